What follows belongs to an exercise in optimizing a design on an open flow for small area, a short achievable clock period and few clock cycles; a production flow would make more cautious choices. The RTL was checked by simulation tests, not by an equivalence proof against the original design. The runs stand in the order in which they began. Some may have run side by side, so a run need not build on the results above it, and the first need not be the original design. Not every run is shown, and edits may drop behaviour that the tests do not exercise. Power is estimated from default activity; no workload was simulated.

**flow/run.sh**
```bash
#!/bin/bash
# synth_recipe.tcl (not shown) runs the flow's synth.tcl, then flattens the netlist and writes it again
# the make line also repeats each setting of config.mk as NAME=value (left out here)
make -C /OpenROAD-flow-scripts/flow DESIGN_CONFIG=/design/flow/config.mk WORK_HOME=/design/flow/orfs CLKGATE_MAP_FILE= SYNTH_SCRIPT=/design/flow/synth_recipe.tcl finish
```
**flow/config.mk**
```make
export PLATFORM = sky130hd
export DESIGN_NAME = zeus_cpu
export DESIGN_NICKNAME = zeus_cpu
export VERILOG_FILES = /design/flow/design.v
export SDC_FILE = /design/flow/constraint.sdc
export NUM_CORES = 4
export LEC_CHECK = 0
export CAP_MARGIN = 20
export CORE_MARGIN = 2
export CORE_UTILIZATION = 40
export SLEW_MARGIN = 20
```
**flow/constraint.sdc**
```tcl
create_clock -name core_clock -period 105.0 [get_ports {clk}]
set_input_delay 21.0000 -clock core_clock [delete_from_list [all_inputs] [get_ports {clk}]]
set_output_delay 21.0000 -clock core_clock [all_outputs]
set_load 0.01 [all_outputs]
```
**flow/design.v**
```verilog
module zeus_cpu (
	input         clk,
	input         rst,
	input  [15:0] entrada,
	input         confirma_bt,
	output [7:0]  imem_addr,
	input  [31:0] imem_rdata,
	output [7:0]  dmem_addr,
	output [31:0] dmem_wdata,
	output        dmem_we,
	output        dmem_re,
	input  [31:0] dmem_rdata,
	output        out_valid,
	output [31:0] out_data,
	output        halted
);
localparam [31:0] NOP = 32'hFC000000;
reg  [7:0]  pc;           
reg  [31:0] ir;           
reg         halted_r;
reg  [31:0] rf [0:31];
reg         busy;
reg  [2:0]  cnt;
reg  [31:0] acc;          
reg  [31:0] qr;           
wire [5:0] op    = ir[31:26];
wire [4:0] rs_a  = ir[25:21];
wire [4:0] rt_a  = ir[20:16];
wire [4:0] rd_a  = ir[15:11];
wire [5:0] funct = ir[5:0];
wire [15:0] imm  = ir[15:0];
wire [31:0] rs_v = rf[rs_a];
wire [31:0] rt_v = rf[rt_a];
wire op_r    = (op == 6'd0);
wire op_addi = (op == 6'd1);
wire op_beq  = (op == 6'd2) | (op == 6'd3);
wire op_lw   = (op == 6'd6);
wire op_sw   = (op == 6'd7);
wire op_j    = (op == 6'd8);
wire op_jr   = (op == 6'd10) | (op == 6'd16) | (op == 6'd17);
wire op_in   = (op == 6'd11);
wire op_out  = (op == 6'd12);
wire op_dly  = (op == 6'd13);
wire op_rec  = (op == 6'd18);
wire op_halt = (op == 6'd19);
wire f_and = op_r & (funct == 6'd2);
wire f_div = (funct == 6'd3) | (funct == 6'd4);
wire f_mul = (funct == 6'd5);
wire f_nor = op_r & (funct == 6'd6);
wire f_xor = op_r & (funct == 6'd7);
wire f_or  = op_r & (funct == 6'd8);
wire f_slt = op_r & (funct == 6'd9);
wire f_sub = (funct == 6'd10) | (funct == 6'd11);
wire is_div = op_r & f_div;
wire is_mul = op_r & f_mul;
wire do_sub = (op_r & (f_sub | f_slt)) | op_beq;
wire [31:0] b_op = (op_addi | op_lw | op_sw) ? {16'd0, imm} : rt_v;
wire [32:0] sum  = {1'b0, rs_v} + {1'b0, b_op ^ {32{do_sub}}} + {32'd0, do_sub};
wire sum_zero = (sum[31:0] == 32'd0);
reg [31:0] alu_res;
always @* begin
	if (f_and)      alu_res = rs_v & rt_v;
	else if (f_nor) alu_res = ~(rs_v | rt_v);
	else if (f_xor) alu_res = rs_v ^ rt_v;
	else if (f_or)  alu_res = rs_v | rt_v;
	else if (f_slt) alu_res = {31'd0, ~sum[32]};
	else            alu_res = sum[31:0];
end
function [3:0] hinib;   
	input [31:0] v;
	begin
		if      (v[31:28] != 0) hinib = 4'd7;
		else if (v[27:24] != 0) hinib = 4'd6;
		else if (v[23:20] != 0) hinib = 4'd5;
		else if (v[19:16] != 0) hinib = 4'd4;
		else if (v[15:12] != 0) hinib = 4'd3;
		else if (v[11:8]  != 0) hinib = 4'd2;
		else if (v[7:4]   != 0) hinib = 4'd1;
		else if (v[3:0]   != 0) hinib = 4'd0;
		else                    hinib = 4'd8;
	end
endfunction
wire [3:0] hn_s = hinib(rs_v);
wire [3:0] hn_t = hinib(rt_v);
wire [2:0] hm_s  = hn_s[3] ? 3'd0 : hn_s[2:0];
wire [2:0] hm_t  = hn_t[3] ? 3'd0 : hn_t[2:0];
wire       swap  = (hm_s < hm_t);           
wire [31:0] mcand = swap ? rt_v : rs_v;
wire [31:0] mplier = swap ? rs_v : rt_v;
wire [2:0] hn_m  = swap ? hm_s : hm_t;
wire       dzero = hn_t[3];
wire [2:0] kq    = dzero ? 3'd0 : ~hn_t[2:0];    
wire [2:0] c = busy ? cnt : (is_mul ? hn_m : kq);
reg [3:0] nib_m, nib_a;
always @* begin
	case (c)
		3'd0: begin nib_m = mplier[3:0];   nib_a = rs_v[3:0];   end
		3'd1: begin nib_m = mplier[7:4];   nib_a = rs_v[7:4];   end
		3'd2: begin nib_m = mplier[11:8];  nib_a = rs_v[11:8];  end
		3'd3: begin nib_m = mplier[15:12]; nib_a = rs_v[15:12]; end
		3'd4: begin nib_m = mplier[19:16]; nib_a = rs_v[19:16]; end
		3'd5: begin nib_m = mplier[23:20]; nib_a = rs_v[23:20]; end
		3'd6: begin nib_m = mplier[27:24]; nib_a = rs_v[27:24]; end
		default: begin nib_m = mplier[31:28]; nib_a = rs_v[31:28]; end
	endcase
end
wire [31:0] p_in = busy ? acc : 32'd0;
wire [31:0] p_next = (p_in << 4)
	+ (nib_m[0] ? mcand : 32'd0)
	+ (nib_m[1] ? {mcand[30:0], 1'b0} : 32'd0)
	+ (nib_m[2] ? {mcand[29:0], 2'b0} : 32'd0)
	+ (nib_m[3] ? {mcand[28:0], 3'b0} : 32'd0);
reg [31:0] r_init;
always @* begin
	case (kq)
		3'd0: r_init = rs_v >> 4;
		3'd1: r_init = rs_v >> 8;
		3'd2: r_init = rs_v >> 12;
		3'd3: r_init = rs_v >> 16;
		3'd4: r_init = rs_v >> 20;
		3'd5: r_init = rs_v >> 24;
		3'd6: r_init = rs_v >> 28;
		default: r_init = 32'd0;
	endcase
end
wire [31:0] r_in = busy ? acc : r_init;
reg [31:0] rr;
reg [3:0]  qn;
reg [32:0] dx, dt;
integer k;
always @* begin
	rr = r_in;
	for (k = 3; k >= 0; k = k - 1) begin
		dx = {rr, nib_a[k]};
		dt = dx - {1'b0, rt_v};
		qn[k] = ~dt[32];
		rr = dt[32] ? dx[31:0] : dt[31:0];
	end
end
wire [31:0] q_next = busy ? {qr[27:0], qn} : {28'd0, qn};
wire [31:0] div_res = dzero ? 32'hFFFFFFFF : q_next;
wire md_more = (is_mul | is_div) & (c != 3'd0);
wire stall = md_more | (op_dly & ~confirma_bt);
wire taken = (op_beq | op_j) & sum_zero;
always @(posedge clk) begin
	if (rst) begin
		pc       <= 8'd0;
		ir       <= NOP;
		halted_r <= 1'b0;
		busy     <= 1'b0;
	end else begin
		if (!halted_r && !stall) begin
			pc <= op_jr ? rs_v[7:0] : (taken ? imm[7:0] : pc + 8'd1);
			ir <= op_halt ? NOP : imem_rdata;
			if (op_halt) halted_r <= 1'b1;
		end
		busy <= md_more;
		if (md_more) begin
			cnt <= c - 3'd1;
			acc <= is_mul ? p_next : rr;
			qr  <= q_next;
		end
	end
end
wire [4:0] wa = op_r ? rd_a : rt_a;
wire we = ((op_r & ~md_more) | op_addi | op_lw | op_in | op_rec);
reg [31:0] wd;
always @* begin
	if (op_lw)        wd = dmem_rdata;
	else if (op_in)   wd = {16'd0, entrada};
	else if (op_rec)  wd = 32'd0;
	else if (is_mul)  wd = p_next;
	else if (is_div)  wd = div_res;
	else              wd = alu_res;
end
always @(posedge clk)
	if (we) rf[wa] <= wd;
assign imem_addr  = pc;
assign dmem_addr  = sum[7:0];
assign dmem_wdata = rt_v;
assign dmem_we    = op_sw & ~rst;
assign dmem_re    = 1'b1;
assign out_valid  = op_out & ~rst;
assign out_data   = rs_v;
assign halted     = halted_r;
endmodule
```
==> run notes, run 1 <==
- The buffer count from post-CTS setup fixing is 0.
- The worst pin sits at a relative slew slack of 18.89%.
- The end of the worst register-to-register path is rf[12][0]$_DFFE_PP_.
- The finished layout holds 8242 standard cells, fillers aside.
- Summed over all layers, the global routing overflow is 0.
- The pre-antenna-repair detailed-routing pass consisted of 6 iterations.
- For this design the static power due to leakage is 27.78 nW.
- The area growth from synthesis to layout is 12.53%.
- The clock skew after layout is 93.80 ps.
- The start point of the worst min-delay path is ir[23]$_SDFFE_PP0P_.
- The share of flip-flops with an asynchronous set or reset after synthesis is 0%.
- The number of distinct library cell variants in the gate-level netlist after synthesis is 104.
- The number of register bits inferred by synthesis is 1139.
- The layout net count is 6218.
- The final critical delay including setup and external delays is 43350 ps.
- The design draws 1.763 mW.
- After detailed routing, the number of vias per cell comes to 6.477.
- The routed length on met1 is 98550 µm.
- The maximum vdd ir drop is 0.02094 mV.
- In this run the core area contains 155 standard-cell rows.
- The core outline area is 177800 µm².
- Cells with a size suffix above 1 make up 17.71% of the layout.
- The detailed-route wire length per cell is 31.90 µm.
- In the synthesized netlist the dominant register cell turns out to be edfxtp_1.
- The starting density of the core is 40.14%.
- Setup violations remaining at the end of the flow were counted as 0.
- The number of sinks handled by clock tree synthesis is 1139.
- The number of placed cells counting well taps is 8016.
- The synthesized cell area is 71390 µm².
- STA puts the critical path data arrival time at 22350 ps.
- The total count of max-transition violations in the final report was 0.
- During placement, the flow inserted port buffers numbering 165.
- Setup repair after global routing left no endpoint under its margin.
- For this run, the top clock speed supported by timing is 0.02307 GHz.
- The width of the die is 426.5 µm.
- The worst hold path cell count is 2.
- At the pin with the least slew margin, the transition time is 1207 ps.
- The worst setup slack after placement is 61640 ps.
- The global-route wire length before repair is 372200 µm.
- The source-to-sink clock delay at the later pin of the worst-skew pair is 780 ps.
- The number of flops mapped to enable cells by yosys is 1087.
- The detailed router used layers up to and including met5.
- The number of gates resized after CTS was 0.
- Dividing total power by cell area gives a power density of 21.94 nW/µm².
- In the synthesized netlist, the number of instances is 5646.
- The number of DRC violations after detailed routing is 0.
- In this run the mean area of a mapped cell was 12.64 µm².
- The number of antenna violations at the first check in global routing is 10.
- The detailed-routed wire length on met3 is 27940 µm.
- STA puts the critical path data required time at 84000 ps.
- Measured in cells, the most critical reg-to-reg path has a length of 85.
- 167 I/O pins were placed.
- Of the synthesized area, sequential elements account for 47.18%.
- Final hold analysis gives a worst-case slack of 423.3 ps.
- The max-cap violation count is 0.
- Detailed placement finished with a half-perimeter wire length of 175600 µm.
- The category of the most critical setup path is in2out.
- The clock transition time at the flip-flop clock pins of the worst setup and hold paths is 60 ps.
- TritonCTS built the clock tree.
- The start point of the critical path is rst.
- The number of buffers created by CTS is 120.
- From bottom edge to top edge, the die measures 426.5 µm.
- The clock tree root driver cell is clkbuf_16.
- In this run the worst path has a maximum fanout of 46.
- The run finished with no timing, DRC or antenna violations.
- The placer's final routability congestion estimate is 0.9652.
- The total routing resource utilization after global routing is 28.39%.
- The type of the tightest min-delay check is reg2reg.
- The share of the clock period used by the worst path after layout is 41.29%.
- The full die area is 181900 µm².
- The finished cells cover 80340 µm².
- The final count of hold timing violations came to 0.
- After detailed routing, the total wire length is 262900 µm.
- The number of H-tree branching levels is 3.
- The total placed instance area is 76370 µm².
- The largest net degree at the start of global routing is 100.
- For this run, the number of Yosys warnings is 1.
- For this run, the share of the core covered by cells in the final layout is 45.17%.
- Setup slack on the worst reg-to-reg path comes out at 77660 ps.
- The total length of routed met2 wires is 120900 µm.
- The maximum buffer depth of the clock tree is 3.
- The via count of the first global-routing pass is 52556.
- The via count is 53386.
- The worst setup path is captured at an output pin.
- The launching element type of the critical path is a primary input.
- The violation count after the first detailed-routing iteration is 6672.
- Setup slack on the critical path of the routed design comes to 61650 ps.
- The number of hold buffers added after CTS is 0.
- The post-route setup TNS is 0 ps.
- Once detail routing completed, the nets flagged for antenna violations numbered 0.
## critical path, cell delays in order
cell,delay [ps]
buf_2,90
buf_4,280
nor4_1,370
clkdlybuf4s50_1,610
## worst max-delay path by stage
stage                 to  slack, ps
2_1_floorplan    dmem_we      62170
3_3_place_gp   out_valid      61710
3_5_place_dp   out_valid      61640
4_1_cts        out_valid      61640
5_1_grt        out_valid      61580
6_report       out_valid      61650
## state kept, by name (all words and copies together) (netlist names), named ones only
register and count:
rf 1024, cnt 3, pc 8, halted_r 1, ir 32, busy 1
qr 28, acc 32
## report_power, final
group	internal (mW)	switching [mW]
logic	0.276	0.477
registers	0.579	0.00393
clock network	0.239	0.187
## cell usage in the layout (no fill, tap or decap), types with 38 or more instances in the layout
master           instances
a21o_1                  69
a21oi_1                304
a22oi_1                163
and2_1                  42
buf_4                  192
clkbuf_16              123
clkdlybuf4s50_1        164
dfxtp_1                 42
edfxtp_1              1087
fa_1                    90
ha_1                   262
inv_1                  210
mux2_2                  53
mux2i_1                280
mux4_2                 465
nand2_1                406
nand2b_1                38
nand3_1                133
nor2_1                 352
nor3_1                  99
o211ai_1                45
o21a_1                  48
o21ai_0                242
xnor2_1                143
xor2_1                  55
## Yosys cell counts (37+ instances only)
master | count | share of area (%)
a21oi_1 | 304 | 2.1
mux2i_1 | 280 | 3.9
o21a_1 | 48 | 0.50
clkbuf_1 | 175 | 0.92
inv_1 | 210 | 1.1
mux4_2 | 465 | 15
nand3_1 | 135 | 0.95
nand2b_1 | 38 | 0.33
ha_1 | 262 | 4.6
nand2_1 | 406 | 2.1
a31oi_1 | 37 | 0.32
dfxtp_1 | 52 | 1.5
xnor2_1 | 146 | 1.8
mux2_2 | 53 | 0.84
a21o_1 | 69 | 0.73
fa_1 | 90 | 2.5
nor3_1 | 100 | 0.70
buf_2 | 102 | 0.72
edfxtp_1 | 1087 | 46
and2_1 | 43 | 0.38
xor2_1 | 55 | 0.67
o211ai_1 | 45 | 0.47
a22oi_1 | 164 | 1.7
nor2_1 | 393 | 2.1
o21ai_0 | 254 | 1.8
## cell families after synthesis
family / synth area share [%]
buffers and inverters: 3.430
adders and majority gates: 7.116
AOI/OAI and AO/OA: 11.27
other: 0.005253
muxes: 19.53
xor gates and xnor gates: 2.497
and+or+nand+nor: 8.968
DFF: 47.18
## routing by layer
layer / global-route usage (%) / vias up
li1: - / 22366
met1: 36.36 / 27093
met2: 45.27 / 3247
met3: 6.350 / 678
met4: 14.39 / 2
met5: 0 / -
## final cells by class
cell class / count / area [µm²]
multi-input combinational: 3943 / 35780
antenna: 2 / 5.005
clock inverter: 80 / 782.0
timing repair buffer: 360 / 3134
inverter: 219 / 824.5
sequential: 1139 / 33710
fill: 15944 / 97500
clock buffer: 144 / 3157
tap: 2355 / 2947
Testbench counts, summed over its fixed seeds: cycles 53,373.
==> run 2, diff against run 1 <==
==> flow/design.v (replaced) <==
module zeus_cpu (
	input         clk,
	input         rst,
	input  [15:0] entrada,
	input         confirma_bt,
	output [7:0]  imem_addr,
	input  [31:0] imem_rdata,
	output [7:0]  dmem_addr,
	output [31:0] dmem_wdata,
	output        dmem_we,
	output        dmem_re,
	input  [31:0] dmem_rdata,
	output        out_valid,
	output [31:0] out_data,
	output        halted
);
localparam [31:0] NOP = 32'hFC000000;
function [32:0] radd32;
	input [31:0] a, b;
	input        ci;
	integer i;
	reg c;
	begin
		c = ci;
		for (i = 0; i < 32; i = i + 1) begin
			radd32[i] = a[i] ^ b[i] ^ c;
			c = (a[i] & b[i]) | (c & (a[i] ^ b[i]));
		end
		radd32[32] = c;
	end
endfunction
function [16:0] radd16;
	input [15:0] a, b;
	input        ci;
	integer i;
	reg c;
	begin
		c = ci;
		for (i = 0; i < 16; i = i + 1) begin
			radd16[i] = a[i] ^ b[i] ^ c;
			c = (a[i] & b[i]) | (c & (a[i] ^ b[i]));
		end
		radd16[16] = c;
	end
endfunction
function [17:0] radd17;
	input [16:0] a, b;
	input        ci;
	integer i;
	reg c;
	begin
		c = ci;
		for (i = 0; i < 17; i = i + 1) begin
			radd17[i] = a[i] ^ b[i] ^ c;
			c = (a[i] & b[i]) | (c & (a[i] ^ b[i]));
		end
		radd17[17] = c;
	end
endfunction
function [33:0] csadd33;
	input [32:0] a, b;
	input        ci;
	reg [16:0] lo;
	reg [17:0] h0, h1;
	begin
		lo = radd16(a[15:0], b[15:0], ci);
		h0 = radd17(a[32:16], b[32:16], 1'b0);
		h1 = radd17(a[32:16], b[32:16], 1'b1);
		csadd33 = {lo[16] ? h1 : h0, lo[15:0]};
	end
endfunction
function [3:0] hinib;
	input [31:0] v;
	begin
		if      (v[31:28] != 0) hinib = 4'd7;
		else if (v[27:24] != 0) hinib = 4'd6;
		else if (v[23:20] != 0) hinib = 4'd5;
		else if (v[19:16] != 0) hinib = 4'd4;
		else if (v[15:12] != 0) hinib = 4'd3;
		else if (v[11:8]  != 0) hinib = 4'd2;
		else if (v[7:4]   != 0) hinib = 4'd1;
		else if (v[3:0]   != 0) hinib = 4'd0;
		else                    hinib = 4'd8;
	end
endfunction
function [3:0] nibble;
	input [31:0] v;
	input [2:0]  i;
	begin
		case (i)
			3'd0: nibble = v[3:0];
			3'd1: nibble = v[7:4];
			3'd2: nibble = v[11:8];
			3'd3: nibble = v[15:12];
			3'd4: nibble = v[19:16];
			3'd5: nibble = v[23:20];
			3'd6: nibble = v[27:24];
			default: nibble = v[31:28];
		endcase
	end
endfunction
reg  [7:0]  pc;           
reg  [31:0] ir;           
reg         halted_r;
reg  [31:0] rf [0:31];
reg         busy;
reg  [2:0]  cnt;
reg  [31:0] acc;          
reg  [31:0] qr;           
wire [5:0] op    = ir[31:26];
wire [4:0] rs_a  = ir[25:21];
wire [4:0] rt_a  = ir[20:16];
wire [4:0] rd_a  = ir[15:11];
wire [5:0] funct = ir[5:0];
wire [15:0] imm  = ir[15:0];
reg  [31:0] rs_v, rt_v;
integer ri;
always @* begin
	rs_v = 32'd0;
	rt_v = 32'd0;
	for (ri = 0; ri < 32; ri = ri + 1) begin
		rs_v = rs_v | (rf[ri] & {32{rs_a == ri}});
		rt_v = rt_v | (rf[ri] & {32{rt_a == ri}});
	end
end
wire op_r    = (op == 6'd0);
wire op_addi = (op == 6'd1);
wire op_beq  = (op == 6'd2) | (op == 6'd3);
wire op_lw   = (op == 6'd6);
wire op_sw   = (op == 6'd7);
wire op_j    = (op == 6'd8);
wire op_jr   = (op == 6'd10) | (op == 6'd16) | (op == 6'd17);
wire op_in   = (op == 6'd11);
wire op_out  = (op == 6'd12);
wire op_dly  = (op == 6'd13);
wire op_rec  = (op == 6'd18);
wire op_halt = (op == 6'd19);
wire f_and = op_r & (funct == 6'd2);
wire f_div = op_r & ((funct == 6'd3) | (funct == 6'd4));
wire f_mul = op_r & (funct == 6'd5);
wire f_nor = op_r & (funct == 6'd6);
wire f_xor = op_r & (funct == 6'd7);
wire f_or  = op_r & (funct == 6'd8);
wire f_slt = op_r & (funct == 6'd9);
wire f_sub = op_r & ((funct == 6'd10) | (funct == 6'd11));
wire do_sub = f_sub | f_slt | op_beq;
wire [31:0] b_op = (op_addi | op_lw | op_sw) ? {16'd0, imm} : rt_v;
wire [32:0] sum  = radd32(rs_v, b_op ^ {32{do_sub}}, do_sub);
wire sum_zero = (sum[31:0] == 32'd0);
reg [31:0] alu_res;
always @* begin
	if (f_and)      alu_res = rs_v & rt_v;
	else if (f_nor) alu_res = ~(rs_v | rt_v);
	else if (f_xor) alu_res = rs_v ^ rt_v;
	else if (f_or)  alu_res = rs_v | rt_v;
	else if (f_slt) alu_res = {31'd0, ~sum[32]};
	else            alu_res = sum[31:0];
end
wire [3:0] hn_s = hinib(rs_v);
wire [3:0] hn_t = hinib(rt_v);
wire [2:0] hm_s  = hn_s[3] ? 3'd0 : hn_s[2:0];
wire [2:0] hm_t  = hn_t[3] ? 3'd0 : hn_t[2:0];
wire       swap  = (hm_s < hm_t);
wire [2:0] hn_m  = swap ? hm_s : hm_t;
wire       dzero = hn_t[3];
wire [2:0] kq    = dzero ? 3'd0 : ~hn_t[2:0];
wire [2:0] c = busy ? cnt : (f_mul ? hn_m : kq);
wire [3:0] nib_s = nibble(rs_v, c);
wire [3:0] nib_t = nibble(rt_v, c);
wire [3:0] nib_m = swap ? nib_s : nib_t;
wire [31:0] y_op = f_div ? ~rt_v : (swap ? rt_v : rs_v);
reg [31:0] r_init;
always @* begin
	case (kq)
		3'd0: r_init = rs_v >> 4;
		3'd1: r_init = rs_v >> 8;
		3'd2: r_init = rs_v >> 12;
		3'd3: r_init = rs_v >> 16;
		3'd4: r_init = rs_v >> 20;
		3'd5: r_init = rs_v >> 24;
		3'd6: r_init = rs_v >> 28;
		default: r_init = 32'd0;
	endcase
end
wire [31:0] r_in = busy ? acc : (f_div ? r_init : 32'd0);
reg [31:0] rr;
reg [3:0]  qn;
reg [32:0] dx;
reg [33:0] dt;
reg        sel;
integer k;
always @* begin
	rr = r_in;
	for (k = 3; k >= 0; k = k - 1) begin
		dx = {rr, f_div & nib_s[k]};
		dt = {1'b0, dx} + {1'b0, f_div, y_op} + {33'd0, f_div};
		sel = f_div ? dt[33] : nib_m[k];
		qn[k] = dt[33];
		rr = sel ? dt[31:0] : dx[31:0];
	end
end
wire [31:0] q_next  = busy ? {qr[27:0], qn} : {28'd0, qn};
wire [31:0] div_res = dzero ? 32'hFFFFFFFF : q_next;
wire md_more = (f_mul | f_div) & (c != 3'd0);
wire stall = md_more | (op_dly & ~confirma_bt);
wire taken = (op_beq | op_j) & sum_zero;
always @(posedge clk) begin
	if (rst) begin
		pc       <= 8'd0;
		ir       <= NOP;
		halted_r <= 1'b0;
	end else if (!halted_r && !stall) begin
		pc <= op_jr ? rs_v[7:0] : (taken ? imm[7:0] : pc + 8'd1);
		ir <= op_halt ? NOP : imem_rdata;
		if (op_halt) halted_r <= 1'b1;
	end
	busy <= md_more & ~rst;
	cnt  <= c - 3'd1;
	acc  <= rr;
	qr   <= q_next;
end
wire [4:0] wa = op_r ? rd_a : rt_a;
wire we = ((op_r & ~md_more) | op_addi | op_lw | op_in | op_rec);
reg [31:0] wd;
always @* begin
	if (op_lw)        wd = dmem_rdata;
	else if (op_in)   wd = {16'd0, entrada};
	else if (op_rec)  wd = 32'd0;
	else if (f_mul)   wd = rr;
	else if (f_div)   wd = div_res;
	else              wd = alu_res;
end
always @(posedge clk)
	if (we) rf[wa] <= wd;
assign imem_addr  = pc;
assign dmem_addr  = sum[7:0];
assign dmem_wdata = rt_v;
assign dmem_we    = op_sw & ~rst;
assign dmem_re    = 1'b1;
assign out_valid  = op_out & ~rst;
assign out_data   = rs_v;
assign halted     = halted_r;
endmodule
==> run 2 against run 1 <==
  * Still clean
  * Clock skew down 4.1 ps
  * Total power up 1.6%
  * Hold slack better by 17 ps
  * Count of clock-buffer cells in the layout down 6
  * Final cell count down 2.5%
  * Setup slack worse by 240 ps
  * Non-clock buffer count up 83
  * Cell area down 9.8%
  * Via count up 15%
  * Flip-flop and latch count down 10
  * Critical path type unchanged
  * Critical endpoint unchanged
  * Largest cell class is now registers
==> run notes, run 2 <==
- The share of synthesized area occupied by flip-flops and latches is 52.27% (+5.1 points).
- The count of synthesis-stage warnings from yosys is 1 (unchanged).
- The placed wire-length estimate after detailed placement was 203200 µm (+16%).
- The full die area is 160300 µm² (-12%).
- The violation count after the first detailed-routing iteration is 13788 (+110%).
- The most used flip-flop cell after synthesis is edfxtp_1.
- The tightest slew margin relative to the limit is 17.22% (-1.7 points).
- The number of cells produced by synthesis was 5703 (+1.0%).
- The type of the tightest min-delay check is reg2reg.
- The number of antenna violations at the first check in global routing was 33 (+23).
- The logic gate share of total power was 43.2% (+0.5 points).
- The total routing resource utilization after global routing is 40.42% (+12 points).
- The net switching power of the design is 0.7080 mW (+6.0%).
- The post-route setup TNS came to 0 ps (unchanged).
- The number of hold buffers added after CTS is 0 (unchanged).
- The clock power share is 24.4% (+0.2 points).
- The worst reg2reg path depth is 89 (+4.7%).
- The via count is 61274 (+15%).
- Yosys attributes the largest share of cell area to edfxtp_1, a22oi_1, and3_1.
- The final critical delay including setup and external delays is 43590 ps (+241.6 ps).
- The I/O pin count is 167 (unchanged).
- The overall overflow remaining after global route was 0 (unchanged).
- The clock skew after layout is 89.66 ps (-4.139 ps).
- The total count of max-transition violations in the final report is 0 (unchanged).
- The source-to-sink clock delay at the later pin of the worst-skew pair came to 820 ps (+40 ps).
- Setup repair after global routing left no endpoint under its margin.
- The total placed instance area is 68350 µm² (-10%).
- The start point of the worst min-delay path is qr[4]$_DFF_P_.
- The data required time of the worst path is 84000 ps (about the same).
- The detailed-route wire length per cell is 42.22 µm (+32%).
- The number of flops mapped to enable cells by yosys came to 1024 (-5.8%).
- The share of cells above drive strength 1 is 11.88% (-5.8 points).
- The count of buffers inserted at the top-level ports is 165 (unchanged).
- The worst flop-to-flop path startpoint is ir[16]$_SDFFE_PP0P_.
- The standard-cell row count is 145 (-6.5%).
- The maximum fanout count along the critical path is 44 (-4.3%).
- The transition at the pin with the smallest max-transition slack is 1239 ps (+31.42 ps).
- The arrival time at the worst endpoint is 22590 ps (+240 ps).
- The post-route cell area is 72450 µm² (-9.8%).
- The kind of cell with the highest combined delay along the critical path is buffers and inverters.
- The maximum clock frequency is 0.02294 GHz (-0.55%).
- The layout net count is 6156 (-1.0%).
- The flow ran to the end and the layout has no timing, DRC or antenna violations.
- The starting density of the core is 40.23% (+0.088 points).
- For this design, the slowest cell found on the critical path is clkdlybuf4s50_1.
- The count of filler cells inserted in the layout is 14187 (-11%).
- TritonCTS built the clock tree.
- The clock transition time at the flip-flop clock pins of the worst setup and hold paths is 60 ps (about the same).
- The final count of hold timing violations is 0 (unchanged).
- In the final layout, the registers with the most flip-flops are rf (1024), acc (32), ir (32).
- The number of sinks handled by clock tree synthesis is 1129 (-0.88%).
- The placer's final routability congestion estimate is 0.9926 (+2.8%).
- The share of the clock period used by the worst path after layout is 41.52% (+0.23 points).
- The number of vias per cell after detailed routing is 7.621 (+18%).
- The number of nets with antenna violations after detailed routing is 0 (unchanged).
- The number of DRC violations after detailed routing is 0 (unchanged).
- The die height is 400.4 µm (-6.1%).
- Walking the worst path, the cells encountered are clkdlybuf4s50_1 > buf_4 > nor4_1 > clkdlybuf4s50_1.
- Counting stages on the worst path, the most repeated cell is clkdlybuf4s50_1.
- The start point of the critical path is rst.
- The count of TritonRoute iterations in the first routing pass was 14 (+8).
- The register with the most flip-flops in the final layout is rf.
- The post-synthesis area per instance came to 11.02 µm² (-13%).
- The most critical setup path has its endpoint at out_valid.
- The global routing met2 resource utilization is 56.50% (+11 points).
- The number of register bits inferred by synthesis is 1129 (-0.88%).
- In the layout the commonest cells are edfxtp_1, a22oi_1, and3_1.
- The total wire length after detailed routing is 339500 µm (+29%).
- The worst setup slack after placement is 61420 ps (-221.2 ps).
- The number of H-tree branching levels is 3 (unchanged).
- The width of the die is 400.4 µm (-6.1%).
- The met3 global-route usage is 18.12% (+12 points).
- The buffer count from post-CTS setup fixing is 0 (unchanged).
- Summed over all instances, the cell type with the most area after synthesis is edfxtp_1.
- The stage delay of the slowest cell on the critical path was 590 ps (-20 ps).
- The static leakage is 27.06 nW (-2.6%).
- The number of failing setup endpoints in the final timing report is 0 (unchanged).
- The launching element type of the critical path is a primary input.
- The area fraction of the dominant cell type after synthesis is 48.93% (+3.2 points).
- The maximum vdd ir drop came to 0.01866 mV (-11%).
- The share of flip-flops with an asynchronous set or reset after synthesis is 0% (unchanged).
- The critical path is of the in2out type.
- The design internal power is 1.084 mW (-1.0%).
- The flip-flop count of the largest register after layout is 1024 (unchanged).
- The most common cell in the synthesized netlist is edfxtp_1.
- The flop-to-flop setup slack came to 74800 ps (-2860 ps).
- The met1 capacity usage during global routing is 48.54% (+12 points).
- The most frequent standard cell in the layout excluding fill and tap cells is edfxtp_1.
- The max-cap violation count is 0 (unchanged).
- The synthesized cell area is 62840 µm² (-12%).
- The clock tree root driver cell is clkbuf_16.
- The core outline area is 156200 µm² (-12%).
- The share of total power consumed by net switching is 39.52% (+1.6 points).
- The global-route wire length before repair is 452200 µm (+21%).
- The power density over the cells is 24.73 nW/µm² (+13%).
- The portion of total power attributed to sequential cells is 32.4% (-0.7 points).
- The synthesis-to-finish area growth is 15.28%.
- The layer with the highest usage after global routing is met2.
- The via count of the first global-routing pass is 55292 (+5.2%).
- The number of distinct library cell variants in the gate-level netlist after synthesis came to 100 (-3.8%).
- The end of the worst register-to-register path is rf[6][13]$_DFFE_PP_.
- The count of buffering cells on the critical path with inverters included came to 3 (unchanged).
- The post-cts gate resize count is 0 (unchanged).
- The capturing element type of the critical path is an output pin.
- The commonest cells after synthesis are edfxtp_1, a22oi_1, and3_1.
- The final worst setup slack was 61410 ps (-241.6 ps).
- The maximum buffer depth of the clock tree is 3 (unchanged).
- The number of buffers created by CTS is 115 (-4.2%).
- The logic depth of the worst path, buffers included is 4 (unchanged).
- The largest net degree at the start of global routing is 67 (-33%).
==> run 2: power groups by stage <==
stage | Sequential (mW) | Clock [mW] | Combinational, mW
floorplan | 0.589 | 0 | 0.478
finish | 0.581 | 0.437 | 0.774
CTS | 0.581 | 0.434 | 0.744
detailed placement | 0.590 | 0 | 0.740
global placement | 0.590 | 0 | 0.734
global route | 0.581 | 0.451 | 0.816
==> run 2: cell families after synthesis <==
group,synth area share [%]
xor+xnor,2.063
other cells,0.005967
mux,1.340
buf+inv,3.807
simple gates,14.53
flops,52.27
compound gates,20.74
fa+ha+maj,5.244
==> run 2: worst min path at each step <==
stage	end	cells after the start	slack, ps
after global placement	qr[22]$_DFF_P_	2	420
after CTS	qr[11]$_DFF_P_	2	440
final	qr[8]$_DFF_P_	2	440
after global routing	qr[11]$_DFF_P_	2	460
after detailed placement	qr[25]$_DFF_P_	2	420
after floorplan	qr[10]$_DFF_P_	2	410
==> run 2: cell type report <==
cell class	count	area (µm²)	area share, %
Antenna cell	49	122.6	0.1692
Timing Repair Buffer	443	3759	5.188
Clock buffer	138	3017	4.164
Sequential cell	1129	32850	45.35
Clock inverter	79	932.1	1.287
Tap cell	2058	2575	3.554
Multi-Input combinational cell	3970	28540	39.39
Inverter	174	653.1	0.9015
==> run 2: metal layers <==
metal	up-vias	wire length, µm	part of all wire [%]
li1	23047	-	-
met1	29242	113100	33
met2	6800	134100	40
met3	2167	58040	17
met4	18	34040	10
met5	-	155	0.046
==> run 2: worst min-delay path, delay by kind of cell (launching register included) <==
kind	cells	cell delay (ps)
buffers and inverters	1	50
DFF	1	300
and+or+nand+nor	1	60
==> run 2: stage by stage <==
| stage | hold slack (ps) | power, mW | utilization [%] | cells |
|---|---|---|---|---|
| global placement | 420.4 | 1.324 | 43.76 | 7773 |
| finish | 440.1 | 1.792 | 46.38 | 8040 |
| global route | 459.8 | 1.848 | 46.31 | 7994 |
| floorplan | 408.5 | 1.067 | - | 5703 |
| CTS | 439.1 | 1.758 | 46.29 | 7990 |
| detailed placement | 422.6 | 1.330 | 43.76 | 7773 |
Testbench counts for the RTL of run 2, summed over its fixed seeds: cycles 53,373.
==> run 3, diff against run 2 <==
--- a/flow/design.v
+++ b/flow/design.v
@@ -30,6 +30,6 @@
 	end
 endfunction
-function [16:0] radd16;
-	input [15:0] a, b;
+function [11:0] radd11;
+	input [10:0] a, b;
 	input        ci;
 	integer i;
@@ -37,35 +37,36 @@
 	begin
 		c = ci;
-		for (i = 0; i < 16; i = i + 1) begin
-			radd16[i] = a[i] ^ b[i] ^ c;
+		for (i = 0; i < 11; i = i + 1) begin
+			radd11[i] = a[i] ^ b[i] ^ c;
 			c = (a[i] & b[i]) | (c & (a[i] ^ b[i]));
 		end
-		radd16[16] = c;
-	end
-endfunction
-function [17:0] radd17;
-	input [16:0] a, b;
+		radd11[11] = c;
+	end
+endfunction
+function [11:0] incr11;
+	input [11:0] s0;
 	input        ci;
 	integer i;
-	reg c;
-	begin
-		c = ci;
-		for (i = 0; i < 17; i = i + 1) begin
-			radd17[i] = a[i] ^ b[i] ^ c;
-			c = (a[i] & b[i]) | (c & (a[i] ^ b[i]));
+	reg p;
+	begin
+		p = 1'b1;
+		for (i = 0; i < 11; i = i + 1) begin
+			incr11[i] = s0[i] ^ (ci & p);
+			p = p & s0[i];
 		end
-		radd17[17] = c;
-	end
-endfunction
-function [33:0] csadd33;
-	input [32:0] a, b;
-	input        ci;
-	reg [16:0] lo;
-	reg [17:0] h0, h1;
-	begin
-		lo = radd16(a[15:0], b[15:0], ci);
-		h0 = radd17(a[32:16], b[32:16], 1'b0);
-		h1 = radd17(a[32:16], b[32:16], 1'b1);
-		csadd33 = {lo[16] ? h1 : h0, lo[15:0]};
+		incr11[11] = s0[11] | (ci & p);
+	end
+endfunction
+function [32:0] ciadd32;
+	input [31:0] a, b;
+	input        ci;
+	reg [11:0] b0, u1, u2, m1, m2;
+	begin
+		b0 = radd11(a[10:0], b[10:0], ci);
+		u1 = radd11(a[21:11], b[21:11], 1'b0);
+		u2 = radd11({1'b0, a[31:22]}, {1'b0, b[31:22]}, 1'b0);
+		m1 = incr11(u1, b0[11]);
+		m2 = incr11({1'b0, u2[10:0]}, m1[11]);
+		ciadd32 = {m2[10], m2[9:0], m1[10:0], b0[10:0]};
 	end
 endfunction
@@ -164,5 +165,6 @@
 wire [2:0] hn_m  = swap ? hm_s : hm_t;
 wire       dzero = hn_t[3];
-wire [2:0] kq    = dzero ? 3'd0 : ~hn_t[2:0];
+wire [3:0] dd    = {1'b0, hn_s[2:0]} - {1'b0, hn_t[2:0]};
+wire [2:0] kq    = (hn_s[3] | hn_t[3] | dd[3]) ? 3'd0 : dd[2:0];
 wire [2:0] c = busy ? cnt : (f_mul ? hn_m : kq);
 wire [3:0] nib_s = nibble(rs_v, c);
@@ -187,5 +189,5 @@
 reg [3:0]  qn;
 reg [32:0] dx;
-reg [33:0] dt;
+reg [32:0] dt;
 reg        sel;
 integer k;
@@ -194,7 +196,7 @@
 	for (k = 3; k >= 0; k = k - 1) begin
 		dx = {rr, f_div & nib_s[k]};
-		dt = {1'b0, dx} + {1'b0, f_div, y_op} + {33'd0, f_div};
-		sel = f_div ? dt[33] : nib_m[k];
-		qn[k] = dt[33];
+		dt = ciadd32(dx[31:0], y_op, f_div);
+		qn[k] = dx[32] | dt[32];
+		sel = f_div ? qn[k] : nib_m[k];
 		rr = sel ? dt[31:0] : dx[31:0];
 	end
==> run 3 against run 2 <==
  * Final cell count down 1.2%
  * Core utilization about the same
  * Clock power increased by 0.9%
  * Sequential power about the same
  * Sequential share of layout area fell by 0.44 points
  * Area after synthesis increased by 1.0%
  * Wire length rose by 8.7%
  * Hold slack gained 2.9 ps
  * Count of clock-buffer cells in the layout unchanged
  * Critical path type is now reg2reg
  * Critical endpoint is now rf[28][17]$_DFFE_PP_
  * Largest power group unchanged
  * Highest routed layer unchanged
==> run notes, run 3 <==
- The standard-cell row count is 146 (+0.69%).
- The predominant post-synthesis flop cell is edfxtp_1.
- The count of buffering cells on the critical path with inverters included is 13 (+10).
- Sorting the synthesized cells by area gives the leading types as edfxtp_1, a22oi_1, fa_1.
- The via count of the first global-routing pass is 55722 (+0.78%).
- The startpoint identified for the worst register-to-register timing path is ir[17]$_SDFFE_PP0P_.
- The launching element type of the critical path is a flop.
- The width of the die came to 402.4 µm (+0.50%).
- The flop-to-flop setup slack was 60890 ps (-13910 ps).
- The share of the clock period used by the worst path after layout is 42.01% (+0.50 points).
- The share of flip-flops with an asynchronous set or reset after synthesis came to 0% (unchanged).
- The flow ran to the end and the layout has no timing, DRC or antenna violations.
- The die height is 402.4 µm (+0.50%).
- The number of sinks handled by clock tree synthesis is 1129 (unchanged).
- The placer's final routability congestion estimate is 1.027 (+3.4%).
- The count of buffers inserted at the top-level ports came to 165 (unchanged).
- The static leakage is 25.58 nW (-5.5%).
- The maximum buffer depth of the clock tree was 3 (unchanged).
- The transition at the pin with the smallest max-transition slack is 1309 ps (+69.86 ps).
- The number of H-tree branching levels is 3 (unchanged).
- The power density over the cells is 25.82 nW/µm² (+4.4%).
- The detailed-route wire length per cell is 46.44 µm (+10%).
- The number of nets with antenna violations after detailed routing is 0 (unchanged).
- The buffer count from post-CTS setup fixing came to 0 (unchanged).
- The number of failing setup endpoints in the final timing report came to 0 (unchanged).
- The post-cts gate resize count is 0 (unchanged).
- The worst hold slack is 443.0 ps (+2.865 ps).
- The area fraction of the dominant cell type after synthesis is 48.44% (-0.49 points).
- The full die area is 161900 µm² (+1.0%).
- The worst setup slack after placement is 61280 ps (-141.9 ps).
- The starting density of the core was 40.17% (-0.059 points).
- The total count of max-transition violations in the final report is 0 (unchanged).
- The maximum vdd ir drop came to 0.02501 mV (+34%).
- The via count is 61773 (+0.81%).
- The overall overflow remaining after global route is 0 (unchanged).
- The final worst setup slack is 60890 ps (-521.6 ps).
- The max-cap violation count is 0 (unchanged).
- STA classifies the critical path endpoint as a flop.
- The total routing resource utilization after global routing is 44.06% (+3.6 points).
- The share of cells above drive strength 1 is 13.65% (+1.8 points).
- The count of TritonRoute iterations in the first routing pass came to 13 (-1).
- The worst hold path cell count is 2 (unchanged).
- The worst reg2reg path depth came to 127 (+43%).
- The violation count after the first detailed-routing iteration is 15671 (+14%).
- The post-synthesis cell type with the largest combined area is edfxtp_1.
- The most common cell in the synthesized netlist is edfxtp_1.
- The endpoint of the worst hold-timing path is qr[6]$_DFF_P_.
- TritonCTS built the clock tree.
- The slowest stage of the critical path belongs to the cell dfxtp_2.
- Setup repair after global routing left no endpoint under its margin.
- The count of synthesis-stage warnings from yosys is 1 (unchanged).
- The number of antenna violations at the first check in global routing was 42 (+27%).
- The top cell types in the final layout, fill and taps aside, are edfxtp_1, a22oi_1, nand2_1.
- The number of register bits inferred by synthesis is 1129 (unchanged).
- The placed wire-length estimate after detailed placement is 230000 µm (+13%).
- The synthesized cell area is 63480 µm² (+1.0%).
- The category of the most critical setup path is reg2reg.
- The total wire length after detailed routing is 368900 µm (+8.7%).
- The flip-flop count of the largest register after layout is 1024 (unchanged).
- The clock transition time at the flip-flop clock pins of the worst setup and hold paths is 70 ps (about the same).
- The end of the worst register-to-register path is rf[28][17]$_DFFE_PP_.
- The synthesis-to-finish area growth was 15.34% (about the same).
- The post-synthesis area per instance is 11.32 µm² (+2.8%).
- The share of synthesized area occupied by flip-flops and latches is 51.75% (-0.52 points).
- The number of DRC violations after detailed routing is 0 (unchanged).
- The core utilization of the finished layout is 46.34% (about the same).
- The number of buffers created by CTS was 118 (+2.6%).
- The layout net count is 6041 (-1.9%).
- The start point of the worst min-delay path is qr[2]$_DFF_P_.
- The arrival time at the worst endpoint is 44690 ps (+22100 ps).
- The I/O pin count is 167 (unchanged).
- The post-route setup TNS is 0 ps (unchanged).
- The number of cells produced by synthesis is 5606 (-1.7%).
- The number of flops mapped to enable cells by yosys is 1024 (unchanged).
- The source-to-sink clock delay at the later pin of the worst-skew pair is 840 ps (+20 ps).
- The tightest slew margin relative to the limit is 12.29% (-4.9 points).
- In this run the worst hold path is classified as reg2reg.
- The largest register by flop count is rf.
- The most frequent standard cell in the layout excluding fill and tap cells is edfxtp_1.
- The global-route wire length before repair is 486900 µm (+7.7%).
- The category of cells accounting for the largest share of critical-path delay is adder cells.
- The maximum clock frequency is 0.02267 GHz (-1.2%).
- The number of distinct library cell variants in the gate-level netlist after synthesis is 107 (+7.0%).
- The largest registers in the layout are rf (1024), acc (32), ir (32).
- The data required time of the worst path is 105570 ps (+21570 ps).
- The cell occurring most often along the worst timing path is fa_1.
- The total power of the final layout is 1.891 mW (+5.5%).
- The commonest cells after synthesis are edfxtp_1, a22oi_1, clkbuf_1.
- The number of hold buffers added after CTS is 0 (unchanged).
- The maximum fanout count along the critical path is 41 (-6.8%).
- The final count of hold timing violations was 0 (unchanged).
- The largest net degree at the start of global routing is 65 (-3.0%).
- The clock tree root driver cell is clkbuf_16.
- The stage delay of the slowest cell on the critical path came to 920 ps (+330 ps).
- The clock skew after layout is 115.0 ps (+25.30 ps).
- The core outline area is 158000 µm² (+1.2%).
- The final critical delay including setup and external delays is 44110 ps (+521.6 ps).
- The number of vias per cell after detailed routing is 7.776 (+2.0%).
[run 3: cell type report]
type / instances / area (µm²)
timing repair buffer: 465 / 3934
fill: 14251 / 84800
sequential: 1129 / 32880
clock inverter: 85 / 910.9
tap: 2072 / 2592
antenna: 55 / 137.6
inverter: 212 / 795.8
multi-input combinational: 3788 / 28900
clock buffer: 138 / 3070
[run 3: routing by layer]
layer / part of all wire [%] / track usage, % / routed length [µm] / up-vias
met4: 10 / 33.23 / 37350 / 24
met5: 0.15 / 1.011 / 544 / -
met2: 38 / 59.29 / 142000 / 7618
li1: - / - / - / 22215
met3: 18 / 22.57 / 67440 / 2274
met1: 33 / 53.06 / 121700 / 29642
[run 3: logic make-up after synthesis]
family | share of synthesized area [%]
simple gates | 14.28
compound gates | 16.77
flops | 51.75
buf+inv | 4.468
mux | 4.530
fa+ha+maj | 6.607
xor+xnor | 1.587
other cells | 0.005908
[run 3: worst register-to-register path: cells and delay by family, from the launching register on]
kind,cells,cell delay (ps)
compound gates,20,6060
mux,2,770
buf+inv,13,3240
flops,1,920
simple gates,43,11850
xor+xnor,4,900
fa+ha+maj,45,20120
[run 3: power by group]
group          switching, mW  total (mW)  internal [mW]
sequential           0.00533       0.583          0.578
clock                  0.199       0.441          0.243
combinational          0.570       0.866          0.297
total                  0.774        1.89           1.12
[run 3: per-stage QoR]
| step | std cells | area (µm²) |
|---|---|---|
| after floorplan | 5606 | 63480 |
| after global placement | 7660 | 68980 |
| after detailed placement | 7661 | 69000 |
| after CTS | 7884 | 72980 |
| after global routing | 7891 | 73080 |
| final | 7944 | 73220 |
[run 3: how the worst max path moves through the flow]
stage                                    from                   end  depth (start not counted)
after global routing      ir[17]$_SDFFE_PP0P_  rf[15][17]$_DFFE_PP_                        127
final                     ir[17]$_SDFFE_PP0P_  rf[28][17]$_DFFE_PP_                        127
after detailed placement  ir[17]$_SDFFE_PP0P_  rf[12][17]$_DFFE_PP_                        125
after floorplan                           rst             out_valid                          3
after CTS                 ir[17]$_SDFFE_PP0P_  rf[20][17]$_DFFE_PP_                        125
after global placement                    rst               dmem_we                          4
Testbench counts for the RTL of run 3, summed over its fixed seeds: cycles 51,593.
==> run 4, diff against run 3 <==
--- a/flow/design.v
+++ b/flow/design.v
@@ -30,43 +30,32 @@
 	end
 endfunction
-function [11:0] radd11;
-	input [10:0] a, b;
-	input        ci;
-	integer i;
-	reg c;
-	begin
-		c = ci;
-		for (i = 0; i < 11; i = i + 1) begin
-			radd11[i] = a[i] ^ b[i] ^ c;
-			c = (a[i] & b[i]) | (c & (a[i] ^ b[i]));
-		end
-		radd11[11] = c;
-	end
-endfunction
-function [11:0] incr11;
-	input [11:0] s0;
-	input        ci;
-	integer i;
-	reg p;
-	begin
-		p = 1'b1;
-		for (i = 0; i < 11; i = i + 1) begin
-			incr11[i] = s0[i] ^ (ci & p);
-			p = p & s0[i];
-		end
-		incr11[11] = s0[11] | (ci & p);
-	end
-endfunction
 function [32:0] ciadd32;
 	input [31:0] a, b;
 	input        ci;
-	reg [11:0] b0, u1, u2, m1, m2;
-	begin
-		b0 = radd11(a[10:0], b[10:0], ci);
-		u1 = radd11(a[21:11], b[21:11], 1'b0);
-		u2 = radd11({1'b0, a[31:22]}, {1'b0, b[31:22]}, 1'b0);
-		m1 = incr11(u1, b0[11]);
-		m2 = incr11({1'b0, u2[10:0]}, m1[11]);
-		ciadd32 = {m2[10], m2[9:0], m1[10:0], b0[10:0]};
+	integer blk, i;
+	reg c, bc, p, g;
+	reg [3:0] s0;
+	reg [31:0] s;
+	begin
+		c = ci;
+		for (blk = 0; blk < 8; blk = blk + 1) begin
+			g = (blk == 0) ? ci : 1'b0;
+			for (i = 0; i < 4; i = i + 1) begin
+				s0[i] = a[4*blk+i] ^ b[4*blk+i] ^ g;
+				g = (a[4*blk+i] & b[4*blk+i]) | (g & (a[4*blk+i] ^ b[4*blk+i]));
+			end
+			if (blk == 0) begin
+				s[3:0] = s0;
+				c = g;
+			end else begin
+				p = 1'b1;
+				for (i = 0; i < 4; i = i + 1) begin
+					s[4*blk+i] = s0[i] ^ (c & p);
+					p = p & s0[i];
+				end
+				c = g | (c & p);
+			end
+		end
+		ciadd32 = {c, s};
 	end
 endfunction
@@ -103,4 +92,5 @@
 reg  [7:0]  pc;           
 reg  [31:0] ir;           
+reg         nv;           
 reg         halted_r;
 reg  [31:0] rf [0:31];
@@ -109,5 +99,5 @@
 reg  [31:0] acc;          
 reg  [31:0] qr;           
-wire [5:0] op    = ir[31:26];
+wire [5:0] op    = nv ? NOP[31:26] : ir[31:26];
 wire [4:0] rs_a  = ir[25:21];
 wire [4:0] rt_a  = ir[20:16];
@@ -208,13 +198,14 @@
 wire taken = (op_beq | op_j) & sum_zero;
 always @(posedge clk) begin
+	nv <= rst;
 	if (rst) begin
 		pc       <= 8'd0;
-		ir       <= NOP;
 		halted_r <= 1'b0;
 	end else if (!halted_r && !stall) begin
 		pc <= op_jr ? rs_v[7:0] : (taken ? imm[7:0] : pc + 8'd1);
+		if (op_halt) halted_r <= 1'b1;
+	end
+	if (!halted_r && !stall)
 		ir <= op_halt ? NOP : imem_rdata;
-		if (op_halt) halted_r <= 1'b1;
-	end
 	busy <= md_more & ~rst;
 	cnt  <= c - 3'd1;
==> flow/flow/run.sh (new file) <==
#!/bin/bash
# The standard layout (standard.sh), with two layout choices changed:
#  - the port buffers are plain buf_2 cells instead of delay buffers;
#  - clock tree synthesis uses sink clusters of up to 20 flip-flops and no dummy loads.
set -euo pipefail
export BUFFER_PORTS_ARGS="-buffer_cell sky130_fd_sc_hd__buf_2"
export CTS_ARGS="-sink_clustering_enable -repair_clock_nets -dont_use_dummy_load -sink_clustering_size 20 -sink_clustering_max_diameter 100"
bash standard.sh finish > standard_finish.log 2>&1
==> flow/standard.sh (new file) <==
#!/bin/bash
# synth_recipe.tcl (not shown) runs the flow's synth.tcl, then flattens the netlist and writes it again
# the make line also repeats each setting of config.mk as NAME=value (left out here)
make -C /OpenROAD-flow-scripts/flow DESIGN_CONFIG=/design/flow/config.mk WORK_HOME=/design/flow/orfs CLKGATE_MAP_FILE= SYNTH_SCRIPT=/design/flow/synth_recipe.tcl "${@:-finish}"
--- a/flow/config.mk
+++ b/flow/config.mk
@@ -9,3 +9,4 @@
 export CORE_MARGIN = 2
 export CORE_UTILIZATION = 40
+export PLACE_DENSITY = 0.45
 export SLEW_MARGIN = 20
removed: flow/run.sh
==> run 4 against run 3 <==
  * Clock power decreased by 37%
  * Area after synthesis is 1.8% lower
  * Die area decreased by 1.7%
  * Final cell count down 5.4%
  * Cell area down 5.9%
  * Count of clock-buffer cells in the layout down 68
  * Combinational power grew 32%
  * Fmax increased by 3.5%
  * Largest power group unchanged
  * Via count down 8.0%
  * Core utilization fell by 1.7 points
  * Critical path type is now in2out
  * Still clean on timing, DRC and antenna
  * Critical path depth down 124
  * Critical endpoint is now out_valid
==> run notes, run 4 <==
- The clock tree root driver cell is clkbuf_16.
- The layout net count is 5802 (-4.0%).
- The area fraction of the dominant cell type after synthesis is 50.85% (+2.4 points).
- The post-synthesis cell type with the largest combined area is edfxtp_1.
- The maximum vdd ir drop is 0.03132 mV (+25%).
- The number of register bits inferred by synthesis was 1130 (+0.089%).
- The post-cts gate resize count is 0 (unchanged).
- The transition at the pin with the smallest max-transition slack is 1329 ps (+20.84 ps).
- The placed wire-length estimate after detailed placement is 231700 µm (+0.75%).
- The share of flip-flops with an asynchronous set or reset after synthesis came to 0% (unchanged).
- Counting instances in the post-synthesis netlist gives the leading cell types as edfxtp_1, a22oi_1, clkbuf_1.
- The starting density of the core is 40.39% (+0.21 points).
- The maximum clock frequency is 0.02346 GHz (+3.5%).
- The number of hold buffers added after CTS came to 0 (unchanged).
- In the layout the commonest cells are edfxtp_1, a22oi_1, buf_4.
- The clock transition time at the flip-flop clock pins of the worst setup and hold paths is 40 ps (-30 ps).
- The synthesized cell area came to 62360 µm² (-1.8%).
- The via count came to 56807 (-8.0%).
- The full die area came to 159100 µm² (-1.7%).
- The run finished with no timing, DRC or antenna violations.
- The clock skew after layout is 76.16 ps (-38.80 ps).
- The data required time of the worst path is 84000 ps (-21570 ps).
- The number of failing setup endpoints in the final timing report is 0 (unchanged).
- The global-route wire length before repair was 488200 µm (+0.26%).
- The start point of the critical path is rst.
- The share of cells above drive strength 1 came to 14.69% (+1.0 points).
- The post-synthesis area per instance is 11.63 µm² (+2.7%).
- The most common cell in the synthesized netlist is edfxtp_1.
- In this run the critical register-to-register path is launched from ir[25]$_SDFFCE_PP0P_.
- The count of filler cells inserted in the layout is 14307 (+0.39%).
- The number of buffers created by CTS was 70 (-41%).
- The die height is 398.8 µm (-0.88%).
- The number of H-tree branching levels is 3 (unchanged).
- The count of buffers inserted at the top-level ports is 165 (unchanged).
- The source-to-sink clock delay at the later pin of the worst-skew pair is 730 ps (-110 ps).
- The critical path in this run is classified as in2out.
- The post-route setup TNS was 0 ps (unchanged).
- The number of cells produced by synthesis is 5363 (-4.3%).
- The total count of max-transition violations in the final report is 0 (unchanged).
- The number of DRC violations after detailed routing is 0 (unchanged).
- The detailed-route wire length per cell is 49.99 µm (+7.6%).
- The total wire length after detailed routing was 375700 µm (+1.8%).
- The buffer count from post-CTS setup fixing is 0 (unchanged).
- The violation count after the first detailed-routing iteration is 11481 (-27%).
- Leaving out fill and tap cells, the most frequent cell in the layout is edfxtp_1.
- The share of the clock period used by the worst path after layout is 40.60% (-1.4 points).
- The standard-cell row count is 144 (-1.4%).
- The area used by multi-input combinational logic is 27690 µm² (-4.2%).
- The final critical delay including setup and external delays was 42630 ps (-1487 ps).
- The number of nets with antenna violations after detailed routing was 0 (unchanged).
- The number of distinct library cell variants in the gate-level netlist after synthesis is 107 (unchanged).
- The largest registers in the layout are rf (1024), acc (32), ir (32).
- The via count of the first global-routing pass is 52364 (-6.0%).
- The power density over the cells came to 30.19 nW/µm² (+17%).
- The combined flip-flop and latch cell area is 33190 µm² (+0.96%).
- The core outline area is 154400 µm² (-2.3%).
- The number of flops mapped to enable cells by yosys is 1056 (+3.1%).
- The count of TritonRoute iterations in the first routing pass is 10 (-3).
- The path class of the tightest hold or removal check is reg2reg.
- The arrival time at the worst endpoint is 21630 ps (-23060 ps).
- Compared with the post-synthesis result, the final layout area differs by 10.44%.
- The maximum fanout count along the critical path came to 13 (-68%).
- The worst hold path cell count came to 1 (-1).
- The total routing resource utilization after global routing is 46.16% (+2.1 points).
- The largest register by flop count is rf.
- The largest net degree at the start of global routing is 65 (unchanged).
- The number of sinks handled by clock tree synthesis is 1130 (+0.089%).
- The final count of hold timing violations came to 0 (unchanged).
- The CTS tree is built.
- The start point of the worst min-delay path is qr[20]$_DFF_P_.
- The static leakage is 24.47 nW (-4.3%).
- The post-route cell area came to 68870 µm² (-5.9%).
- The placer's final routability congestion estimate was 0.9903 (-3.5%).
- The width of the die was 398.8 µm (-0.88%).
- The worst reg2reg path depth came to 106 (-17%).
- The predominant post-synthesis flop cell is edfxtp_1.
- Setup repair after global routing left no endpoint under its margin.
- The total placed instance area is 67030 µm² (-2.9%).
- The number of vias per cell after detailed routing is 7.559 (-2.8%).
- The max-cap violation count came to 0 (unchanged).
- The share of synthesized area occupied by flip-flops and latches came to 53.23% (+1.5 points).
- The I/O pin count is 167 (unchanged).
- The number of antenna violations at the first check in global routing is 35 (-17%).
- The maximum buffer depth of the clock tree is 3 (unchanged).
- The flip-flop count of the largest register after layout is 1024 (unchanged).
- The count of synthesis-stage warnings from yosys was 1 (unchanged).
- Sorting the synthesized cells by area gives the leading types as edfxtp_1, a22oi_1, fa_1.
- The overall overflow remaining after global route is 0 (unchanged).
- The launching element type of the critical path is a primary input.
- The capturing element type of the critical path is an output pin.
- The tightest slew margin relative to the limit is 11.19% (-1.1 points).
- The total power of the final layout came to 2.079 mW (+10%).
## run 4: cell types whose count changed in the layout (fill, tap and decap cells not counted), sizes merged, moves of 34 or more
cell	previous run	this run
clkdlybuf4s50	164	0
buf	300	449
nand2	322	226
a22oi	531	624
clkbuf	139	70
mux2i	186	121
clkinv	55	0
nand3	286	236
inv	218	172
ha	92	132
diode	55	18
nor3	112	77
and2	17	51
## run 4: cells by family after synthesis
group | Yosys count | synth area share [%]
other cells | 1 | 0.006014
mux | 193 | 3.260
buf+inv | 601 | 3.860
xor+xnor | 122 | 1.714
fa+ha+maj | 264 | 6.886
flops | 1130 | 53.23
simple gates | 1597 | 13.98
compound gates | 1455 | 17.06
## run 4: path summary, 6_finish.rpt
kind                                        endpoint  slack [ps]
worst max-delay path                       out_valid       62370
worst min-delay path                  qr[24]$_DFF_P_         460
worst max register to register  rf[13][31]$_DFFE_PP_       71540
worst min register to register        qr[24]$_DFF_P_         460
## run 4: where the power goes
group | total (mW) | switching [mW] | leakage (nW) | internal [mW]
Clock | 0.279 | 0.160 | 0.863 | 0.119
Sequential | 0.661 | 0.00437 | 10.1 | 0.656
Combinational | 1.14 | 0.756 | 13.5 | 0.383
Total | 2.08 | 0.921 | 24.5 | 1.16
## run 4: worst max-delay path, stage by stage
cell	delay (ps)
buf_2	190
nor3_1	260
buf_2	180
## run 4: layer usage
metal	vias to the layer above	wire [µm]	track usage, %
li1	21223	-	-
met1	28412	129700	55.87
met2	5535	155800	66.59
met3	1623	53280	16.47
met4	14	36790	36.37
met5	-	109	0
## run 4: layout make-up
type,instances,area share (%)
Antenna cell,18,0.06541
Clock buffer,70,2.544
Inverter,172,0.9375
Multi-Input combinational cell,3632,40.21
Sequential cell,1130,48.20
Tap cell,2044,3.714
Timing Repair Buffer,449,4.328
## run 4: per-stage QoR
stage | cells | hold WS, ps | worst slack (ps) | utilization (%)
6_report | 7515 | 460.0 | 62370 | 44.60
5_1_grt | 7498 | 485.7 | 62330 | 44.57
4_1_cts | 7494 | 456.1 | 62350 | 44.54
3_5_place_dp | 7424 | 442.5 | 62360 | 43.41
3_3_place_gp | 7424 | 441.5 | 62300 | 43.41
2_1_floorplan | 5363 | 429.1 | 62560 | -
Testbench counts for the RTL of run 4, summed over its fixed seeds: cycles 51,593.
==> run 5, diff against run 4 <==
--- a/flow/design.v
+++ b/flow/design.v
@@ -93,4 +93,6 @@
 reg  [31:0] ir;           
 reg         nv;           
+reg         sw_r;         
+reg         out_r;        
 reg         halted_r;
 reg  [31:0] rf [0:31];
@@ -208,4 +210,11 @@
 	if (!halted_r && !stall)
 		ir <= op_halt ? NOP : imem_rdata;
+	if (rst) begin
+		sw_r  <= 1'b0;
+		out_r <= 1'b0;
+	end else if (!halted_r && !stall) begin
+		sw_r  <= ~op_halt & (imem_rdata[31:26] == 6'd7);
+		out_r <= ~op_halt & (imem_rdata[31:26] == 6'd12);
+	end
 	busy <= md_more & ~rst;
 	cnt  <= c - 3'd1;
@@ -229,7 +238,7 @@
 assign dmem_addr  = sum[7:0];
 assign dmem_wdata = rt_v;
-assign dmem_we    = op_sw & ~rst;
+assign dmem_we    = sw_r & ~rst;
 assign dmem_re    = 1'b1;
-assign out_valid  = op_out & ~rst;
+assign out_valid  = out_r & ~rst;
 assign out_data   = rs_v;
 assign halted     = halted_r;
==> run 5 against run 4 <==
  * Largest cell class unchanged
  * Hold slack worse by 1.3 ps
  * Critical endpoint unchanged
  * Wire length increased by 5.4%
  * Largest power group unchanged
  * Still clean
  * Final cell count increased by 2.7%
  * Flip-flop and latch count up 2
==> run notes, run 5 <==
- The number of DRC violations after detailed routing is 0 (unchanged).
- The data required time of the worst path is 84000 ps (about the same).
- The most common cell in the synthesized netlist is edfxtp_1.
- The number of H-tree branching levels is 3 (unchanged).
- The max-cap violation count is 0 (unchanged).
- The width of the die came to 402.3 µm (+0.86%).
- The worst setup path is captured at an output pin.
- The worst hold slack is 458.7 ps (-1.321 ps).
- The largest net degree at the start of global routing was 65 (unchanged).
- The combined flip-flop and latch cell area was 33230 µm² (+0.12%).
- The worst hold path cell count came to 1 (unchanged).
- On the critical path, the stage with the largest delay is an instance of buf_2.
- The maximum buffer depth of the clock tree is 3 (unchanged).
- The total wire length after detailed routing came to 395900 µm (+5.4%).
- The endpoint of the worst hold-timing path is qr[10]$_DFF_P_.
- The number of nets with antenna violations after detailed routing is 0 (unchanged).
- The full die area is 161800 µm² (+1.7%).
- The area fraction of the dominant cell type after synthesis is 49.98% (-0.87 points).
- The count of buffers inserted at the top-level ports came to 165 (unchanged).
- The count of synthesis-stage warnings from yosys is 1 (unchanged).
- The share of flip-flops with an asynchronous set or reset after synthesis was 0% (unchanged).
- The final critical delay including setup and external delays is 42480 ps (-146.5 ps).
- The via count of the first global-routing pass is 53691 (+2.5%).
- Setup repair after global routing left no endpoint under its margin.
- The flop-to-flop setup slack is 71250 ps (-290 ps).
- The clock transition time at the flip-flop clock pins of the worst setup and hold paths is 50 ps (about the same).
- The count of TritonRoute iterations in the first routing pass is 8 (-2).
- The power density over the cells is 30.29 nW/µm² (+0.34%).
- The source-to-sink clock delay at the later pin of the worst-skew pair was 760 ps (+30 ps).
- The standard-cell row count came to 146 (+1.4%).
- The maximum clock frequency is 0.02354 GHz (+0.34%).
- The via count is 60046 (+5.7%).
- The most frequent standard cell in the layout excluding fill and tap cells is edfxtp_1.
- The number of failing setup endpoints in the final timing report is 0 (unchanged).
- The design internal power is 1.150 mW (-0.67%).
- The share of the clock period used by the worst path after layout came to 40.46% (-0.14 points).
- The total routing resource utilization after global routing came to 47.42% (+1.3 points).
- The number of vias per cell after detailed routing is 7.779 (+2.9%).
- The share of total power consumed by net switching is 45.81% (+1.5 points).
- The stage delay of the slowest cell on the critical path came to 250 ps (about the same).
- The worst reg2reg path depth is 100 (-5.7%).
- The setup path with the least slack is of type in2out.
- The launching element type of the critical path is a primary input.
- The core outline area is 158000 µm² (+2.3%).
- In the layout the commonest cells are edfxtp_1, a22oi_1, buf_4.
- The area used by multi-input combinational logic is 28560 µm² (+3.1%).
- The logic gate share of total power is 56.5% (+1.7 points).
- The number of hold buffers added after CTS is 0 (unchanged).
- The number of antenna violations at the first check in global routing is 57 (+63%).
- The number of register bits inferred by synthesis is 1132 (+0.18%).
- The flow ran to the end and the layout has no timing, DRC or antenna violations.
- The global-route wire length before repair was 511200 µm (+4.7%).
- The clock power share is 13.1% (-0.3 points).
- The placer's final routability congestion estimate was 0.9913 (+0.10%).
- rf holds more flip-flops than any other register.
- The share of synthesized area occupied by flip-flops and latches is 52.38% (-0.85 points).
- Ranked by total cell area, the synthesized netlist is headed by edfxtp_1, a22oi_1, fa_1.
- The total count of max-transition violations in the final report is 0 (unchanged).
- The flip-flop count of the largest register after layout is 1024 (unchanged).
- The clock skew after layout is 86.23 ps (+10.08 ps).
- The synthesized cell area is 63440 µm² (+1.7%).
- The number of cells produced by synthesis came to 5501 (+2.6%).
- The transition at the pin with the smallest max-transition slack came to 1316 ps (-12.95 ps).
- Summed over all instances, the cell type with the most area after synthesis is edfxtp_1.
- The placed wire-length estimate after detailed placement is 248500 µm (+7.2%).
- The number of buffers created by CTS came to 69 (-1.4%).
- The die height is 402.3 µm (+0.86%).
- The net switching power of the design came to 0.9726 mW (+5.6%).
- The number of flops mapped to enable cells by yosys is 1056 (unchanged).
- The share of cells above drive strength 1 is 14.77% (+0.078 points).
- The starting density of the core is 40.15% (-0.23 points).
- The end of the worst register-to-register path is rf[28][26]$_DFFE_PP_.
- In the synthesized netlist the dominant register cell turns out to be edfxtp_1.
- The portion of total power attributed to sequential cells is 30.4% (-1.4 points).
- The violation count after the first detailed-routing iteration is 13594 (+18%).
- The min-delay analysis places its worst path in the category reg2reg.
- The count of filler cells inserted in the layout was 14821 (+3.6%).
- The largest registers in the layout are rf (1024), acc (32), ir (32).
- The number of sinks handled by clock tree synthesis is 1132 (+0.18%).
- The signal on the critical path passes through buf_2 > nor2b_1 > buf_2.
- The post-route setup TNS is 0 ps (unchanged).
- The buffer count from post-CTS setup fixing is 0 (unchanged).
- After synthesis, the most frequently instantiated cells are edfxtp_1, a22oi_1, clkbuf_1.
- The CTS tree is built.
- CTS placed an instance of clkbuf_16 at the clock tree root.
- The maximum vdd ir drop is 0.02937 mV (-6.2%).
- The post-cts gate resize count came to 0 (unchanged).
- The final count of hold timing violations is 0 (unchanged).
- The detailed-route wire length per cell is 51.28 µm (+2.6%).
- The number of distinct library cell variants in the gate-level netlist after synthesis came to 103 (-3.7%).
- The tightest slew margin relative to the limit came to 12.23% (+1.0 points).
- The post-synthesis area per instance is 11.53 µm² (-0.81%).
- The worst flop-to-flop path startpoint is ir[16]$_SDFFCE_PN0P_.
- The synthesis-to-finish area growth is 10.47% (about the same).
- The static leakage was 25.09 nW (+2.5%).
- The maximum fanout count along the critical path is 15 (+2).
- The startpoint identified for the worst hold timing path is qr[6]$_DFF_P_.
- The arrival time at the worst endpoint was 21480 ps (-150 ps).
- By instance count, the cell type seen most on the critical path is buf_2.
- The layout net count is 5956 (+2.7%).
- The I/O pin count is 167 (unchanged).
- The overall overflow remaining after global route was 0 (unchanged).
run 5: cell count changes after synthesis, sizes merged, moves of 12 or more:
| cell | before | now |
|---|---|---|
| and3 | 247 | 262 |
| a22o | 65 | 84 |
| o32ai | 4 | 17 |
| buf | 110 | 124 |
| nand2 | 226 | 279 |
| nand4 | 158 | 135 |
| a21oi | 181 | 193 |
| o21ai | 142 | 174 |
| mux2i | 121 | 187 |
| a22oi | 624 | 519 |
| inv | 171 | 185 |
| nand3 | 236 | 182 |
run 5: layout make-up:
cell class	instances	share of cell area, %
timing repair buffer	477	4.538
antenna	40	0.1428
clock buffer	69	2.464
multi-input combinational	3744	40.75
sequential	1132	47.42
inverter	185	0.9908
tap	2072	3.699
run 5: layer usage:
metal | track usage (%) | wire (µm) | vias up | part of all wire, %
li1 | - | - | 21745 | -
met4 | 30.07 | 31600 | 36 | 8.0
met2 | 63.00 | 152700 | 6462 | 39
met5 | 0 | 256 | - | 0.065
met1 | 63.98 | 148600 | 30160 | 38
met3 | 18.36 | 62710 | 1643 | 16
run 5: worst max-delay path by stage:
stage	start	end	slack, ps
detailed placement	rst	dmem_we	62520
CTS	rst	out_valid	62520
floorplan	rst	dmem_we	62820
global route	rst	dmem_we	62470
finish	rst	out_valid	62520
global placement	rst	out_valid	62510
run 5: cells by family (layout without fill, tap and decap cells):
family,count (synthesis),count (layout),share of synthesized area [%]
other cells,1,41,0.005911
compound gates,1493,1493,17.19
flops,1132,1132,52.38
buf+inv,625,731,4.033
fa+ha+maj,264,264,6.768
xor+xnor,121,121,1.670
simple gates,1608,1608,13.73
mux,257,257,4.216
run 5: worst max-delay path, delay by kind of cell:
family	cells	cell delay (ps)
simple gates	1	80
buf+inv	2	390
run 5: power by group through the flow:
stage | Sequential [mW] | Combinational [mW] | Clock (mW)
after floorplan | 0.657 | 0.710 | 0
after global placement | 0.654 | 1.14 | 0
after detailed placement | 0.655 | 1.15 | 0
after CTS | 0.644 | 1.16 | 0.276
after global routing | 0.645 | 1.27 | 0.289
final | 0.645 | 1.20 | 0.278
run 5: stage by stage:
stage	cells	setup WS, ps	utilization [%]	instance area [µm²]	total power, mW
finish	7719	62520	44.35	70090	2.123
global route	7680	62470	44.29	69990	2.208
CTS	7679	62520	44.28	69970	2.076
detailed placement	7610	62520	43.19	68240	1.800
global placement	7610	62510	43.18	68240	1.792
floorplan	5501	62820	-	63440	1.367
Testbench counts for the RTL of run 5, summed over its fixed seeds: cycles 51,593.
==> run 6, diff against run 5 <==
--- a/flow/design.v
+++ b/flow/design.v
@@ -93,6 +93,4 @@
 reg  [31:0] ir;           
 reg         nv;           
-reg         sw_r;         
-reg         out_r;        
 reg         halted_r;
 reg  [31:0] rf [0:31];
@@ -210,11 +208,4 @@
 	if (!halted_r && !stall)
 		ir <= op_halt ? NOP : imem_rdata;
-	if (rst) begin
-		sw_r  <= 1'b0;
-		out_r <= 1'b0;
-	end else if (!halted_r && !stall) begin
-		sw_r  <= ~op_halt & (imem_rdata[31:26] == 6'd7);
-		out_r <= ~op_halt & (imem_rdata[31:26] == 6'd12);
-	end
 	busy <= md_more & ~rst;
 	cnt  <= c - 3'd1;
@@ -238,7 +229,7 @@
 assign dmem_addr  = sum[7:0];
 assign dmem_wdata = rt_v;
-assign dmem_we    = sw_r & ~rst;
+assign dmem_we    = op_sw & ~rst;
 assign dmem_re    = 1'b1;
-assign out_valid  = out_r & ~rst;
+assign out_valid  = op_out & ~rst;
 assign out_data   = rs_v;
 assign halted     = halted_r;
==> flow/flow/run.sh (replaced) <==
#!/bin/bash
# The standard layout (standard.sh), with two layout choices changed:
#  - the port buffers are plain buf_2 cells instead of delay buffers;
#  - clock tree synthesis uses sink clusters of up to 22 flip-flops and no dummy loads.
set -euo pipefail
export BUFFER_PORTS_ARGS="-buffer_cell sky130_fd_sc_hd__buf_2"
export CTS_ARGS="-sink_clustering_enable -repair_clock_nets -dont_use_dummy_load -sink_clustering_size 22 -sink_clustering_max_diameter 100"
bash standard.sh finish > standard_finish.log 2>&1
--- a/flow/config.mk
+++ b/flow/config.mk
@@ -6,7 +6,7 @@
 export NUM_CORES = 4
 export LEC_CHECK = 0
-export CAP_MARGIN = 20
+export CAP_MARGIN = 5
 export CORE_MARGIN = 2
 export CORE_UTILIZATION = 40
 export PLACE_DENSITY = 0.45
-export SLEW_MARGIN = 20
+export SLEW_MARGIN = 5
==> run 6 against run 5 <==
  * Highest routed layer unchanged
  * Cell area down 1.9%
  * Sequential share of layout area is 0.86 points higher
  * Setup slack got worse by 150 ps
  * Clock skew about the same
  * Now fails the layout checks on max-capacitance violations, max-slew violations
  * Die area shrank 1.7%
  * Register-to-register slack gained 220 ps
  * Fmax fell by 0.35%
  * Largest power group unchanged
==> run notes, run 6 <==
- The number of failing setup endpoints in the final timing report is 0 (unchanged).
- The placed wire-length estimate after detailed placement is 231700 µm (-6.7%).
- The total placed instance area was 67030 µm² (-1.8%).
- The I/O pin count came to 167 (unchanged).
- The clock transition time at the flip-flop clock pins of the worst setup and hold paths is 100 ps (+50 ps).
- The data required time of the worst path is 84000 ps (about the same).
- rf holds more flip-flops than any other register.
- The library cell used most frequently in the layout, excluding fill and tap cells, is edfxtp_1.
- The full die area is 159100 µm² (-1.7%).
- The number of cells in the finished layout apart from fillers came to 7520 (-2.6%).
- The share of flip-flops with an asynchronous set or reset after synthesis is 0% (unchanged).
- The violation count after the first detailed-routing iteration is 11780 (-13%).
- The largest net degree at the start of global routing is 65 (unchanged).
- The number of distinct library cell variants in the gate-level netlist after synthesis is 107 (+3.9%).
- The post-synthesis area per instance was 11.63 µm² (+0.82%).
- The final critical delay including setup and external delays was 42630 ps (+147.5 ps).
- The total routing resource utilization after global routing came to 46.21% (-1.2 points).
- The category of the most critical setup path is in2out.
- The share of cells above drive strength 1 was 14.50% (-0.27 points).
- In the synthesized netlist, the cells that appear most often are edfxtp_1, a22oi_1, clkbuf_1.
- The CTS tree is built.
- The most common cell in the synthesized netlist is edfxtp_1.
- Ranked by total cell area, the synthesized netlist is headed by edfxtp_1, a22oi_1, fa_1.
- The power density over the cells is 30.19 nW/µm² (-0.33%).
- The number of placed cells counting well taps is 7424 (-2.4%).
- The via count of the first global-routing pass is 52363 (-2.5%).
- The final worst setup slack is 62370 ps (-147.5 ps).
- The die height is 398.8 µm (-0.85%).
- The core outline area came to 154400 µm² (-2.3%).
- The number of nets with antenna violations after detailed routing is 0 (unchanged).
- The number of H-tree branching levels came to 3 (unchanged).
- The area fraction of the dominant cell type after synthesis is 50.85% (+0.87 points).
- The max-cap violation count is 1 (+1).
- The overall overflow remaining after global route is 0 (unchanged).
- The number of cells produced by synthesis came to 5363 (-2.5%).
- The flip-flop count of the largest register after layout is 1024 (unchanged).
- The predominant post-synthesis flop cell is edfxtp_1.
- The static leakage is 24.41 nW (-2.7%).
- The source-to-sink clock delay at the later pin of the worst-skew pair came to 730 ps (-30 ps).
- The arrival time at the worst endpoint came to 21630 ps (+150 ps).
- The share of synthesized area occupied by flip-flops and latches is 53.23% (+0.85 points).
- The post-cts gate resize count is 0 (unchanged).
- The post-synthesis cell type with the largest combined area is edfxtp_1.
- The starting density of the core is 40.39% (+0.23 points).
- The worst hold slack came to 450.9 ps (-7.763 ps).
- The maximum buffer depth of the clock tree is 3 (unchanged).
- The post-route setup TNS came to 0 ps (unchanged).
- The count of TritonRoute iterations in the first routing pass is 10 (+2).
- The number of flops mapped to enable cells by yosys is 1056 (unchanged).
- The final count of hold timing violations is 0 (unchanged).
- The synthesized cell area came to 62360 µm² (-1.7%).
- In the final layout, the registers with the most flip-flops are rf (1024), acc (32), ir (32).
- The tightest slew margin relative to the limit is -0.3268% (-13 points).
- The layout net count was 5797 (-2.7%).
- The worst setup slack after placement was 62360 ps (-152.9 ps).
- The maximum vdd ir drop is 0.03147 mV (+7.2%).
- The transition at the pin with the smallest max-transition slack is 1502 ps (+185.3 ps).
- The number of sinks handled by clock tree synthesis came to 1130 (-0.18%).
- The number of register bits inferred by synthesis is 1130 (-0.18%).
- The post-route cell area is 68760 µm² (-1.9%).
- The via count is 57212 (-4.7%).
- The worst setup path is captured at an output pin.
- The total wire length after detailed routing is 376300 µm (-4.9%).
- The count of synthesis-stage warnings from yosys came to 1 (unchanged).
- The total count of max-transition violations in the final report is 5 (+5).
- In this run the layout check failures are max-capacitance violations, max-slew violations.
- The buffer count from post-CTS setup fixing is 0 (unchanged).
- The share of the clock period used by the worst path after layout was 40.60% (+0.14 points).
- The number of antenna violations at the first check in global routing is 42 (-26%).
- The number of DRC violations after detailed routing came to 0 (unchanged).
- The maximum fanout count along the critical path is 13 (-2).
- The placer's final routability congestion estimate is 0.9903 (-0.10%).
- The width of the die is 398.8 µm (-0.85%).
- The clock skew after layout is 86.71 ps (+0.4759 ps).
- The clock tree root driver cell is clkbuf_16.
- The number of buffers created by CTS came to 66 (-4.3%).
- The detailed-route wire length per cell came to 50.03 µm (-2.4%).
- The launching element type of the critical path is a primary input.
- The number of vias per cell after detailed routing was 7.608 (-2.2%).
- The path class of the tightest hold or removal check is reg2reg.
- The global-route wire length before repair is 488500 µm (-4.4%).
- The maximum clock frequency was 0.02346 GHz (-0.35%).
- The standard-cell row count is 144 (-1.4%).
- Setup repair after global routing left no endpoint under its margin.
- The number of hold buffers added after CTS was 0 (unchanged).
- The synthesis-to-finish area growth is 10.27%.
- The library cells used most frequently in the layout, excluding fill and tap cells, are edfxtp_1, a22oi_1, buf_4.
- The count of buffers inserted at the top-level ports is 165 (unchanged).
- The run finished, with violations left.
run 6: changes by cell type after synthesis, sizes merged, moves of 15 or more:
cell / change
a22o: -19
a22oi: +105
and3: -15
mux2i: -66
nand2: -53
nand3: +54
nand4: +23
o21ai: -32
run 6: stage by stage:
step                power (mW)  util, %
CTS                      2.050    44.48
global placement         1.773    43.41
finish                   2.076    44.53
global route             2.170    44.49
floorplan                1.375        -
detailed placement       1.785    43.41
run 6: cells by family after synthesis:
group	count (synthesis)	synth area share (%)
AOI/OAI and AO/OA	1455	17.06
xor gates and xnor gates	122	1.714
adders and majority gates	264	6.886
buffers and inverters	601	3.860
DFF	1130	53.23
muxes	193	3.260
other	1	0.006014
and+or+nand+nor	1597	13.98
run 6: critical path, stage by stage:
cell and delay, ps:
buf_2 190, nor3_1 260, buf_2 180
run 6: power breakdown:
part / switching [mW] / internal, mW
clock network: 0.159 / 0.113
logic: 0.761 / 0.382
registers: 0.00442 / 0.657
run 6: worst paths after layout:
path,startpoint,to,slack (ps),depth (start not counted)
max,rst,out_valid,62370,3
min,qr[8]$_DFF_P_,qr[12]$_DFF_P_,450,1
max reg2reg,ir[25]$_SDFFCE_PP0P_,rf[23][30]$_DFFE_PP_,71470,106
min reg2reg,qr[8]$_DFF_P_,qr[12]$_DFF_P_,450,1
run 6: final cells by class:
cell class              count  area (µm²)
inverters                 172       645.6
diodes                     28       70.07
repair buffers            448        2973
multi-input cells        3632       27670
clock buffers              66        1652
fillers                 14317       85650
well taps                2044        2557
flip-flops and latches   1130       33190
run 6: metal layers:
metal  track usage (%)  up-vias  wire length, µm
met5            0.3935        -              266
met4             35.82       27            35310
met3             16.35     1591            52610
met2             66.84     5678           157100
met1             56.07    28699           131000
li1                  -    21217                -
Testbench counts for the RTL of run 6, summed over its fixed seeds: cycles 51,593.
==> run 7, diff against run 6 <==
--- a/flow/design.v
+++ b/flow/design.v
@@ -93,4 +93,6 @@
 reg  [31:0] ir;           
 reg         nv;           
+reg         sw_r;         
+reg         out_r;        
 reg         halted_r;
 reg  [31:0] rf [0:31];
@@ -208,4 +210,11 @@
 	if (!halted_r && !stall)
 		ir <= op_halt ? NOP : imem_rdata;
+	if (rst) begin
+		sw_r  <= 1'b0;
+		out_r <= 1'b0;
+	end else if (!halted_r && !stall) begin
+		sw_r  <= ~op_halt & (imem_rdata[31:26] == 6'd7);
+		out_r <= ~op_halt & (imem_rdata[31:26] == 6'd12);
+	end
 	busy <= md_more & ~rst;
 	cnt  <= c - 3'd1;
@@ -229,7 +238,7 @@
 assign dmem_addr  = sum[7:0];
 assign dmem_wdata = rt_v;
-assign dmem_we    = op_sw & ~rst;
+assign dmem_we    = sw_r & ~rst;
 assign dmem_re    = 1'b1;
-assign out_valid  = op_out & ~rst;
+assign out_valid  = out_r & ~rst;
 assign out_data   = rs_v;
 assign halted     = halted_r;
==> flow/flow/run.sh (replaced) <==
#!/bin/bash
# The standard layout (standard.sh), with these layout choices changed:
#  - the port buffers are plain buf_2 cells instead of delay buffers;
#  - clock tree synthesis uses sink clusters of up to 20 flip-flops and no dummy loads;
#  - the pins of rst, dmem_we and out_valid are placed next to each other
#    (rst gates both outputs combinationally).
set -euo pipefail
export BUFFER_PORTS_ARGS="-buffer_cell sky130_fd_sc_hd__buf_2"
export CTS_ARGS="-sink_clustering_enable -repair_clock_nets -dont_use_dummy_load -sink_clustering_size 20 -sink_clustering_max_diameter 100"
export IO_CONSTRAINTS="$PWD/flow/io.tcl"
bash standard.sh finish > standard_finish.log 2>&1
==> flow/flow/io.tcl (new file) <==
set_io_pin_constraint -group -order -pin_names {dmem_we rst out_valid}
--- a/flow/config.mk
+++ b/flow/config.mk
@@ -6,7 +6,7 @@
 export NUM_CORES = 4
 export LEC_CHECK = 0
-export CAP_MARGIN = 5
+export CAP_MARGIN = 20
 export CORE_MARGIN = 2
 export CORE_UTILIZATION = 40
 export PLACE_DENSITY = 0.45
-export SLEW_MARGIN = 5
+export SLEW_MARGIN = 20
==> run 7 against run 6 <==
  * The run now finishes clean
  * Die area increased by 1.7%
  * Clock skew rose by 23 ps
  * Wire length is 5.0% higher
  * Core utilization about the same
  * Sequential power is 3% lower
  * Total power up 0.94%
  * Hold slack worse by 2.3 ps
  * Critical path type unchanged
  * Largest cell class unchanged
==> run notes, run 7 <==
- The share of the clock period used by the worst path after layout is 40.45% (-0.15 points).
- The most common cell in the synthesized netlist is edfxtp_1.
- The standard-cell row count came to 146 (+1.4%).
- The number of distinct library cell variants in the gate-level netlist after synthesis was 103 (-3.7%).
- The number of cells produced by synthesis is 5501 (+2.6%).
- The via count was 60122 (+5.1%).
- The post-route cell area was 70320 µm² (+2.3%).
- The starting density of the core was 40.15% (-0.23 points).
- The total wire length after detailed routing is 395100 µm (+5.0%).
- The run finished with no timing, DRC or antenna violations.
- The max-cap violation count is 0 (-1).
- The top cell types in the final layout, fill and taps aside, are edfxtp_1, a22oi_1, buf_4.
- The global routing met2 resource utilization was 62.65% (-4.2 points).
- The area fraction of the dominant cell type after synthesis came to 49.98% (-0.87 points).
- Sorting the synthesized cells by area gives the leading types as edfxtp_1, a22oi_1, fa_1.
- In this run the clock root is driven by a clkbuf_16.
- The full die area is 161800 µm² (+1.7%).
- The synthesized cell area was 63440 µm² (+1.7%).
- The met1 capacity usage during global routing is 62.41% (+6.3 points).
- The overall overflow remaining after global route was 0 (unchanged).
- The tightest slew margin relative to the limit came to 8.556% (+8.9 points).
- The die height is 402.3 µm (+0.86%).
- The number of antenna violations at the first check in global routing is 69 (+64%).
- The maximum fanout count along the critical path is 15 (+2).
- The synthesis-to-finish area growth is 10.84%.
- The total placed instance area is 68370 µm² (+2.0%).
- The portion of total power attributed to sequential cells is 30.8% (-1.1 points).
- The share of total power consumed by net switching is 45.25% (+0.73 points).
- The number of hold buffers added after CTS is 0 (unchanged).
- The number of flops mapped to enable cells by yosys was 1056 (unchanged).
- The capturing element type of the critical path is an output pin.
- The post-cts gate resize count is 0 (unchanged).
- The static leakage was 25.16 nW (+3.1%).
- The transition at the pin with the smallest max-transition slack came to 1372 ps (-130.1 ps).
- The layer with the highest usage after global routing is met2.
- The number of nets with antenna violations after detailed routing is 0 (unchanged).
- The largest net degree at the start of global routing is 65 (unchanged).
- Ranked by instance count, the synthesized netlist is headed by edfxtp_1, a22oi_1, clkbuf_1.
- The number of vias per cell after detailed routing is 7.757 (+2.0%).
- The post-route setup TNS is 0 ps (unchanged).
- The arrival time at the worst endpoint is 21470 ps (-160 ps).
- The layout net count came to 5961 (+2.8%).
- The share of flip-flops with an asynchronous set or reset after synthesis is 0% (unchanged).
- The final critical delay including setup and external delays was 42470 ps (-155.6 ps).
- The maximum vdd ir drop was 0.03096 mV (-1.6%).
- Setup repair after global routing left no endpoint under its margin.
- The number of buffers created by CTS was 69 (+4.5%).
- The CTS tree is built.
- The path class of the tightest hold or removal check is reg2reg.
- The buffer count from post-CTS setup fixing is 0 (unchanged).
- The final count of hold timing violations was 0 (unchanged).
- The power density over the cells is 29.80 nW/µm² (-1.3%).
- The clock power share is 13.3% (+0.2 points).
- The detailed-route wire length per cell is 50.97 µm (+1.9%).
- The width of the die is 402.3 µm (+0.86%).
- The clock skew after layout came to 109.4 ps (+22.68 ps).
- The count of synthesis-stage warnings from yosys was 1 (unchanged).
- The number of failing setup endpoints in the final timing report was 0 (unchanged).
- The clock transition time at the flip-flop clock pins of the worst setup and hold paths is 80 ps (-20 ps).
- The category of the most critical setup path is in2out.
- The total routing resource utilization after global routing was 47.29% (+1.1 points).
- The count of buffers inserted at the top-level ports is 165 (unchanged).
- The I/O pin count came to 167 (unchanged).
- The core outline area is 158000 µm² (+2.3%).
- The largest register by flop count is rf.
- The number of register bits inferred by synthesis is 1132 (+0.18%).
- The source-to-sink clock delay at the later pin of the worst-skew pair is 760 ps (+30 ps).
- The count of filler cells inserted in the layout is 14630 (+2.2%).
- The launching element type of the critical path is a primary input.
- In the synthesized netlist the dominant register cell turns out to be edfxtp_1.
- The flip-flop count of the largest register after layout was 1024 (unchanged).
- The via count of the first global-routing pass is 53626 (+2.4%).
- The design internal power is 1.147 mW (-0.39%).
- The largest registers in the layout are rf (1024), acc (32), ir (32).
- The share of cells above drive strength 1 is 14.77% (+0.27 points).
- The count of TritonRoute iterations in the first routing pass came to 7 (-3).
- The share of synthesized area occupied by flip-flops and latches is 52.38% (-0.85 points).
- The maximum buffer depth of the clock tree is 3 (unchanged).
- The logic gate share of total power is 55.9% (+0.8 points).
- The net switching power of the design is 0.9482 mW (+2.6%).
- The data required time of the worst path came to 84000 ps (about the same).
- The number of H-tree branching levels was 3 (unchanged).
- The met3 global-route usage is 20.18% (+3.8 points).
- The post-synthesis area per instance was 11.53 µm² (-0.81%).
- Leaving out fill and tap cells, the most frequent cell in the layout is edfxtp_1.
- The number of sinks handled by clock tree synthesis is 1132 (+0.18%).
- The placed wire-length estimate after detailed placement is 247300 µm (+6.7%).
- The placer's final routability congestion estimate is 0.9886 (-0.17%).
- The number of DRC violations after detailed routing is 0 (unchanged).
- The largest total area in the synthesized netlist belongs to edfxtp_1.
- The violation count after the first detailed-routing iteration came to 14526 (+23%).
- The maximum clock frequency is 0.02354 GHz (+0.37%).
- The total count of max-transition violations in the final report came to 0 (-5).
- The global-route wire length before repair was 510400 µm (+4.5%).
==> run 7: changes by cell type after synthesis, sizes merged, moves of 15 or more <==
cell	before	now
a22o	65	84
a22oi	624	519
and3	247	262
mux2i	121	187
nand2	226	279
nand3	236	182
nand4	158	135
o21ai	142	174
==> run 7: kinds of logic (layout without fill, tap and decap cells) <==
kind of cell / count (synthesis) / count (layout) / share of synthesized area (%)
adder cells (fa/ha/maj): 264 / 264 / 6.768
XOR/XNOR: 121 / 121 / 1.670
AO/OA/AOI/OAI: 1493 / 1493 / 17.19
AND/OR/NAND/NOR: 1608 / 1608 / 13.73
buffers and inverters: 625 / 736 / 4.033
multiplexers: 257 / 257 / 4.216
flip-flops: 1132 / 1132 / 52.38
other: 1 / 68 / 0.005911
==> run 7: through the flow <==
| stage | hold slack [ps] | utilization, % | total power, mW | setup WS [ps] | instances |
|---|---|---|---|---|---|
| after CTS | 449.5 | 44.36 | 2.051 | 62530 | 7681 |
| after floorplan | 429.1 | - | 1.367 | 62820 | 5501 |
| final | 448.6 | 44.50 | 2.096 | 62530 | 7751 |
| after detailed placement | 440.8 | 43.27 | 1.779 | 62530 | 7612 |
| after global placement | 432.4 | 43.18 | 1.770 | 62470 | 7607 |
| after global routing | 460.0 | 44.40 | 2.181 | 62470 | 7686 |
==> run 7: final timing paths <==
path,start,end,slack (ps),cells past startpoint
setup reg to reg,ir[20]$_SDFFCE_PN0P_,rf[3][4]$_DFFE_PP_,71080,96
hold / removal,qr[10]$_DFF_P_,qr[14]$_DFF_P_,450,1
hold reg to reg,qr[10]$_DFF_P_,qr[14]$_DFF_P_,450,1
setup / recovery,rst,dmem_we,62530,3
==> run 7: cell type report <==
class                           instances  area, µm²  area share, %
Sequential cell                      1132      33230          47.26
Multi-Input combinational cell       3744      28540          40.58
Timing Repair Buffer                  482       3368          4.790
Inverter                              185      694.4         0.9875
Tap cell                             2072       2592          3.687
Clock buffer                           69       1727          2.455
Antenna cell                           67      167.7         0.2384
==> run 7: per-layer routing <==
metal | wire length, µm | vias up
li1 | - | 21804
met1 | 145700 | 29989
met2 | 153200 | 6562
met3 | 64360 | 1739
met4 | 31640 | 28
met5 | 261 | -
==> run 7: power groups by stage <==
stage	logic [mW]	clock network [mW]	registers (mW)
after floorplan	0.710	0	0.657
after global placement	1.12	0	0.654
after detailed placement	1.12	0	0.654
after CTS	1.13	0.276	0.644
after global routing	1.25	0.289	0.645
final	1.17	0.279	0.644
==> run 7: critical path, stage by stage <==
cell	delay [ps]
buf_2	250
nor2b_1	80
buf_2	150
Testbench counts for the RTL of run 7, summed over its fixed seeds: cycles 51,593.
==> run 8, diff against run 7 <==
--- a/flow/design.v
+++ b/flow/design.v
@@ -93,6 +93,4 @@
 reg  [31:0] ir;           
 reg         nv;           
-reg         sw_r;         
-reg         out_r;        
 reg         halted_r;
 reg  [31:0] rf [0:31];
@@ -210,11 +208,4 @@
 	if (!halted_r && !stall)
 		ir <= op_halt ? NOP : imem_rdata;
-	if (rst) begin
-		sw_r  <= 1'b0;
-		out_r <= 1'b0;
-	end else if (!halted_r && !stall) begin
-		sw_r  <= ~op_halt & (imem_rdata[31:26] == 6'd7);
-		out_r <= ~op_halt & (imem_rdata[31:26] == 6'd12);
-	end
 	busy <= md_more & ~rst;
 	cnt  <= c - 3'd1;
@@ -238,7 +229,7 @@
 assign dmem_addr  = sum[7:0];
 assign dmem_wdata = rt_v;
-assign dmem_we    = sw_r & ~rst;
+assign dmem_we    = op_sw & ~rst;
 assign dmem_re    = 1'b1;
-assign out_valid  = out_r & ~rst;
+assign out_valid  = op_out & ~rst;
 assign out_data   = rs_v;
 assign halted     = halted_r;
==> run 8 against run 7 <==
  * Still clean
  * Register-to-register slack gained 1200 ps
  * Cell area shrank 2.1%
  * Combinational power is essentially flat
  * Count of clock-buffer cells in the layout grew 1
  * Sequential share of layout area grew 0.96 points
  * Area after synthesis shrank 1.7%
  * Global-route usage shrank 0.90 points
  * Die area shrank 1.7%
  * Critical path type unchanged
==> run notes, run 8 <==
- The total count of max-transition violations in the final report came to 0 (unchanged).
- The number of buffers created by CTS is 70 (+1.4%).
- The worst flop-to-flop path startpoint is ir[19]$_SDFFCE_PP0P_.
- The post-route cell area is 68840 µm² (-2.1%).
- The final critical delay including setup and external delays is 42680 ps (+203.7 ps).
- The library cell used most frequently in the layout, excluding fill and tap cells, is edfxtp_1.
- The arrival time at the worst endpoint was 21680 ps (+210 ps).
- The count of filler cells inserted in the layout came to 14287 (-2.3%).
- The die height was 398.8 µm (-0.85%).
- The worst hold path cell count is 1 (unchanged).
- The via count came to 56975 (-5.2%).
- The area fraction of the dominant cell type after synthesis is 50.85% (+0.87 points).
- The flop-to-flop setup slack is 72230 ps (+1150 ps).
- The number of cells produced by synthesis is 5363 (-2.5%).
- The post-synthesis cell type with the largest combined area is edfxtp_1.
- The maximum fanout count along the critical path was 13 (-2).
- The count of TritonRoute iterations in the first routing pass came to 9 (+2).
- The global-route wire length before repair is 491400 µm (-3.7%).
- The worst hold slack was 462.3 ps (+13.65 ps).
- The maximum clock frequency is 0.02343 GHz (-0.48%).
- The share of the clock period used by the worst path after layout is 40.64% (+0.19 points).
- The layout net count is 5800 (-2.7%).
- The standard-cell row count is 144 (-1.4%).
- The number of failing setup endpoints in the final timing report is 0 (unchanged).
- The count of synthesis-stage warnings from yosys is 1 (unchanged).
- The post-cts gate resize count is 0 (unchanged).
- The clock tree root driver cell is clkbuf_16.
- The number of flops mapped to enable cells by yosys came to 1056 (unchanged).
- The start point of the critical path is rst.
- The placed wire-length estimate after detailed placement is 232700 µm (-5.9%).
- The max-cap violation count is 0 (unchanged).
- The total placed instance area came to 66990 µm² (-2.0%).
- The starting density of the core was 40.39% (+0.23 points).
- The static leakage is 24.45 nW (-2.8%).
- The endpoint of the worst hold-timing path is qr[20]$_DFF_P_.
- The number of nets with antenna violations after detailed routing came to 0 (unchanged).
- The I/O pin count is 167 (unchanged).
- The worst register-to-register path ends at rf[0][31]$_DFFE_PP_.
- The worst setup slack after placement came to 62320 ps (-211.6 ps).
- The placer's final routability congestion estimate came to 0.9945 (+0.60%).
- The clock transition time at the flip-flop clock pins of the worst setup and hold paths came to 40 ps (-40 ps).
- The share of flip-flops with an asynchronous set or reset after synthesis is 0% (unchanged).
- The number of register bits inferred by synthesis is 1130 (-0.18%).
- The run finished with no timing, DRC or antenna violations.
- STA classifies the critical path endpoint as an output pin.
- The top cell types in the final layout, fill and taps aside, are edfxtp_1, a22oi_1, buf_4.
- The worst setup path is launched from a primary input.
- The synthesized cell area was 62360 µm² (-1.7%).
- The count of buffers inserted at the top-level ports is 165 (unchanged).
- The share of synthesized area occupied by flip-flops and latches is 53.23% (+0.85 points).
- The number of cells in the finished layout apart from fillers is 7519 (-3.0%).
- The number of sinks handled by clock tree synthesis is 1130 (-0.18%).
- The core utilization of the finished layout was 44.58% (+0.077 points).
- The largest net degree at the start of global routing is 65 (unchanged).
- The number of antenna violations at the first check in global routing came to 34 (-51%).
- The overall overflow remaining after global route is 0 (unchanged).
- The tightest slew margin relative to the limit came to 11.82% (+3.3 points).
- The via count of the first global-routing pass is 52821 (-1.5%).
- The number of distinct library cell variants in the gate-level netlist after synthesis is 107 (+3.9%).
- The synthesis-to-finish area growth is 10.39%.
- The width of the die is 398.8 µm (-0.85%).
- The total wire length after detailed routing was 376300 µm (-4.7%).
- The number of DRC violations after detailed routing is 0 (unchanged).
- The buffer count from post-CTS setup fixing is 0 (unchanged).
- In the final layout, the registers with the most flip-flops are rf (1024), acc (32), ir (32).
- The worst reg2reg path depth came to 106 (+10%).
- The share of cells above drive strength 1 was 14.69% (-0.077 points).
- The number of placed cells counting well taps is 7422 (-2.5%).
- The path class of the tightest hold or removal check is reg2reg.
- The flip-flop count of the largest register after layout was 1024 (unchanged).
- The final count of hold timing violations came to 0 (unchanged).
- The detailed-route wire length per cell is 50.05 µm (-1.8%).
- The transition at the pin with the smallest max-transition slack is 1321 ps (-50.37 ps).
- The full die area was 159100 µm² (-1.7%).
- The final worst setup slack came to 62320 ps (-203.7 ps).
- The total power of the final layout came to 2.087 mW (-0.40%).
- The predominant post-synthesis flop cell is edfxtp_1.
- The clock skew after layout came to 71.85 ps (-37.54 ps).
- The core outline area is 154400 µm² (-2.3%).
- Setup repair after global routing left no endpoint under its margin.
- By count the netlist is led by edfxtp_1, a22oi_1, clkbuf_1.
- The post-route setup TNS was 0 ps (unchanged).
- In the post-synthesis netlist, the cell with the most instances is edfxtp_1.
- After synthesis, the cell types taking the most area are edfxtp_1, a22oi_1, fa_1.
- The source-to-sink clock delay at the later pin of the worst-skew pair came to 740 ps (-20 ps).
- The power density over the cells is 30.32 nW/µm² (+1.8%).
- The maximum buffer depth of the clock tree is 3 (unchanged).
- The largest register by flop count is rf.
- The number of hold buffers added after CTS is 0 (unchanged).
- The number of H-tree branching levels is 3 (unchanged).
- The violation count after the first detailed-routing iteration is 11212 (-23%).
- The maximum vdd ir drop is 0.02404 mV (-22%).
- The worst hold path begins at qr[16]$_DFF_P_.
- The post-synthesis area per instance is 11.63 µm² (+0.82%).
- The total routing resource utilization after global routing was 46.40% (-0.90 points).
- The CTS tree is built.
- The data required time of the worst path is 84000 ps (about the same).
- The category of the most critical setup path is in2out.
- The number of vias per cell after detailed routing is 7.577 (-2.3%).
-- run 8: cell families after synthesis --
group | Yosys count | synth area share, %
compound gates | 1455 | 17.06
mux | 193 | 3.260
simple gates | 1597 | 13.98
fa+ha+maj | 264 | 6.886
other cells | 1 | 0.006014
xor+xnor | 122 | 1.714
buf+inv | 601 | 3.860
flops | 1130 | 53.23
-- run 8: metal layers --
| metal | share of wire [%] | vias to the layer above | global-route usage (%) |
|---|---|---|---|
| met2 | 41 | 5491 | 66.28 |
| met3 | 14 | 1578 | 17.22 |
| li1 | - | 21237 | - |
| met1 | 35 | 28653 | 56.13 |
| met4 | 9.7 | 16 | 36.87 |
| met5 | 0.070 | - | 0.2119 |
-- run 8: worst max-delay path, stage by stage --
cell and delay, ps:
buf_2 180, nor4b_1 290, buf_2 190
-- run 8: power breakdown --
| group | total [mW] | internal (mW) | switching [mW] |
|---|---|---|---|
| registers | 0.661 | 0.656 | 0.00424 |
| logic | 1.15 | 0.382 | 0.766 |
| clock network | 0.279 | 0.119 | 0.160 |
| total | 2.09 | 1.16 | 0.930 |
-- run 8: worst max-delay path by stage --
stage,endpoint,slack (ps),depth (start not counted)
final,dmem_we,62320,3
after global routing,dmem_we,62240,3
after CTS,dmem_we,62310,3
after detailed placement,dmem_we,62320,3
after global placement,dmem_we,62380,3
after floorplan,dmem_we,62560,1
-- run 8: area by class of cell --
type	instances	area [µm²]	area share, %
Timing Repair Buffer	447	2942	4.273
Antenna cell	24	60.06	0.08725
Tap cell	2044	2557	3.715
Sequential cell	1130	33190	48.22
Clock buffer	70	1752	2.545
Multi-Input combinational cell	3632	27690	40.22
Inverter	172	645.6	0.9379
Testbench counts for the RTL of run 8, summed over its fixed seeds: cycles 51,593.
==> run 9, diff against run 8 <==
--- a/flow/design.v
+++ b/flow/design.v
@@ -1,2 +1,25 @@
+module Banco_Registradores (
+	input         clk,
+	input  [4:0]  ra,
+	input  [4:0]  rb,
+	input         we,
+	input  [4:0]  wa,
+	input  [31:0] wd,
+	output reg [31:0] qa,
+	output reg [31:0] qb
+);
+reg [31:0] rf [0:31];
+integer ri;
+always @* begin
+	qa = 32'd0;
+	qb = 32'd0;
+	for (ri = 0; ri < 32; ri = ri + 1) begin
+		qa = qa | (rf[ri] & {32{ra == ri}});
+		qb = qb | (rf[ri] & {32{rb == ri}});
+	end
+end
+always @(posedge clk)
+	if (we) rf[wa] <= wd;
+endmodule
 module zeus_cpu (
 	input         clk,
@@ -94,5 +117,4 @@
 reg         nv;           
 reg         halted_r;
-reg  [31:0] rf [0:31];
 reg         busy;
 reg  [2:0]  cnt;
@@ -105,14 +127,5 @@
 wire [5:0] funct = ir[5:0];
 wire [15:0] imm  = ir[15:0];
-reg  [31:0] rs_v, rt_v;
-integer ri;
-always @* begin
-	rs_v = 32'd0;
-	rt_v = 32'd0;
-	for (ri = 0; ri < 32; ri = ri + 1) begin
-		rs_v = rs_v | (rf[ri] & {32{rs_a == ri}});
-		rt_v = rt_v | (rf[ri] & {32{rt_a == ri}});
-	end
-end
+wire [31:0] rs_v, rt_v;
 wire op_r    = (op == 6'd0);
 wire op_addi = (op == 6'd1);
@@ -224,6 +237,5 @@
 	else              wd = alu_res;
 end
-always @(posedge clk)
-	if (we) rf[wa] <= wd;
+Banco_Registradores banco (.clk(clk), .ra(rs_a), .rb(rt_a), .we(we), .wa(wa), .wd(wd), .qa(rs_v), .qb(rt_v));
 assign imem_addr  = pc;
 assign dmem_addr  = sum[7:0];
==> flow/flow/run.sh (replaced) <==
#!/bin/bash
# The standard layout (standard.sh), with two layout choices changed:
#  - the port buffers are plain buf_2 cells instead of delay buffers;
#  - clock tree synthesis uses sink clusters of up to 20 flip-flops and no dummy loads.
set -euo pipefail
export BUFFER_PORTS_ARGS="-buffer_cell sky130_fd_sc_hd__buf_2"
export CTS_ARGS="-sink_clustering_enable -repair_clock_nets -dont_use_dummy_load -sink_clustering_size 20 -sink_clustering_max_diameter 100"
bash standard.sh finish > standard_finish.log 2>&1
--- a/flow/config.mk
+++ b/flow/config.mk
@@ -11,2 +11,4 @@
 export PLACE_DENSITY = 0.45
 export SLEW_MARGIN = 20
+export SYNTH_HIERARCHICAL = 1
+export SYNTH_MINIMUM_KEEP_SIZE = 0
removed: flow/flow/io.tcl
==> run 9 against run 8 <==
  * Largest power group unchanged
  * Critical path type unchanged
  * Non-clock buffer count is 29 lower
  * Critical path depth is 1 higher
  * Still clean on timing, DRC and antenna
  * Total power is 4.9% lower
  * Sequential power is 8.5% lower
  * Area after synthesis is 1.2% lower
  * Core utilization is 0.54 points lower
  * Clock skew is 22 ps higher
==> run notes, run 9 <==
- The number of cells in the finished layout apart from fillers is 7322 (-2.6%).
- The number of placed cells counting well taps is 7240 (-2.5%).
- The share of cells above drive strength 1 is 13.33% (-1.4 points).
- The count of synthesis-stage warnings from yosys was 8 (+7).
- The total routing resource utilization after global routing is 40.27% (-6.1 points).
- The number of vias per cell after detailed routing is 7.126 (-6.0%).
- The max-cap violation count is 0 (unchanged).
- The run finished with no timing, DRC or antenna violations.
- The number of distinct library cell variants in the gate-level netlist after synthesis is 95 (-11%).
- The share of flip-flops with an asynchronous set or reset after synthesis is 0% (unchanged).
- Among all flip-flop cells after synthesis, the most frequent one is edfxtp_1.
- The via count is 52178 (-8.4%).
- The synthesis-to-finish area growth is 9.754%.
- The total power of the final layout is 1.984 mW (-4.9%).
- The capturing element type of the critical path is an output pin.
- In the layout the commonest cells are edfxtp_1, a22oi_1, and3_1.
- The post-synthesis cell type with the largest combined area is edfxtp_1.
- The total wire length after detailed routing is 324400 µm (-14%).
- The cell with the largest stage delay on the worst path is buf_2.
- The number of H-tree branching levels is 3 (unchanged).
- The number of failing setup endpoints in the final timing report is 0 (unchanged).
- The post-route setup TNS was 0 ps (unchanged).
- The starting density of the core is 40.13% (-0.26 points).
- The standard-cell row count is 144 (unchanged).
- The number of cells produced by synthesis is 5201 (-3.0%).
- The number of DRC violations after detailed routing is 0 (unchanged).
- The tightest slew margin relative to the limit is 22.26% (+10 points).
- The full die area is 157100 µm² (-1.2%).
- The power density over the cells came to 29.35 nW/µm² (-3.2%).
- The share of synthesized area occupied by flip-flops and latches is 53.89% (+0.66 points).
- The largest net degree at the start of global routing was 65 (unchanged).
- The final count of hold timing violations came to 0 (unchanged).
- The source-to-sink clock delay at the later pin of the worst-skew pair was 740 ps (about the same).
- The core outline area is 153500 µm² (-0.58%).
- The width of the die is 396.4 µm (-0.61%).
- The placer's final routability congestion estimate came to 0.9442 (-5.1%).
- The global-route wire length before repair was 430000 µm (-13%).
- Sorting the synthesized cells by area gives the leading types as edfxtp_1, a22oi_1, fa_1.
- The flip-flop count of the largest register after layout came to 1024 (unchanged).
- The number of flops mapped to enable cells by yosys came to 1056 (unchanged).
- The category of the most critical setup path is in2out.
- Traced cell by cell, the critical path runs through buf_2 > nand3b_1 > nor3_1 > buf_2.
- The area fraction of the dominant cell type after synthesis is 51.48% (+0.63 points).
- The total count of max-transition violations in the final report is 0 (unchanged).
- The detailed-route wire length per cell is 44.30 µm (-11%).
- The maximum fanout count along the critical path is 13 (unchanged).
- In the final layout, the registers with the most flip-flops are banco.rf (1024), acc (32), ir (32).
- The synthesized cell area is 61600 µm² (-1.2%).
- The library cell used most frequently in the layout, excluding fill and tap cells, is edfxtp_1.
- The clock skew after layout was 93.88 ps (+22.03 ps).
- The number of register bits inferred by synthesis is 1130 (unchanged).
- The buffer count from post-CTS setup fixing was 0 (unchanged).
- CTS placed an instance of clkbuf_16 at the clock tree root.
- Among cell families on the critical path, the largest total delay comes from simple AND/OR/NAND/NOR gates.
- The number of buffers created by CTS is 69 (-1.4%).
- The maximum clock frequency is 0.02341 GHz (about the same).
- The static leakage is 24.24 nW (-0.87%).
- Among the stages of the critical path, the cell type that occurs most often is buf_2.
- The die height is 396.4 µm (-0.61%).
- STA classifies the critical path startpoint as a primary input.
- The number of sinks handled by clock tree synthesis was 1130 (unchanged).
- The transition at the pin with the smallest max-transition slack is 1158 ps (-163.0 ps).
- The most common cell in the synthesized netlist is edfxtp_1.
- The layout net count is 5614 (-3.2%).
- The final critical delay including setup and external delays was 42710 ps (+36.40 ps).
- The post-synthesis area per instance was 11.84 µm² (+1.9%).
- In the synthesized netlist, the cells that appear most often are edfxtp_1, a22oi_1, clkbuf_1.
- The number of hold buffers added after CTS is 0 (unchanged).
- The clock transition time at the flip-flop clock pins of the worst setup and hold paths is 80 ps (+40 ps).
- The count of TritonRoute iterations in the first routing pass came to 9 (unchanged).
- The number of antenna violations at the first check in global routing is 16 (-53%).
- The post-cts gate resize count is 0 (unchanged).
- The via count of the first global-routing pass is 49583 (-6.1%).
- The number of nets with antenna violations after detailed routing was 0 (unchanged).
- The maximum buffer depth of the clock tree came to 3 (unchanged).
- The share of the clock period used by the worst path after layout is 40.68% (about the same).
- The CTS tree is built.
- Setup repair after global routing left no endpoint under its margin.
- The overall overflow remaining after global route is 0 (unchanged).
- The arrival time at the worst endpoint is 21710 ps (+30 ps).
- The min-delay analysis places its worst path in the category reg2reg.
- The count of filler cells inserted in the layout is 14396 (+0.76%).
- The stage delay of the slowest cell on the critical path came to 190 ps (-100 ps).
- The maximum vdd ir drop is 0.03474 mV (+45%).
- The I/O pin count was 167 (unchanged).
- The largest register by flop count is banco.rf.
- The count of buffering cells on the critical path with inverters included was 2 (unchanged).
- The placed wire-length estimate after detailed placement came to 198500 µm (-15%).
- The data required time of the worst path came to 84000 ps (about the same).
- The count of buffers inserted at the top-level ports is 165 (unchanged).
- The violation count after the first detailed-routing iteration came to 8737 (-22%).
==> run 9: cell types whose count changed after synthesis, sizes merged, moves of 20 or more <==
cell	delta
a22oi	+20
a221oi	-27
a22o	-57
nor2	-68
o21ai	+44
mux2i	+47
nand3	-131
mux2	-31
a2bb2oi	+25
and2	+23
a31oi	+27
and3	+40
or3	-22
a222oi	+42
==> run 9: through the flow <==
stage,setup slack [ps],area (µm²),hold slack (ps),utilization [%]
after floorplan,62580,61600,435.1,-
after detailed placement,62270,65840,447.9,42.89
after CTS,62260,67570,446.1,44.02
after global placement,62220,65840,444.0,42.89
after global routing,62190,67570,455.4,44.02
final,62290,67600,437.5,44.04
==> run 9: worst paths after layout <==
path                            cells past startpoint  slack (ps)                 start                        end
worst max-delay path                                4       62290                   rst                    dmem_we
worst min-delay path                                1         440         qr[7]$_DFF_P_             qr[11]$_DFF_P_
worst min register to register                      1         440         qr[7]$_DFF_P_             qr[11]$_DFF_P_
worst max register to register                     95       72330  ir[22]$_SDFFCE_PP0P_  banco.rf[2][11]$_DFFE_PP_
==> run 9: logic make-up (layout without fill, tap and decap cells) <==
family / Yosys count / count (layout) / share of synthesized area (%)
compound gates: 1521 / 1521 / 17.78
fa+ha+maj: 264 / 264 / 6.971
simple gates: 1355 / 1355 / 12.19
buf+inv: 608 / 672 / 4.034
xor+xnor: 112 / 112 / 1.593
other cells: 1 / 14 / 0.006088
mux: 210 / 210 / 3.541
flops: 1130 / 1130 / 53.89
==> run 9: cell type report <==
cell class	instances	area, µm²	area share [%]
inverter	185	694.4	1.027
clock buffer	69	1727	2.554
timing repair buffer	418	2725	4.031
antenna	13	32.53	0.04812
sequential	1130	33190	49.10
tap	2044	2557	3.783
multi-input combinational	3463	26670	39.46
==> run 9: report_power, final <==
part           internal (mW)  leakage, nW  switching, mW
sequential             0.600         10.2        0.00443
clock                  0.117        0.850          0.158
combinational          0.366         13.2          0.738
total                   1.08         24.2          0.900
==> run 9: per-module statistics from Yosys (local to each module, per instance) <==
| module | copies in the design | area (µm²) | cells |
|---|---|---|---|
| Banco_Registradores | 1 | 44430 | 3084 |
| zeus_cpu | 1 | 17160 | 2117 |
==> run 9: layer usage <==
metal	share of wire, %	up-vias	global-route usage, %
met3	12	1062	10.28
met2	45	4223	62.61
met1	36	26304	49.94
li1	-	20587	-
met4	7.5	2	25.66
met5	0.0040	-	0
Testbench counts for the RTL of run 9, summed over its fixed seeds: cycles 51,593.
==> run 10, diff against run 9 <==
--- a/flow/design.v
+++ b/flow/design.v
@@ -1,6 +1,6 @@
 module Banco_Registradores (
 	input         clk,
-	input  [4:0]  ra,
-	input  [4:0]  rb,
+	input  [31:0] sa,       
+	input  [31:0] sb,       
 	input         we,
 	input  [4:0]  wa,
@@ -15,10 +15,16 @@
 	qb = 32'd0;
 	for (ri = 0; ri < 32; ri = ri + 1) begin
-		qa = qa | (rf[ri] & {32{ra == ri}});
-		qb = qb | (rf[ri] & {32{rb == ri}});
+		qa = qa | (rf[ri] & {32{sa[ri]}});
+		qb = qb | (rf[ri] & {32{sb[ri]}});
 	end
 end
 always @(posedge clk)
 	if (we) rf[wa] <= wd;
+endmodule
+module Mux_5b (
+	input  [4:0]  a,
+	output [31:0] oh
+);
+assign oh = 32'd1 << a;
 endmodule
 module zeus_cpu (
@@ -237,5 +243,8 @@
 	else              wd = alu_res;
 end
-Banco_Registradores banco (.clk(clk), .ra(rs_a), .rb(rt_a), .we(we), .wa(wa), .wd(wd), .qa(rs_v), .qb(rt_v));
+wire [31:0] sel_s, sel_t;
+Mux_5b dec_s (.a(rs_a), .oh(sel_s));
+Mux_5b dec_t (.a(rt_a), .oh(sel_t));
+Banco_Registradores banco (.clk(clk), .sa(sel_s), .sb(sel_t), .we(we), .wa(wa), .wd(wd), .qa(rs_v), .qb(rt_v));
 assign imem_addr  = pc;
 assign dmem_addr  = sum[7:0];
==> run 10 against run 9 <==
  * Sequential share of layout area rose by 1.3 points
  * Setup slack gained 37 ps
  * Highest routed layer unchanged
  * Clock skew rose by 5.3 ps
  * Flip-flop and latch count stayed put
==> run notes, run 10 <==
- The flow ran to the end and the layout has no timing, DRC or antenna violations.
- The share of the clock period used by the worst path after layout was 40.64% (about the same).
- The cell occurring most often along the worst timing path is buf_2.
- The count of TritonRoute iterations in the first routing pass came to 6 (-3).
- The violation count after the first detailed-routing iteration is 5599 (-36%).
- The total count of max-transition violations in the final report was 0 (unchanged).
- The buffer count from post-CTS setup fixing is 0 (unchanged).
- The number of H-tree branching levels came to 3 (unchanged).
- The post-synthesis area per instance is 12.27 µm² (+3.6%).
- The post-cts gate resize count is 0 (unchanged).
- The final worst setup slack was 62320 ps (+36.70 ps).
- The global-route wire length before repair was 351200 µm (-18%).
- The largest net degree at the start of global routing was 65 (unchanged).
- The maximum vdd ir drop is 0.03169 mV (-8.8%).
- The transition at the pin with the smallest max-transition slack is 1131 ps (-27.43 ps).
- Leaving out fill and tap cells, the most frequent cell in the layout is a22oi_1.
- The number of flops mapped to enable cells by yosys was 1056 (unchanged).
- The data required time of the worst path is 84000 ps (about the same).
- The area fraction of the dominant cell type after synthesis was 53.07% (+1.6 points).
- The standard-cell row count is 141 (-2.1%).
- The number of buffers created by CTS is 72 (+4.3%).
- The total power of the final layout is 2.092 mW (+5.4%).
- The flop-to-flop setup slack is 74980 ps (+2650 ps).
- The static leakage was 22.01 nW (-9.2%).
- The maximum fanout count along the critical path was 13 (unchanged).
- Counting instances in the post-synthesis netlist gives the leading cell types as a22oi_1, edfxtp_1, nand4_1.
- The number of cells produced by synthesis is 4870 (-6.4%).
- The largest registers in the layout are banco.rf (1024), acc (32), ir (32).
- The count of filler cells inserted in the layout is 13656 (-5.1%).
- The number of vias per cell after detailed routing came to 6.710 (-5.8%).
- The final critical delay including setup and external delays came to 42680 ps (-36.70 ps).
- The placer's final routability congestion estimate was 0.9223 (-2.3%).
- The share of synthesized area occupied by flip-flops and latches is 55.55% (+1.7 points).
- The source-to-sink clock delay at the later pin of the worst-skew pair is 730 ps (about the same).
- The number of antenna violations at the first check in global routing is 17 (+1).
- The detailed-route wire length per cell came to 36.79 µm (-17%).
- The top cell types in the final layout, fill and taps aside, are a22oi_1, edfxtp_1, nand4_1.
- The synthesized cell area is 59750 µm² (-3.0%).
- The critical path goes through buf_2 > nor4_1 > buf_2.
- The core utilization of the finished layout is 44.54% (+0.50 points).
- The count of buffers inserted at the top-level ports was 165 (unchanged).
- TritonCTS built the clock tree.
- The core outline area is 148000 µm² (-3.6%).
- The most common cell in the synthesized netlist is a22oi_1.
- The arrival time at the worst endpoint came to 21680 ps (-30 ps).
- The worst register-to-register path begins at ir[23]$_SDFFCE_PP0P_.
- The number of failing setup endpoints in the final timing report is 0 (unchanged).
- The flip-flop count of the largest register after layout is 1024 (unchanged).
- The number of distinct library cell variants in the gate-level netlist after synthesis came to 99 (+4.2%).
- The full die area was 152500 µm² (-3.0%).
- The width of the die is 390.5 µm (-1.5%).
- The overall overflow remaining after global route is 0 (unchanged).
- Setup repair after global routing left no endpoint under its margin.
- Yosys attributes the largest share of cell area to edfxtp_1, a22oi_1, fa_1.
- The tightest slew margin relative to the limit came to 23.81% (+1.6 points).
- The count of synthesis-stage warnings from yosys is 8 (unchanged).
- The launching element type of the critical path is a primary input.
- The termination of the worst setup path is out_valid.
- The I/O pin count is 167 (unchanged).
- The total placed instance area is 64100 µm² (-2.6%).
- The worst register-to-register path ends at banco.rf[4][20]$_DFFE_PP_.
- The number of nets with antenna violations after detailed routing is 0 (unchanged).
- Ranked by flip-flop count, first place goes to banco.rf.
- The final count of hold timing violations was 0 (unchanged).
- The clock skew after layout is 99.15 ps (+5.272 ps).
- The placed wire-length estimate after detailed placement is 168300 µm (-15%).
- The clock transition time at the flip-flop clock pins of the worst setup and hold paths is 90 ps (about the same).
- The layout net count came to 5331 (-5.0%).
- The maximum clock frequency is 0.02343 GHz (about the same).
- The maximum buffer depth of the clock tree came to 3 (unchanged).
- The power density over the cells is 31.73 nW/µm² (+8.1%).
- The post-route setup TNS is 0 ps (unchanged).
- The number of sinks handled by clock tree synthesis is 1130 (unchanged).
- The number of DRC violations after detailed routing is 0 (unchanged).
- The post-route cell area is 65920 µm² (-2.5%).
- The cell with the largest stage delay on the worst path is nor4_1.
- The critical path starts at rst.
- The worst reg2reg path depth was 83 (-13%).
- The share of flip-flops with an asynchronous set or reset after synthesis is 0% (unchanged).
- Among all flip-flop cells after synthesis, the most frequent one is edfxtp_1.
- The clock tree root driver cell is clkbuf_16.
- The total wire length after detailed routing is 254500 µm (-22%).
- The number of hold buffers added after CTS came to 0 (unchanged).
- The category of the most critical setup path is in2out.
- The starting density of the core is 40.37% (+0.24 points).
- The type of the tightest min-delay check is reg2reg.
- From synthesis to final layout, the design area changed by 10.34%.
- The share of cells above drive strength 1 is 13.69% (+0.36 points).
- The post-synthesis cell type with the largest combined area is edfxtp_1.
- The capturing element type of the critical path is an output pin.
- The via count of the first global-routing pass is 44174 (-11%).
- The total routing resource utilization after global routing is 32.71% (-7.6 points).
- The worst setup slack after placement is 62340 ps (+75.40 ps).
- The die height is 390.5 µm (-1.5%).
- The via count is 46420 (-11%).
- The number of register bits inferred by synthesis is 1130 (unchanged).
- The stage delay of the slowest cell on the critical path came to 300 ps (+110 ps).
- The max-cap violation count came to 0 (unchanged).
-- run 10: cell type report --
cell class                      instances  area [µm²]  share of cell area (%)
Antenna cell                            6       15.01                 0.02278
Clock buffer                           72        1802                   2.733
Inverter                              181       679.4                   1.031
Multi-Input combinational cell       3217       25370                   38.48
Timing Repair Buffer                  382        2455                   3.724
Tap cell                             1930        2415                   3.663
Sequential cell                      1130       33190                   50.35
-- run 10: routing by layer --
| layer | wire, µm | global-route usage (%) | vias to the layer above | share of wire [%] |
|---|---|---|---|---|
| met4 | 12720 | 14.55 | 12 | 5.0 |
| met3 | 22470 | 7.147 | 482 | 8.8 |
| met2 | 114500 | 50.46 | 2319 | 45 |
| met1 | 104700 | 44.20 | 23915 | 41 |
| met5 | 79 | 0 | - | 0.031 |
| li1 | - | - | 19692 | - |
-- run 10: through the flow --
| step | hold WS (ps) | instances |
|---|---|---|
| 2_1_floorplan | 429.0 | 4870 |
| 3_3_place_gp | 442.0 | 6840 |
| 3_5_place_dp | 440.8 | 6840 |
| 4_1_cts | 414.9 | 6912 |
| 5_1_grt | 431.6 | 6912 |
| 6_report | 419.6 | 6918 |
-- run 10: power breakdown --
part           switching, mW  internal [mW]
Clock                  0.152          0.122
Combinational          0.770          0.388
Sequential           0.00503          0.655
Total                  0.927           1.17
-- run 10: worst min path at each step --
stage                         from              to  slack, ps  cells past startpoint
global placement     qr[5]$_DFF_P_   qr[9]$_DFF_P_        440                      1
floorplan           qr[16]$_DFF_P_  qr[20]$_DFF_P_        430                      1
detailed placement  qr[22]$_DFF_P_  qr[26]$_DFF_P_        440                      1
finish              qr[11]$_DFF_P_  qr[15]$_DFF_P_        420                      1
CTS                 qr[11]$_DFF_P_  qr[15]$_DFF_P_        410                      1
global route        qr[11]$_DFF_P_  qr[15]$_DFF_P_        430                      1
-- run 10: cell families (layout without fill, tap and decap cells) --
logic type	count (synthesis)	in the layout	synth area share (%)
AOI/OAI and AO/OA	1638	1638	19.71
and+or+nand+nor	1069	1069	9.822
adders and majority gates	264	264	7.187
buffers and inverters	523	635	3.725
other	1	7	0.006276
xor gates and xnor gates	113	113	1.656
DFF	1130	1130	55.55
muxes	132	132	2.341
-- run 10: critical path: cells and delay by family --
family | cells | cell delay [ps]
buffers and inverters | 2 | 370
and+or+nand+nor | 1 | 300
-- run 10: Yosys stat by module (local to each module, per instance) --
module | cell area, µm² | copies in the design | cells inside | flops+latches
Banco_Registradores | 41650 | 1 | 2606 | 1024
Mux_5b | 214.0 | 2 | 47 | 0
zeus_cpu | 17660 | 1 | 2170 | 106
Testbench counts for the RTL of run 10, summed over its fixed seeds: cycles 51,593.
==> run 11, diff against run 10 <==
--- a/flow/design.v
+++ b/flow/design.v
@@ -122,4 +122,6 @@
 reg  [31:0] ir;           
 reg         nv;           
+reg         sw_r;         
+reg         out_r;        
 reg         halted_r;
 reg         busy;
@@ -183,5 +185,5 @@
 reg [31:0] r_init;
 always @* begin
-	case (kq)
+	case (f_div ? kq : 3'd7)
 		3'd0: r_init = rs_v >> 4;
 		3'd1: r_init = rs_v >> 8;
@@ -194,5 +196,5 @@
 	endcase
 end
-wire [31:0] r_in = busy ? acc : (f_div ? r_init : 32'd0);
+wire [31:0] r_in = busy ? acc : r_init;
 reg [31:0] rr;
 reg [3:0]  qn;
@@ -218,13 +220,21 @@
 always @(posedge clk) begin
 	nv <= rst;
-	if (rst) begin
-		pc       <= 8'd0;
+	if (rst)
 		halted_r <= 1'b0;
-	end else if (!halted_r && !stall) begin
+	else if (!halted_r && !stall && op_halt)
+		halted_r <= 1'b1;
+	if (nv)
+		pc <= 8'd1;          
+	else if (!halted_r && !stall)
 		pc <= op_jr ? rs_v[7:0] : (taken ? imm[7:0] : pc + 8'd1);
-		if (op_halt) halted_r <= 1'b1;
-	end
 	if (!halted_r && !stall)
 		ir <= op_halt ? NOP : imem_rdata;
+	if (rst) begin
+		sw_r  <= 1'b0;
+		out_r <= 1'b0;
+	end else if (!halted_r && !stall) begin
+		sw_r  <= ~op_halt & (imem_rdata[31:26] == 6'd7);
+		out_r <= ~op_halt & (imem_rdata[31:26] == 6'd12);
+	end
 	busy <= md_more & ~rst;
 	cnt  <= c - 3'd1;
@@ -247,10 +257,10 @@
 Mux_5b dec_t (.a(rt_a), .oh(sel_t));
 Banco_Registradores banco (.clk(clk), .sa(sel_s), .sb(sel_t), .we(we), .wa(wa), .wd(wd), .qa(rs_v), .qb(rt_v));
-assign imem_addr  = pc;
+assign imem_addr  = nv ? 8'd0 : pc;
 assign dmem_addr  = sum[7:0];
 assign dmem_wdata = rt_v;
-assign dmem_we    = op_sw & ~rst;
+assign dmem_we    = sw_r & ~rst;
 assign dmem_re    = 1'b1;
-assign out_valid  = op_out & ~rst;
+assign out_valid  = out_r & ~rst;
 assign out_data   = rs_v;
 assign halted     = halted_r;
==> run 11 against run 10 <==
  * Still clean on timing, DRC and antenna
  * Global-route usage grew 1.4 points
  * Flip-flop and latch count grew 2
  * Final cell count shrank 0.46%
  * Synthesized cell count shrank 0.53%
  * Cell area shrank 0.69%
  * Sequential power shrank 4.7%
  * Setup slack gained 240 ps
  * Via count grew 0.51%
  * Fmax grew 0.56%
  * Hold slack gained 43 ps
==> run notes, run 11 <==
- The flow ran to the end and the layout has no timing, DRC or antenna violations.
- The maximum buffer depth of the clock tree is 3 (unchanged).
- The max-cap violation count is 0 (unchanged).
- The count of filler cells inserted in the layout is 13697 (+0.30%).
- The global-route wire length before repair was 362700 µm (+3.3%).
- The combined flip-flop and latch cell area was 33230 µm² (+0.12%).
- Leaving out fill and tap cells, the most frequent cells in the layout are a22oi_1, edfxtp_1, nand4_1.
- The I/O pin count was 167 (unchanged).
- The post-route setup TNS came to 0 ps (unchanged).
- The maximum clock frequency was 0.02356 GHz (+0.56%).
- The critical path in this run is classified as in2out.
- The area used by multi-input combinational logic is 24890 µm² (-1.9%).
- Setup repair after global routing left no endpoint under its margin.
- The count of synthesis-stage warnings from yosys is 8 (unchanged).
- The width of the die is 389.7 µm (-0.19%).
- The uppermost layer routed is met5.
- The maximum vdd ir drop is 0.02844 mV (-10%).
- The clock skew after layout was 83.79 ps (-15.36 ps).
- The total routing resource utilization after global routing is 34.09% (+1.4 points).
- The launching element type of the critical path is a primary input.
- The capturing element type of the critical path is an output pin.
- The final count of hold timing violations is 0 (unchanged).
- The number of failing setup endpoints in the final timing report is 0 (unchanged).
- The number of cells produced by synthesis is 4844 (-0.53%).
- The starting density of the core was 40.31% (-0.060 points).
- Ranked by instance count, the synthesized netlist is headed by a22oi_1, edfxtp_1, nand4_1.
- The most common cell in the synthesized netlist is a22oi_1.
- The detailed-routed wire length on met3 came to 25490 µm (+13%).
- The post-cts gate resize count is 0 (unchanged).
- The buffer count from post-CTS setup fixing was 0 (unchanged).
- The data required time of the worst path came to 84000 ps (about the same).
- The synthesis-to-finish area growth is 10.00%.
- The total power of the final layout came to 1.988 mW (-5.0%).
- The overall overflow remaining after global route came to 0 (unchanged).
- The via count is 46659 (+0.51%).
- The clock tree root driver cell is clkbuf_16.
- The total length of routed met2 wires is 117300 µm (+2.4%).
- The number of antenna violations at the first check in global routing came to 20 (+3).
- The share of flip-flops with an asynchronous set or reset after synthesis is 0% (unchanged).
- In the final layout, the registers with the most flip-flops are banco.rf (1024), acc (32), ir (32).
- The flip-flop count of the largest register after layout was 1024 (unchanged).
- The placer's final routability congestion estimate came to 0.9079 (-1.6%).
- The number of sinks handled by clock tree synthesis is 1132 (+0.18%).
- Leaving out fill and tap cells, the most frequent cell in the layout is a22oi_1.
- The predominant post-synthesis flop cell is edfxtp_1.
- The number of nets with antenna violations after detailed routing came to 0 (unchanged).
- The power density over the cells is 30.37 nW/µm² (-4.3%).
- The die height is 389.7 µm (-0.19%).
- The via count of the first global-routing pass was 44823 (+1.5%).
- The share of the clock period used by the worst path after layout is 40.42% (-0.23 points).
- The clock transition time at the flip-flop clock pins of the worst setup and hold paths is 70 ps (-20 ps).
- The number of distinct library cell variants in the gate-level netlist after synthesis is 83 (-16%).
- The count of TritonRoute iterations in the first routing pass is 8 (+2).
- The number of hold buffers added after CTS is 0 (unchanged).
- The transition at the pin with the smallest max-transition slack is 1308 ps (+177.5 ps).
- The worst setup slack after placement is 62570 ps (+225.0 ps).
- The standard-cell row count is 141 (unchanged).
- The synthesized cell area is 59520 µm² (-0.39%).
- The detailed-route wire length per cell is 38.23 µm (+3.9%).
- The final critical delay including setup and external delays is 42440 ps (-238.3 ps).
- The largest net degree at the start of global routing is 65 (unchanged).
- The number of buffers created by CTS is 71 (-1.4%).
- The share of cells above drive strength 1 is 13.17% (-0.52 points).
- The core outline area came to 147700 µm² (-0.24%).
- The routed length on met1 is 110400 µm (+5.4%).
- The full die area came to 151900 µm² (-0.38%).
- The static leakage is 21.52 nW (-2.3%).
- The number of DRC violations after detailed routing is 0 (unchanged).
- The number of H-tree branching levels is 3 (unchanged).
- Ranked by flip-flop count, first place goes to banco.rf.
- The post-synthesis cell type with the largest combined area is edfxtp_1.
- The number of vias per cell after detailed routing is 6.776 (+0.98%).
- The violation count after the first detailed-routing iteration is 6222 (+11%).
- The number of flops mapped to enable cells by yosys is 1056 (unchanged).
- The core utilization of the finished layout came to 44.34% (-0.20 points).
- The total count of max-transition violations in the final report is 0 (unchanged).
- The share of synthesized area occupied by flip-flops and latches is 55.84% (+0.28 points).
- The maximum fanout count along the critical path is 7 (-6).
- The area fraction of the dominant cell type after synthesis is 53.28% (+0.21 points).
- TritonCTS built the clock tree.
- The count of buffers inserted at the top-level ports is 165 (unchanged).
- The final worst setup slack is 62560 ps (+238.3 ps).
- By area the synthesized netlist is led by edfxtp_1, a22oi_1, fa_1.
- The arrival time at the worst endpoint is 21440 ps (-240 ps).
- The layout net count was 5292 (-0.73%).
- The source-to-sink clock delay at the later pin of the worst-skew pair is 710 ps (-20 ps).
- The tightest slew margin relative to the limit is 11.97% (-12 points).
- The number of register bits inferred by synthesis is 1132 (+0.18%).
- The post-synthesis area per instance was 12.29 µm² (+0.15%).
- The total wire length after detailed routing is 263200 µm (+3.4%).
- The placed wire-length estimate after detailed placement is 170500 µm (+1.3%).
- The type of the tightest min-delay check is reg2reg.
-- run 11: cell types whose count changed after synthesis, sizes merged, moves of 15 or more --
cell,before,now
nand2,182,197
o21ai,143,165
a21oi,152,104
o311ai,3,33
o221ai,20,1
nor2,245,211
-- run 11: worst paths after layout --
path                             start                         end  slack [ps]  cells past startpoint
setup / recovery                   rst                     dmem_we       62560                      3
hold / removal          qr[19]$_DFF_P_              qr[23]$_DFF_P_         460                      1
setup reg to reg  ir[18]$_SDFFCE_PN0P_  banco.rf[23][15]$_DFFE_PP_       75180                     83
hold reg to reg         qr[19]$_DFF_P_              qr[23]$_DFF_P_         460                      1
-- run 11: final cells by class --
class                      count  area share, %
clock buffer                  71          2.714
timing repair buffer         380          3.727
multi-input combinational   3177          38.01
tap                         1930          3.688
antenna                       13        0.04969
sequential                  1132          50.76
inverter                     183          1.049
-- run 11: per-stage QoR --
stage	cell area, µm²	cells	hold WS [ps]
after floorplan	59520	4844	434.9
after global placement	63660	6802	445.0
after detailed placement	63660	6802	444.3
after CTS	65440	6873	460.1
after global routing	65440	6873	474.5
final	65470	6886	462.2
-- run 11: routing by layer --
layer,global-route usage [%],vias to the layer above
met5,0,-
met4,11.74,4
met3,7.295,452
met2,52.23,2492
met1,47.86,24125
li1,-,19586
-- run 11: Yosys stat by module, one instance, submodules excluded --
module | flops+latches | cell area, µm² | cells
zeus_cpu | 108 | 17430 | 2144
Banco_Registradores | 1024 | 41650 | 2606
Mux_5b | 0 | 214.0 | 47
-- run 11: kinds of logic after synthesis --
logic type | after synthesis | share of synthesized area [%]
other | 1 | 0.006301
adder cells (fa/ha/maj) | 264 | 7.215
buffers and inverters | 535 | 3.795
multiplexers | 124 | 2.193
flip-flops | 1132 | 55.84
XOR/XNOR | 111 | 1.633
AO/OA/AOI/OAI | 1632 | 19.81
AND/OR/NAND/NOR | 1045 | 9.509
-- run 11: where the power goes --
group          internal, mW  switching (mW)
registers             0.624         0.00471
logic                 0.368           0.718
clock network         0.120           0.152
-- run 11: critical path, stage by stage --
cell	delay (ps)
buf_2	160
nor2b_1	130
buf_2	140
Testbench counts for the RTL of run 11, summed over its fixed seeds: cycles 51,593.
==> run 12, diff against run 11 <==
--- a/flow/design.v
+++ b/flow/design.v
@@ -6,19 +6,33 @@
 	input  [4:0]  wa,
 	input  [31:0] wd,
-	output reg [31:0] qa,
-	output reg [31:0] qb
-);
-reg [31:0] rf [0:31];
-integer ri;
-always @* begin
-	qa = 32'd0;
-	qb = 32'd0;
-	for (ri = 0; ri < 32; ri = ri + 1) begin
-		qa = qa | (rf[ri] & {32{sa[ri]}});
-		qb = qb | (rf[ri] & {32{sb[ri]}});
-	end
-end
+	output [31:0] qa,
+	output [31:0] qb
+);
+reg  [31:0] rf [0:31];
+wire [10:0] ga [0:31];
+wire [10:0] gb [0:31];
+wire [32:0] sa1 = {1'b0, sa};
+wire [32:0] sb1 = {1'b0, sb};
+genvar j, g;
+generate
+	for (j = 0; j < 32; j = j + 1) begin : bit_
+		for (g = 0; g < 11; g = g + 1) begin : grp
+			wire [2:0] d = {(3*g+2 < 32) ? rf[(3*g+2)%32][j] : 1'b0, rf[3*g+1][j], rf[3*g][j]};
+			Mux_32b ua (.d(d), .s(sa1[3*g+2:3*g]), .y(ga[j][g]));
+			Mux_32b ub (.d(d), .s(sb1[3*g+2:3*g]), .y(gb[j][g]));
+		end
+		assign qa[j] = ~&ga[j];
+		assign qb[j] = ~&gb[j];
+	end
+endgenerate
 always @(posedge clk)
 	if (we) rf[wa] <= wd;
+endmodule
+module Mux_32b (
+	input  [2:0] d,
+	input  [2:0] s,
+	output       y
+);
+assign y = ~|(d & s);
 endmodule
 module Mux_5b (
==> run 12 against run 11 <==
  * Still clean on timing, DRC and antenna
  * Core utilization increased by 0.95 points
  * Hold slack got worse by 50 ps
  * Count of clock-buffer cells in the layout decreased by 1
  * Critical path depth unchanged
  * Flip-flop and latch count unchanged
  * Combinational power decreased by 4%
  * Final cell count decreased by 4.0%
  * Clock skew increased by 36 ps
  * Synthesized cell count decreased by 12%
  * Register-to-register slack got worse by 2000 ps
  * Highest routed layer unchanged
==> run notes, run 12 <==
- The layout net count is 5055 (-4.5%).
- The core outline area is 143100 µm² (-3.1%).
- Counting instances in the post-synthesis netlist gives the leading cell types as edfxtp_1, a222oi_1, nor2_1.
- The source-to-sink clock delay at the later pin of the worst-skew pair was 710 ps (about the same).
- The via count of the first global-routing pass was 43536 (-2.9%).
- The cell occurring most often along the worst timing path is buf_2.
- The number of flops mapped to enable cells by yosys is 1056 (unchanged).
- The total routing resource utilization after global routing came to 33.96% (-0.12 points).
- The library cell used most frequently in the layout, excluding fill and tap cells, is edfxtp_1.
- The area fraction of the dominant cell type after synthesis is 55.10% (+1.8 points).
- The worst hold slack was 412.1 ps (-50.01 ps).
- The standard-cell row count is 139 (-1.4%).
- The category of the most critical setup path is in2out.
- The arrival time at the worst endpoint is 21400 ps (-40 ps).
- The static leakage is 22.34 nW (+3.8%).
- The number of nets with antenna violations after detailed routing was 0 (unchanged).
- The maximum vdd ir drop is 0.06796 mV (+140%).
- The total count of max-transition violations in the final report is 0 (unchanged).
- The count of filler cells inserted in the layout is 13019 (-4.9%).
- The number of cells in the finished layout apart from fillers is 6614 (-4.0%).
- The capturing element type of the critical path is an output pin.
- The share of cells above drive strength 1 is 13.94% (+0.77 points).
- The post-route setup TNS is 0 ps (unchanged).
- The flow ran to the end and the layout has no timing, DRC or antenna violations.
- The post-cts gate resize count came to 0 (unchanged).
- The largest registers in the layout are banco.rf (1024), acc (32), ir (32).
- The flip-flop count of the largest register after layout is 1024 (unchanged).
- The count of buffers inserted at the top-level ports is 165 (unchanged).
- The area used by multi-input combinational logic was 24290 µm² (-2.4%).
- The tree is rooted in a clkbuf_16.
- The final count of hold timing violations is 0 (unchanged).
- The most used flip-flop cell after synthesis is edfxtp_1.
- The tightest slew margin relative to the limit is 13.25% (+1.3 points).
- Compared with the post-synthesis result, the final layout area differs by 12.62%.
- The number of vias per cell after detailed routing is 6.855 (+1.2%).
- The biggest area contributor in the post-synthesis netlist is edfxtp_1.
- The number of buffers created by CTS was 70 (-1.4%).
- The number of register bits inferred by synthesis is 1132 (unchanged).
- The global-route wire length before repair is 347900 µm (-4.1%).
- The detailed-route wire length per cell is 38.55 µm (+0.85%).
- The max-cap violation count is 0 (unchanged).
- In the layout the commonest cells are edfxtp_1, a222oi_1, buf_4.
- The placed wire-length estimate after detailed placement was 163400 µm (-4.2%).
- The clock skew after layout came to 119.6 ps (+35.76 ps).
- The uppermost layer routed is met5.
- Yosys instantiated no cell more often than edfxtp_1.
- The type of the tightest min-delay check is reg2reg.
- The maximum buffer depth of the clock tree is 3 (unchanged).
- The die height was 383.3 µm (-1.6%).
- The maximum fanout count along the critical path is 7 (unchanged).
- The launching element type of the critical path is a primary input.
- The I/O pin count is 167 (unchanged).
- The share of synthesized area occupied by flip-flops and latches is 57.74% (+1.9 points).
- The post-synthesis area per instance is 13.45 µm² (+9.4%).
- The number of antenna violations at the first check in global routing is 6 (-70%).
- The number of cells produced by synthesis is 4280 (-12%).
- The final critical delay including setup and external delays came to 42400 ps (-34.50 ps).
- The total placed instance area is 63040 µm² (-0.97%).
- The number of sinks handled by clock tree synthesis is 1132 (unchanged).
- The starting density of the core is 40.21% (-0.094 points).
- The power density over the cells came to 31.12 nW/µm² (+2.5%).
- The detailed-routed wire length on met3 is 22950 µm (-10%).
- The count of TritonRoute iterations in the first routing pass is 11 (+3).
- The placer's final routability congestion estimate was 0.9722 (+7.1%).
- The clock transition time at the flip-flop clock pins of the worst setup and hold paths is 90 ps (+20 ps).
- The number of hold buffers added after CTS is 0 (unchanged).
- The overall overflow remaining after global route is 0 (unchanged).
- Setup repair after global routing left no endpoint under its margin.
- Yosys attributes the largest share of cell area to edfxtp_1, a222oi_1, fa_1.
- The routed length on met1 was 96830 µm (-12%).
- The total wire length after detailed routing is 255000 µm (-3.1%).
- The stage delay of the slowest cell on the critical path was 140 ps (-20 ps).
- The via count is 45336 (-2.8%).
- The number of DRC violations after detailed routing is 0 (unchanged).
- The largest individual stage delay along the critical path comes from the cell buf_2.
- The transition at the pin with the smallest max-transition slack is 1288 ps (-20.83 ps).
- The share of the clock period used by the worst path after layout is 40.38% (about the same).
- The largest net degree at the start of global routing is 72 (+11%).
- The buffer count from post-CTS setup fixing was 0 (unchanged).
- The CTS tree is built.
- The width of the die came to 383.3 µm (-1.6%).
- The number of placed cells counting well taps is 6539 (-3.9%).
- The synthesized cell area is 57560 µm² (-3.3%).
- The full die area is 146900 µm² (-3.3%).
- The post-route cell area came to 64820 µm² (-0.99%).
- The combined flip-flop and latch cell area is 33230 µm² (unchanged).
- The share of flip-flops with an asynchronous set or reset after synthesis is 0% (unchanged).
- Ranked by flip-flop count, first place goes to banco.rf.
- The violation count after the first detailed-routing iteration is 7784 (+25%).
- The number of failing setup endpoints in the final timing report came to 0 (unchanged).
- Walking the worst path, the cells encountered are buf_2 > nor2b_1 > buf_2.
- The number of H-tree branching levels was 3 (unchanged).
- The data required time of the worst path came to 84000 ps (about the same).
- The count of synthesis-stage warnings from yosys is 8 (unchanged).
- The number of distinct library cell variants in the gate-level netlist after synthesis is 92 (+11%).
- The total length of routed met2 wires is 116800 µm (-0.37%).
- The maximum clock frequency is 0.02358 GHz (about the same).
[run 12: path summary, 6_finish.rpt]
path | startpoint | to | slack [ps] | cells past startpoint
worst max-delay path | rst | dmem_we | 62600 | 3
worst max register to register | ir[23]$_SDFFCE_PN0P_ | banco.rf[1][26]$_DFFE_PP_ | 73140 | 87
worst min register to register | qr[11]$_DFF_P_ | qr[15]$_DFF_P_ | 410 | 1
worst min-delay path | qr[11]$_DFF_P_ | qr[15]$_DFF_P_ | 410 | 1
[run 12: where the power goes]
group          switching, mW  internal (mW)
Sequential           0.00595          0.695
Clock                  0.149          0.119
Combinational          0.709          0.340
[run 12: logic make-up (layout without fill, tap and decap cells)]
kind of cell	count (synthesis)	after routing	share of synthesized area, %
compound gates	1297	1297	19.00
xor+xnor	117	117	1.780
fa+ha+maj	264	264	7.461
buf+inv	338	637	2.311
flops	1132	1132	57.74
mux	147	147	2.678
other cells	2	134	0.01305
simple gates	983	983	9.017
[run 12: routing by layer]
| layer | GRT usage, % | up-vias |
|---|---|---|
| met3 | 5.100 | 518 |
| met5 | 0 | - |
| met1 | 43.62 | 23189 |
| li1 | - | 19056 |
| met2 | 53.94 | 2571 |
| met4 | 21.46 | 2 |
[run 12: final cells by class]
type / count / share of cell area [%]
diodes: 5 / 0.01930
inverters: 188 / 1.089
clock buffers: 70 / 2.702
well taps: 1903 / 3.673
flip-flops and latches: 1132 / 51.27
repair buffers: 379 / 3.770
multi-input cells: 2937 / 37.48
[run 12: through the flow]
| step | total power, mW | util [%] | worst slack [ps] |
|---|---|---|---|
| global route | 2.129 | 45.28 | 62540 |
| CTS | 2.019 | 45.27 | 62590 |
| global placement | 1.742 | 44.03 | 62600 |
| detailed placement | 1.751 | 44.04 | 62590 |
| floorplan | 1.336 | - | 62820 |
| finish | 2.017 | 45.29 | 62600 |
[run 12: Yosys stat by module, one instance, submodules excluded]
module	times used	area [µm²]	flip-flops and latches
Banco_Registradores	1	32490	1024
zeus_cpu	1	17590	108
Mux_5b	2	214.0	0
Mux_32b	704	10.01	0
[run 12: worst max-delay path, delay by kind of cell]
kind,cells,cell delay (ps)
AND/OR/NAND/NOR,1,120
buffers and inverters,2,280
Testbench counts for the RTL of run 12, summed over its fixed seeds: cycles 51,593.
==> run 13, diff against run 12 <==
--- a/flow/design.v
+++ b/flow/design.v
@@ -174,13 +174,4 @@
 wire [32:0] sum  = radd32(rs_v, b_op ^ {32{do_sub}}, do_sub);
 wire sum_zero = (sum[31:0] == 32'd0);
-reg [31:0] alu_res;
-always @* begin
-	if (f_and)      alu_res = rs_v & rt_v;
-	else if (f_nor) alu_res = ~(rs_v | rt_v);
-	else if (f_xor) alu_res = rs_v ^ rt_v;
-	else if (f_or)  alu_res = rs_v | rt_v;
-	else if (f_slt) alu_res = {31'd0, ~sum[32]};
-	else            alu_res = sum[31:0];
-end
 wire [3:0] hn_s = hinib(rs_v);
 wire [3:0] hn_t = hinib(rt_v);
@@ -258,13 +249,24 @@
 wire [4:0] wa = op_r ? rd_a : rt_a;
 wire we = ((op_r & ~md_more) | op_addi | op_lw | op_in | op_rec);
-reg [31:0] wd;
-always @* begin
-	if (op_lw)        wd = dmem_rdata;
-	else if (op_in)   wd = {16'd0, entrada};
-	else if (op_rec)  wd = 32'd0;
-	else if (f_mul)   wd = rr;
-	else if (f_div)   wd = div_res;
-	else              wd = alu_res;
-end
+wire s_lw  = op_lw;
+wire s_in  = op_in;
+wire s_md  = f_mul | f_div;
+wire s_sum = ~(op_lw | op_in | op_rec | f_mul | f_div | f_and | f_nor | f_xor | f_or | f_slt);
+wire [31:0] md_res = f_mul ? rr : div_res;
+wire [31:0] v_and = rs_v & rt_v;
+wire [31:0] v_or  = rs_v | rt_v;
+wire [31:0] v_xor = rs_v ^ rt_v;
+wire [31:0] v_in  = {16'd0, entrada};
+wire [31:0] wd;
+genvar wj;
+generate
+	for (wj = 0; wj < 32; wj = wj + 1) begin : wd_
+		wire [2:0] g;
+		Mux_32b m0 (.d({md_res[wj], v_in[wj], dmem_rdata[wj]}), .s({s_md, s_in, s_lw}), .y(g[0]));
+		Mux_32b m1 (.d({v_or[wj], v_and[wj], sum[wj]}), .s({f_or, f_and, s_sum}), .y(g[1]));
+		Mux_32b m2 (.d({(wj == 0) ? ~sum[32] : 1'b0, ~v_or[wj], v_xor[wj]}), .s({f_slt, f_nor, f_xor}), .y(g[2]));
+		assign wd[wj] = ~&g;
+	end
+endgenerate
 wire [31:0] sel_s, sel_t;
 Mux_5b dec_s (.a(rs_a), .oh(sel_s));
==> run 13 against run 12 <==
  * Still clean
  * Global-route usage rose by 0.20 points
  * Via count grew 0.41%
  * Non-clock buffer count fell by 11
  * Clock skew shrank 30 ps
  * Count of clock-buffer cells in the layout is the same
  * First-iteration DRC count up 14%
  * Register-to-register slack got worse by 490 ps
  * Clock power about the same
==> run notes, run 13 <==
- The count of buffering cells on the critical path with inverters included is 2 (unchanged).
- The run finished with no timing, DRC or antenna violations.
- The overall overflow remaining after global route is 0 (unchanged).
- The max-cap violation count was 0 (unchanged).
- The placer's final routability congestion estimate is 0.9500 (-2.3%).
- The buffer count from post-CTS setup fixing was 0 (unchanged).
- The I/O pin count is 167 (unchanged).
- The share of synthesized area occupied by flip-flops and latches was 57.86% (+0.12 points).
- The number of vias per cell after detailed routing is 6.928 (+1.1%).
- Leaving out fill and tap cells, the most frequent cells in the layout are edfxtp_1, a222oi_1, inv_1.
- The global-route wire length before repair is 349700 µm (+0.51%).
- The arrival time at the worst endpoint is 21410 ps (about the same).
- STA classifies the critical path endpoint as an output pin.
- The number of H-tree branching levels is 3 (unchanged).
- The number of register bits inferred by synthesis is 1132 (unchanged).
- The cell that appears most often on the critical path is buf_2.
- The area used by multi-input combinational logic is 24290 µm² (about the same).
- The transition at the pin with the smallest max-transition slack was 1183 ps (-104.2 ps).
- The placed wire-length estimate after detailed placement is 163000 µm (-0.24%).
- Traced cell by cell, the critical path runs through buf_2 > nor2b_1 > buf_2.
- The clock skew after layout is 89.64 ps (-29.91 ps).
- The maximum buffer depth of the clock tree is 3 (unchanged).
- The detailed-route wire length per cell is 39.10 µm (+1.4%).
- The count of TritonRoute iterations in the first routing pass came to 13 (+2).
- The violation count after the first detailed-routing iteration came to 8865 (+14%).
- The cell with the largest stage delay on the worst path is buf_2.
- The static leakage is 22.29 nW (-0.21%).
- The full die area came to 146600 µm² (-0.20%).
- The count of synthesis-stage warnings from yosys is 8 (unchanged).
- The number of sinks handled by clock tree synthesis came to 1132 (unchanged).
- The count of filler cells inserted in the layout is 12989 (-0.23%).
- The combined flip-flop and latch cell area is 33230 µm² (unchanged).
- The standard-cell row count is 139 (unchanged).
- The post-synthesis cell type with the largest combined area is edfxtp_1.
- The maximum clock frequency is 0.02358 GHz (about the same).
- Sorting the synthesized cells by area gives the leading types as edfxtp_1, a222oi_1, fa_1.
- The post-cts gate resize count came to 0 (unchanged).
- The final count of hold timing violations is 0 (unchanged).
- The most common cell in the synthesized netlist is edfxtp_1.
- The layout net count came to 5011 (-0.87%).
- The largest registers in the layout are banco.rf (1024), acc (32), ir (32).
- The number of failing setup endpoints in the final timing report is 0 (unchanged).
- The share of cells above drive strength 1 came to 13.84% (-0.10 points).
- The clock transition time at the flip-flop clock pins of the worst setup and hold paths is 70 ps (-20 ps).
- The number of cells produced by synthesis is 4184 (-2.2%).
- Counting flops per register, the top entry is banco.rf.
- TritonCTS built the clock tree.
- The synthesized cell area is 57440 µm² (-0.20%).
- The die height is 382.9 µm (-0.10%).
- The total count of max-transition violations in the final report was 0 (unchanged).
- The area fraction of the dominant cell type after synthesis came to 55.21% (+0.11 points).
- The number of flops mapped to enable cells by yosys is 1056 (unchanged).
- The starting density of the core came to 40.13% (-0.082 points).
- The post-route setup TNS came to 0 ps (unchanged).
- The total power of the final layout is 1.627 mW (-19%).
- Setup repair after global routing left no endpoint under its margin.
- The type of the tightest min-delay check is reg2reg.
- The number of distinct library cell variants in the gate-level netlist after synthesis is 85 (-7.6%).
- The share of the clock period used by the worst path after layout was 40.39% (about the same).
- The power density over the cells is 25.06 nW/µm² (-19%).
- The source-to-sink clock delay at the later pin of the worst-skew pair is 710 ps (about the same).
- The via count was 45524 (+0.41%).
- The number of antenna violations at the first check in global routing is 8 (+2).
- The number of DRC violations after detailed routing is 0 (unchanged).
- The category of cells accounting for the largest share of critical-path delay is buffers and inverters.
- The total wire length after detailed routing came to 257000 µm (+0.78%).
- The maximum vdd ir drop was 0.03404 mV (-50%).
- The synthesis-to-finish area growth is 12.99%.
- The count of buffers inserted at the top-level ports was 165 (unchanged).
- The share of flip-flops with an asynchronous set or reset after synthesis was 0% (unchanged).
- The post-synthesis area per instance is 13.73 µm² (+2.1%).
- The cell sitting at the root of the clock tree is a clkbuf_16.
- The data required time of the worst path was 84000 ps (about the same).
- The launching element type of the critical path is a primary input.
- The total routing resource utilization after global routing is 34.16% (+0.20 points).
- The number of buffers created by CTS is 70 (unchanged).
- The stage delay of the slowest cell on the critical path is 140 ps (about the same).
- The flip-flop count of the largest register after layout is 1024 (unchanged).
- Ranked by instance count, the synthesized netlist is headed by edfxtp_1, a222oi_1, inv_1.
- Leaving out fill and tap cells, the most frequent cell in the layout is edfxtp_1.
- The final critical delay including setup and external delays was 42410 ps (+4.400 ps).
- The number of hold buffers added after CTS came to 0 (unchanged).
- The predominant post-synthesis flop cell is edfxtp_1.
- The core outline area was 143100 µm² (unchanged).
- The maximum fanout count along the critical path was 7 (unchanged).
- The tightest slew margin relative to the limit came to 20.57% (+7.3 points).
- The category of the most critical setup path is in2out.
- The number of nets with antenna violations after detailed routing is 0 (unchanged).
- The via count of the first global-routing pass was 43661 (+0.29%).
- The largest net degree at the start of global routing is 71 (-1.4%).
- The width of the die came to 382.9 µm (-0.10%).
## run 13: changes by cell type in the layout (fill, tap and decap cells not counted), sizes merged, moves of 24 or more
cell,previous run,this run
nand3,103,127
inv,188,232
a21oi,146,63
nand2,172,123
o21ai,147,107
a222oi,715,821
conb,129,176
a211oi,3,54
a22oi,47,15
## run 13: final cells by class
| class | instances | area share, % |
|---|---|---|
| inverters | 232 | 1.342 |
| diodes | 6 | 0.02313 |
| well taps | 1903 | 3.669 |
| repair buffers | 368 | 3.636 |
| multi-input cells | 2860 | 37.42 |
| clock buffers | 70 | 2.699 |
| flip-flops and latches | 1132 | 51.21 |
## run 13: power by group
part / switching (mW) / total, mW / internal (mW)
Combinational: 0.498 / 0.771 / 0.274
Clock: 0.150 / 0.268 / 0.119
Sequential: 0.00588 / 0.587 / 0.581
## run 13: kinds of logic after synthesis
kind of cell	synth area share, %
buffers and inverters	2.512
other	0.01960
muxes	2.627
adders and majority gates	7.476
DFF	57.86
and+or+nand+nor	8.872
AOI/OAI and AO/OA	18.87
xor gates and xnor gates	1.769
## run 13: path summary, 6_finish.rpt
kind                                            from                        end  slack (ps)  depth (start not counted)
worst max register to register  ir[25]$_SDFFCE_PN0P_  banco.rf[0][12]$_DFFE_PP_       72650                         88
worst min-delay path                   qr[2]$_DFF_P_              qr[6]$_DFF_P_         470                          1
worst max-delay path                             rst                  out_valid       62590                          3
worst min register to register         qr[2]$_DFF_P_              qr[6]$_DFF_P_         470                          1
## run 13: modules after synthesis, one instance, submodules excluded
module               cells  cell area (µm²)  times used
Mux_32b                  1            10.01         800
Banco_Registradores   1326            32490           1
Mux_5b                  47            214.0           2
zeus_cpu              1964            16510           1
## run 13: stage by stage
stage | hold slack (ps) | instance area [µm²] | std cells | worst slack [ps] | utilization (%)
6_report | 472.1 | 64900 | 6571 | 62590 | 45.34
5_1_grt | 500.8 | 64880 | 6565 | 62560 | 45.33
4_1_cts | 466.2 | 64880 | 6565 | 62580 | 45.33
3_5_place_dp | 453.6 | 63130 | 6495 | 62580 | 44.11
3_3_place_gp | 447.8 | 63130 | 6494 | 62560 | 44.10
2_1_floorplan | 425.6 | 58090 | 4357 | 62820 | -
## run 13: per-layer routing
metal,part of all wire [%],vias to the layer above,track usage [%]
met5,0.0093,-,0
met4,6.1,4,18.12
met3,9.9,510,6.509
met2,46,2743,54.81
met1,38,23221,43.86
li1,-,19046,-
Testbench counts for the RTL of run 13, summed over its fixed seeds: cycles 51,593.
==> run 14, diff against run 13 <==
--- a/flow/config.mk
+++ b/flow/config.mk
@@ -6,9 +6,9 @@
 export NUM_CORES = 4
 export LEC_CHECK = 0
-export CAP_MARGIN = 20
+export CAP_MARGIN = 10
 export CORE_MARGIN = 2
 export CORE_UTILIZATION = 40
 export PLACE_DENSITY = 0.45
-export SLEW_MARGIN = 20
+export SLEW_MARGIN = 10
 export SYNTH_HIERARCHICAL = 1
 export SYNTH_MINIMUM_KEEP_SIZE = 0
==> run 14 against run 13 <==
  * Flip-flop and latch count did not move
  * Fmax barely moved
  * Critical path depth did not move
  * Die area did not move
  * Hold slack barely moved
  * Total power barely moved
  * Largest power group unchanged
  * Highest routed layer is now met4
==> run notes, run 14 <==
- The run finished with no timing, DRC or antenna violations.
- The maximum clock frequency came to 0.02358 GHz (about the same).
- banco.rf holds more flip-flops than any other register.
- The post-synthesis area per instance is 13.73 µm² (unchanged).
- Setup repair after global routing left no endpoint under its margin.
- The data required time of the worst path is 84000 ps (about the same).
- The portion of total power attributed to sequential cells is 36.1% (about the same).
- The number of failing setup endpoints in the final timing report is 0 (unchanged).
- The max-cap violation count was 0 (unchanged).
- The share of the clock period used by the worst path after layout is 40.38% (about the same).
- The start point of the worst min-delay path is qr[3]$_DFF_P_.
- The predominant post-synthesis flop cell is edfxtp_1.
- The count of TritonRoute iterations in the first routing pass is 14 (+1).
- The die height was 382.9 µm (unchanged).
- The worst setup path is captured at an output pin.
- The power density over the cells is 25.06 nW/µm² (about the same).
- The synthesis-to-finish area growth is 12.97% (about the same).
- The worst setup path is launched from a primary input.
- The number of H-tree branching levels came to 3 (unchanged).
- The count of synthesis-stage warnings from yosys was 8 (unchanged).
- The net switching power of the design is 0.6534 mW (about the same).
- The maximum fanout count along the critical path is 7 (unchanged).
- The type of the tightest min-delay check is reg2reg.
- The number of nets with antenna violations after detailed routing is 0 (unchanged).
- The clock skew after layout came to 95.35 ps (+5.715 ps).
- The violation count after the first detailed-routing iteration is 8664 (-2.3%).
- In the final layout, the registers with the most flip-flops are banco.rf (1024), acc (32), ir (32).
- The I/O pin count is 167 (unchanged).
- The source-to-sink clock delay at the later pin of the worst-skew pair is 710 ps (about the same).
- The post-route setup TNS is 0 ps (unchanged).
- The via count was 45428 (-0.21%).
- The share of flip-flops with an asynchronous set or reset after synthesis is 0% (unchanged).
- On the critical path, the stage with the largest delay is an instance of buf_2.
- The number of register bits inferred by synthesis is 1132 (unchanged).
- The share of synthesized area occupied by flip-flops and latches was 57.86% (unchanged).
- The maximum vdd ir drop was 0.02986 mV (-12%).
- The width of the die came to 382.9 µm (unchanged).
- The cell occurring most often along the worst timing path is buf_2.
- The total wire length after detailed routing was 256800 µm (about the same).
- The via count of the first global-routing pass is 43779 (+0.27%).
- The design internal power is 0.9725 mW (about the same).
- The most common cell in the synthesized netlist is edfxtp_1.
- The synthesized cell area is 57440 µm² (unchanged).
- The combined flip-flop and latch cell area was 33230 µm² (unchanged).
- The number of buffers created by CTS is 70 (unchanged).
- The overall overflow remaining after global route is 0 (unchanged).
- The share of cells above drive strength 1 is 13.82% (-0.018 points).
- The share of total power consumed by net switching came to 40.18% (about the same).
- The worst flop-to-flop path startpoint is ir[20]$_SDFFCE_PN0P_.
- The number of placed cells counting well taps came to 6494 (-0.015%).
- The number of distinct library cell variants in the gate-level netlist after synthesis is 85 (unchanged).
- The number of DRC violations after detailed routing is 0 (unchanged).
- The transition at the pin with the smallest max-transition slack is 1233 ps (+49.44 ps).
- The number of flops mapped to enable cells by yosys is 1056 (unchanged).
- The library cell used most frequently in the layout, excluding fill and tap cells, is edfxtp_1.
- The static leakage is 22.29 nW (about the same).
- The stage delay of the slowest cell on the critical path is 140 ps (about the same).
- The largest net degree at the start of global routing came to 71 (unchanged).
- In this run the clock root is driven by a clkbuf_16.
- The count of filler cells inserted in the layout came to 13018 (+0.22%).
- By count the netlist is led by edfxtp_1, a222oi_1, inv_1.
- The total count of max-transition violations in the final report is 0 (unchanged).
- The placer's final routability congestion estimate is 0.9500 (unchanged).
- Yosys attributes the largest share of cell area to edfxtp_1, a222oi_1, fa_1.
- The arrival time at the worst endpoint is 21400 ps (about the same).
- The number of antenna violations at the first check in global routing came to 6 (-2).
- The detailed-route wire length per cell is 39.10 µm (about the same).
- The post-synthesis cell type with the largest combined area is edfxtp_1.
- The critical path is of the in2out type.
- The post-cts gate resize count is 0 (unchanged).
- The count of buffers inserted at the top-level ports was 165 (unchanged).
- The total routing resource utilization after global routing is 34.16% (about the same).
- The global-route wire length before repair came to 349800 µm (about the same).
- The final critical delay including setup and external delays came to 42400 ps (-7.100 ps).
- The placed wire-length estimate after detailed placement is 163100 µm (about the same).
- The flip-flop count of the largest register after layout is 1024 (unchanged).
- The maximum buffer depth of the clock tree was 3 (unchanged).
- The signal on the critical path passes through buf_2 > nor2b_1 > buf_2.
- The logic gate share of total power is 47.3% (about the same).
- The starting density of the core came to 40.13% (unchanged).
- The core outline area is 143100 µm² (unchanged).
- The number of sinks handled by clock tree synthesis is 1132 (unchanged).
- The clock power share is 16.6% (about the same).
- The worst hold slack was 471.9 ps (-0.2150 ps).
- The area fraction of the dominant cell type after synthesis came to 55.21% (unchanged).
- The number of vias per cell after detailed routing is 6.917 (-0.17%).
- The number of cells in the finished layout apart from fillers was 6568 (-0.046%).
- The clock transition time at the flip-flop clock pins of the worst setup and hold paths is 80 ps (about the same).
- The number of hold buffers added after CTS came to 0 (unchanged).
- The standard-cell row count is 139 (unchanged).
- The area used by multi-input combinational logic is 24290 µm² (unchanged).
- The layout net count came to 5010 (-0.020%).
- The number of cells produced by synthesis came to 4184 (unchanged).
- The tightest slew margin relative to the limit is 17.25% (-3.3 points).
- The buffer count from post-CTS setup fixing is 0 (unchanged).
- The final count of hold timing violations was 0 (unchanged).
- The CTS tree is built.
- In the layout the commonest cells are edfxtp_1, a222oi_1, inv_1.
- Tracing the worst setup path back leads to its startpoint at rst.
- The full die area is 146600 µm² (unchanged).
-- run 14: changes by cell type in the layout (fill, tap and decap cells not counted) --
| cell | before | now |
|---|---|---|
| a21boi_0 | 3 | 4 |
| buf_2 | 166 | 165 |
| diode_2 | 6 | 4 |
| a21boi_1 | 1 | 0 |
-- run 14: power groups by stage --
stage                     sequential, mW  combinational (mW)  clock [mW]
after detailed placement           0.597               0.760           0
after floorplan                    0.596               0.508           0
after global placement             0.597               0.758           0
final                              0.587               0.770       0.269
after CTS                          0.587               0.765       0.274
after global routing               0.588               0.840       0.289
-- run 14: cells by family (layout without fill, tap and decap cells) --
logic type	Yosys count	after routing	synth area share [%]
fa+ha+maj	264	264	7.476
compound gates	1209	1209	18.87
simple gates	950	950	8.872
xor+xnor	116	116	1.769
buf+inv	365	669	2.512
flops	1132	1132	57.86
mux	145	145	2.627
other cells	3	180	0.01960
-- run 14: critical path: cells and delay by family --
kind | cells | cell delay, ps
simple gates | 1 | 120
buf+inv | 2 | 280
-- run 14: area by class of cell --
cell class	instances	area share (%)
sequential	1132	51.21
multi-input combinational	2860	37.43
tap	1903	3.669
timing repair buffer	367	3.629
clock buffer	70	2.699
inverter	232	1.342
antenna	4	0.01543
-- run 14: routing by layer --
layer / wire [µm] / GRT usage [%]
met4: 16840 / 19.36
met1: 97040 / 44.28
met5: 0 / 0
met2: 118000 / 54.37
met3: 24930 / 5.668
-- run 14: stage by stage --
stage	instance area, µm²	setup slack, ps	total power, mW	utilization, %
2_1_floorplan	58090	62820	1.104	-
3_3_place_gp	63130	62560	1.355	44.10
3_5_place_dp	63130	62580	1.357	44.10
4_1_cts	64880	62580	1.626	45.33
5_1_grt	64880	62550	1.716	45.33
6_report	64890	62600	1.626	45.34
-- run 14: per-module statistics from Yosys, one instance, submodules excluded --
module / flops+latches / times used
Mux_5b: 0 / 2
Mux_32b: 0 / 800
zeus_cpu: 108 / 1
Banco_Registradores: 1024 / 1
-- run 14: worst paths after layout --
path,end,slack (ps),depth (start not counted)
max reg2reg,banco.rf[10][12]$_DFFE_PP_,72570,89
min reg2reg,qr[7]$_DFF_P_,470,1
max,out_valid,62600,3
min,qr[7]$_DFF_P_,470,1
==> run 15, diff against run 14 <==
--- a/flow/design.v
+++ b/flow/design.v
@@ -174,4 +174,13 @@
 wire [32:0] sum  = radd32(rs_v, b_op ^ {32{do_sub}}, do_sub);
 wire sum_zero = (sum[31:0] == 32'd0);
+reg [31:0] alu_res;
+always @* begin
+	if (f_and)      alu_res = rs_v & rt_v;
+	else if (f_nor) alu_res = ~(rs_v | rt_v);
+	else if (f_xor) alu_res = rs_v ^ rt_v;
+	else if (f_or)  alu_res = rs_v | rt_v;
+	else if (f_slt) alu_res = {31'd0, ~sum[32]};
+	else            alu_res = sum[31:0];
+end
 wire [3:0] hn_s = hinib(rs_v);
 wire [3:0] hn_t = hinib(rt_v);
@@ -249,24 +258,13 @@
 wire [4:0] wa = op_r ? rd_a : rt_a;
 wire we = ((op_r & ~md_more) | op_addi | op_lw | op_in | op_rec);
-wire s_lw  = op_lw;
-wire s_in  = op_in;
-wire s_md  = f_mul | f_div;
-wire s_sum = ~(op_lw | op_in | op_rec | f_mul | f_div | f_and | f_nor | f_xor | f_or | f_slt);
-wire [31:0] md_res = f_mul ? rr : div_res;
-wire [31:0] v_and = rs_v & rt_v;
-wire [31:0] v_or  = rs_v | rt_v;
-wire [31:0] v_xor = rs_v ^ rt_v;
-wire [31:0] v_in  = {16'd0, entrada};
-wire [31:0] wd;
-genvar wj;
-generate
-	for (wj = 0; wj < 32; wj = wj + 1) begin : wd_
-		wire [2:0] g;
-		Mux_32b m0 (.d({md_res[wj], v_in[wj], dmem_rdata[wj]}), .s({s_md, s_in, s_lw}), .y(g[0]));
-		Mux_32b m1 (.d({v_or[wj], v_and[wj], sum[wj]}), .s({f_or, f_and, s_sum}), .y(g[1]));
-		Mux_32b m2 (.d({(wj == 0) ? ~sum[32] : 1'b0, ~v_or[wj], v_xor[wj]}), .s({f_slt, f_nor, f_xor}), .y(g[2]));
-		assign wd[wj] = ~&g;
-	end
-endgenerate
+reg [31:0] wd;
+always @* begin
+	if (op_lw)        wd = dmem_rdata;
+	else if (op_in)   wd = {16'd0, entrada};
+	else if (op_rec)  wd = 32'd0;
+	else if (f_mul)   wd = rr;
+	else if (f_div)   wd = div_res;
+	else              wd = alu_res;
+end
 wire [31:0] sel_s, sel_t;
 Mux_5b dec_s (.a(rs_a), .oh(sel_s));
--- a/flow/config.mk
+++ b/flow/config.mk
@@ -6,9 +6,9 @@
 export NUM_CORES = 4
 export LEC_CHECK = 0
-export CAP_MARGIN = 10
+export CAP_MARGIN = 20
 export CORE_MARGIN = 2
 export CORE_UTILIZATION = 40
-export PLACE_DENSITY = 0.45
-export SLEW_MARGIN = 10
+export PLACE_DENSITY = 0.6
+export SLEW_MARGIN = 20
 export SYNTH_HIERARCHICAL = 1
 export SYNTH_MINIMUM_KEEP_SIZE = 0
==> run 15 against run 14 <==
  * Still clean
  * Sequential power increased by 19%
  * First-iteration DRC count increased by 10%
  * Die area increased by 0.20%
  * Non-clock buffer count down 1
  * Fmax about the same
  * Register-to-register slack improved by 370 ps
  * Highest routed layer is now met5
==> run notes, run 15 <==
- The flow ran to the end and the layout has no timing, DRC or antenna violations.
- The uppermost layer routed is met5.
- The number of DRC violations after detailed routing is 0 (unchanged).
- The static leakage was 22.25 nW (-0.17%).
- The largest net degree at the start of global routing came to 72 (+1.4%).
- The number of H-tree branching levels is 3 (unchanged).
- The area fraction of the dominant cell type after synthesis is 55.10% (-0.11 points).
- The largest registers in the layout are banco.rf (1024), acc (32), ir (32).
- The total wire length after detailed routing is 232700 µm (-9.4%).
- The placer's final routability congestion estimate came to 0.9471 (-0.31%).
- The I/O pin count is 167 (unchanged).
- The layout net count is 5040 (+0.60%).
- The max-cap violation count was 0 (unchanged).
- The starting density of the core is 40.21% (+0.082 points).
- The top cell types in the final layout, fill and taps aside, are edfxtp_1, a222oi_1, buf_4.
- The clock power share was 13.0% (-3.6 points).
- The post-cts gate resize count was 0 (unchanged).
- The via count is 46139 (+1.6%).
- The number of hold buffers added after CTS was 0 (unchanged).
- The share of the clock period used by the worst path after layout is 40.38% (unchanged).
- The detailed-routed wire length on met3 is 31580 µm (+27%).
- The number of vias per cell after detailed routing was 6.994 (+1.1%).
- The core outline area is 143100 µm² (unchanged).
- The buffer count from post-CTS setup fixing was 0 (unchanged).
- The category of the most critical setup path is in2out.
- The share of synthesized area occupied by flip-flops and latches is 57.74% (-0.12 points).
- The synthesized-area fraction occupied by ao, oa, aoi and oai cells was 19.00% (+0.13 points).
- The count of TritonRoute iterations in the first routing pass is 14 (unchanged).
- The number of nets with antenna violations after detailed routing is 0 (unchanged).
- The placed wire-length estimate after detailed placement is 150300 µm (-7.8%).
- The count of filler cells inserted in the layout is 12776 (-1.9%).
- The via count of the first global-routing pass came to 44372 (+1.4%).
- The share of cells above drive strength 1 is 13.71% (-0.11 points).
- The adder and majority cell fraction of the synthesized area is 7.461% (-0.015 points).
- The core utilization of the finished layout was 45.12% (-0.22 points).
- The design internal power came to 1.145 mW (+18%).
- The post-route setup TNS is 0 ps (unchanged).
- Setup repair after global routing left no endpoint under its margin.
- The maximum vdd ir drop is 0.04230 mV (+42%).
- The total count of max-transition violations in the final report is 0 (unchanged).
- The standard-cell row count is 139 (unchanged).
- The multiplexer area fraction after synthesis is 2.678% (+0.051 points).
- The number of flops mapped to enable cells by yosys came to 1056 (unchanged).
- Among all flip-flop cells after synthesis, the most frequent one is edfxtp_1.
- The number of placed cells counting well taps is 6525 (+0.48%).
- The total routing resource utilization after global routing was 30.76% (-3.4 points).
- The portion of total power attributed to sequential cells was 35.1% (-1.0 points).
- The share of flip-flops with an asynchronous set or reset after synthesis is 0% (unchanged).
- The combined flip-flop and latch cell area was 33230 µm² (unchanged).
- The source-to-sink clock delay at the later pin of the worst-skew pair came to 690 ps (-20 ps).
- The end of the worst register-to-register path is banco.rf[3][17]$_DFFE_PP_.
- The die height is 383.3 µm (+0.10%).
- The overall overflow remaining after global route came to 0 (unchanged).
- The largest family of logic cells by synthesized area is compound AO/OA/AOI/OAI gates.
- The most frequent standard cell in the layout excluding fill and tap cells is edfxtp_1.
- The violation count after the first detailed-routing iteration is 9550 (+10%).
- The share of synthesized cell area in and, or, nand and nor gates is 9.017% (+0.14 points).
- The number of register bits inferred by synthesis is 1132 (unchanged).
- The data required time of the worst path came to 84000 ps (about the same).
- The number of distinct library cell variants in the gate-level netlist after synthesis is 92 (+8.2%).
- The full die area came to 146900 µm² (+0.20%).
- The tightest slew margin relative to the limit is 21.54% (+4.3 points).
- The net switching power of the design was 0.8474 mW (+30%).
- The number of antenna violations at the first check in global routing is 12 (+6).
- The fraction of synthesized cell area in xor and xnor cells came to 1.780% (+0.012 points).
- The launching element type of the critical path is a primary input.
- The worst hold path cell count is 2 (+1).
- Sorting the synthesized cells by area gives the leading types as edfxtp_1, a222oi_1, fa_1.
- The worst setup slack after placement is 62590 ps (+7.600 ps).
- The width of the die is 383.3 µm (+0.10%).
- The synthesized cell area was 57560 µm² (+0.20%).
- The clock transition time at the flip-flop clock pins of the worst setup and hold paths was 80 ps (about the same).
- The transition at the pin with the smallest max-transition slack is 1176 ps (-57.17 ps).
- The worst flop-to-flop path startpoint is ir[25]$_SDFFCE_PN0P_.
- The area used by multi-input combinational logic is 24180 µm² (-0.43%).
- The number of sinks handled by clock tree synthesis is 1132 (unchanged).
- The final critical delay including setup and external delays is 42400 ps (unchanged).
- The worst hold path begins at qr[1]$_DFF_P_.
- The share of total power consumed by net switching was 42.53% (+2.3 points).
- The number of cells in the finished layout apart from fillers is 6597 (+0.44%).
- The detailed-route wire length per cell is 35.28 µm (-9.8%).
- The capturing element type of the critical path is an output pin.
- The CTS tree is built.
- The flip-flop count of the largest register after layout was 1024 (unchanged).
- The count of buffers inserted at the top-level ports came to 165 (unchanged).
- The logic gate share of total power is 51.9% (+4.6 points).
- Summed over all instances, the cell type with the most area after synthesis is edfxtp_1.
- The maximum clock frequency is 0.02358 GHz (about the same).
- The clock tree root driver cell is clkbuf_16.
- The clock skew after layout is 127.8 ps (+32.49 ps).
- The largest register by flop count is banco.rf.
- The count of synthesis-stage warnings from yosys is 8 (unchanged).
- The maximum fanout count along the critical path is 7 (unchanged).
- The most common cell in the synthesized netlist is edfxtp_1.
- The final worst setup slack is 62600 ps (unchanged).
- The routed length on met1 is 80930 µm (-17%).
- The number of buffers created by CTS is 68 (-2.9%).
- The number of cells produced by synthesis came to 4280 (+2.3%).
- The post-synthesis area per instance was 13.45 µm² (-2.0%).
- The flop-to-flop setup slack is 72940 ps (+370 ps).
- The type of the tightest min-delay check is reg2reg.
- Sorting the synthesized cells by how often they occur yields edfxtp_1, a222oi_1, nor2_1.
- The final count of hold timing violations is 0 (unchanged).
- The number of failing setup endpoints in the final timing report came to 0 (unchanged).
- The power density over the cells is 30.85 nW/µm² (+23%).
- The arrival time at the worst endpoint is 21400 ps (about the same).
- The maximum buffer depth of the clock tree came to 3 (unchanged).
- For hold timing, the worst endpoint is qr[5]$_DFF_P_.
- The worst reg2reg path depth is 84 (-5.6%).
- The total length of routed met2 wires is 102200 µm (-13%).
- The worst hold slack came to 406.4 ps (-65.54 ps).
- Compared with the post-synthesis result, the final layout area differs by 12.20%.
- The global-route wire length before repair is 322700 µm (-7.8%).
run 15: routing by layer:
metal,up-vias,global-route usage (%)
li1,19021,-
met1,22810,38.91
met2,3575,46.71
met3,721,7.566
met4,12,20.73
met5,-,0
run 15: cell families after synthesis:
group | count (synthesis)
AOI/OAI and AO/OA | 1297
DFF | 1132
and+or+nand+nor | 983
buffers and inverters | 338
adders and majority gates | 264
muxes | 147
xor gates and xnor gates | 117
other | 2
run 15: how the worst max path moves through the flow:
stage          start   endpoint  slack, ps  depth (start not counted)
5_1_grt          rst    dmem_we      62560                          3
3_3_place_gp     rst  out_valid      62600                          3
3_5_place_dp     rst    dmem_we      62590                          3
4_1_cts          rst    dmem_we      62590                          3
2_1_floorplan    rst    dmem_we      62820                          1
6_report         rst    dmem_we      62600                          3
run 15: power groups by stage:
| stage | Sequential [mW] | Clock, mW | Combinational, mW |
|---|---|---|---|
| after detailed placement | 0.712 | 0 | 1.01 |
| after global placement | 0.711 | 0 | 0.993 |
| after global routing | 0.701 | 0.274 | 1.11 |
| after floorplan | 0.709 | 0 | 0.627 |
| final | 0.700 | 0.259 | 1.03 |
| after CTS | 0.701 | 0.260 | 1.02 |
run 15: Yosys stat by module (local to each module, per instance):
module,area [µm²],flip-flops and latches,cells
zeus_cpu,17590,108,2156
Mux_32b,10.01,0,1
Mux_5b,214.0,0,47
Banco_Registradores,32490,1024,1326
run 15: final cells by class:
class | count | share of cell area, %
Antenna cell | 3 | 0.01162
Clock buffer | 68 | 2.635
Inverter | 188 | 1.093
Multi-Input combinational cell | 2937 | 37.45
Sequential cell | 1132 | 51.46
Tap cell | 1903 | 3.687
Timing Repair Buffer | 366 | 3.666
run 15: worst max-delay path: stages:
cell and delay [ps]:
buf_2 150, nor2b_1 110, buf_2 140
run 15: per-stage QoR:
| step | instance area [µm²] | power, mW |
|---|---|---|
| 2_1_floorplan | 58030 | 1.336 |
| 3_3_place_gp | 62790 | 1.704 |
| 3_5_place_dp | 62820 | 1.726 |
| 4_1_cts | 64520 | 1.981 |
| 5_1_grt | 64570 | 2.088 |
| 6_report | 64580 | 1.993 |
Testbench counts for the RTL of run 15, summed over its fixed seeds: cycles 51,593.
==> run 16, diff against run 15 <==
--- a/flow/config.mk
+++ b/flow/config.mk
@@ -8,6 +8,6 @@
 export CAP_MARGIN = 20
 export CORE_MARGIN = 2
-export CORE_UTILIZATION = 40
-export PLACE_DENSITY = 0.6
+export CORE_UTILIZATION = 50
+export PLACE_DENSITY = 0.55
 export SLEW_MARGIN = 20
 export SYNTH_HIERARCHICAL = 1
==> run 16 against run 15 <==
  * Total power is 1.4% higher
  * Area after synthesis stayed put
  * Die area is 20% lower
  * Fmax about the same
  * Hold slack gained 15 ps
  * Register-to-register slack improved by 1100 ps
  * Sequential power about the same
  * Sequential share of layout area rose by 0.30 points
==> run notes, run 16 <==
- The number of flops mapped to enable cells by yosys was 1056 (unchanged).
- The detailed-route wire length per cell was 38.20 µm (+8.3%).
- From synthesis to final layout, the design area changed by 11.55%.
- The clock power share was 13.0% (about the same).
- The maximum buffer depth of the clock tree came to 3 (unchanged).
- The number of buffers created by CTS was 69 (+1.5%).
- The net switching power of the design is 0.8693 mW (+2.6%).
- The number of H-tree branching levels was 3 (unchanged).
- The capturing element type of the critical path is an output pin.
- The post-route setup TNS is 0 ps (unchanged).
- The start point of the worst min-delay path is qr[4]$_DFF_P_.
- The data required time of the worst path came to 84000 ps (about the same).
- Yosys attributes the largest share of cell area to edfxtp_1, a222oi_1, fa_1.
- The most common cell in the synthesized netlist is edfxtp_1.
- The number of nets with antenna violations after detailed routing is 0 (unchanged).
- The number of cells produced by synthesis came to 4280 (unchanged).
- The starting density of the core is 50.40% (+10 points).
- The worst hold slack is 421.0 ps (+14.60 ps).
- The number of register bits inferred by synthesis is 1132 (unchanged).
- The type of the tightest min-delay check is reg2reg.
- The clock skew after layout is 97.81 ps (-30.04 ps).
- The post-cts gate resize count came to 0 (unchanged).
- The category of the most critical setup path is in2out.
- The share of the clock period used by the worst path after layout was 40.37% (about the same).
- The placed wire-length estimate after detailed placement is 151300 µm (+0.70%).
- The largest net degree at the start of global routing is 70 (-2.8%).
- The share of cells above drive strength 1 came to 13.63% (-0.076 points).
- The worst setup path is launched from a primary input.
- The core outline area is 114200 µm² (-20%).
- The worst reg2reg path depth came to 84 (unchanged).
- The via count of the first global-routing pass is 43777 (-1.3%).
- The core utilization of the finished layout is 56.22% (+11 points).
- The clock tree root driver cell is clkbuf_16.
- The arrival time at the worst endpoint is 21390 ps (about the same).
- The final count of hold timing violations is 0 (unchanged).
- The worst hold path cell count was 2 (unchanged).
- The number of sinks handled by clock tree synthesis came to 1132 (unchanged).
- The number of antenna violations at the first check in global routing is 6 (-6).
- The portion of total power attributed to sequential cells is 34.6% (-0.5 points).
- The standard-cell row count is 124 (-11%).
- The synthesized cell area is 57560 µm² (unchanged).
- The tightest slew margin relative to the limit came to 17.23% (-4.3 points).
- The combined flip-flop and latch cell area is 33230 µm² (unchanged).
- The flip-flop count of the largest register after layout is 1024 (unchanged).
- The overall overflow remaining after global route is 0 (unchanged).
- The logic gate share of total power is 52.4% (+0.5 points).
- The top cell types in the final layout, fill and taps aside, are edfxtp_1, a222oi_1, buf_4.
- The total count of max-transition violations in the final report was 0 (unchanged).
- The number of failing setup endpoints in the final timing report was 0 (unchanged).
- In the final layout, the registers with the most flip-flops are banco.rf (1024), acc (32), ir (32).
- The number of DRC violations after detailed routing came to 0 (unchanged).
- The violation count after the first detailed-routing iteration is 8811 (-7.7%).
- The count of TritonRoute iterations in the first routing pass is 12 (-2).
- The maximum clock frequency came to 0.02359 GHz (about the same).
- The static leakage came to 22.27 nW (about the same).
- The full die area is 117800 µm² (-20%).
- The via count is 45986 (-0.33%).
- The source-to-sink clock delay at the later pin of the worst-skew pair was 690 ps (about the same).
- The worst setup slack after placement is 62610 ps (+21.30 ps).
- The flop-to-flop setup slack is 74050 ps (+1110 ps).
- The placer's final routability congestion estimate came to 1.003 (+5.9%).
- The worst flop-to-flop path startpoint is ir[25]$_SDFFCE_PN0P_.
- The predominant post-synthesis flop cell is edfxtp_1.
- The post-synthesis area per instance is 13.45 µm² (unchanged).
- The CTS tree is built.
- The commonest cells after synthesis are edfxtp_1, a222oi_1, nor2_1.
- The share of synthesized area occupied by flip-flops and latches is 57.74% (unchanged).
- The I/O pin count is 167 (unchanged).
- The width of the die was 343.3 µm (-10%).
- Leaving out fill and tap cells, the most frequent cell in the layout is edfxtp_1.
- The area used by multi-input combinational logic is 24270 µm² (+0.34%).
- The maximum fanout count along the critical path is 7 (unchanged).
- The total power of the final layout was 2.020 mW (+1.4%).
- The total routing resource utilization after global routing is 39.62% (+8.9 points).
- The share of flip-flops with an asynchronous set or reset after synthesis is 0% (unchanged).
- The number of vias per cell after detailed routing is 7.399 (+5.8%).
- Ranked by flip-flop count, first place goes to banco.rf.
- The count of buffers inserted at the top-level ports is 165 (unchanged).
- The number of hold buffers added after CTS is 0 (unchanged).
- The design internal power was 1.151 mW (+0.52%).
- The layout net count is 5044 (+0.079%).
- The flow ran to the end and the layout has no timing, DRC or antenna violations.
- The post-synthesis cell type with the largest combined area is edfxtp_1.
- The number of distinct library cell variants in the gate-level netlist after synthesis was 92 (unchanged).
- The transition at the pin with the smallest max-transition slack is 1231 ps (+55.35 ps).
- The power density over the cells is 31.47 nW/µm² (+2.0%).
- Setup repair after global routing left no endpoint under its margin.
- The clock transition time at the flip-flop clock pins of the worst setup and hold paths is 100 ps (+20 ps).
- The total wire length after detailed routing is 237400 µm (+2.0%).
- The count of synthesis-stage warnings from yosys is 8 (unchanged).
- The maximum vdd ir drop was 0.05875 mV (+39%).
- The end of the worst register-to-register path is banco.rf[29][19]$_DFFE_PP_.
- The die height is 343.3 µm (-10%).
- The area fraction of the dominant cell type after synthesis came to 55.10% (unchanged).
- The final critical delay including setup and external delays is 42390 ps (-14.90 ps).
- The buffer count from post-CTS setup fixing is 0 (unchanged).
- The path with the worst hold slack has its endpoint at qr[8]$_DFF_P_.
- The final worst setup slack came to 62610 ps (+14.90 ps).
- The count of filler cells inserted in the layout came to 9681 (-24%).
- The global-route wire length before repair came to 327200 µm (+1.4%).
- The share of total power consumed by net switching came to 43.03% (+0.50 points).
- The max-cap violation count is 0 (unchanged).
[run 16: modules after synthesis (local to each module, per instance)]
module               flip-flops and latches  copies in the design  area (µm²)
Mux_5b                                    0                     2       214.0
Mux_32b                                   0                   704       10.01
zeus_cpu                                108                     1       17590
Banco_Registradores                    1024                     1       32490
[run 16: area by class of cell]
| cell class | count | area share, % |
|---|---|---|
| flip-flops and latches | 1132 | 51.76 |
| multi-input cells | 2937 | 37.80 |
| repair buffers | 369 | 3.672 |
| well taps | 1512 | 2.947 |
| clock buffers | 69 | 2.689 |
| inverters | 188 | 1.099 |
| diodes | 8 | 0.03118 |
[run 16: kinds of logic after synthesis]
logic type	synth area share (%)
XOR/XNOR	1.780
buffers and inverters	2.311
adder cells (fa/ha/maj)	7.461
flip-flops	57.74
AO/OA/AOI/OAI	19.00
AND/OR/NAND/NOR	9.017
multiplexers	2.678
other	0.01305
[run 16: critical path: stages]
cell and delay (ps):
buf_2 140, nor2b_1 110, buf_2 140
[run 16: per-stage QoR]
step,std cells,instance area (µm²)
after floorplan,4407,58030
after global placement,6135,62420
after detailed placement,6136,62430
after CTS,6205,64150
after global routing,6207,64180
final,6215,64200
[run 16: power by group through the flow]
stage,Combinational (mW),Clock (mW),Sequential (mW)
floorplan,0.627,0,0.709
global placement,1.02,0,0.709
detailed placement,1.04,0,0.709
CTS,1.04,0.264,0.699
global route,1.13,0.280,0.700
finish,1.06,0.262,0.700
[run 16: worst max-delay path by stage]
stage / from / slack [ps] / depth (start not counted) / to
3_3_place_gp: rst / 62620 / 3 / out_valid
4_1_cts: rst / 62610 / 3 / out_valid
2_1_floorplan: rst / 62820 / 1 / dmem_we
6_report: rst / 62610 / 3 / out_valid
3_5_place_dp: rst / 62610 / 3 / out_valid
5_1_grt: rst / 62580 / 3 / out_valid
[run 16: routing by layer]
metal  vias to the layer above  track usage [%]  part of all wire, %
met4                         0            28.09                  8.2
met5                         -                0                    0
met3                       662            8.256                   12
met1                     22982            49.72                   35
li1                      19038                -                    -
met2                      3304            61.53                   45
==> run 17, diff against run 16 <==
==> flow/flow/run.sh (replaced) <==
#!/bin/bash
# The standard layout (standard.sh), with these layout choices changed:
#  - the port buffers are plain buf_2 cells instead of delay buffers;
#  - clock tree synthesis uses clkbuf_8 buffers, sink clusters of up to
#    12 flip-flops and no dummy loads.
set -euo pipefail
export BUFFER_PORTS_ARGS="-buffer_cell sky130_fd_sc_hd__buf_2"
export CTS_ARGS="-sink_clustering_enable -repair_clock_nets -dont_use_dummy_load -sink_clustering_size 12 -sink_clustering_max_diameter 80 -buf_list sky130_fd_sc_hd__clkbuf_8"
bash standard.sh finish > standard_finish.log 2>&1
--- a/flow/config.mk
+++ b/flow/config.mk
@@ -8,6 +8,6 @@
 export CAP_MARGIN = 20
 export CORE_MARGIN = 2
-export CORE_UTILIZATION = 50
-export PLACE_DENSITY = 0.55
+export CORE_UTILIZATION = 40
+export PLACE_DENSITY = 0.6
 export SLEW_MARGIN = 20
 export SYNTH_HIERARCHICAL = 1
==> run 17 against run 16 <==
  * Critical path type unchanged
  * First-iteration DRC count grew 5.0%
  * Count of clock-buffer cells in the layout grew 37
  * Hold slack gained 23 ps
  * Still clean
  * Flip-flop and latch count is the same
  * Wire length shrank 1.7%
  * Largest power group unchanged
  * Non-clock buffer count shrank 3
  * Via count grew 0.90%
  * Register-to-register slack lost 1000 ps
  * Final cell count grew 6.8%
  * Global-route usage shrank 8.8 points
==> run notes, run 17 <==
- The run finished with no timing, DRC or antenna violations.
- The transition at the pin with the smallest max-transition slack was 1154 ps (-76.83 ps).
- The share of total power consumed by net switching was 43.13% (+0.10 points).
- The die height is 383.3 µm (+12%).
- The launching element type of the critical path is a primary input.
- The maximum buffer depth of the clock tree is 3 (unchanged).
- The clock skew after layout is 103.5 ps (+5.676 ps).
- The clock power share is 11.9% (-1.1 points).
- The I/O pin count is 167 (unchanged).
- The number of failing setup endpoints in the final timing report came to 0 (unchanged).
- The tree is rooted in a clkbuf_8.
- Summed over all instances, the cell type with the most area after synthesis is edfxtp_1.
- The most common cell in the synthesized netlist is edfxtp_1.
- The most frequent standard cell in the layout excluding fill and tap cells is edfxtp_1.
- The cell occurring most often along the worst timing path is buf_2.
- The total routing resource utilization after global routing is 30.84% (-8.8 points).
- The number of vias per cell after detailed routing is 6.992 (-5.5%).
- The number of sinks handled by clock tree synthesis is 1132 (unchanged).
- The power density over the cells is 30.58 nW/µm² (-2.8%).
- The endpoint of the worst hold-timing path is qr[6]$_DFF_P_.
- The standard-cell row count is 139 (+12%).
- The number of nets with antenna violations after detailed routing is 0 (unchanged).
- The worst setup slack after placement came to 62590 ps (-21.30 ps).
- The detailed-route wire length per cell came to 35.18 µm (-7.9%).
- In this run the worst setup path begins at rst.
- The number of DRC violations after detailed routing came to 0 (unchanged).
- The violation count after the first detailed-routing iteration is 9249 (+5.0%).
- The largest net degree at the start of global routing was 72 (+2.9%).
- The post-cts gate resize count is 0 (unchanged).
- The logic gate share of total power is 52.6% (+0.2 points).
- The worst reg2reg path depth came to 84 (unchanged).
- The width of the die was 383.3 µm (+12%).
- The predominant post-synthesis flop cell is edfxtp_1.
- The net switching power of the design is 0.8486 mW (-2.4%).
- The source-to-sink clock delay at the later pin of the worst-skew pair came to 830 ps (+140 ps).
- The clock transition time at the flip-flop clock pins of the worst setup and hold paths is 60 ps (-40 ps).
- The worst register-to-register path begins at ir[25]$_SDFFCE_PN0P_.
- The min-delay analysis places its worst path in the category reg2reg.
- The largest registers in the layout are banco.rf (1024), acc (32), ir (32).
- The final worst setup slack came to 62600 ps (-14.60 ps).
- The placed wire-length estimate after detailed placement is 150300 µm (-0.70%).
- The overall overflow remaining after global route is 0 (unchanged).
- The total power of the final layout was 1.967 mW (-2.6%).
- The synthesized cell area is 57560 µm² (unchanged).
- The start point of the worst min-delay path is qr[2]$_DFF_P_.
- The flip-flop count of the largest register after layout came to 1024 (unchanged).
- The worst register-to-register path ends at banco.rf[28][17]$_DFFE_PP_.
- The tightest slew margin relative to the limit is 22.97% (+5.7 points).
- The number of hold buffers added after CTS is 0 (unchanged).
- The full die area is 146900 µm² (+25%).
- The number of antenna violations at the first check in global routing was 13 (+7).
- The worst setup path is captured at an output pin.
- The post-route setup TNS was 0 ps (unchanged).
- The count of TritonRoute iterations in the first routing pass came to 13 (+1).
- The count of synthesis-stage warnings from yosys is 8 (unchanged).
- The flop-to-flop setup slack is 73010 ps (-1040 ps).
- In the layout the commonest cells are edfxtp_1, a222oi_1, buf_4.
- The number of flops mapped to enable cells by yosys came to 1056 (unchanged).
- The via count of the first global-routing pass came to 44516 (+1.7%).
- The share of synthesized area occupied by flip-flops and latches is 57.74% (unchanged).
- The data required time of the worst path was 84000 ps (about the same).
- The total wire length after detailed routing is 233400 µm (-1.7%).
- The via count is 46398 (+0.90%).
- The total count of max-transition violations in the final report came to 0 (unchanged).
- The arrival time at the worst endpoint is 21400 ps (about the same).
- The final count of hold timing violations is 0 (unchanged).
- The layout net count is 5078 (+0.67%).
- The post-synthesis area per instance is 13.45 µm² (unchanged).
- The design internal power is 1.119 mW (-2.8%).
- The number of register bits inferred by synthesis came to 1132 (unchanged).
- The worst hold slack is 443.9 ps (+22.94 ps).
- The maximum clock frequency is 0.02358 GHz (about the same).
- The max-cap violation count was 0 (unchanged).
- The static leakage is 22.17 nW (-0.43%).
- The count of buffers inserted at the top-level ports is 165 (unchanged).
- The category of the most critical setup path is in2out.
- The signal on the critical path passes through buf_2 > nor2b_1 > buf_2.
- The number of cells produced by synthesis came to 4280 (unchanged).
- The number of buffers created by CTS is 106 (+54%).
- The share of flip-flops with an asynchronous set or reset after synthesis is 0% (unchanged).
- Compared with the post-synthesis result, the final layout area differs by 11.79%.
- The stage delay of the slowest cell on the critical path is 150 ps (about the same).
- Ranked by flip-flop count, first place goes to banco.rf.
- The final critical delay including setup and external delays is 42400 ps (+14.60 ps).
- The area fraction of the dominant cell type after synthesis is 55.10% (unchanged).
- The number of H-tree branching levels came to 3 (unchanged).
- The maximum fanout count along the critical path is 7 (unchanged).
- The share of cells above drive strength 1 was 14.40% (+0.77 points).
- TritonCTS built the clock tree.
- The worst hold path cell count was 2 (unchanged).
- The global-route wire length before repair was 323500 µm (-1.1%).
- The portion of total power attributed to sequential cells is 35.6% (+1.0 points).
- The maximum vdd ir drop was 0.04276 mV (-27%).
- The core outline area is 143100 µm² (+25%).
- The cell with the largest stage delay on the worst path is buf_2.
- Ranked by instance count, the synthesized netlist is headed by edfxtp_1, a222oi_1, nor2_1.
- The placer's final routability congestion estimate came to 0.9471 (-5.6%).
- The buffer count from post-CTS setup fixing is 0 (unchanged).
- Setup repair after global routing left no endpoint under its margin.
- The share of the clock period used by the worst path after layout was 40.38% (about the same).
- In the post-synthesis netlist, the biggest area contributors are edfxtp_1, a222oi_1, fa_1.
- The starting density of the core is 40.21% (-10 points).
- The number of distinct library cell variants in the gate-level netlist after synthesis is 92 (unchanged).
run 17: kinds of logic after synthesis:
kind of cell | share of synthesized area (%)
other | 0.01305
buffers and inverters | 2.311
flip-flops | 57.74
AND/OR/NAND/NOR | 9.017
AO/OA/AOI/OAI | 19.00
multiplexers | 2.678
adder cells (fa/ha/maj) | 7.461
XOR/XNOR | 1.780
run 17: per-stage QoR:
stage / area [µm²] / utilization [%] / instances
2_1_floorplan: 58030 / - / 4407
3_3_place_gp: 62790 / 43.87 / 6523
3_5_place_dp: 62820 / 43.89 / 6525
4_1_cts: 64280 / 44.91 / 6631
5_1_grt: 64330 / 44.95 / 6634
6_report: 64340 / 44.95 / 6636
run 17: worst max-delay path: cells and delay by family:
kind                   cells  cell delay [ps]
buffers and inverters      2              290
AND/OR/NAND/NOR            1              110
run 17: final cells by class:
type                    count  area (µm²)
diodes                      4       10.01
clock buffers             106        1459
fillers                 12846       78790
inverters                 188       705.7
multi-input cells        2937       24180
flip-flops and latches   1132       33230
well taps                1903        2381
repair buffers            366        2367
run 17: power groups by stage:
stage	Sequential, mW	Clock (mW)	Combinational [mW]
final	0.700	0.233	1.03
after CTS	0.701	0.235	1.02
after floorplan	0.709	0	0.627
after global routing	0.701	0.250	1.11
after detailed placement	0.712	0	1.01
after global placement	0.711	0	0.993
run 17: Yosys stat by module, one instance, submodules excluded:
module | area [µm²] | flip-flops and latches | times used
Mux_32b | 10.01 | 0 | 704
Banco_Registradores | 32490 | 1024 | 1
zeus_cpu | 17590 | 108 | 1
Mux_5b | 214.0 | 0 | 2
run 17: worst max path at each step:
stage	endpoint	slack (ps)	depth (start not counted)
6_report	dmem_we	62600	3
3_5_place_dp	dmem_we	62590	3
4_1_cts	dmem_we	62590	3
3_3_place_gp	out_valid	62600	3
5_1_grt	dmem_we	62560	3
2_1_floorplan	dmem_we	62820	1
run 17: metal layers:
layer  share of wire (%)  GRT usage [%]  vias up
met4                 7.7          20.65       14
li1                    -              -    19075
met5               0.048              0        -
met1                  35          38.80    22941
met3                  13          8.209      745
met2                  44          46.67     3623

==> what the ideal ports hide <==
The results above use ideal ports. As a check the final layouts listed here were re-extracted and re-timed, cells and wires unchanged. Step 1 assumes that a clkbuf_16 drives the clock port and a buf_2 every other input. Step 2 times the ports against the registers' clock, not the clock port: input delays grow and output delays shrink by t, the midpoint of the rising clock arrivals with the driver on. Slacks: no drivers / after step 1 / after step 2; pairs: no drivers / after step 1.
run	t, ns	setup WS [ns]	hold WS [ns]	latest minus earliest clock arrival (ns)	worst register clock-pin slew, ns
run 1	0.817	61.650 / 61.628 / 61.628	0.423 / 0.423 / 0.423	0.094 / 0.093	0.07 / 0.07
run 2	0.856	61.408 / 61.384 / 61.384	0.440 / 0.440 / 0.440	0.090 / 0.090	0.07 / 0.07
run 3	0.857	60.886 / 60.886 / 60.886	0.443 / 0.443 / 0.443	0.115 / 0.115	0.07 / 0.07
run 4	0.764	62.373 / 62.354 / 62.354	0.460 / 0.460 / 0.460	0.095 / 0.095	0.10 / 0.10
run 5	0.795	62.520 / 62.499 / 62.499	0.459 / 0.459 / 0.459	0.086 / 0.086	0.10 / 0.10
run 6	0.765	62.372 / 62.353 / 62.353	0.451 / 0.451 / 0.451	0.086 / 0.086	0.11 / 0.11
run 7	0.789	62.528 / 62.502 / 62.502	0.449 / 0.449 / 0.449	0.110 / 0.109	0.10 / 0.10
run 8	0.793	62.324 / 62.304 / 62.304	0.462 / 0.462 / 0.462	0.084 / 0.084	0.10 / 0.10
run 9	0.781	62.287 / 62.270 / 62.270	0.438 / 0.438 / 0.438	0.094 / 0.093	0.10 / 0.10
run 10	0.760	62.324 / 62.306 / 62.306	0.420 / 0.420 / 0.420	0.099 / 0.099	0.09 / 0.09
run 11	0.751	62.563 / 62.542 / 62.542	0.462 / 0.462 / 0.462	0.083 / 0.084	0.09 / 0.09
run 12	0.727	62.597 / 62.574 / 62.574	0.412 / 0.412 / 0.412	0.119 / 0.120	0.09 / 0.09
run 13	0.753	62.593 / 62.568 / 62.568	0.472 / 0.472 / 0.472	0.090 / 0.090	0.09 / 0.09
run 14	0.748	62.600 / 62.580 / 62.580	0.472 / 0.472 / 0.472	0.095 / 0.096	0.09 / 0.09
run 15	0.702	62.600 / 62.576 / 62.576	0.406 / 0.406 / 0.406	0.128 / 0.128	0.10 / 0.10
run 16	0.720	62.615 / 62.596 / 62.596	0.421 / 0.421 / 0.421	0.098 / 0.098	0.10 / 0.10
run 17	0.852	62.600 / 62.576 / 62.576	0.444 / 0.444 / 0.444	0.104 / 0.104	0.10 / 0.10
For run 7, which loses most, drivers alone change the setup slack by -0.026 ns; drivers and shift together by -0.026 ns.
